Source: an optimization exercise on an open RTL-to-GDS flow (aim: small area, a short achievable clock period and few clock cycles). Production flows keep margins and buffers that such runs may drop. RTL that was checked went through simulation tests only; none was proved equivalent to the original. The runs stand in the order in which they began. Some may have run side by side, so a run need not build on the results above it, and the first need not be the original design. The series may have gaps, and a smaller design here may also do less where the tests do not look. The RTL of runs 2 and 3 was laid out without a check of its function. Power figures rest on the tool's default switching activity, not on a simulated workload.

### design/flow/design.v
module alu #(
    parameter DATA_WIDTH = 32         
) (
    input  logic [DATA_WIDTH-1:0] operand_a,     
    input  logic [DATA_WIDTH-1:0] operand_b,     
    input  logic [3:0]             alu_control,   
    output logic [DATA_WIDTH-1:0] result,        
    output logic                   zero_flag      
);
    logic [DATA_WIDTH-1:0] alu_result;
    logic [4:0] shift_amount;
    assign shift_amount = operand_b[4:0];
    always_comb begin
        case (alu_control)
            4'b0000: begin
                alu_result = operand_a & operand_b;
            end
            4'b0001: begin
                alu_result = operand_a | operand_b;
            end
            4'b0010: begin
                alu_result = operand_a + operand_b;
            end
            4'b0110: begin
                alu_result = operand_a - operand_b;
            end
            4'b0111: begin
                alu_result = ($signed(operand_a) < $signed(operand_b)) ? 32'd1 : 32'd0;
            end
            4'b1101: begin
                alu_result = (operand_a < operand_b) ? 32'd1 : 32'd0;
            end
            4'b1000: begin
                alu_result = operand_a << shift_amount;
            end
            4'b1001: begin
                alu_result = operand_a >> shift_amount;
            end
            4'b1010: begin
                alu_result = $signed(operand_a) >>> shift_amount;
            end
            4'b1100: begin
                alu_result = operand_a ^ operand_b;
            end
            default: begin
                alu_result = operand_a + operand_b;
            end
        endcase
    end
    assign result = alu_result;
    assign zero_flag = (alu_result == 32'd0) ? 1'b1 : 1'b0;
endmodule
module branch_jump_control #(
    parameter DATA_WIDTH = 32,            
    parameter ADDR_WIDTH = 32             
) (
    input  logic                        Branch,            
    input  logic                        Jump,              
    input  logic [2:0]                  funct3,            
    input  logic                        zero_flag,         
    input  logic [DATA_WIDTH-1:0]       rs1_data,          
    input  logic [DATA_WIDTH-1:0]       rs2_data,          
    input  logic [ADDR_WIDTH-1:0]       branch_target,     
    input  logic [ADDR_WIDTH-1:0]       jump_target,      
    output logic                        PCSrc,             
    output logic                        flush,             
    output logic                        branch_taken       
);
    logic signed_less_than;
    assign signed_less_than = ($signed(rs1_data) < $signed(rs2_data));
    logic unsigned_less_than;
    assign unsigned_less_than = (rs1_data < rs2_data);
    always_comb begin
        if (Branch) begin
            case (funct3)
                3'b000: begin
                    branch_taken = zero_flag;
                end
                3'b001: begin
                    branch_taken = !zero_flag;
                end
                3'b100: begin
                    branch_taken = signed_less_than;
                end
                3'b101: begin
                    branch_taken = !signed_less_than;
                end
                3'b110: begin
                    branch_taken = unsigned_less_than;
                end
                3'b111: begin
                    branch_taken = !unsigned_less_than;
                end
                default: begin
                    branch_taken = 1'b0;
                end
            endcase
        end else begin
            branch_taken = 1'b0;
        end
    end
    logic jump_taken;
    assign jump_taken = Jump;   
    always_comb begin
        if (Jump) begin
            PCSrc = 1'b1;
        end else if (Branch && branch_taken) begin
            PCSrc = 1'b1;
        end else begin
            PCSrc = 1'b0;
        end
    end
    assign flush = branch_taken || jump_taken;
endmodule
module control_unit (
    input  logic [6:0]  opcode,         
    input  logic [2:0]  funct3,         
    input  logic [6:0]  funct7,         
    output logic        RegWrite,       
    output logic        MemRead,        
    output logic        MemWrite,       
    output logic        MemToReg,       
    output logic        ALUSrc,         
    output logic [1:0]  ALUOp,          
    output logic        Branch,          
    output logic        Jump            
);
    always_comb begin
        RegWrite = 1'b0;
        MemRead = 1'b0;
        MemWrite = 1'b0;
        MemToReg = 1'b0;
        ALUSrc = 1'b0;
        ALUOp = 2'b00;
        Branch = 1'b0;
        Jump = 1'b0;
        case (opcode)
            7'b0110011: begin
                RegWrite = 1'b1;       
                MemRead = 1'b0;        
                MemWrite = 1'b0;       
                MemToReg = 1'b0;       
                ALUSrc = 1'b0;         
                ALUOp = 2'b10;         
                Branch = 1'b0;         
                Jump = 1'b0;           
            end
            7'b0010011: begin
                RegWrite = 1'b1;       
                MemRead = 1'b0;        
                MemWrite = 1'b0;       
                MemToReg = 1'b0;       
                ALUSrc = 1'b1;         
                ALUOp = 2'b11;         
                Branch = 1'b0;         
                Jump = 1'b0;           
            end
            7'b0000011: begin
                RegWrite = 1'b1;       
                MemRead = 1'b1;        
                MemWrite = 1'b0;       
                MemToReg = 1'b1;       
                ALUSrc = 1'b1;         
                ALUOp = 2'b00;         
                Branch = 1'b0;         
                Jump = 1'b0;           
            end
            7'b0100011: begin
                RegWrite = 1'b0;       
                MemRead = 1'b0;        
                MemWrite = 1'b1;       
                MemToReg = 1'b0;       
                ALUSrc = 1'b1;         
                ALUOp = 2'b00;         
                Branch = 1'b0;         
                Jump = 1'b0;           
            end
            7'b1100011: begin
                RegWrite = 1'b0;       
                MemRead = 1'b0;        
                MemWrite = 1'b0;       
                MemToReg = 1'b0;       
                ALUSrc = 1'b0;         
                ALUOp = 2'b01;         
                Branch = 1'b1;         
                Jump = 1'b0;           
            end
            7'b0110111: begin
                RegWrite = 1'b1;       
                MemRead = 1'b0;        
                MemWrite = 1'b0;       
                MemToReg = 1'b0;       
                ALUSrc = 1'b1;         
                ALUOp = 2'b11;         
                Branch = 1'b0;         
                Jump = 1'b0;           
            end
            7'b0010111: begin
                RegWrite = 1'b1;       
                MemRead = 1'b0;        
                MemWrite = 1'b0;       
                MemToReg = 1'b0;       
                ALUSrc = 1'b1;         
                ALUOp = 2'b00;         
                Branch = 1'b0;         
                Jump = 1'b0;           
            end
            7'b1101111: begin
                RegWrite = 1'b1;       
                MemRead = 1'b0;        
                MemWrite = 1'b0;       
                MemToReg = 1'b0;       
                ALUSrc = 1'b0;         
                ALUOp = 2'b00;         
                Branch = 1'b0;         
                Jump = 1'b1;           
            end
            7'b1100111: begin
                RegWrite = 1'b1;       
                MemRead = 1'b0;        
                MemWrite = 1'b0;       
                MemToReg = 1'b0;       
                ALUSrc = 1'b1;         
                ALUOp = 2'b00;         
                Branch = 1'b0;         
                Jump = 1'b1;           
            end
            7'b1110011: begin
                RegWrite = 1'b0;       
                MemRead = 1'b0;        
                MemWrite = 1'b0;       
                MemToReg = 1'b0;       
                ALUSrc = 1'b0;         
                ALUOp = 2'b00;         
                Branch = 1'b0;         
                Jump = 1'b0;           
            end
            default: begin
                RegWrite = 1'b0;
                MemRead = 1'b0;
                MemWrite = 1'b0;
                MemToReg = 1'b0;
                ALUSrc = 1'b0;
                ALUOp = 2'b00;
                Branch = 1'b0;
                Jump = 1'b0;
            end
        endcase
    end
endmodule
module forwarding_unit (
    input  logic [4:0]  id_ex_rs1_addr,    
    input  logic [4:0]  id_ex_rs2_addr,    
    input  logic [4:0]  ex_mem_rd_addr,    
    input  logic [4:0]  mem_wb_rd_addr,    
    input  logic        ex_mem_reg_write,  
    input  logic        mem_wb_reg_write,  
    output logic [1:0]  ForwardA,          
    output logic [1:0]  ForwardB           
);
    always_comb begin
        ForwardA = 2'b00;
        if (ex_mem_reg_write && 
            (ex_mem_rd_addr != 5'b00000) && 
            (ex_mem_rd_addr == id_ex_rs1_addr)) begin
            ForwardA = 2'b10;
        end
        else if (mem_wb_reg_write && 
                 (mem_wb_rd_addr != 5'b00000) && 
                 (mem_wb_rd_addr == id_ex_rs1_addr)) begin
            ForwardA = 2'b01;
        end
    end
    always_comb begin
        ForwardB = 2'b00;
        if (ex_mem_reg_write && 
            (ex_mem_rd_addr != 5'b00000) && 
            (ex_mem_rd_addr == id_ex_rs2_addr)) begin
            ForwardB = 2'b10;
        end
        else if (mem_wb_reg_write && 
                 (mem_wb_rd_addr != 5'b00000) && 
                 (mem_wb_rd_addr == id_ex_rs2_addr)) begin
            ForwardB = 2'b01;
        end
    end
endmodule
module hazard_detection_unit (
    input  logic                        id_ex_MemRead,   
    input  logic [4:0]                  id_ex_rd_addr,   
    input  logic [4:0]                  if_id_rs1_addr,   
    input  logic [4:0]                  if_id_rs2_addr,  
    output logic                        stall,           
    output logic                        id_ex_flush      
);
    logic rs1_hazard;   
    logic rs2_hazard;   
    logic load_use_hazard;   
    assign rs1_hazard = id_ex_MemRead && 
                        (id_ex_rd_addr != 5'b00000) && 
                        (id_ex_rd_addr == if_id_rs1_addr);
    assign rs2_hazard = id_ex_MemRead && 
                        (id_ex_rd_addr != 5'b00000) && 
                        (id_ex_rd_addr == if_id_rs2_addr);
    assign load_use_hazard = rs1_hazard || rs2_hazard;
    assign stall = load_use_hazard;
    assign id_ex_flush = load_use_hazard;
endmodule
module imm_gen (
    input  logic [31:0] instruction,      
    output logic [31:0] immediate         
);
    always_comb begin
        case (instruction[6:0])
            7'b0010011,   
            7'b0000011,   
            7'b1100111:   
            begin
                immediate = {{20{instruction[31]}}, instruction[31:20]};
            end
            7'b0100011:   
            begin
                immediate = {{20{instruction[31]}}, instruction[31:25], instruction[11:7]};
            end
            7'b1100011:   
            begin
                immediate = {{19{instruction[31]}}, instruction[31], instruction[7], instruction[30:25], instruction[11:8], 1'b0};
            end
            7'b0110111,   
            7'b0010111:   
            begin
                immediate = {instruction[31:12], 12'b0};
            end
            7'b1101111:   
            begin
                immediate = {{11{instruction[31]}}, instruction[31], instruction[19:12], instruction[20], instruction[30:21], 1'b0};
            end
            default: begin
                immediate = 32'b0;
            end
        endcase
    end
endmodule
module reg_file #(
    parameter DATA_WIDTH = 32,         
    parameter ADDR_WIDTH = 5,           
    parameter NUM_REGS   = 32           
) (
    input  logic                        clk,            
    input  logic                        rst_n,          
    input  logic [ADDR_WIDTH-1:0]       rs1_addr,       
    output logic [DATA_WIDTH-1:0]       rs1_data,       
    input  logic [ADDR_WIDTH-1:0]       rs2_addr,       
    output logic [DATA_WIDTH-1:0]       rs2_data,       
    input  logic                        reg_write_en,   
    input  logic [ADDR_WIDTH-1:0]       rd_addr,        
    input  logic [DATA_WIDTH-1:0]       rd_data         
);
    logic [DATA_WIDTH-1:0] registers [NUM_REGS-1:0];
    always_ff @(posedge clk or negedge rst_n) begin
        if (!rst_n) begin
            for (int i = 0; i < NUM_REGS; i++) begin
                registers[i] <= {DATA_WIDTH{1'b0}};
            end
        end else begin
            if (reg_write_en && (rd_addr != 5'b00000)) begin
                registers[rd_addr] <= rd_data;
            end
        end
    end
    always_comb begin
        if (rs1_addr == 5'b00000) begin
            rs1_data = {DATA_WIDTH{1'b0}};
        end else begin
            rs1_data = (reg_write_en && (rd_addr == rs1_addr)) ? rd_data : registers[rs1_addr];
        end
        if (rs2_addr == 5'b00000) begin
            rs2_data = {DATA_WIDTH{1'b0}};
        end else begin
            rs2_data = (reg_write_en && (rd_addr == rs2_addr)) ? rd_data : registers[rs2_addr];
        end
    end
endmodule
module if_stage #(
    parameter DATA_WIDTH = 32,            
    parameter ADDR_WIDTH = 32,             
    parameter IMEM_DEPTH = 1024,           
    parameter IMEM_ADDR_WIDTH = 10         
) (
    input  logic                        clk,               
    input  logic                        rst_n,             
    input  logic [ADDR_WIDTH-1:0]       branch_target,    
    input  logic                        branch_taken,     
    input  logic                        stall,             
    input  logic                        flush,            
    output logic [ADDR_WIDTH-1:0]      imem_addr,        
    input  logic [DATA_WIDTH-1:0]       imem_data,        
    output logic [DATA_WIDTH-1:0]      instruction,       
    output logic [ADDR_WIDTH-1:0]      PC,                
    output logic [ADDR_WIDTH-1:0]      PC_plus_4         
);
    logic [ADDR_WIDTH-1:0] PC_reg;
    logic [ADDR_WIDTH-1:0] PC_next;
    logic [ADDR_WIDTH-1:0] PC_inc;
    assign PC_inc = PC_reg + 32'd4;
    always_comb begin
        if (branch_taken) begin
            PC_next = branch_target;
        end else if (stall) begin
            PC_next = PC_reg;
        end else begin
            PC_next = PC_inc;
        end
    end
    always_ff @(posedge clk or negedge rst_n) begin
        if (!rst_n) begin
            PC_reg <= {ADDR_WIDTH{1'b0}};
        end else begin
            PC_reg <= PC_next;
        end
    end
    assign imem_addr = PC_reg;
    logic [DATA_WIDTH-1:0] instruction_reg;
    logic [ADDR_WIDTH-1:0] PC_reg_out;
    logic [ADDR_WIDTH-1:0] PC_plus_4_reg;
    always_ff @(posedge clk or negedge rst_n) begin
        if (!rst_n) begin
            instruction_reg <= {DATA_WIDTH{1'b0}};
            PC_reg_out <= {ADDR_WIDTH{1'b0}};
            PC_plus_4_reg <= {ADDR_WIDTH{1'b0}};
        end else if (flush) begin
            instruction_reg <= 32'h00000013;
            PC_reg_out <= PC_reg;
            PC_plus_4_reg <= PC_inc;
        end else if (!stall) begin
            instruction_reg <= imem_data;
            PC_reg_out <= PC_reg;
            PC_plus_4_reg <= PC_inc;
        end
    end
    assign instruction = instruction_reg;
    assign PC = PC_reg_out;
    assign PC_plus_4 = PC_plus_4_reg;
endmodule
module if_id_reg #(
    parameter DATA_WIDTH = 32,            
    parameter ADDR_WIDTH = 32              
) (
    input  logic                        clk,               
    input  logic                        rst_n,             
    input  logic                        enable,            
    input  logic                        flush,             
    input  logic [DATA_WIDTH-1:0]       if_instruction,   
    input  logic [ADDR_WIDTH-1:0]       if_PC,             
    input  logic [ADDR_WIDTH-1:0]       if_PC_plus_4,      
    output logic [DATA_WIDTH-1:0]      id_instruction,    
    output logic [ADDR_WIDTH-1:0]       id_PC,             
    output logic [ADDR_WIDTH-1:0]       id_PC_plus_4      
);
    logic [DATA_WIDTH-1:0] instruction_reg;
    logic [ADDR_WIDTH-1:0] PC_reg;
    logic [ADDR_WIDTH-1:0] PC_plus_4_reg;
    always_ff @(posedge clk or negedge rst_n) begin
        if (!rst_n) begin
            instruction_reg <= {DATA_WIDTH{1'b0}};
            PC_reg <= {ADDR_WIDTH{1'b0}};
            PC_plus_4_reg <= {ADDR_WIDTH{1'b0}};
        end else if (flush) begin
            instruction_reg <= 32'h00000013;
            PC_reg <= if_PC;
            PC_plus_4_reg <= if_PC_plus_4;
        end else if (enable) begin
            instruction_reg <= if_instruction;
            PC_reg <= if_PC;
            PC_plus_4_reg <= if_PC_plus_4;
        end
    end
    assign id_instruction = instruction_reg;
    assign id_PC = PC_reg;
    assign id_PC_plus_4 = PC_plus_4_reg;
endmodule
module id_stage #(
    parameter DATA_WIDTH = 32,            
    parameter ADDR_WIDTH = 32             
) (
    input  logic                        clk,               
    input  logic                        rst_n,             
    input  logic [DATA_WIDTH-1:0]       instruction,       
    input  logic [ADDR_WIDTH-1:0]      PC,                
    input  logic [ADDR_WIDTH-1:0]      PC_plus_4,         
    input  logic                        wb_reg_write_en,   
    input  logic [4:0]                  wb_rd_addr,       
    input  logic [DATA_WIDTH-1:0]      wb_rd_data,        
    input  logic                        stall,             
    input  logic                        flush,             
    output logic [DATA_WIDTH-1:0]      rs1_data,          
    output logic [DATA_WIDTH-1:0]      rs2_data,          
    output logic [DATA_WIDTH-1:0]      immediate,         
    output logic [ADDR_WIDTH-1:0]      PC_out,            
    output logic [ADDR_WIDTH-1:0]      PC_plus_4_out,     
    output logic                        RegWrite,          
    output logic                        MemRead,           
    output logic                        MemWrite,          
    output logic                        MemToReg,          
    output logic                        ALUSrc,            
    output logic [1:0]                  ALUOp,             
    output logic                        Branch,             
    output logic                        Jump,               
    output logic [4:0]                  rs1_addr,          
    output logic [4:0]                  rs2_addr,          
    output logic [4:0]                  rd_addr,           
    output logic [2:0]                  funct3,            
    output logic [6:0]                  funct7,            
    output logic [6:0]                  opcode             
);
    assign opcode = instruction[6:0];
    assign funct3 = instruction[14:12];
    assign funct7 = instruction[31:25];
    assign rs1_addr = instruction[19:15];   
    assign rs2_addr = instruction[24:20];  
    assign rd_addr = instruction[11:7];    
    reg_file reg_file_inst (
        .clk(clk),
        .rst_n(rst_n),
        .rs1_addr(rs1_addr),
        .rs1_data(rs1_data),
        .rs2_addr(rs2_addr),
        .rs2_data(rs2_data),
        .reg_write_en(wb_reg_write_en),
        .rd_addr(wb_rd_addr),
        .rd_data(wb_rd_data)
    );
    control_unit control_unit_inst (
        .opcode(opcode),
        .funct3(funct3),
        .funct7(funct7),
        .RegWrite(RegWrite),
        .MemRead(MemRead),
        .MemWrite(MemWrite),
        .MemToReg(MemToReg),
        .ALUSrc(ALUSrc),
        .ALUOp(ALUOp),
        .Branch(Branch),
        .Jump(Jump)
    );
    imm_gen imm_gen_inst (
        .instruction(instruction),
        .immediate(immediate)
    );
    assign PC_out = PC;
    assign PC_plus_4_out = PC_plus_4;
endmodule
module id_ex_reg #(
    parameter DATA_WIDTH = 32,            
    parameter ADDR_WIDTH = 32             
) (
    input  logic                        clk,               
    input  logic                        rst_n,             
    input  logic                        enable,            
    input  logic                        flush,             
    input  logic [DATA_WIDTH-1:0]       id_rs1_data,       
    input  logic [DATA_WIDTH-1:0]       id_rs2_data,      
    input  logic [4:0]                  id_rs1_addr,       
    input  logic [4:0]                  id_rs2_addr,      
    input  logic [4:0]                  id_rd_addr,       
    input  logic [DATA_WIDTH-1:0]       id_immediate,      
    input  logic [ADDR_WIDTH-1:0]       id_PC,             
    input  logic [ADDR_WIDTH-1:0]       id_PC_plus_4,      
    input  logic                        id_RegWrite,       
    input  logic                        id_MemRead,        
    input  logic                        id_MemWrite,       
    input  logic                        id_MemToReg,       
    input  logic                        id_ALUSrc,         
    input  logic [1:0]                  id_ALUOp,          
    input  logic                        id_Branch,         
    input  logic                        id_Jump,           
    input  logic [2:0]                  id_funct3,         
    input  logic [6:0]                  id_funct7,         
    input  logic [6:0]                  id_opcode,         
    output logic [DATA_WIDTH-1:0]      ex_rs1_data,       
    output logic [DATA_WIDTH-1:0]      ex_rs2_data,       
    output logic [4:0]                  ex_rs1_addr,       
    output logic [4:0]                  ex_rs2_addr,      
    output logic [4:0]                  ex_rd_addr,       
    output logic [DATA_WIDTH-1:0]      ex_immediate,      
    output logic [ADDR_WIDTH-1:0]      ex_PC,             
    output logic [ADDR_WIDTH-1:0]      ex_PC_plus_4,      
    output logic                        ex_RegWrite,       
    output logic                        ex_MemRead,        
    output logic                        ex_MemWrite,       
    output logic                        ex_MemToReg,       
    output logic                        ex_ALUSrc,         
    output logic [1:0]                  ex_ALUOp,          
    output logic                        ex_Branch,         
    output logic                        ex_Jump,           
    output logic [2:0]                  ex_funct3,         
    output logic [6:0]                  ex_funct7,         
    output logic [6:0]                  ex_opcode          
);
    logic [DATA_WIDTH-1:0] rs1_data_reg;
    logic [DATA_WIDTH-1:0] rs2_data_reg;
    logic [4:0] rs1_addr_reg;
    logic [4:0] rs2_addr_reg;
    logic [4:0] rd_addr_reg;
    logic [DATA_WIDTH-1:0] immediate_reg;
    logic [ADDR_WIDTH-1:0] PC_reg;
    logic [ADDR_WIDTH-1:0] PC_plus_4_reg;
    logic RegWrite_reg;
    logic MemRead_reg;
    logic MemWrite_reg;
    logic MemToReg_reg;
    logic ALUSrc_reg;
    logic [1:0] ALUOp_reg;
    logic Branch_reg;
    logic Jump_reg;
    logic [2:0] funct3_reg;
    logic [6:0] funct7_reg;
    logic [6:0] opcode_reg;
    always_ff @(posedge clk or negedge rst_n) begin
        if (!rst_n) begin
            rs1_data_reg <= {DATA_WIDTH{1'b0}};
            rs2_data_reg <= {DATA_WIDTH{1'b0}};
            rs1_addr_reg <= 5'b00000;
            rs2_addr_reg <= 5'b00000;
            rd_addr_reg <= 5'b00000;
            immediate_reg <= {DATA_WIDTH{1'b0}};
            PC_reg <= {ADDR_WIDTH{1'b0}};
            PC_plus_4_reg <= {ADDR_WIDTH{1'b0}};
            RegWrite_reg <= 1'b0;
            MemRead_reg <= 1'b0;
            MemWrite_reg <= 1'b0;
            MemToReg_reg <= 1'b0;
            ALUSrc_reg <= 1'b0;
            ALUOp_reg <= 2'b00;
            Branch_reg <= 1'b0;
            Jump_reg <= 1'b0;
            funct3_reg <= 3'b000;
            funct7_reg <= 7'b0000000;
            opcode_reg <= 7'b0000000;
        end else if (flush) begin
            rs1_data_reg <= {DATA_WIDTH{1'b0}};
            rs2_data_reg <= {DATA_WIDTH{1'b0}};
            rs1_addr_reg <= 5'b00000;
            rs2_addr_reg <= 5'b00000;
            rd_addr_reg <= 5'b00000;
            immediate_reg <= {DATA_WIDTH{1'b0}};
            PC_reg <= id_PC;               
            PC_plus_4_reg <= id_PC_plus_4;  
            RegWrite_reg <= 1'b0;          
            MemRead_reg <= 1'b0;           
            MemWrite_reg <= 1'b0;          
            MemToReg_reg <= 1'b0;          
            ALUSrc_reg <= 1'b0;            
            ALUOp_reg <= 2'b00;            
            Branch_reg <= 1'b0;            
            Jump_reg <= 1'b0;              
            funct3_reg <= 3'b000;          
            funct7_reg <= 7'b0000000;      
        end else if (enable) begin
            rs1_data_reg <= id_rs1_data;
            rs2_data_reg <= id_rs2_data;
            rs1_addr_reg <= id_rs1_addr;
            rs2_addr_reg <= id_rs2_addr;
            rd_addr_reg <= id_rd_addr;
            immediate_reg <= id_immediate;
            PC_reg <= id_PC;
            PC_plus_4_reg <= id_PC_plus_4;
            RegWrite_reg <= id_RegWrite;
            MemRead_reg <= id_MemRead;
            MemWrite_reg <= id_MemWrite;
            MemToReg_reg <= id_MemToReg;
            ALUSrc_reg <= id_ALUSrc;
            ALUOp_reg <= id_ALUOp;
            Branch_reg <= id_Branch;
            Jump_reg <= id_Jump;
            funct3_reg <= id_funct3;
            funct7_reg <= id_funct7;
            opcode_reg <= id_opcode;
        end
    end
    assign ex_rs1_data = rs1_data_reg;
    assign ex_rs2_data = rs2_data_reg;
    assign ex_rs1_addr = rs1_addr_reg;
    assign ex_rs2_addr = rs2_addr_reg;
    assign ex_rd_addr = rd_addr_reg;
    assign ex_immediate = immediate_reg;
    assign ex_PC = PC_reg;
    assign ex_PC_plus_4 = PC_plus_4_reg;
    assign ex_RegWrite = RegWrite_reg;
    assign ex_MemRead = MemRead_reg;
    assign ex_MemWrite = MemWrite_reg;
    assign ex_MemToReg = MemToReg_reg;
    assign ex_ALUSrc = ALUSrc_reg;
    assign ex_ALUOp = ALUOp_reg;
    assign ex_Branch = Branch_reg;
    assign ex_Jump = Jump_reg;
    assign ex_funct3 = funct3_reg;
    assign ex_funct7 = funct7_reg;
    assign ex_opcode = opcode_reg;
endmodule
module ex_stage #(
    parameter DATA_WIDTH = 32,            
    parameter ADDR_WIDTH = 32             
) (
    input  logic [DATA_WIDTH-1:0]       id_ex_rs1_data,     
    input  logic [DATA_WIDTH-1:0]       id_ex_rs2_data,     
    input  logic [DATA_WIDTH-1:0]       id_ex_immediate,    
    input  logic [ADDR_WIDTH-1:0]       id_ex_PC,           
    input  logic [ADDR_WIDTH-1:0]       id_ex_PC_plus_4,    
    input  logic [DATA_WIDTH-1:0]       ex_mem_alu_result,  
    input  logic [DATA_WIDTH-1:0]       mem_wb_write_data,  
    input  logic [1:0]                   ForwardA,           
    input  logic [1:0]                   ForwardB,           
    input  logic                        ALUSrc,             
    input  logic [1:0]                  ALUOp,              
    input  logic [2:0]                  funct3,              
    input  logic [6:0]                  funct7,              
    input  logic [6:0]                  opcode,               
    input  logic                        Branch,              
    input  logic                        Jump,                
    output logic [DATA_WIDTH-1:0]       alu_result,         
    output logic                        zero_flag,          
    output logic                        branch_taken,        
    output logic [ADDR_WIDTH-1:0]       branch_target,      
    output logic [ADDR_WIDTH-1:0]       jump_target,        
    output logic [DATA_WIDTH-1:0]       rs2_data_out,       
    output logic [DATA_WIDTH-1:0]       rs1_data_forwarded_out,  
    output logic [DATA_WIDTH-1:0]       rs2_data_forwarded_out   
);
    logic [DATA_WIDTH-1:0] rs1_data_forwarded;   
    logic [DATA_WIDTH-1:0] rs2_data_forwarded;   
    logic [DATA_WIDTH-1:0] alu_operand_a;        
    logic [DATA_WIDTH-1:0] alu_operand_b;         
    logic [3:0] alu_control;
    always_comb begin
        case (ForwardA)
            2'b00: begin
                rs1_data_forwarded = id_ex_rs1_data;
            end
            2'b01: begin
                rs1_data_forwarded = mem_wb_write_data;
            end
            2'b10: begin
                rs1_data_forwarded = ex_mem_alu_result;
            end
            default: begin
                rs1_data_forwarded = id_ex_rs1_data;
            end
        endcase
    end
    always_comb begin
        case (ForwardB)
            2'b00: begin
                rs2_data_forwarded = id_ex_rs2_data;
            end
            2'b01: begin
                rs2_data_forwarded = mem_wb_write_data;
            end
            2'b10: begin
                rs2_data_forwarded = ex_mem_alu_result;
            end
            default: begin
                rs2_data_forwarded = id_ex_rs2_data;
            end
        endcase
    end
    assign alu_operand_a = (opcode == 7'b0010111) ? id_ex_PC : rs1_data_forwarded;
    assign alu_operand_b = ALUSrc ? id_ex_immediate : rs2_data_forwarded;
    always_comb begin
        case (ALUOp)
            2'b00: begin
                alu_control = 4'b0010;   
            end
            2'b01: begin
                alu_control = 4'b0110;   
            end
            2'b10: begin
                case ({funct7[5], funct3})
                    4'b0_000: alu_control = 4'b0010;   
                    4'b1_000: alu_control = 4'b0110;   
                    4'b0_001: alu_control = 4'b1000;   
                    4'b0_101: alu_control = 4'b1001;   
                    4'b1_101: alu_control = 4'b1010;   
                    4'b0_010: alu_control = 4'b0111;   
                    4'b0_011: alu_control = 4'b1101;   
                    4'b0_100: alu_control = 4'b1100;   
                    4'b0_110: alu_control = 4'b0001;   
                    4'b0_111: alu_control = 4'b0000;   
                    default:  alu_control = 4'b0010;   
                endcase
            end
            2'b11: begin
                case (funct3)
                    3'b000: alu_control = 4'b0010;   
                    3'b010: alu_control = 4'b0111;   
                    3'b011: alu_control = 4'b1101;   
                    3'b100: alu_control = 4'b1100;   
                    3'b110: alu_control = 4'b0001;   
                    3'b111: alu_control = 4'b0000;   
                    3'b001: alu_control = 4'b1000;   
                    3'b101: begin
                        if (funct7[5])
                            alu_control = 4'b1010;   
                        else
                            alu_control = 4'b1001;   
                    end
                    default: alu_control = 4'b0010;   
                endcase
            end
            default: begin
                alu_control = 4'b0010;   
            end
        endcase
    end
    logic [DATA_WIDTH-1:0] alu_raw_result;
    assign alu_result = Jump ? id_ex_PC_plus_4 :
                        (opcode == 7'b0110111) ? id_ex_immediate : alu_raw_result;
    alu alu_inst (
        .operand_a(alu_operand_a),
        .operand_b(alu_operand_b),
        .alu_control(alu_control),
        .result(alu_raw_result),
        .zero_flag(zero_flag)
    );
    assign branch_target = id_ex_PC + id_ex_immediate;
    always_comb begin
        if (Jump && opcode == 7'b1100111) begin
            jump_target = (rs1_data_forwarded + id_ex_immediate) & 32'hFFFFFFFE;
        end else if (Jump && opcode == 7'b1101111) begin
            jump_target = id_ex_PC + id_ex_immediate;
        end else begin
            jump_target = id_ex_PC + id_ex_immediate;
        end
    end
    logic less_than_flag;
    assign less_than_flag = ($signed(rs1_data_forwarded) < $signed(rs2_data_forwarded));
    always_comb begin
        if (Branch) begin
            case (funct3)
                3'b000: branch_taken = zero_flag;            
                3'b001: branch_taken = !zero_flag;           
                3'b100: branch_taken = less_than_flag;       
                3'b101: branch_taken = !less_than_flag;      
                3'b110: branch_taken = (rs1_data_forwarded < rs2_data_forwarded);   
                3'b111: branch_taken = (rs1_data_forwarded >= rs2_data_forwarded);  
                default: branch_taken = 1'b0;
            endcase
        end else begin
            branch_taken = 1'b0;
        end
    end
    assign rs2_data_out = rs2_data_forwarded;
    assign rs1_data_forwarded_out = rs1_data_forwarded;
    assign rs2_data_forwarded_out = rs2_data_forwarded;
endmodule
module ex_mem_reg #(
    parameter DATA_WIDTH = 32,            
    parameter ADDR_WIDTH = 32             
) (
    input  logic                        clk,               
    input  logic                        rst_n,             
    input  logic                        enable,            
    input  logic                        flush,             
    input  logic [DATA_WIDTH-1:0]       ex_alu_result,     
    input  logic [DATA_WIDTH-1:0]       ex_rs2_data,       
    input  logic [4:0]                  ex_rd_addr,        
    input  logic                        ex_MemRead,        
    input  logic                        ex_MemWrite,       
    input  logic                        ex_MemToReg,       
    input  logic                        ex_RegWrite,       
    input  logic                        ex_Branch,         
    input  logic                        ex_Jump,           
    input  logic                        ex_branch_taken,   
    input  logic [ADDR_WIDTH-1:0]       ex_branch_target,  
    input  logic [ADDR_WIDTH-1:0]       ex_jump_target,    
    input  logic                        ex_PCSrc,          
    input  logic                        ex_branch_flush,   
    output logic [DATA_WIDTH-1:0]      mem_alu_result,    
    output logic [DATA_WIDTH-1:0]      mem_rs2_data,       
    output logic [4:0]                  mem_rd_addr,       
    output logic                        mem_MemRead,       
    output logic                        mem_MemWrite,      
    output logic                        mem_MemToReg,      
    output logic                        mem_RegWrite,      
    output logic                        mem_Branch,        
    output logic                        mem_Jump,          
    output logic                        mem_branch_taken,  
    output logic [ADDR_WIDTH-1:0]       mem_branch_target,  
    output logic [ADDR_WIDTH-1:0]       mem_jump_target,   
    output logic                        mem_PCSrc,         
    output logic                        mem_branch_flush   
);
    logic [DATA_WIDTH-1:0] alu_result_reg;
    logic [DATA_WIDTH-1:0] rs2_data_reg;
    logic [4:0] rd_addr_reg;
    logic MemRead_reg;
    logic MemWrite_reg;
    logic MemToReg_reg;
    logic RegWrite_reg;
    logic Branch_reg;
    logic PCSrc_reg;
    logic branch_flush_reg;
    logic Jump_reg;
    logic branch_taken_reg;
    logic [ADDR_WIDTH-1:0] branch_target_reg;
    logic [ADDR_WIDTH-1:0] jump_target_reg;
    always_ff @(posedge clk or negedge rst_n) begin
        if (!rst_n) begin
            alu_result_reg <= {DATA_WIDTH{1'b0}};
            rs2_data_reg <= {DATA_WIDTH{1'b0}};
            rd_addr_reg <= 5'b00000;
            MemRead_reg <= 1'b0;
            MemWrite_reg <= 1'b0;
            MemToReg_reg <= 1'b0;
            RegWrite_reg <= 1'b0;
            Branch_reg <= 1'b0;
            Jump_reg <= 1'b0;
            branch_taken_reg <= 1'b0;
            branch_target_reg <= {ADDR_WIDTH{1'b0}};
            jump_target_reg <= {ADDR_WIDTH{1'b0}};
            PCSrc_reg <= 1'b0;
            branch_flush_reg <= 1'b0;
        end else if (flush) begin
            alu_result_reg <= {DATA_WIDTH{1'b0}};
            rs2_data_reg <= {DATA_WIDTH{1'b0}};
            rd_addr_reg <= 5'b00000;
            MemRead_reg <= 1'b0;          
            MemWrite_reg <= 1'b0;         
            MemToReg_reg <= 1'b0;         
            RegWrite_reg <= 1'b0;         
            Branch_reg <= 1'b0;           
            Jump_reg <= 1'b0;             
            branch_taken_reg <= 1'b0;     
            branch_target_reg <= {ADDR_WIDTH{1'b0}};
            jump_target_reg <= {ADDR_WIDTH{1'b0}};
            PCSrc_reg <= 1'b0;            
            branch_flush_reg <= 1'b0;     
        end else if (enable) begin
            alu_result_reg <= ex_alu_result;
            rs2_data_reg <= ex_rs2_data;
            rd_addr_reg <= ex_rd_addr;
            MemRead_reg <= ex_MemRead;
            MemWrite_reg <= ex_MemWrite;
            MemToReg_reg <= ex_MemToReg;
            RegWrite_reg <= ex_RegWrite;
            Branch_reg <= ex_Branch;
            Jump_reg <= ex_Jump;
            branch_taken_reg <= ex_branch_taken;
            branch_target_reg <= ex_branch_target;
            jump_target_reg <= ex_jump_target;
            PCSrc_reg <= ex_PCSrc;
            branch_flush_reg <= ex_branch_flush;
        end
    end
    assign mem_alu_result = alu_result_reg;
    assign mem_rs2_data = rs2_data_reg;
    assign mem_rd_addr = rd_addr_reg;
    assign mem_MemRead = MemRead_reg;
    assign mem_MemWrite = MemWrite_reg;
    assign mem_MemToReg = MemToReg_reg;
    assign mem_RegWrite = RegWrite_reg;
    assign mem_Branch = Branch_reg;
    assign mem_Jump = Jump_reg;
    assign mem_branch_taken = branch_taken_reg;
    assign mem_branch_target = branch_target_reg;
    assign mem_jump_target = jump_target_reg;
    assign mem_PCSrc = PCSrc_reg;
    assign mem_branch_flush = branch_flush_reg;
endmodule
module mem_wb_reg #(
    parameter DATA_WIDTH = 32,            
    parameter ADDR_WIDTH = 32             
) (
    input  logic                        clk,               
    input  logic                        rst_n,             
    input  logic                        enable,            
    input  logic                        flush,             
    input  logic [DATA_WIDTH-1:0]       mem_read_data,     
    input  logic [DATA_WIDTH-1:0]       mem_alu_result,     
    input  logic [4:0]                  mem_rd_addr,      
    input  logic                        mem_MemToReg,       
    input  logic                        mem_RegWrite,       
    output logic [DATA_WIDTH-1:0]      wb_mem_read_data,  
    output logic [DATA_WIDTH-1:0]      wb_alu_result,      
    output logic [4:0]                  wb_rd_addr,        
    output logic                        wb_MemToReg,       
    output logic                        wb_RegWrite         
);
    logic [DATA_WIDTH-1:0] mem_read_data_reg;
    logic [DATA_WIDTH-1:0] alu_result_reg;
    logic [4:0] rd_addr_reg;
    logic MemToReg_reg;
    logic RegWrite_reg;
    always_ff @(posedge clk or negedge rst_n) begin
        if (!rst_n) begin
            mem_read_data_reg <= {DATA_WIDTH{1'b0}};
            alu_result_reg <= {DATA_WIDTH{1'b0}};
            rd_addr_reg <= 5'b00000;
            MemToReg_reg <= 1'b0;
            RegWrite_reg <= 1'b0;
        end else if (flush) begin
            mem_read_data_reg <= {DATA_WIDTH{1'b0}};
            alu_result_reg <= {DATA_WIDTH{1'b0}};
            rd_addr_reg <= 5'b00000;
            MemToReg_reg <= 1'b0;         
            RegWrite_reg <= 1'b0;         
        end else if (enable) begin
            mem_read_data_reg <= mem_read_data;
            alu_result_reg <= mem_alu_result;
            rd_addr_reg <= mem_rd_addr;
            MemToReg_reg <= mem_MemToReg;
            RegWrite_reg <= mem_RegWrite;
        end
    end
    assign wb_mem_read_data = mem_read_data_reg;
    assign wb_alu_result = alu_result_reg;
    assign wb_rd_addr = rd_addr_reg;
    assign wb_MemToReg = MemToReg_reg;
    assign wb_RegWrite = RegWrite_reg;
endmodule
module wb_stage #(
    parameter DATA_WIDTH = 32            
) (
    input  logic [DATA_WIDTH-1:0]       mem_wb_alu_result,   
    input  logic [DATA_WIDTH-1:0]       mem_wb_mem_read_data,  
    input  logic                        mem_wb_MemToReg,      
    output logic [DATA_WIDTH-1:0]       wb_write_data        
);
    assign wb_write_data = mem_wb_MemToReg ? mem_wb_mem_read_data : mem_wb_alu_result;
endmodule
module riscv_pipeline #(
    parameter DATA_WIDTH = 32,            
    parameter ADDR_WIDTH = 32             
) (
    input  logic                        clk,               
    input  logic                        rst_n,             
    output logic [ADDR_WIDTH-1:0]       imem_addr,
    input  logic [DATA_WIDTH-1:0]       imem_rdata,
    output logic [ADDR_WIDTH-1:0]       dmem_addr,
    output logic [DATA_WIDTH-1:0]       dmem_wdata,
    output logic                        dmem_we,
    output logic                        dmem_re,
    input  logic [DATA_WIDTH-1:0]       dmem_rdata,
    output logic                        wb_valid,
    output logic [4:0]                  wb_rd,
    output logic [DATA_WIDTH-1:0]       wb_data
);
    logic [ADDR_WIDTH-1:0]             if_imem_addr;      
    logic [DATA_WIDTH-1:0]             if_imem_data;      
    logic [DATA_WIDTH-1:0]             if_instruction;    
    logic [ADDR_WIDTH-1:0]             if_PC;             
    logic [ADDR_WIDTH-1:0]             if_PC_plus_4;      
    logic [DATA_WIDTH-1:0]             id_instruction;    
    logic [ADDR_WIDTH-1:0]             id_PC;             
    logic [ADDR_WIDTH-1:0]             id_PC_plus_4;       
    logic [DATA_WIDTH-1:0]             id_rs1_data;       
    logic [DATA_WIDTH-1:0]             id_rs2_data;       
    logic [DATA_WIDTH-1:0]             id_immediate;      
    logic [ADDR_WIDTH-1:0]             id_PC_out;         
    logic [ADDR_WIDTH-1:0]             id_PC_plus_4_out;  
    logic [4:0]                        id_rs1_addr;      
    logic [4:0]                        id_rs2_addr;      
    logic [4:0]                        id_rd_addr;        
    logic [2:0]                        id_funct3;         
    logic [6:0]                        id_funct7;         
    logic [6:0]                        id_opcode;         
    logic                              id_RegWrite;       
    logic                              id_MemRead;         
    logic                              id_MemWrite;        
    logic                              id_MemToReg;        
    logic                              id_ALUSrc;          
    logic [1:0]                        id_ALUOp;          
    logic                              id_Branch;          
    logic                              id_Jump;            
    logic [DATA_WIDTH-1:0]             ex_rs1_data;       
    logic [DATA_WIDTH-1:0]             ex_rs2_data;       
    logic [DATA_WIDTH-1:0]             ex_immediate;      
    logic [ADDR_WIDTH-1:0]             ex_PC;             
    logic [ADDR_WIDTH-1:0]             ex_PC_plus_4;      
    logic [4:0]                        ex_rs1_addr;       
    logic [4:0]                        ex_rs2_addr;       
    logic [4:0]                        ex_rd_addr;        
    logic [2:0]                        ex_funct3;         
    logic [6:0]                        ex_funct7;         
    logic [6:0]                        ex_opcode;         
    logic                              ex_RegWrite;       
    logic                              ex_MemRead;        
    logic                              ex_MemWrite;       
    logic                              ex_MemToReg;       
    logic                              ex_ALUSrc;         
    logic [1:0]                        ex_ALUOp;          
    logic                              ex_Branch;         
    logic                              ex_Jump;           
    logic [DATA_WIDTH-1:0]             ex_alu_result;    
    logic                               ex_zero_flag;      
    logic                               ex_branch_taken;   
    logic [ADDR_WIDTH-1:0]             ex_branch_target;  
    logic [ADDR_WIDTH-1:0]             ex_jump_target;    
    logic [DATA_WIDTH-1:0]             ex_rs2_data_out;   
    logic [1:0]                        ForwardA;          
    logic [1:0]                        ForwardB;          
    logic [DATA_WIDTH-1:0]             mem_alu_result;    
    logic [DATA_WIDTH-1:0]             mem_rs2_data;     
    logic [4:0]                        mem_rd_addr;       
    logic                              mem_MemRead;       
    logic                              mem_MemWrite;      
    logic                              mem_MemToReg;      
    logic                              mem_RegWrite;      
    logic                              mem_Branch;        
    logic                              mem_Jump;          
    logic                              mem_branch_taken;  
    logic [ADDR_WIDTH-1:0]             mem_branch_target;  
    logic [ADDR_WIDTH-1:0]             mem_jump_target;   
    logic [DATA_WIDTH-1:0]             mem_read_data;     
    logic [DATA_WIDTH-1:0]             mem_alu_result_out;  
    logic [DATA_WIDTH-1:0]             wb_mem_read_data;  
    logic [DATA_WIDTH-1:0]             wb_alu_result;     
    logic [4:0]                        wb_rd_addr;        
    logic                              wb_MemToReg;       
    logic                              wb_RegWrite;       
    logic [DATA_WIDTH-1:0]             wb_write_data;    
    logic [ADDR_WIDTH-1:0]             branch_target;     
    logic                              branch_taken;       
    logic                              ex_PCSrc;           
    logic                              ex_branch_flush;    
    logic                              mem_PCSrc;          
    logic                              mem_branch_flush;   
    logic [DATA_WIDTH-1:0]             ex_rs1_data_forwarded;  
    logic [DATA_WIDTH-1:0]             ex_rs2_data_forwarded;  
    logic                              hazard_stall;             
    logic                              hazard_id_ex_flush;       
    logic                              pipeline_stall_internal;   
    logic                              pipeline_flush_internal;   
    assign imem_addr    = if_imem_addr;
    assign if_imem_data = imem_rdata;
    if_stage #(
        .DATA_WIDTH(DATA_WIDTH),
        .ADDR_WIDTH(ADDR_WIDTH)
    ) if_stage_inst (
        .clk(clk),
        .rst_n(rst_n),
        .branch_target(branch_target),       
        .branch_taken(mem_PCSrc),            
        .stall(pipeline_stall_internal),      
        .flush(pipeline_flush_internal),      
        .imem_addr(if_imem_addr),             
        .imem_data(if_imem_data),             
        .instruction(if_instruction),         
        .PC(if_PC),                           
        .PC_plus_4(if_PC_plus_4)              
    );
    if_id_reg #(
        .DATA_WIDTH(DATA_WIDTH),
        .ADDR_WIDTH(ADDR_WIDTH)
    ) if_id_reg_inst (
        .clk(clk),
        .rst_n(rst_n),
        .enable(~pipeline_stall_internal),   
        .flush(pipeline_flush_internal),     
        .if_instruction(if_instruction),     
        .if_PC(if_PC),                        
        .if_PC_plus_4(if_PC_plus_4),          
        .id_instruction(id_instruction),      
        .id_PC(id_PC),                        
        .id_PC_plus_4(id_PC_plus_4)           
    );
    id_stage #(
        .DATA_WIDTH(DATA_WIDTH),
        .ADDR_WIDTH(ADDR_WIDTH)
    ) id_stage_inst (
        .clk(clk),
        .rst_n(rst_n),
        .instruction(id_instruction),         
        .PC(id_PC),                           
        .PC_plus_4(id_PC_plus_4),             
        .wb_reg_write_en(wb_RegWrite),        
        .wb_rd_addr(wb_rd_addr),              
        .wb_rd_data(wb_write_data),           
        .stall(pipeline_stall_internal),      
        .flush(pipeline_flush_internal),      
        .rs1_data(id_rs1_data),               
        .rs2_data(id_rs2_data),               
        .immediate(id_immediate),             
        .PC_out(id_PC_out),                   
        .PC_plus_4_out(id_PC_plus_4_out),     
        .RegWrite(id_RegWrite),               
        .MemRead(id_MemRead),                 
        .MemWrite(id_MemWrite),               
        .MemToReg(id_MemToReg),               
        .ALUSrc(id_ALUSrc),                   
        .ALUOp(id_ALUOp),                     
        .Branch(id_Branch),                   
        .Jump(id_Jump),                       
        .rs1_addr(id_rs1_addr),                
        .rs2_addr(id_rs2_addr),               
        .rd_addr(id_rd_addr),                 
        .funct3(id_funct3),                   
        .funct7(id_funct7),                   
        .opcode(id_opcode)                    
    );
    id_ex_reg #(
        .DATA_WIDTH(DATA_WIDTH),
        .ADDR_WIDTH(ADDR_WIDTH)
    ) id_ex_reg_inst (
        .clk(clk),
        .rst_n(rst_n),
        .enable(~pipeline_stall_internal),     
        .flush(pipeline_flush_internal || hazard_id_ex_flush),  
        .id_rs1_data(id_rs1_data),            
        .id_rs2_data(id_rs2_data),            
        .id_rs1_addr(id_rs1_addr),             
        .id_rs2_addr(id_rs2_addr),             
        .id_rd_addr(id_rd_addr),               
        .id_immediate(id_immediate),           
        .id_PC(id_PC_out),                     
        .id_PC_plus_4(id_PC_plus_4_out),       
        .id_RegWrite(id_RegWrite),            
        .id_MemRead(id_MemRead),              
        .id_MemWrite(id_MemWrite),            
        .id_MemToReg(id_MemToReg),            
        .id_ALUSrc(id_ALUSrc),                
        .id_ALUOp(id_ALUOp),                  
        .id_Branch(id_Branch),                
        .id_Jump(id_Jump),                    
        .id_funct3(id_funct3),                
        .id_funct7(id_funct7),                
        .id_opcode(id_opcode),                
        .ex_rs1_data(ex_rs1_data),            
        .ex_rs2_data(ex_rs2_data),           
        .ex_rs1_addr(ex_rs1_addr),             
        .ex_rs2_addr(ex_rs2_addr),            
        .ex_rd_addr(ex_rd_addr),               
        .ex_immediate(ex_immediate),          
        .ex_PC(ex_PC),                        
        .ex_PC_plus_4(ex_PC_plus_4),          
        .ex_RegWrite(ex_RegWrite),            
        .ex_MemRead(ex_MemRead),              
        .ex_MemWrite(ex_MemWrite),            
        .ex_MemToReg(ex_MemToReg),            
        .ex_ALUSrc(ex_ALUSrc),                
        .ex_ALUOp(ex_ALUOp),                  
        .ex_Branch(ex_Branch),                
        .ex_Jump(ex_Jump),                    
        .ex_funct3(ex_funct3),                
        .ex_funct7(ex_funct7),                
        .ex_opcode(ex_opcode)                 
    );
    hazard_detection_unit hazard_detection_unit_inst (
        .id_ex_MemRead(ex_MemRead),           
        .id_ex_rd_addr(ex_rd_addr),            
        .if_id_rs1_addr(id_rs1_addr),         
        .if_id_rs2_addr(id_rs2_addr),         
        .stall(hazard_stall),                  
        .id_ex_flush(hazard_id_ex_flush)      
    );
    assign pipeline_stall_internal = hazard_stall;
    forwarding_unit forwarding_unit_inst (
        .id_ex_rs1_addr(ex_rs1_addr),         
        .id_ex_rs2_addr(ex_rs2_addr),         
        .ex_mem_rd_addr(mem_rd_addr),         
        .mem_wb_rd_addr(wb_rd_addr),          
        .ex_mem_reg_write(mem_RegWrite),      
        .mem_wb_reg_write(wb_RegWrite),      
        .ForwardA(ForwardA),                  
        .ForwardB(ForwardB)                    
    );
    ex_stage #(
        .DATA_WIDTH(DATA_WIDTH),
        .ADDR_WIDTH(ADDR_WIDTH)
    ) ex_stage_inst (
        .id_ex_rs1_data(ex_rs1_data),         
        .id_ex_rs2_data(ex_rs2_data),         
        .id_ex_immediate(ex_immediate),       
        .id_ex_PC(ex_PC),                     
        .id_ex_PC_plus_4(ex_PC_plus_4),      
        .ex_mem_alu_result(mem_alu_result),  
        .mem_wb_write_data(wb_write_data),    
        .ForwardA(ForwardA),                  
        .ForwardB(ForwardB),                   
        .ALUSrc(ex_ALUSrc),                   
        .ALUOp(ex_ALUOp),                     
        .funct3(ex_funct3),                   
        .funct7(ex_funct7),                   
        .opcode(ex_opcode),                   
        .Branch(ex_Branch),                   
        .Jump(ex_Jump),                       
        .alu_result(ex_alu_result),           
        .zero_flag(ex_zero_flag),             
        .branch_taken(ex_branch_taken),       
        .branch_target(ex_branch_target),     
        .jump_target(ex_jump_target),         
        .rs2_data_out(ex_rs2_data_out),       
        .rs1_data_forwarded_out(ex_rs1_data_forwarded),  
        .rs2_data_forwarded_out(ex_rs2_data_forwarded)   
    );
    branch_jump_control #(
        .DATA_WIDTH(DATA_WIDTH),
        .ADDR_WIDTH(ADDR_WIDTH)
    ) branch_jump_control_inst (
        .Branch(ex_Branch),                   
        .Jump(ex_Jump),                       
        .funct3(ex_funct3),                   
        .zero_flag(ex_zero_flag),             
        .rs1_data(ex_rs1_data_forwarded),    
        .rs2_data(ex_rs2_data_forwarded),    
        .branch_target(ex_branch_target),     
        .jump_target(ex_jump_target),         
        .PCSrc(ex_PCSrc),                     
        .flush(ex_branch_flush),              
        .branch_taken()                       
    );
    always_comb begin
        if (mem_PCSrc) begin
            if (mem_Jump) begin
                branch_target = mem_jump_target;
            end else begin
                branch_target = mem_branch_target;
            end
            branch_taken = 1'b1;
        end else begin
            branch_target = {ADDR_WIDTH{1'b0}};   
            branch_taken = 1'b0;
        end
    end
    assign pipeline_flush_internal = mem_branch_flush;
    ex_mem_reg #(
        .DATA_WIDTH(DATA_WIDTH),
        .ADDR_WIDTH(ADDR_WIDTH)
    ) ex_mem_reg_inst (
        .clk(clk),
        .rst_n(rst_n),
        .enable(1'b1)                    ,    
        .flush(pipeline_flush_internal),      
        .ex_alu_result(ex_alu_result),        
        .ex_rs2_data(ex_rs2_data_out),        
        .ex_rd_addr(ex_rd_addr),              
        .ex_MemRead(ex_MemRead),              
        .ex_MemWrite(ex_MemWrite),            
        .ex_MemToReg(ex_MemToReg),            
        .ex_RegWrite(ex_RegWrite),            
        .ex_Branch(ex_Branch),                
        .ex_Jump(ex_Jump),                    
        .ex_branch_taken(ex_branch_taken),    
        .ex_branch_target(ex_branch_target),  
        .ex_jump_target(ex_jump_target),      
        .ex_PCSrc(ex_PCSrc),                  
        .ex_branch_flush(ex_branch_flush),    
        .mem_alu_result(mem_alu_result),      
        .mem_rs2_data(mem_rs2_data),          
        .mem_rd_addr(mem_rd_addr),            
        .mem_MemRead(mem_MemRead),            
        .mem_MemWrite(mem_MemWrite),          
        .mem_MemToReg(mem_MemToReg),          
        .mem_RegWrite(mem_RegWrite),          
        .mem_Branch(mem_Branch),              
        .mem_Jump(mem_Jump),                  
        .mem_branch_taken(mem_branch_taken),  
        .mem_branch_target(mem_branch_target),  
        .mem_jump_target(mem_jump_target),    
        .mem_PCSrc(mem_PCSrc),                
        .mem_branch_flush(mem_branch_flush)   
    );
    assign dmem_addr          = mem_alu_result;
    assign dmem_wdata         = mem_rs2_data;
    assign dmem_we            = mem_MemWrite;
    assign dmem_re            = mem_MemRead;
    assign mem_read_data      = dmem_rdata;
    assign mem_alu_result_out = mem_alu_result;
    mem_wb_reg #(
        .DATA_WIDTH(DATA_WIDTH),
        .ADDR_WIDTH(ADDR_WIDTH)
    ) mem_wb_reg_inst (
        .clk(clk),
        .rst_n(rst_n),
        .enable(1'b1)                    ,    
        .flush(1'b0)                   ,      
        .mem_read_data(mem_read_data),        
        .mem_alu_result(mem_alu_result_out),  
        .mem_rd_addr(mem_rd_addr),            
        .mem_MemToReg(mem_MemToReg),          
        .mem_RegWrite(mem_RegWrite),          
        .wb_mem_read_data(wb_mem_read_data),  
        .wb_alu_result(wb_alu_result),         
        .wb_rd_addr(wb_rd_addr),              
        .wb_MemToReg(wb_MemToReg),            
        .wb_RegWrite(wb_RegWrite)             
    );
    wb_stage #(
        .DATA_WIDTH(DATA_WIDTH)
    ) wb_stage_inst (
        .mem_wb_alu_result(wb_alu_result),       
        .mem_wb_mem_read_data(wb_mem_read_data),  
        .mem_wb_MemToReg(wb_MemToReg),            
        .wb_write_data(wb_write_data)             
    );
    assign wb_valid = wb_RegWrite && (wb_rd_addr != 5'b00000);
    assign wb_rd    = wb_rd_addr;
    assign wb_data  = wb_write_data;
endmodule
### design/flow/run.sh
#!/bin/bash
# synth_recipe.tcl (not shown) runs the flow's synth.tcl, then flattens the netlist and writes it again
# the make line also repeats each setting of config.mk as NAME=value (left out here)
make -C /OpenROAD-flow-scripts/flow DESIGN_CONFIG=/design/flow/config.mk WORK_HOME=/design/flow/orfs CLKGATE_MAP_FILE= SYNTH_SCRIPT=/design/flow/synth_recipe.tcl finish
### design/flow/config.mk
export PLATFORM = sky130hd
export DESIGN_NAME = riscv_pipeline
export DESIGN_NICKNAME = riscv_pipeline
export VERILOG_FILES = /design/flow/design.v
export SDC_FILE = /design/flow/constraint.sdc
export NUM_CORES = 8
export LEC_CHECK = 0
export CAP_MARGIN = 20
export CORE_MARGIN = 2
export CORE_UTILIZATION = 40
export PLACE_DENSITY = 0.6
export SLEW_MARGIN = 20
### design/flow/constraint.sdc
create_clock -name core_clock -period 12.0 [get_ports {clk}]
set_input_delay 2.4000 -clock core_clock [delete_from_list [all_inputs] [get_ports {clk}]]
set_output_delay 2.4000 -clock core_clock [all_outputs]
set_load 0.01 [all_outputs]
==> summary.txt, run 1 <==
critical path's largest stage delay around 870 ps; drt total wl about 460,000 um; Sum Neg Setup Slack 0 ps; share of Yosys cell area claimed by the top area cell type roughly 47%; global-route wire length before repair around 630,000 um; drt drc 0; clock latency (worst-skew pair) around 900 ps; vias per cell ~7; initial core utilization slightly above 40%; FF+latch count, synth around 1,600; # Post-CTS Setup Buffers 0; most frequent cell after synthesis dfrtp_1; # port buffers approximately 200; Final ANT Viol Nets 0; H-tree levels 4; antenna violations before repair 38; vias in the first global route 78,200; Mapped Cells 9,417; Via Count 83,900; status no timing/DRC/antenna violations; slew margin rel. between 10% and 20%; post-synth top area cell dfrtp_1; required time of the critical path ~13,000 ps; global route hottest layer met2; unrepaired setup endpoints after global routing false; Slew Viols, Final 0; DR pass1 iterations 10; Overflow after GRT 0; M3 GR Usage 15.5%; # setup viols final 0; CP arrival 10,150 ps; Cell Rows about 170; met1 Use GR a little over half; post-synthesis sequential area ratio a little under half; met2 usage in global routing a little under three fifths; Root Driver clkbuf_16; Startpoint Class flop; Worst Path Max Fanout 38; Place WS around 3000 ps; yosys warns 14; worst vdd ir 0.185 mV; post-cts resize count 0; Reg with most FFs id_stage_inst.reg_file_inst.registers; PD cells approximately 170 nW/um2; Net count, final 9,456; slowest cell on the critical path a311oi_1; Crit. End Element flop; DIE AREA approximately 220,000 um2; GRT Overall Usage between 40% and 50%; Synth area leaders dfrtp_1 47%, a21oi_1 5.7%, a22oi_1 5.4%; worst hold-check path type reg -> reg; Final Wtd Congestion between 1 and 1.5; Worst-Margin Slew around 1300 ps; clk sink count around 1,600; leak pwr approximately 42 nW; Hold Buf Count CTS 0; Die X about 470 um; DP HPWL roughly 300,000 um; largest net degree at the start of global routing 165; Synth async-reset ratio 100%; clock slew at reported path FFs roughly 60 ps; Max-cap violations 0; initial DRC count between 10,000 and 15,000; crit path kind reg -> reg; layout cells sized above 1 a little over a tenth; Synth Cell Area approximately 85,000 um2; worst path bufs/invs 3; Final Critical Period about 9400 ps; Min Hold Slack 367 ps; total core area 212,000 um2; clk buf depth 3; Top FF cell, synth dfrtp_1; I/O pin total between 200 and 250; Setup Skew roughly 68 ps; # fillers around 20,000; synth unique cells 94; Fin. Hold Viols 0; Mean Syn Cell Area 9.05 um2; family with the most delay on the worst path compound AO/OA/AOI/OAI gates; Final Worst Setup Slack approximately 2600 ps; die height 466 um; f_max around 0.11 GHz; wire per inst between 30 and 40 um; CTS tree done; total CTS buffers 176; Final Cycle Share 78.2%; Post-Place Cell Area roughly 90,000 um2; post-layout power around 16 mW; max reg flops 992; Commonest cells post-synth 1,613 x dfrtp_1, 1,215 x nor2_1, 970 x a21oi_1; area delta synth->final 14.0%; final instance area ~97,000 um2; Post-synth EDFFs 0
where the power goes:
group / total (mW) / switching (mW) / internal, mW / leakage (nW)
Clock: 5.91 / 2.47 / 3.44 / 3.04
Combinational: 3.45 / 2.27 / 1.18 / 17.4
Sequential: 6.87 / 0.731 / 6.14 / 21.5
Total: 16.2 / 5.47 / 10.8 / 41.9
cells in the final DEF (no fill, tap or decap), drive strengths merged, types with 194 or more instances in the layout:
cell,instances
dfrtp,1613
nor2,1217
a21oi,971
nand2,737
a22oi,618
o21ai,609
buf,261
clkbuf,241
nor3,228
inv,201
clkdlybuf4s50,200
ha,194
through the flow:
step / std cells / utilization, %
floorplan: 9417 / -
global placement: 11800 / 42.7
detailed placement: 11800 / 42.8
CTS: 12100 / 45.7
global route: 12200 / 45.8
finish: 12200 / 45.8
final cells by class:
type	instances	area, um2	share of cell area [%]
inverter	194	728	0.750
timing repair buffer	463	4220	4.34
clock buffer	239	4960	5.11
clock inverter	80	1260	1.30
antenna	42	105	0.108
sequential	1613	40400	41.6
multi-input combinational	6744	42000	43.2
tap	2821	3530	3.63
routing by layer:
layer	wire length [um]	share of wire (%)
met1	179000	39
met2	180000	39
met3	61000	13
met4	35400	7.8
met5	390	0.086
logic make-up after synthesis:
family | synth area share (%)
mux | 3.57
buf+inv | 4.75
compound gates | 23.9
flops | 47.4
fa+ha+maj | 2.94
simple gates | 15.8
xor+xnor | 1.64
path summary, 6_finish.rpt:
kind | end | slack (ps) | from | cells past startpoint
max | ex_mem_reg_inst.PCSrc_reg$_DFF_PN0_ | 2610 | mem_wb_reg_inst.rd_addr_reg[1]$_DFF_PN0_ | 25
max in group asynchronous | mem_wb_reg_inst.alu_result_reg[3]$_DFF_PN0_ | 8040 | rst_n | 3
min reg2reg | id_ex_reg_inst.PC_reg[30]$_DFFE_PN0P_ | 370 | if_id_reg_inst.PC_reg[30]$_DFFE_PN0P_ | 0
min | id_ex_reg_inst.PC_reg[30]$_DFFE_PN0P_ | 370 | if_id_reg_inst.PC_reg[30]$_DFFE_PN0P_ | 0
max reg2reg | ex_mem_reg_inst.PCSrc_reg$_DFF_PN0_ | 2610 | mem_wb_reg_inst.rd_addr_reg[1]$_DFF_PN0_ | 25
min in group asynchronous | id_stage_inst.reg_file_inst.registers[8][24]$_DFFE_PN0P_ | 1500 | rst_n | 1
Testbench counts, summed over its fixed seeds: cycles 44,178.
==> run 2, diff against run 1 <==
==> design/flow/design.v (replaced) <==
module pfx_add #(
    parameter int N = 32
) (
    input  logic [N-1:0] a,
    input  logic [N-1:0] b,
    input  logic         cin,
    output logic [N-1:0] s,
    output logic         cout
);
    localparam int L = $clog2(N);
    logic [N-1:0] p, g;
    assign p = a ^ b;
    assign g = a & b;
    logic [N-1:0] gl [0:L];
    logic [N-1:0] pl [0:L];
    assign gl[0] = {g[N-1:1], g[0] | (p[0] & cin)};
    assign pl[0] = p;
    for (genvar l = 0; l < L; l++) begin : g_lvl
        for (genvar i = 0; i < N; i++) begin : g_bit
            if (i >= (1 << l)) begin : g_op
                assign gl[l+1][i] = gl[l][i] | (pl[l][i] & gl[l][i-(1<<l)]);
                assign pl[l+1][i] = pl[l][i] & pl[l][i-(1<<l)];
            end else begin : g_pass
                assign gl[l+1][i] = gl[l][i];
                assign pl[l+1][i] = pl[l][i];
            end
        end
    end
    assign s    = p ^ {gl[L][N-2:0], cin};
    assign cout = gl[L][N-1];
endmodule
module pfx_incdec #(
    parameter int N = 20
) (
    input  logic [N-1:0] x,
    input  logic         sgn,
    input  logic         cin,
    output logic [N-1:0] s
);
    localparam int L = $clog2(N);
    logic [N-1:0] ol [0:L];
    logic [N-1:0] zl [0:L];
    assign ol[0] = x;
    assign zl[0] = ~x;
    for (genvar l = 0; l < L; l++) begin : g_lvl
        for (genvar i = 0; i < N; i++) begin : g_bit
            if (i >= (1 << l)) begin : g_op
                assign ol[l+1][i] = ol[l][i] & ol[l][i-(1<<l)];
                assign zl[l+1][i] = zl[l][i] & zl[l][i-(1<<l)];
            end else begin : g_pass
                assign ol[l+1][i] = ol[l][i];
                assign zl[l+1][i] = zl[l][i];
            end
        end
    end
    logic [N-1:0] inc, dec;
    assign inc = x ^ {ol[L][N-2:0], 1'b1};
    assign dec = x ^ {zl[L][N-2:0], 1'b1};
    assign s = (sgn == cin) ? x : cin ? inc : dec;
endmodule
module pfx_inc #(
    parameter int N = 30
) (
    input  logic [N-1:0] x,
    output logic [N-1:0] s
);
    localparam int L = $clog2(N);
    logic [N-1:0] ol [0:L];
    assign ol[0] = x;
    for (genvar l = 0; l < L; l++) begin : g_lvl
        for (genvar i = 0; i < N; i++) begin : g_bit
            if (i >= (1 << l)) begin : g_op
                assign ol[l+1][i] = ol[l][i] & ol[l][i-(1<<l)];
            end else begin : g_pass
                assign ol[l+1][i] = ol[l][i];
            end
        end
    end
    assign s = x ^ {ol[L][N-2:0], 1'b1};
endmodule
module riscv_pipeline #(
    parameter DATA_WIDTH = 32,
    parameter ADDR_WIDTH = 32
) (
    input  logic                        clk,
    input  logic                        rst_n,
    output logic [ADDR_WIDTH-1:0]       imem_addr,
    input  logic [DATA_WIDTH-1:0]       imem_rdata,
    output logic [ADDR_WIDTH-1:0]       dmem_addr,
    output logic [DATA_WIDTH-1:0]       dmem_wdata,
    output logic                        dmem_we,
    output logic                        dmem_re,
    input  logic [DATA_WIDTH-1:0]       dmem_rdata,
    output logic                        wb_valid,
    output logic [4:0]                  wb_rd,
    output logic [DATA_WIDTH-1:0]       wb_data
);
    logic [31:2] x_pc4;          
    logic [31:2] x_tgt;          
    logic        x_pred;         
    logic [31:0] x_a;            
    logic [31:0] x_b;            
    logic [11:0] x_off;          
    logic [4:0]  x_rd;
    logic        x_we;           
    logic        x_link;         
    logic        x_ld, x_st, x_br, x_jalr;
    logic [2:0]  x_f3;           
    logic        x_alt;          
    logic        x_sub;          
    logic [31:0] wdata;          
    logic [31:2] npc;            
    logic        kill;           
    logic [31:2] fix;            
    logic [31:0] rf [1:31];
    logic [31:1] rf_v;
    for (genvar i = 1; i < 32; i++) begin : g_rf
        always_ff @(posedge clk)
            if (x_we && x_rd == i) rf[i] <= wdata;
        always_ff @(posedge clk or negedge rst_n)
            if (!rst_n) rf_v[i] <= 1'b0;
            else if (x_we && x_rd == i) rf_v[i] <= 1'b1;
    end
    assign npc = x_pred ? x_tgt : x_pc4;
    assign imem_addr = {npc, 2'b00};
    logic [31:0] ins;
    assign ins = imem_rdata;
    logic [4:0] f_op, f_rd, f_rs1, f_rs2;
    logic [2:0] f_f3;
    assign f_op  = ins[6:2];
    assign f_rd  = ins[11:7];
    assign f_f3  = ins[14:12];
    assign f_rs1 = ins[19:15];
    assign f_rs2 = ins[24:20];
    logic f_lui, f_auipc, f_jal, f_jalr, f_br, f_ld, f_st, f_opi, f_opr;
    assign f_lui   = (f_op == 5'b01101);
    assign f_auipc = (f_op == 5'b00101);
    assign f_jal   = (f_op == 5'b11011);
    assign f_jalr  = (f_op == 5'b11001);
    assign f_br    = (f_op == 5'b11000);
    assign f_ld    = (f_op == 5'b00000);
    assign f_st    = (f_op == 5'b01000);
    assign f_opi   = (f_op == 5'b00100);
    assign f_opr   = (f_op == 5'b01100);
    logic [31:0] imm_i, imm_s, imm_b, imm_u, imm_j;
    assign imm_i = {{20{ins[31]}}, ins[31:20]};
    assign imm_s = {{20{ins[31]}}, ins[31:25], ins[11:7]};
    assign imm_b = {{19{ins[31]}}, ins[31], ins[7], ins[30:25], ins[11:8], 1'b0};
    assign imm_u = {ins[31:12], 12'b0};
    assign imm_j = {{11{ins[31]}}, ins[31], ins[19:12], ins[20], ins[30:21], 1'b0};
    logic [31:0] rf_r1, rf_r2;
    always_comb begin
        rf_r1 = '0;
        rf_r2 = '0;
        for (int i = 1; i < 32; i++) begin
            rf_r1 = rf_r1 | (rf[i] & {32{rf_v[i] && f_rs1 == i}});
            rf_r2 = rf_r2 | (rf[i] & {32{rf_v[i] && f_rs2 == i}});
        end
    end
    logic [31:0] f_r1, f_r2;
    assign f_r1 = (x_we && x_rd == f_rs1) ? wdata : rf_r1;
    assign f_r2 = (x_we && x_rd == f_rs2) ? wdata : rf_r2;
    logic [20:2] f_off;
    logic [31:2] f_tgt;
    logic        f_tc;
    assign f_off = ins[3] ? imm_j[20:2] : imm_b[20:2];    
    pfx_add #(.N(19)) u_tgt_lo (.a(npc[20:2]), .b(f_off), .cin(1'b0), .s(f_tgt[20:2]), .cout(f_tc));
    pfx_incdec #(.N(11)) u_tgt_hi (.x(npc[31:21]), .sgn(ins[31]), .cin(f_tc), .s(f_tgt[31:21]));
    logic [31:2] f_pc4;
    pfx_inc #(.N(30)) u_pc4 (.x(npc), .s(f_pc4));
    always_ff @(posedge clk or negedge rst_n) begin
        if (!rst_n) begin
            x_pc4  <= 30'd0;              
            x_pred <= 1'b0;
            x_we   <= 1'b0;
            x_ld   <= 1'b0;
            x_st   <= 1'b0;
            x_br   <= 1'b0;
            x_jalr <= 1'b0;
        end else if (kill) begin
            x_pc4  <= fix;
            x_pred <= 1'b0;
            x_we   <= 1'b0;
            x_ld   <= 1'b0;
            x_st   <= 1'b0;
            x_br   <= 1'b0;
            x_jalr <= 1'b0;
        end else begin
            x_pc4  <= f_pc4;
            x_pred <= f_jal | (f_br & ins[31]);
            x_we   <= (f_lui | f_auipc | f_jal | f_jalr | f_ld | f_opi | f_opr) && f_rd != 5'd0;
            x_ld   <= f_ld;
            x_st   <= f_st;
            x_br   <= f_br;
            x_jalr <= f_jalr;
        end
    end
    always_ff @(posedge clk) begin
        x_tgt  <= f_tgt;
        x_rd   <= f_rd;
        x_link <= f_jal | f_jalr;
        x_f3   <= (f_lui | f_auipc) ? 3'b000 : f_f3;
        x_alt  <= ins[30] & (f_opr | (f_opi & f_f3 == 3'b101));
        x_sub  <= (ins[30] & f_opr & f_f3 == 3'b000) | ((f_opr | f_opi) & f_f3[2:1] == 2'b01) | f_br;
        x_a    <= f_auipc ? {npc, 2'b00} : f_lui ? 32'd0 : f_r1;
        x_b    <= f_opi ? imm_i : (f_lui | f_auipc) ? imm_u : f_r2;
        x_off  <= f_st ? imm_s[11:0] : imm_i[11:0];
    end
    logic [31:0] addr_sum;
    logic        addr_c;
    pfx_add #(.N(12)) u_addr_lo (.a(x_a[11:0]), .b(x_off), .cin(1'b0), .s(addr_sum[11:0]), .cout(addr_c));
    pfx_incdec #(.N(20)) u_addr_hi (.x(x_a[31:12]), .sgn(x_off[11]), .cin(addr_c), .s(addr_sum[31:12]));
    logic [31:0] sum;
    logic        sum_c;
    pfx_add #(.N(32)) u_sum (.a(x_a), .b(x_b ^ {32{x_sub}}), .cin(x_sub), .s(sum), .cout(sum_c));
    logic        slt, sltu;
    assign sltu = !sum_c;
    assign slt  = (x_a[31] ^ x_b[31]) ? x_a[31] : sum[31];
    logic b_eq, b_lt, b_ltu, b_cond;
    assign b_eq  = ~|(x_a ^ x_b);
    assign b_lt  = slt;
    assign b_ltu = sltu;
    always_comb begin
        case (x_f3)
            3'b000:  b_cond = b_eq;
            3'b001:  b_cond = !b_eq;
            3'b100:  b_cond = b_lt;
            3'b101:  b_cond = !b_lt;
            3'b110:  b_cond = b_ltu;
            3'b111:  b_cond = !b_ltu;
            default: b_cond = 1'b0;
        endcase
    end
    assign kill = x_jalr || (x_br && (b_cond != x_pred));
    assign fix  = x_jalr ? addr_sum[31:2] : b_cond ? x_tgt : x_pc4;
    logic        sh_left;
    logic [31:0] sh_in, sh_r, sh_out;
    assign sh_left = (x_f3 == 3'b001);
    always_comb begin
        for (int i = 0; i < 32; i++) sh_in[i] = sh_left ? x_a[31-i] : x_a[i];
    end
    assign sh_r = 32'($signed({x_alt & x_a[31], sh_in}) >>> x_b[4:0]);
    always_comb begin
        for (int i = 0; i < 32; i++) sh_out[i] = sh_left ? sh_r[31-i] : sh_r[i];
    end
    logic [31:0] alu;
    always_comb begin
        case (x_f3)
            3'b000:  alu = sum;
            3'b001:  alu = sh_out;
            3'b010:  alu = {31'd0, slt};
            3'b011:  alu = {31'd0, sltu};
            3'b100:  alu = x_a ^ x_b;
            3'b101:  alu = sh_out;
            3'b110:  alu = x_a | x_b;
            default: alu = x_a & x_b;
        endcase
    end
    assign wdata = x_ld ? dmem_rdata : x_link ? {x_pc4, 2'b00} : alu;
    assign dmem_addr  = addr_sum;
    assign dmem_wdata = x_b;
    assign dmem_we    = x_st;
    assign dmem_re    = x_ld;
    logic        t_valid;
    logic [4:0]  t_rd;
    logic [31:0] t_data;
    always_ff @(posedge clk or negedge rst_n)
        if (!rst_n) t_valid <= 1'b0;
        else        t_valid <= x_we;
    always_ff @(posedge clk) begin
        t_rd   <= x_rd;
        t_data <= wdata;
    end
    assign wb_valid = t_valid;
    assign wb_rd    = t_rd;
    assign wb_data  = t_data;
endmodule
==> design/flow/flow/run.sh (new file) <==
#!/bin/bash
set -euo pipefail
M=$(cat flow/margin.txt)
bash standard.sh SETUP_SLACK_MARGIN=$M finish > standard_flow.log 2>&1
==> design/flow/flow/margin.txt (new file) <==
7
==> design/flow/standard.sh (new file) <==
#!/bin/bash
# synth_recipe.tcl (not shown) runs the flow's synth.tcl, then flattens the netlist and writes it again
# the make line also repeats each setting of config.mk as NAME=value (left out here)
make -C /OpenROAD-flow-scripts/flow DESIGN_CONFIG=/design/flow/config.mk WORK_HOME=/design/flow/orfs CLKGATE_MAP_FILE= SYNTH_SCRIPT=/design/flow/synth_recipe.tcl "${@:-finish}"
removed: design/flow/run.sh
==> run 2 against run 1 <==
Net effect: sequential share of layout area rose by 6.9 points; global-route usage up 0.99 points; worst setup slack better by 3200 ps; power down 23%; register-to-register slack better by 4200 ps; cell count shrank 41%; die area decreased by 29%; final area decreased by 26%; first-iteration DRC count shrank 12%; synthesized area is 30% lower; synthesized cell count decreased by 48%.
==> summary.txt, run 2 <==
Synth area leaders edfxtp_1 50%, a22oi_1 6.7%, dfxtp_1 5.1%; Top FF cell, synth edfxtp_1; Reg with most FFs rf; CTS tree done; Mapped Cells 4,933 (-48%); Synth Cell Area 59,900 um2 (-30%); DP HPWL 190,000 um (-35%); commonest non-fill, non-tap cell in the layout edfxtp_1; Mean Syn Cell Area 12.1 um2 (+34%); crit path kind reg -> out; Worst R2R Start x_f3[0]$_SDFF_PP0_; Post-Layout Cell Count 7,211 (-41%); Synth async-reset ratio 5.60% (-94 points); leak pwr 24.8 nW (-41%); Final Critical Period 6230 ps (-3160 ps); R2R Setup Slk 6830 ps (+4220 ps); Crit. End Element output port; post-synth top area cell edfxtp_1; unrepaired setup endpoints after global routing true; share of Yosys cell area claimed by the top area cell type 49.7% (+2.4 points); Critical Path End dmem_addr[27]; die height 391 um (-16%); Multi-input gate area 25,100 um2 (-40%); clk buf depth 3 (unchanged); most frequent cell after synthesis edfxtp_1; clock latency (worst-skew pair) 810 ps (-100 ps); Worst-Margin Slew 1190 ps (-111 ps); commonest non-fill, non-tap cells in the layout 992 x edfxtp_1, 535 x a22oi_1, 262 x buf_4; FF+latch count, synth 1,214 (-25%); Setup Skew 61.2 ps (-7.12 ps); PD cells 175 nW/um2 (+4.9%); Via Count 56,300 (-33%); f_max 0.161 GHz (+51%); Worst Path Max Fanout 9 (-76%); H-tree levels 4 (unchanged); DR pass1 iterations 10 (unchanged); clock slew at reported path FFs 60 ps (about the same); worst reg2reg path endpoint rf[23][10]$_DFFE_PP_; Worst Setup SP x_a[7]$_DFF_P_; post-synthesis sequential area ratio 57.7% (+10 points); Sum Neg Setup Slack 0 ps (unchanged); drt drc 0 (unchanged); CP arrival 3830 ps (-6320 ps); Final Cycle Share 51.9% (-26 points); Final ANT Viol Nets 0 (unchanged); max reg flops 992 (unchanged); Die X 391 um (-16%); synth unique cells 95 (+1.1%); Fin. Hold Viols 0 (unchanged); DIE AREA 153,000 um2 (-29%); worst hold-check path type reg -> reg; Max-cap violations 0 (unchanged); drt total wl 331,000 um (-27%); # setup viols final 0 (unchanged); Startpoint Class flop; vias in the first global route 51,800 (-34%); wire per inst 45.9 um (+23%); Post-synth EDFFs 992 (+992); # fillers 13,100 (-35%); Overflow after GRT 0 (unchanged); status no timing/DRC/antenna violations; Net count, final 5,355 (-43%); GRT Overall Usage 42.0% (+0.99 points); Final Wtd Congestion 1.03 (+0.53%); initial core utilization 40.4% (+0.20 points); vias per cell 7.81 (+14%); required time of the critical path 9600 ps (-3170 ps); slew margin rel. 20.4% (+7.4 points); yosys warns 19 (+5); clk sink count 1,214 (-25%); antenna violations before repair 32 (-16%); layout cells sized above 1 18.9% (+8.4 points); Register Area 34,600 um2 (-14%); total core area 148,000 um2 (-30%); Cells after DPL 6,829 (-42%); Commonest cells post-synth 992 x edfxtp_1, 535 x a22oi_1, 357 x clkbuf_1; area delta synth->final 19.3%; Root Driver clkbuf_16; initial DRC count 13,000 (-12%); global-route wire length before repair 440,000 um (-30%); worst r2r path cells 13 (-48%); I/O pin total 202 (unchanged); Cell Rows 141 (-17%); largest net degree at the start of global routing 69 (-58%); Slew Viols, Final 0 (unchanged); total CTS buffers 130 (-26%); # port buffers 197 (-2.0%); post-layout power 12.5 mW (-23%); worst vdd ir 0.146 mV (-21%)
run 2: changes by cell type after synthesis, moves of 141 or more:
| cell | before | now |
|---|---|---|
| a21oi_1 | 970 | 190 |
| clkbuf_1 | 766 | 357 |
| dfrtp_1 | 1613 | 68 |
| dfxtp_1 | 0 | 154 |
| edfxtp_1 | 0 | 992 |
| nand2_1 | 737 | 238 |
| nor2_1 | 1215 | 167 |
| nor3_1 | 227 | 86 |
| o21ai_0 | 604 | 135 |
run 2: cells by family after synthesis:
group	Yosys count	share of synthesized area, %
multiplexers	148	3.57
adder cells (fa/ha/maj)	130	2.75
buffers and inverters	564	3.65
other	1	0.00626
AO/OA/AOI/OAI	1681	21.3
XOR/XNOR	152	2.22
AND/OR/NAND/NOR	1043	8.82
flip-flops	1214	57.7
run 2: worst min path at each step:
| stage | startpoint | endpoint | slack (ps) | cells after the start |
|---|---|---|---|---|
| 5_1_grt | x_rd[1]$_DFF_P_ | t_rd[1]$_DFF_P_ | 500 | 0 |
| 3_3_place_gp | rf_v[6]$_DFFE_PN0P_ | rf_v[6]$_DFFE_PN0P_ | 460 | 1 |
| 4_1_cts | rf_v[19]$_DFFE_PN0P_ | rf_v[19]$_DFFE_PN0P_ | 480 | 1 |
| 3_5_place_dp | rf_v[18]$_DFFE_PN0P_ | rf_v[18]$_DFFE_PN0P_ | 460 | 1 |
| 2_1_floorplan | x_rd[2]$_DFF_P_ | t_rd[2]$_DFF_P_ | 330 | 0 |
| 6_report | x_rd[1]$_DFF_P_ | t_rd[1]$_DFF_P_ | 480 | 0 |
run 2: metal layers:
metal  GRT usage, %  up-vias  wire [um]
li1               -    20500          -
met1           49.4    27200     107000
met2           58.4     6549     131000
met3           20.4     2020      59100
met4           32.5       34      33800
met5          0.574        -        355
run 2: final cells by class:
type                       count  area share, %
timing repair buffer         511           6.37
multi-input combinational   3162           35.1
sequential                  1214           48.4
inverter                     134          0.757
antenna                       22         0.0771
tap                         1930           3.38
clock inverter                61          0.848
clock buffer                 171           4.95
timing repair inverter         6         0.0595
run 2: stage by stage:
stage,utilization [%],instance area (um2),setup slack [ps],hold WS (ps)
finish,48.2,71400,5770,485
global route,48.2,71400,5760,502
CTS,47.6,70600,5860,479
detailed placement,43.6,64700,5200,463
global placement,43.6,64700,5220,458
floorplan,-,60000,6710,329
run 2: repair_timing:
action,in CTS,in global routing
pin swaps,62,50
gates cloned,14,2
setup buffers,69,43
resized for setup,404,129
hold buffers,0,0
endpoints found under the setup margin,512,355
run 2: power by group:
group | leakage (nW) | total, mW | switching, mW | internal (mW)
clock network | 2.03 | 4.01 | 1.79 | 2.21
registers | 11.2 | 5.28 | 0.337 | 4.94
logic | 11.6 | 3.24 | 2.07 | 1.17
total | 24.8 | 12.5 | 4.20 | 8.32
run 2: critical path: stages (launching register included):
cell and delay, ps:
dfxtp_2 700, ha_1 440, and3_1 250, a31o_4 250
o21bai_4 220, buf_6 160, buf_6 100, buf_6 100
nand4_1 200, mux2i_4 240, xnor2_2 170, buf_2 190
==> run 3, diff against run 2 <==
--- a/design/flow/design.v
+++ b/design/flow/design.v
@@ -100,6 +100,7 @@
     logic        x_pred;         
     logic [31:0] x_a;            
     logic [31:0] x_b;            
+    logic        x_fa, x_fb;     
     logic [11:0] x_off;          
     logic [4:0]  x_rd;
     logic        x_we;           
@@ -108,18 +109,24 @@
     logic [2:0]  x_f3;           
     logic        x_alt;          
     logic        x_sub;          
-    logic [31:0] wdata;          
+    logic [31:0] m_addr;         
+    logic [31:0] m_val;          
+    logic [4:0]  m_rd;
+    logic        m_we, m_ld, m_st;
+    logic [31:0] x_res;          
+    logic [31:0] m_wdata;        
     logic [31:2] npc;            
     logic        kill;           
     logic [31:2] fix;            
+    logic        stall;          
     logic [31:0] rf [1:31];
     logic [31:1] rf_v;
     for (genvar i = 1; i < 32; i++) begin : g_rf
         always_ff @(posedge clk)
-            if (x_we && x_rd == i) rf[i] <= wdata;
+            if (m_we && m_rd == i) rf[i] <= m_wdata;
         always_ff @(posedge clk or negedge rst_n)
             if (!rst_n) rf_v[i] <= 1'b0;
-            else if (x_we && x_rd == i) rf_v[i] <= 1'b1;
+            else if (m_we && m_rd == i) rf_v[i] <= 1'b1;
     end
     assign npc = x_pred ? x_tgt : x_pc4;
     assign imem_addr = {npc, 2'b00};
@@ -157,9 +164,15 @@
             rf_r2 = rf_r2 | (rf[i] & {32{rf_v[i] && f_rs2 == i}});
         end
     end
+    logic f_x1, f_x2, f_m1, f_m2;
+    assign f_x1 = x_we && x_rd == f_rs1;
+    assign f_x2 = x_we && x_rd == f_rs2;
+    assign stall = x_ld && ((f_x1 && !(f_lui || f_auipc || f_jal)) || (f_x2 && (f_opr || f_br || f_st)));
+    assign f_m1 = m_we && m_rd == f_rs1;
+    assign f_m2 = m_we && m_rd == f_rs2;
     logic [31:0] f_r1, f_r2;
-    assign f_r1 = (x_we && x_rd == f_rs1) ? wdata : rf_r1;
-    assign f_r2 = (x_we && x_rd == f_rs2) ? wdata : rf_r2;
+    assign f_r1 = f_m1 ? m_wdata : rf_r1;
+    assign f_r2 = f_m2 ? m_wdata : rf_r2;
     logic [20:2] f_off;
     logic [31:2] f_tgt;
     logic        f_tc;
@@ -177,8 +190,8 @@
             x_st   <= 1'b0;
             x_br   <= 1'b0;
             x_jalr <= 1'b0;
-        end else if (kill) begin
-            x_pc4  <= fix;
+        end else if (kill || stall) begin
+            x_pc4  <= stall ? npc : fix;
             x_pred <= 1'b0;
             x_we   <= 1'b0;
             x_ld   <= 1'b0;
@@ -204,30 +217,33 @@
         x_sub  <= (ins[30] & f_opr & f_f3 == 3'b000) | ((f_opr | f_opi) & f_f3[2:1] == 2'b01) | f_br;
         x_a    <= f_auipc ? {npc, 2'b00} : f_lui ? 32'd0 : f_r1;
         x_b    <= f_opi ? imm_i : (f_lui | f_auipc) ? imm_u : f_r2;
+        x_fa   <= f_x1 && !(f_auipc || f_lui);
+        x_fb   <= f_x2 && !(f_opi || f_lui || f_auipc);
         x_off  <= f_st ? imm_s[11:0] : imm_i[11:0];
     end
+    logic [31:0] a, b;
+    assign a = x_fa ? m_val : x_a;
+    assign b = x_fb ? m_val : x_b;
     logic [31:0] addr_sum;
     logic        addr_c;
-    pfx_add #(.N(12)) u_addr_lo (.a(x_a[11:0]), .b(x_off), .cin(1'b0), .s(addr_sum[11:0]), .cout(addr_c));
-    pfx_incdec #(.N(20)) u_addr_hi (.x(x_a[31:12]), .sgn(x_off[11]), .cin(addr_c), .s(addr_sum[31:12]));
+    pfx_add #(.N(12)) u_addr_lo (.a(a[11:0]), .b(x_off), .cin(1'b0), .s(addr_sum[11:0]), .cout(addr_c));
+    pfx_incdec #(.N(20)) u_addr_hi (.x(a[31:12]), .sgn(x_off[11]), .cin(addr_c), .s(addr_sum[31:12]));
     logic [31:0] sum;
     logic        sum_c;
-    pfx_add #(.N(32)) u_sum (.a(x_a), .b(x_b ^ {32{x_sub}}), .cin(x_sub), .s(sum), .cout(sum_c));
+    pfx_add #(.N(32)) u_sum (.a(a), .b(b ^ {32{x_sub}}), .cin(x_sub), .s(sum), .cout(sum_c));
     logic        slt, sltu;
     assign sltu = !sum_c;
-    assign slt  = (x_a[31] ^ x_b[31]) ? x_a[31] : sum[31];
-    logic b_eq, b_lt, b_ltu, b_cond;
-    assign b_eq  = ~|(x_a ^ x_b);
-    assign b_lt  = slt;
-    assign b_ltu = sltu;
+    assign slt  = (a[31] ^ b[31]) ? a[31] : sum[31];
+    logic b_eq, b_cond;
+    assign b_eq = ~|(a ^ b);
     always_comb begin
         case (x_f3)
             3'b000:  b_cond = b_eq;
             3'b001:  b_cond = !b_eq;
-            3'b100:  b_cond = b_lt;
-            3'b101:  b_cond = !b_lt;
-            3'b110:  b_cond = b_ltu;
-            3'b111:  b_cond = !b_ltu;
+            3'b100:  b_cond = slt;
+            3'b101:  b_cond = !slt;
+            3'b110:  b_cond = sltu;
+            3'b111:  b_cond = !sltu;
             default: b_cond = 1'b0;
         endcase
     end
@@ -237,9 +253,9 @@
     logic [31:0] sh_in, sh_r, sh_out;
     assign sh_left = (x_f3 == 3'b001);
     always_comb begin
-        for (int i = 0; i < 32; i++) sh_in[i] = sh_left ? x_a[31-i] : x_a[i];
-    end
-    assign sh_r = 32'($signed({x_alt & x_a[31], sh_in}) >>> x_b[4:0]);
+        for (int i = 0; i < 32; i++) sh_in[i] = sh_left ? a[31-i] : a[i];
+    end
+    assign sh_r = 32'($signed({x_alt & a[31], sh_in}) >>> b[4:0]);
     always_comb begin
         for (int i = 0; i < 32; i++) sh_out[i] = sh_left ? sh_r[31-i] : sh_r[i];
     end
@@ -250,26 +266,43 @@
             3'b001:  alu = sh_out;
             3'b010:  alu = {31'd0, slt};
             3'b011:  alu = {31'd0, sltu};
-            3'b100:  alu = x_a ^ x_b;
+            3'b100:  alu = a ^ b;
             3'b101:  alu = sh_out;
-            3'b110:  alu = x_a | x_b;
-            default: alu = x_a & x_b;
+            3'b110:  alu = a | b;
+            default: alu = a & b;
         endcase
     end
-    assign wdata = x_ld ? dmem_rdata : x_link ? {x_pc4, 2'b00} : alu;
-    assign dmem_addr  = addr_sum;
-    assign dmem_wdata = x_b;
-    assign dmem_we    = x_st;
-    assign dmem_re    = x_ld;
+    assign x_res = x_link ? {x_pc4, 2'b00} : alu;
+    always_ff @(posedge clk or negedge rst_n) begin
+        if (!rst_n) begin
+            m_we <= 1'b0;
+            m_ld <= 1'b0;
+            m_st <= 1'b0;
+        end else begin
+            m_we <= x_we;
+            m_ld <= x_ld;
+            m_st <= x_st;
+        end
+    end
+    always_ff @(posedge clk) begin
+        m_addr <= addr_sum;
+        m_val  <= x_st ? b : x_res;
+        m_rd   <= x_rd;
+    end
+    assign dmem_addr  = m_addr;
+    assign dmem_wdata = m_val;
+    assign dmem_we    = m_st;
+    assign dmem_re    = m_ld;
+    assign m_wdata = m_ld ? dmem_rdata : m_val;
     logic        t_valid;
     logic [4:0]  t_rd;
     logic [31:0] t_data;
     always_ff @(posedge clk or negedge rst_n)
         if (!rst_n) t_valid <= 1'b0;
-        else        t_valid <= x_we;
+        else        t_valid <= m_we;
     always_ff @(posedge clk) begin
-        t_rd   <= x_rd;
-        t_data <= wdata;
+        t_rd   <= m_rd;
+        t_data <= m_wdata;
     end
     assign wb_valid = t_valid;
     assign wb_rd    = t_rd;
==> design/flow/flow/margin.txt (replaced) <==
8
==> run 3 against run 2 <==
Net effect: sequential share of layout area shrank 6.0 points; still clean on timing, DRC and antenna; clock skew shrank 4.7 ps; count of clock-buffer cells in the layout grew 13; critical path type is now in -> reg; sequential power grew 7.4%; via count grew 10%.
==> summary.txt, run 3 <==
slew margin rel. 10.7% (-9.7 points); f_max 0.214 GHz (+33%); DP HPWL 195,000 um (+2.7%); Final Cycle Share 38.9% (-13 points); Synth area leaders edfxtp_1 48%, dfxtp_1 7.2%, a22oi_1 6.3%; Startpoint Class input port; Final Worst Setup Slack 7330 ps (+1560 ps); DR pass1 iterations 15 (+5); fin util 55.2% (+7.0 points); drt drc 0 (unchanged); initial core utilization 40.4% (about the same); wire per inst 45.4 um (-1.0%); clock latency (worst-skew pair) 850 ps (+40 ps); Mapped Cells 5,177 (+4.9%); Setup Skew 56.5 ps (-4.68 ps); post-synth top area cell edfxtp_1; commonest non-fill, non-tap cell in the layout edfxtp_1; Synth Cell Area 62,400 um2 (+4.2%); global-route wire length before repair 477,000 um (+8.5%); clock slew at reported path FFs 60 ps (about the same); CTS tree done; max reg flops 992 (unchanged); Fin. Hold Viols 0 (unchanged); initial DRC count 14,600 (+12%); clk sink count 1,288 (+6.1%); Overflow after GRT 0 (unchanged); Sum Neg Setup Slack 0 ps (unchanged); Crit. End Element flop; Final Wtd Congestion 1.03 (about the same); Root Driver clkbuf_16; Synth async-reset ratio 5.51% (-0.089 points); Post-Place Cell Area 67,800 um2 (+4.9%); most frequent cell after synthesis edfxtp_1; Top FF cell, synth edfxtp_1; Post-synth EDFFs 992 (unchanged); most frequent CP cell nand2_1; Slew Viols, Final 0 (unchanged); # port buffers 197 (unchanged); Die X 399 um (+2.0%); CP arrival 5420 ps (+1590 ps); Commonest cells post-synth 992 x edfxtp_1, 526 x a22oi_1, 355 x clkbuf_1; synth unique cells 100 (+5.3%); Final ANT Viol Nets 0 (unchanged); worst hold-check path type reg -> reg; GRT Overall Usage 44.1% (+2.1 points); share of Yosys cell area claimed by the top area cell type 47.7% (-2.0 points); antenna violations before repair 43 (+34%); Net count, final 6,111 (+14%); largest net degree at the start of global routing 68 (-1.4%); worst vdd ir 0.154 mV (+5.8%); slowest cell on the critical path clkdlybuf4s50_1; Reg with most FFs rf; crit path kind in -> reg; drt total wl 368,000 um (+11%); die height 399 um (+2.0%); critical path's largest stage delay 820 ps (+120 ps); total CTS buffers 141 (+8.5%); worst path bufs/invs 3 (-1); Mean Syn Cell Area 12.1 um2 (-0.74%); final instance area 85,200 um2 (+19%); post-synthesis sequential area ratio 57.8% (+0.088 points); clk buf depth 3 (unchanged); Cell Rows 144 (+2.1%); Worst Path Max Fanout 6 (-3); Worst-Margin Slew 1330 ps (+136 ps); Max-cap violations 0 (unchanged); # setup viols final 0 (unchanged); H-tree levels 4 (unchanged); leak pwr 31.0 nW (+25%); Via Count 62,100 (+10%); total core area 154,000 um2 (+4.2%); vias in the first global route 56,400 (+9.0%); Min Hold Slack 396 ps (-88.8 ps); area delta synth->final 36.6%; family with the most delay on the worst path buffers and inverters; DIE AREA 159,000 um2 (+4.1%); # fillers 12,400 (-5.0%); unrepaired setup endpoints after global routing true; required time of the critical path 12,750 ps (+3150 ps); FF+latch count, synth 1,288 (+6.1%); commonest non-fill, non-tap cells in the layout 992 x edfxtp_1, 500 x buf_4, 480 x a22oi_1; I/O pin total 202 (unchanged); Place WS 5220 ps (+17.1 ps); yosys warns 19 (unchanged); crit-path cells clkdlybuf4s50_1, nand2_1, nand2_1, ha_1, a21o_1, nor2_2, a211oi_4, nor2_4, buf_4, o21ai_4, buf_12, mux2i_2, xnor2_1; PD cells 166 nW/um2 (-5.5%); layout cells sized above 1 33.8% (+15 points); status no timing/DRC/antenna violations; Final Critical Period 4670 ps (-1560 ps); vias per cell 7.66 (-2.0%)
run 3: path summary, 6_finish.rpt:
| check | from | to | slack [ps] | cells after the start |
|---|---|---|---|---|
| worst max-delay path | imem_rdata[14] | x_tgt[25]$_DFF_P_ | 7330 | 13 |
| worst min-delay path | x_rd[0]$_DFF_P_ | m_rd[0]$_DFF_P_ | 400 | 0 |
| worst max register to register | x_fb$_DFF_P_ | x_pc4[16]$_DFFE_PN0P_ | 7330 | 21 |
| worst min register to register | x_rd[0]$_DFF_P_ | m_rd[0]$_DFF_P_ | 400 | 0 |
| min in group asynchronous | rst_n | rf_v[4]$_DFFE_PN0P_ | 1630 | 1 |
| max in group asynchronous | rst_n | x_pred$_DFF_PN0_ | 9360 | 2 |
run 3: power by group:
part	leakage (nW)	switching, mW	internal [mW]
combinational	16.8	2.29	1.52
sequential	11.8	0.381	5.29
clock	2.33	2.02	2.62
run 3: timing repair:
action | in CTS | in global routing
setup buffers | 452 | 150
resized for setup | 1267 | 375
hold buffers | 0 | 0
gates cloned | 48 | 10
endpoints found under the setup margin | 316 | 190
endpoints found under the hold margin | 0 | 0
pin swaps | 256 | 223
run 3: worst register-to-register path: stages, from the launching register on:
cell and delay, ps:
dfxtp_4 370, buf_12 160, buf_16 170, or3b_2 510, nand2_4 110, nor2_4 40
fa_2 420, a211oi_4 260, o21ai_2 100, o211ai_1 100, buf_4 190, o311ai_4 120
buf_12 160, a21oi_4 190, xnor2_2 130, nor2_4 230, nor4_4 70, buf_4 160
nor3_4 340, buf_4 190, mux2_4 300, o32ai_2 250
run 3: cell type report:
class	count	area (um2)	area share, %
Antenna cell	35	87.6	0.103
Clock buffer	184	3850	4.52
Clock inverter	74	966	1.13
Inverter	128	556	0.652
Multi-Input combinational cell	3341	29500	34.6
Sequential cell	1288	36200	42.5
Tap cell	2044	2560	3.00
Timing Repair Buffer	1014	11500	13.5
Timing Repair inverter	1	5.00	0.00587
run 3: routing by layer:
metal / vias up / GRT usage (%) / share of wire, %
li1: 22400 / - / -
met1: 29600 / 49.0 / 31
met2: 7410 / 61.2 / 39
met3: 2649 / 22.7 / 18
met4: 42 / 39.3 / 12
met5: - / 3.03 / 0.33
run 3: cells by family after synthesis:
kind of cell,Yosys count,share of synthesized area (%)
AO/OA/AOI/OAI,1691,20.4
flip-flops,1288,57.8
AND/OR/NAND/NOR,1083,8.76
buffers and inverters,555,3.45
multiplexers,279,4.79
XOR/XNOR,150,2.11
adder cells (fa/ha/maj),130,2.64
other,1,0.00601
run 3: stage by stage:
step / total power [mW] / std cells
2_1_floorplan: 7.07 / 5178
3_3_place_gp: 8.40 / 7153
3_5_place_dp: 8.42 / 7155
4_1_cts: 13.6 / 7913
5_1_grt: 14.4 / 8084
6_report: 14.1 / 8109
==> run 4, diff against run 3 <==
--- a/design/flow/design.v
+++ b/design/flow/design.v
@@ -7,7 +7,7 @@
     output logic [N-1:0] s,
     output logic         cout
 );
-    localparam int L = $clog2(N);
+    localparam int L = (N <= 2) ? 1 : (N <= 4) ? 2 : (N <= 8) ? 3 : (N <= 16) ? 4 : (N <= 32) ? 5 : 6;
     logic [N-1:0] p, g;
     assign p = a ^ b;
     assign g = a & b;
@@ -37,7 +37,7 @@
     input  logic         cin,
     output logic [N-1:0] s
 );
-    localparam int L = $clog2(N);
+    localparam int L = (N <= 2) ? 1 : (N <= 4) ? 2 : (N <= 8) ? 3 : (N <= 16) ? 4 : (N <= 32) ? 5 : 6;
     logic [N-1:0] ol [0:L];
     logic [N-1:0] zl [0:L];
     assign ol[0] = x;
@@ -64,7 +64,7 @@
     input  logic [N-1:0] x,
     output logic [N-1:0] s
 );
-    localparam int L = $clog2(N);
+    localparam int L = (N <= 2) ? 1 : (N <= 4) ? 2 : (N <= 8) ? 3 : (N <= 16) ? 4 : (N <= 32) ? 5 : 6;
     logic [N-1:0] ol [0:L];
     assign ol[0] = x;
     for (genvar l = 0; l < L; l++) begin : g_lvl
==> design/flow/flow/margin.txt (replaced) <==
7.6
==> run 4 against run 3 <==
Net effect: maximum frequency shrank 0.78%; critical endpoint is now x_tgt[29]$_DFF_P_; die area unchanged; still clean; largest power group unchanged; clock power about the same; register-to-register slack gained 30 ps.
==> summary.txt, run 4 <==
M3 GR Usage 19.0% (-3.8 points); Root Driver clkbuf_16; global-route wire length before repair 449,000 um (-5.9%); total core area 154,000 um2 (unchanged); min-delay src x_rd[0]$_DFF_P_; f_max 0.212 GHz (-0.78%); vias per cell 7.57 (-1.2%); DIE AREA 159,000 um2 (unchanged); Max-cap violations 0 (unchanged); worst reg2reg path endpoint x_pc4[14]$_DFFE_PN0P_; Crit. End Element flop; total CTS buffers 142 (+0.71%); Post-Place Cell Area 67,000 um2 (-1.2%); most frequent cell after synthesis edfxtp_1; Reg with most FFs rf; hold depth 0 (unchanged); Sum Neg Setup Slack 0 ps (unchanged); initial DRC count 12,700 (-13%); Startpoint Class input port; crit path kind in -> reg; Final Critical Period 4710 ps (+36.8 ps); slew margin rel. 15.9% (+5.2 points); I/O pin total 202 (unchanged); Final Wtd Congestion 1.01 (-1.6%); yosys warns 19 (unchanged); met2 usage in global routing 58.2% (-3.0 points); antenna violations before repair 26 (-40%); CP arrival 5430 ps (about the same); leak pwr 27.8 nW (-10%); max reg flops 992 (unchanged); clk buf depth 3 (unchanged); Final ANT Viol Nets 0 (unchanged); DR pass1 iterations 14 (-1); post-synthesis sequential area ratio 57.8% (unchanged); Worst-Margin Slew 1260 ps (-71.3 ps); share of Yosys cell area claimed by the top area cell type 47.7% (unchanged); clock slew at reported path FFs 70 ps (about the same); # port buffers 197 (unchanged); Overflow after GRT 0 (unchanged); Synth area leaders edfxtp_1 48%, dfxtp_1 7.2%, a22oi_1 6.3%; vias in the first global route 53,700 (-4.8%); Post-Synth Simple-Gate Area 8.76% (unchanged); # setup viols final 0 (unchanged); Mean Syn Cell Area 12.1 um2 (unchanged); Worst R2R Start x_fa$_DFF_P_; Synth Area in Compound Gates 20.4% (unchanged); commonest non-fill, non-tap cell in the layout edfxtp_1; Post-synth EDFFs 992 (unchanged); worst r2r path cells 21 (unchanged); Worst Path Max Fanout 5 (-1); synth unique cells 100 (unchanged); Min Hold Slack 379 ps (-17.4 ps); Final Cycle Share 39.2% (+0.31 points); Via Count 58,800 (-5.4%); multiplexer area fraction after synthesis 4.79% (unchanged); layout cells sized above 1 24.0% (-9.8 points); Synth Cell Area 62,400 um2 (unchanged); required time of the critical path 12,720 ps (-30 ps); R2R Setup Slk 7360 ps (+30 ps); Die X 399 um (unchanged); Net count, final 5,789 (-5.3%); Post-Synth Adder-Cell Area 2.64% (unchanged); met1 Use GR 47.7% (-1.3 points); GRT Overall Usage 41.2% (-2.9 points); # fillers 13,100 (+5.7%); Multi-input gate area 27,100 um2 (-8.0%); commonest non-fill, non-tap cells in the layout 992 x edfxtp_1, 524 x a22oi_1, 343 x buf_4; area delta synth->final 25.9%; drt drc 0 (unchanged); drt total wl 342,000 um (-7.3%); status no timing/DRC/antenna violations; Register Area 36,100 um2 (-0.21%); wire per inst 44.0 um (-3.2%); FF+latch count, synth 1,288 (unchanged); unrepaired setup endpoints after global routing true; clk sink count 1,288 (unchanged); post-synth top area cell edfxtp_1; CTS tree done; Slew Viols, Final 0 (unchanged); initial core utilization 40.4% (unchanged); die height 399 um (unchanged); Synth async-reset ratio 5.51% (unchanged); Min-Delay Endpoint m_rd[0]$_DFF_P_; Cell Rows 144 (unchanged); Mapped Cells 5,177 (unchanged); Hold Buf Count CTS 0 (unchanged); clock latency (worst-skew pair) 820 ps (-30 ps); PD cells 176 nW/um2 (+6.1%); global route hottest layer met2; final instance area 78,500 um2 (-7.9%); Setup Skew 72.4 ps (+15.9 ps); largest net degree at the start of global routing 69 (+1.5%); Post-Synth XOR/XNOR Area 2.11% (unchanged); worst vdd ir 0.141 mV (-8.3%); Fin. Hold Viols 0 (unchanged); DP HPWL 190,000 um (-3.0%); largest family of logic cells by synthesized area compound AO/OA/AOI/OAI gates; H-tree levels 4 (unchanged); worst hold-check path type reg -> reg; Top FF cell, synth edfxtp_1; Commonest cells post-synth 992 x edfxtp_1, 526 x a22oi_1, 355 x clkbuf_1
[run 4: cell count changes in the layout (fill, tap and decap cells not counted), sizes merged, moves of 7 or more]
| cell | before | now |
|---|---|---|
| bufbuf | 18 | 9 |
| dlygate4sd2 | 97 | 5 |
| clkinvlp | 18 | 7 |
| clkdlybuf4s50 | 39 | 143 |
| buf | 839 | 522 |
| clkinv | 46 | 62 |
| diode | 35 | 10 |
| clkdlybuf4s15 | 8 | 1 |
[run 4: layer usage]
metal  vias to the layer above  wire [um]
li1                      21700          -
met1                     28200     109000
met2                      6697     136000
met3                      2090      58200
met4                        34      38000
met5                         -        485
[run 4: how the worst max path moves through the flow]
stage	startpoint	endpoint	slack (ps)	cells after the start
after floorplan	imem_rdata[3]	x_tgt[24]$_DFF_P_	7070	16
after global placement	imem_rdata[3]	x_pc4[8]$_DFFE_PN0P_	5110	15
after detailed placement	imem_rdata[3]	x_pc4[8]$_DFFE_PN0P_	5120	15
after CTS	x_fb$_DFF_P_	x_pc4[15]$_DFFE_PN0P_	7390	15
after global routing	imem_rdata[3]	x_tgt[29]$_DFF_P_	7190	18
final	imem_rdata[27]	x_tgt[29]$_DFF_P_	7290	11
[run 4: final cells by class]
class                      count  share of cell area (%)
antenna                       10                  0.0319
clock buffer                 189                    5.06
clock inverter                74                    1.14
inverter                     128                   0.679
multi-input combinational   3339                    34.5
sequential                  1288                    46.0
tap                         2044                    3.26
timing repair buffer         694                    9.31
[run 4: metrics by stage]
step                      total power, mW  setup WS [ps]  instances  util (%)
after floorplan                      7.04           7070       5178         -
after global placement               8.38           5110       7157      43.4
after detailed placement             8.40           5120       7157      43.4
after CTS                            13.4           7390       7622      49.3
after global routing                 14.1           7190       7757      50.8
final                                13.8           7290       7766      50.9
[run 4: cells by family after synthesis]
group	Yosys count
simple gates	1083
buf+inv	555
other cells	1
flops	1288
mux	279
xor+xnor	150
compound gates	1691
fa+ha+maj	130
[run 4: what timing repair did]
| item | CTS | global route |
|---|---|---|
| setup buffers | 178 | 128 |
| gates resized for setup | 733 | 265 |
| setup endpoints to repair | 217 | 147 |
| pin swaps | 74 | 108 |
| cloned | 24 | 5 |
[run 4: power by group]
part	switching (mW)	internal, mW
clock network	1.97	2.66
logic	2.12	1.40
registers	0.375	5.28
total	4.46	9.33
[run 4: worst max-delay path, stage by stage]
cell and delay, ps:
clkdlybuf4s50_1 890, ha_1 290, nand4_1 80, a21boi_0 390, o31ai_4 110, a211oi_2 340
nor2_2 90, o21ai_4 220, clkbuf_16 200, mux2i_1 250, xnor2_1 160
Testbench counts for the RTL of run 4, summed over its fixed seeds: cycles 32,739.
==> run 5, diff against run 4 <==
--- a/design/flow/design.v
+++ b/design/flow/design.v
@@ -78,6 +78,40 @@
     end
     assign s = x ^ {ol[L][N-2:0], 1'b1};
 endmodule
+module pfx_cmp (
+    input  logic [31:0] a,
+    input  logic [31:0] b,
+    output logic        eq,
+    output logic        ltu,
+    output logic        lts
+);
+    logic [31:0] l0, e0;
+    logic [15:0] l1, e1;
+    logic [7:0]  l2, e2;
+    logic [3:0]  l3, e3;
+    logic [1:0]  l4, e4;
+    assign l0 = ~a & b;
+    assign e0 = ~(a ^ b);
+    for (genvar j = 0; j < 16; j++) begin : g1
+        assign l1[j] = l0[2*j+1] | (e0[2*j+1] & l0[2*j]);
+        assign e1[j] = e0[2*j+1] & e0[2*j];
+    end
+    for (genvar j = 0; j < 8; j++) begin : g2
+        assign l2[j] = l1[2*j+1] | (e1[2*j+1] & l1[2*j]);
+        assign e2[j] = e1[2*j+1] & e1[2*j];
+    end
+    for (genvar j = 0; j < 4; j++) begin : g3
+        assign l3[j] = l2[2*j+1] | (e2[2*j+1] & l2[2*j]);
+        assign e3[j] = e2[2*j+1] & e2[2*j];
+    end
+    for (genvar j = 0; j < 2; j++) begin : g4
+        assign l4[j] = l3[2*j+1] | (e3[2*j+1] & l3[2*j]);
+        assign e4[j] = e3[2*j+1] & e3[2*j];
+    end
+    assign ltu = l4[1] | (e4[1] & l4[0]);
+    assign eq  = e4[1] & e4[0];
+    assign lts = ltu ^ (a[31] ^ b[31]);
+endmodule
 module riscv_pipeline #(
     parameter DATA_WIDTH = 32,
     parameter ADDR_WIDTH = 32
@@ -95,17 +129,16 @@
     output logic [4:0]                  wb_rd,
     output logic [DATA_WIDTH-1:0]       wb_data
 );
-    logic [31:2] x_pc4;          
-    logic [31:2] x_tgt;          
+    logic [31:2] x_nxt;          
+    logic [31:2] x_oth;          
     logic        x_pred;         
     logic [31:0] x_a;            
     logic [31:0] x_b;            
-    logic        x_fa, x_fb;     
     logic [11:0] x_off;          
     logic [4:0]  x_rd;
     logic        x_we;           
-    logic        x_link;         
-    logic        x_ld, x_st, x_br, x_jalr;
+    logic        x_jmp;          
+    logic        x_ld, x_st, x_br;
     logic [2:0]  x_f3;           
     logic        x_alt;          
     logic        x_sub;          
@@ -116,8 +149,6 @@
     logic [31:0] x_res;          
     logic [31:0] m_wdata;        
     logic [31:2] npc;            
-    logic        kill;           
-    logic [31:2] fix;            
     logic        stall;          
     logic [31:0] rf [1:31];
     logic [31:1] rf_v;
@@ -128,7 +159,7 @@
             if (!rst_n) rf_v[i] <= 1'b0;
             else if (m_we && m_rd == i) rf_v[i] <= 1'b1;
     end
-    assign npc = x_pred ? x_tgt : x_pc4;
+    assign npc = x_nxt;
     assign imem_addr = {npc, 2'b00};
     logic [31:0] ins;
     assign ins = imem_rdata;
@@ -170,60 +201,67 @@
     assign stall = x_ld && ((f_x1 && !(f_lui || f_auipc || f_jal)) || (f_x2 && (f_opr || f_br || f_st)));
     assign f_m1 = m_we && m_rd == f_rs1;
     assign f_m2 = m_we && m_rd == f_rs2;
-    logic [31:0] f_r1, f_r2;
-    assign f_r1 = f_m1 ? m_wdata : rf_r1;
-    assign f_r2 = f_m2 ? m_wdata : rf_r2;
-    logic [20:2] f_off;
+    logic        f_use1, f_use2;     
+    logic [31:0] f_oth1, f_oth2;
+    logic        f_fa, f_fb;         
+    assign f_fa   = f_x1 && !(f_auipc || f_lui || f_jal);
+    assign f_fb   = f_x2 && !(f_opi || f_lui || f_auipc || f_jal || f_jalr);
+    assign f_use1 = !(f_auipc || f_lui || f_jal || f_x1 || f_m1);
+    assign f_use2 = !(f_opi || f_lui || f_auipc || f_jal || f_jalr || f_x2 || f_m2);
+    assign f_oth1 = f_fa ? x_res : (f_auipc | f_jal) ? {npc, 2'b00} : f_lui ? 32'd0 : m_wdata;
+    assign f_oth2 = f_fb ? x_res : (f_opi | f_jalr) ? imm_i : f_jal ? imm_j :
+                    (f_lui | f_auipc) ? imm_u : m_wdata;
     logic [31:2] f_tgt;
-    logic        f_tc;
-    assign f_off = ins[3] ? imm_j[20:2] : imm_b[20:2];    
-    pfx_add #(.N(19)) u_tgt_lo (.a(npc[20:2]), .b(f_off), .cin(1'b0), .s(f_tgt[20:2]), .cout(f_tc));
-    pfx_incdec #(.N(11)) u_tgt_hi (.x(npc[31:21]), .sgn(ins[31]), .cin(f_tc), .s(f_tgt[31:21]));
+    logic        f_cb;
+    pfx_add #(.N(11)) u_tgt_lo (.a(npc[12:2]), .b(imm_b[12:2]), .cin(1'b0), .s(f_tgt[12:2]), .cout(f_cb));
+    pfx_incdec #(.N(19)) u_tgt_hi (.x(npc[31:13]), .sgn(ins[31]), .cin(f_cb), .s(f_tgt[31:13]));
     logic [31:2] f_pc4;
     pfx_inc #(.N(30)) u_pc4 (.x(npc), .s(f_pc4));
+    logic        f_pred;              
+    logic        f_go;                
+    assign f_pred = f_br & ins[31];
+    assign f_go   = !x_jmp && !stall && !(x_br && (b_cond != x_pred));
+    logic        s_tgt, s_pc4, s_oth, s_addr, s_hold;
+    logic [31:2] nxt_d;
+    assign s_tgt  = f_go && f_pred;
+    assign s_pc4  = f_go && !f_pred;
+    assign s_oth  = x_br && (b_cond != x_pred);
+    assign s_addr = x_jmp;
+    assign s_hold = stall;
+    assign nxt_d  = (f_tgt & {30{s_tgt}}) | (f_pc4 & {30{s_pc4}}) | (x_oth & {30{s_oth}}) |
+                    (sum[31:2] & {30{s_addr}}) | (x_nxt & {30{s_hold}});
     always_ff @(posedge clk or negedge rst_n) begin
         if (!rst_n) begin
-            x_pc4  <= 30'd0;              
-            x_pred <= 1'b0;
-            x_we   <= 1'b0;
-            x_ld   <= 1'b0;
-            x_st   <= 1'b0;
-            x_br   <= 1'b0;
-            x_jalr <= 1'b0;
-        end else if (kill || stall) begin
-            x_pc4  <= stall ? npc : fix;
+            x_nxt  <= 30'd0;              
             x_pred <= 1'b0;
             x_we   <= 1'b0;
             x_ld   <= 1'b0;
             x_st   <= 1'b0;
             x_br   <= 1'b0;
-            x_jalr <= 1'b0;
+            x_jmp  <= 1'b0;
         end else begin
-            x_pc4  <= f_pc4;
-            x_pred <= f_jal | (f_br & ins[31]);
-            x_we   <= (f_lui | f_auipc | f_jal | f_jalr | f_ld | f_opi | f_opr) && f_rd != 5'd0;
-            x_ld   <= f_ld;
-            x_st   <= f_st;
-            x_br   <= f_br;
-            x_jalr <= f_jalr;
+            x_nxt  <= nxt_d;
+            x_pred <= f_go && f_pred;
+            x_we   <= f_go && (f_lui | f_auipc | f_jal | f_jalr | f_ld | f_opi | f_opr) && f_rd != 5'd0;
+            x_ld   <= f_go && f_ld;
+            x_st   <= f_go && f_st;
+            x_br   <= f_go && f_br;
+            x_jmp  <= f_go && (f_jal | f_jalr);
         end
     end
     always_ff @(posedge clk) begin
-        x_tgt  <= f_tgt;
+        x_oth  <= f_pred ? f_pc4 : f_tgt;
         x_rd   <= f_rd;
-        x_link <= f_jal | f_jalr;
-        x_f3   <= (f_lui | f_auipc) ? 3'b000 : f_f3;
+        x_f3   <= (f_lui | f_auipc | f_jal) ? 3'b000 : f_f3;
         x_alt  <= ins[30] & (f_opr | (f_opi & f_f3 == 3'b101));
-        x_sub  <= (ins[30] & f_opr & f_f3 == 3'b000) | ((f_opr | f_opi) & f_f3[2:1] == 2'b01) | f_br;
-        x_a    <= f_auipc ? {npc, 2'b00} : f_lui ? 32'd0 : f_r1;
-        x_b    <= f_opi ? imm_i : (f_lui | f_auipc) ? imm_u : f_r2;
-        x_fa   <= f_x1 && !(f_auipc || f_lui);
-        x_fb   <= f_x2 && !(f_opi || f_lui || f_auipc);
+        x_sub  <= ins[30] & f_opr & f_f3 == 3'b000;
+        x_a    <= f_use1 ? rf_r1 : f_oth1;
+        x_b    <= f_use2 ? rf_r2 : f_oth2;
         x_off  <= f_st ? imm_s[11:0] : imm_i[11:0];
     end
     logic [31:0] a, b;
-    assign a = x_fa ? m_val : x_a;
-    assign b = x_fb ? m_val : x_b;
+    assign a = x_a;
+    assign b = x_b;
     logic [31:0] addr_sum;
     logic        addr_c;
     pfx_add #(.N(12)) u_addr_lo (.a(a[11:0]), .b(x_off), .cin(1'b0), .s(addr_sum[11:0]), .cout(addr_c));
@@ -231,11 +269,8 @@
     logic [31:0] sum;
     logic        sum_c;
     pfx_add #(.N(32)) u_sum (.a(a), .b(b ^ {32{x_sub}}), .cin(x_sub), .s(sum), .cout(sum_c));
-    logic        slt, sltu;
-    assign sltu = !sum_c;
-    assign slt  = (a[31] ^ b[31]) ? a[31] : sum[31];
-    logic b_eq, b_cond;
-    assign b_eq = ~|(a ^ b);
+    logic b_eq, slt, sltu, b_cond;
+    pfx_cmp u_cmp (.a(a), .b(b), .eq(b_eq), .ltu(sltu), .lts(slt));
     always_comb begin
         case (x_f3)
             3'b000:  b_cond = b_eq;
@@ -247,8 +282,6 @@
             default: b_cond = 1'b0;
         endcase
     end
-    assign kill = x_jalr || (x_br && (b_cond != x_pred));
-    assign fix  = x_jalr ? addr_sum[31:2] : b_cond ? x_tgt : x_pc4;
     logic        sh_left;
     logic [31:0] sh_in, sh_r, sh_out;
     assign sh_left = (x_f3 == 3'b001);
@@ -272,7 +305,7 @@
             default: alu = a & b;
         endcase
     end
-    assign x_res = x_link ? {x_pc4, 2'b00} : alu;
+    assign x_res = x_jmp ? {x_nxt, 2'b00} : alu;
     always_ff @(posedge clk or negedge rst_n) begin
         if (!rst_n) begin
             m_we <= 1'b0;
==> design/flow/flow/run.sh (replaced) <==
#!/bin/bash
set -euo pipefail
ARGS=()
while IFS= read -r line; do
  [[ -z "$line" || "$line" == \#* ]] && continue
  ARGS+=("$line")
done < flow/knobs.txt
bash standard.sh "${ARGS[@]}" finish > standard_flow.log 2>&1
==> design/flow/flow/knobs.txt (new file) <==
SETUP_SLACK_MARGIN=7.8
CTS_BUF_LIST=sky130_fd_sc_hd__clkbuf_4 sky130_fd_sc_hd__clkbuf_8
BUFFER_PORTS_ARGS=-buffer_cell sky130_fd_sc_hd__buf_2
--- a/design/flow/config.mk
+++ b/design/flow/config.mk
@@ -7,6 +7,6 @@
 export LEC_CHECK = 0
 export CAP_MARGIN = 20
 export CORE_MARGIN = 2
-export CORE_UTILIZATION = 40
-export PLACE_DENSITY = 0.6
+export CORE_UTILIZATION = 50
+export PLACE_DENSITY = 0.65
 export SLEW_MARGIN = 20
removed: design/flow/flow/margin.txt
==> run 5 against run 4 <==
Net effect: critical path depth down 1; first-iteration DRC count grew 12%; clock power is 14% lower; largest cell class unchanged; highest routed layer unchanged.
==> summary.txt, run 5 <==
# setup viols final 0 (unchanged); worst hold-check path type reg -> reg; total core area 124,000 um2 (-20%); Post-synth EDFFs 992 (unchanged); # port buffers 197 (unchanged); I/O pin total 202 (unchanged); vias per cell 7.97 (+5.3%); Sum Neg Setup Slack 0 ps (unchanged); commonest non-fill, non-tap cells in the layout 992 x edfxtp_1, 403 x a221oi_1, 400 x a22o_1; slew margin rel. 11.6% (-4.3 points); Final Worst Setup Slack 7580 ps (+285 ps); Max-cap violations 0 (unchanged); Place WS 5930 ps (+813 ps); Final Cycle Share 36.9% (-2.4 points); Synth Cell Area 62,300 um2 (about the same); share of Yosys cell area claimed by the top area cell type 47.8% (about the same); Post-Layout Cell Count 7,144 (-8.0%); slowest cell on the critical path nor3_2; status no timing/DRC/antenna violations; Slew Viols, Final 0 (unchanged); Commonest cells post-synth 992 x edfxtp_1, 414 x a221oi_1, 400 x a22o_1; H-tree levels 4 (unchanged); Die X 357 um (-10%); DIE AREA 128,000 um2 (-20%); Final Wtd Congestion 1.04 (+3.3%); final instance area 72,400 um2 (-7.8%); GRT Overall Usage 47.4% (+6.1 points); max reg flops 992 (unchanged); initial core utilization 50.4% (+10 points); Min Hold Slack 386 ps (+6.87 ps); CP arrival 5240 ps (-190 ps); PD cells 174 nW/um2 (-1.2%); Net count, final 5,522 (-4.6%); Post-Place Cell Area 65,500 um2 (-2.2%); fin util 58.5% (+7.7 points); Cell Rows 129 (-10%); post-synthesis sequential area ratio 57.8% (about the same); Mean Syn Cell Area 12.3 um2 (+1.7%); Cells after DPL 6,654 (-7.0%); worst vdd ir 0.156 mV (+10%); vias in the first global route 52,000 (-3.2%); Hold Buf Count CTS 0 (unchanged); Synth area leaders edfxtp_1 48%, dfxtp_1 7.1%, a221oi_1 5.8%; Final ANT Viol Nets 0 (unchanged); global-route wire length before repair 415,000 um (-7.5%); clk buf depth 3 (unchanged); unrepaired setup endpoints after global routing true; leak pwr 25.9 nW (-6.7%); synth unique cells 97 (-3.0%); DP HPWL 179,000 um (-5.3%); Root Driver clkbuf_8; Overflow after GRT 0 (unchanged); Crit. End Element flop; clk sink count 1,285 (-0.23%); f_max 0.226 GHz (+6.4%); drt total wl 314,000 um (-8.1%); Setup Skew 71.2 ps (-1.17 ps); most frequent cell after synthesis edfxtp_1; Synth async-reset ratio 5.53% (+0.013 points); Startpoint Class input port; family with the most delay on the worst path simple AND/OR/NAND/NOR gates; antenna violations before repair 29 (+12%); clock slew at reported path FFs 70 ps (about the same); die height 357 um (-10%); Worst-Margin Slew 1290 ps (+30.2 ps); commonest non-fill, non-tap cell in the layout edfxtp_1; initial DRC count 14,200 (+12%); critical path's largest stage delay 730 ps (-160 ps); worst path bufs/invs 2 (unchanged); largest net degree at the start of global routing 75 (+8.7%); wire per inst 44.0 um (about the same); Reg with most FFs rf; drt drc 0 (unchanged); DR pass1 iterations 15 (+1); post-layout power 12.6 mW (-8.9%); total CTS buffers 201 (+42%); clock latency (worst-skew pair) 990 ps (+170 ps); post-synth top area cell edfxtp_1; Via Count 56,900 (-3.1%); yosys warns 19 (unchanged); crit path kind in -> reg; layout cells sized above 1 23.1% (-0.90 points); Fin. Hold Viols 0 (unchanged); CTS tree done; Top FF cell, synth edfxtp_1; FF+latch count, synth 1,285 (-0.23%); required time of the critical path 12,820 ps (+100 ps); Final Critical Period 4420 ps (-285 ps); Worst Path Max Fanout 32 (+27); crit-path cells clkbuf_4, nor2b_2, and2_1, and3_2, buf_6, a22o_1, a221oi_1, nand4_1, nor3_2, a2111oi_2; area delta synth->final 16.1%; Mapped Cells 5,088 (-1.7%)
## run 5: cell types whose count changed after synthesis, moves of 23 or more
cell / before / now
nand3_1: 155 / 100
xor2_1: 32 / 76
a22oi_1: 526 / 112
mux4_2: 8 / 41
ha_1: 127 / 150
o31ai_1: 36 / 12
a22o_1: 207 / 400
a21oi_1: 136 / 185
a221oi_1: 220 / 414
mux2_2: 64 / 39
nor3_1: 64 / 100
xnor2_1: 118 / 86
mux2i_1: 205 / 93
## run 5: metal layers
metal | up-vias | global-route usage, % | wire [um]
met3 | 2202 | 22.6 | 55600
met2 | 6579 | 66.2 | 125000
met1 | 27000 | 55.1 | 97700
li1 | 21100 | - | -
met5 | - | 1.56 | 971
met4 | 50 | 38.6 | 34900
## run 5: layout make-up
type                            instances  area, um2
Antenna cell                           28       70.1
Clock buffer                          287       3600
Clock inverter                         92        656
Fill cell                           10100      51300
Inverter                              130        531
Multi-Input combinational cell       3245      25900
Sequential cell                      1285      36100
Tap cell                             1637       2050
Timing Repair Buffer                  440       3460
## run 5: timing repair
item | CTS | global route
buffers inserted | 32 | 41
gates cloned | 2 | 8
endpoints found under the setup margin | 169 | 114
resized for setup | 246 | 186
pin swaps | 23 | 46
## run 5: cell families (layout without fill, tap and decap cells)
| family | count (synthesis) | count (layout) | synth area share (%) |
|---|---|---|---|
| DFF | 1285 | 1285 | 57.8 |
| buffers and inverters | 560 | 949 | 3.57 |
| adders and majority gates | 153 | 153 | 3.11 |
| xor gates and xnor gates | 162 | 162 | 2.28 |
| muxes | 176 | 176 | 3.76 |
| and+or+nand+nor | 1094 | 1094 | 8.78 |
| AOI/OAI and AO/OA | 1657 | 1658 | 20.7 |
| other | 1 | 30 | 0.00602 |
## run 5: power by group
group | internal [mW] | switching (mW) | leakage [nW]
logic | 0.977 | 1.93 | 11.9
clock network | 2.09 | 1.87 | 2.24
registers | 5.27 | 0.436 | 11.8
total | 8.34 | 4.23 | 25.9
## run 5: final timing paths
kind | slack (ps) | cells past startpoint | from | end
hold reg to reg | 390 | 0 | x_st$_DFF_PN0_ | m_st$_DFF_PN0_
setup reg to reg | 7670 | 15 | x_sub$_DFF_P_ | x_a[27]$_DFF_P_
hold / removal | 390 | 0 | x_st$_DFF_PN0_ | m_st$_DFF_PN0_
min in group asynchronous | 1310 | 1 | rst_n | x_nxt[11]$_DFF_PN0_
setup / recovery | 7580 | 10 | imem_rdata[15] | x_a[1]$_DFF_P_
max in group asynchronous | 9500 | 2 | rst_n | x_nxt[4]$_DFF_PN0_
Testbench counts for the RTL of run 5, summed over its fixed seeds: cycles 33,074.
==> run 6, diff against run 5 <==
==> design/flow/flow/knobs.txt (replaced) <==
SETUP_SLACK_MARGIN=7.8
CTS_ARGS=-sink_clustering_enable -repair_clock_nets -dont_use_dummy_load -buf_list {sky130_fd_sc_hd__clkbuf_4 sky130_fd_sc_hd__clkbuf_8}
BUFFER_PORTS_ARGS=-buffer_cell sky130_fd_sc_hd__buf_2
==> run 6 against run 5 <==
Net effect: cell count down 2.5%; critical path type unchanged; final area down 1.9%; critical endpoint is now x_b[5]$_DFF_P_; power down 6.9%.
==> summary.txt, run 6 <==
die height 357 um (unchanged); required time of the critical path 12,760 ps (-60 ps); Reg with most FFs rf; met1 Use GR 55.1% (about the same); Min Hold Slack 388 ps (+2.21 ps); Setup Skew 94.9 ps (+23.8 ps); CP arrival 5160 ps (-80 ps); Final Worst Setup Slack 7600 ps (+24.4 ps); area delta synth->final 13.9%; Fin. Hold Viols 0 (unchanged); crit-path cells clkbuf_4, nor3b_1, and3_2, buf_8, a222oi_1, nand3_1, nor3_4, nor2_1, a221oi_1, o21ai_0; Cell Rows 129 (unchanged); slowest cell on the critical path a222oi_1; Crit. End Element flop; post-layout power 11.7 mW (-6.9%); Overflow after GRT 0 (unchanged); crit path kind in -> reg; Mapped Cells 5,088 (unchanged); drt total wl 313,000 um (-0.28%); max reg flops 992 (unchanged); commonest non-fill, non-tap cell in the layout edfxtp_1; Max-cap violations 0 (unchanged); largest net degree at the start of global routing 75 (unchanged); Place WS 5930 ps (unchanged); Register Area 36,100 um2 (about the same); # fillers 10,100 (+0.40%); leak pwr 25.1 nW (-2.9%); Synth Cell Area 62,300 um2 (unchanged); # port buffers 197 (unchanged); vias in the first global route 51,600 (-0.82%); I/O pin total 202 (unchanged); Post-synth EDFFs 992 (unchanged); # setup viols final 0 (unchanged); PD cells 165 nW/um2 (-5.1%); Hold Buf Count CTS 0 (unchanged); Final Cycle Share 36.7% (-0.20 points); Final Wtd Congestion 1.04 (unchanged); met2 usage in global routing 66.1% (-0.11 points); critical path's largest stage delay 490 ps (-240 ps); Synth area leaders edfxtp_1 48%, dfxtp_1 7.1%, a221oi_1 5.8%; worst hold-check path type reg -> reg; clk sink count 1,285 (unchanged); post-synthesis sequential area ratio 57.8% (unchanged); drt drc 0 (unchanged); CTS tree done; Synth async-reset ratio 5.53% (unchanged); Via Count 56,400 (-0.88%); total core area 124,000 um2 (unchanged); worst vdd ir 0.133 mV (-15%); Root Driver clkbuf_8; H-tree levels 4 (unchanged); FF+latch count, synth 1,285 (unchanged); post-synth top area cell edfxtp_1; DP HPWL 179,000 um (unchanged); vias per cell 8.10 (+1.6%); Final ANT Viol Nets 0 (unchanged); commonest non-fill, non-tap cells in the layout 992 x edfxtp_1, 403 x a221oi_1, 400 x a22o_1; Final Critical Period 4400 ps (-24.4 ps); M3 GR Usage 22.8% (+0.20 points); Worst Path Max Fanout 32 (unchanged); initial DRC count 14,300 (+1.1%); min-delay src x_st$_DFF_PN0_; status no timing/DRC/antenna violations; clk buf depth 3 (unchanged); Mean Syn Cell Area 12.3 um2 (unchanged); GRT Overall Usage 47.3% (-0.069 points); Worst Setup SP imem_rdata[22]; DIE AREA 128,000 um2 (unchanged); Worst R2R Start x_f3[0]$_SDFF_PP0_; Worst-Margin Slew 1230 ps (-56.5 ps); DR pass1 iterations 15 (unchanged); Startpoint Class input port; layout cells sized above 1 21.4% (-1.7 points); Sum Neg Setup Slack 0 ps (unchanged); Net count, final 5,523 (+0.018%); clock latency (worst-skew pair) 980 ps (about the same); f_max 0.227 GHz (+0.56%); Top FF cell, synth edfxtp_1; Die X 357 um (unchanged); clock slew at reported path FFs 50 ps (-20 ps); wire per inst 44.9 um (+2.2%); global-route wire length before repair 414,000 um (-0.34%); most frequent cell after synthesis edfxtp_1; Slew Viols, Final 0 (unchanged); share of Yosys cell area claimed by the top area cell type 47.8% (unchanged); unrepaired setup endpoints after global routing true; Multi-input gate area 25,900 um2 (about the same); total CTS buffers 201 (unchanged); initial core utilization 50.4% (unchanged); synth unique cells 97 (unchanged); yosys warns 19 (unchanged); Cells after DPL 6,654 (unchanged); Post-Layout Cell Count 6,968 (-2.5%); slew margin rel. 15.5% (+3.9 points); global route hottest layer met2; Commonest cells post-synth 992 x edfxtp_1, 414 x a221oi_1, 400 x a22o_1; antenna violations before repair 27 (-6.9%)
-- run 6: changes by cell type in the layout (fill, tap and decap cells not counted), sizes merged --
| cell | change |
|---|---|
| clkbuf | -83 |
| clkinv | -72 |
| inv | -8 |
| bufinv | -7 |
| clkinvlp | -5 |
| buf | -1 |
| bufbuf | -1 |
| diode | +1 |
-- run 6: worst max-delay path, delay by kind of cell --
kind            cells  cell delay, ps
buf+inv             2             470
compound gates      3             980
simple gates        5            1280
-- run 6: report_power, final --
part / internal [mW] / total (mW) / switching, mW
combinational: 0.985 / 2.90 / 1.92
sequential: 5.27 / 5.72 / 0.447
clock: 1.46 / 3.08 / 1.62
total: 7.72 / 11.7 / 3.98
-- run 6: metal layers --
layer | wire length (um) | part of all wire [%]
met1 | 97600 | 31
met5 | 878 | 0.28
met2 | 124000 | 40
met4 | 34400 | 11
met3 | 55900 | 18
-- run 6: area by class of cell --
| class | instances | share of cell area, % |
|---|---|---|
| clock buffers | 201 | 3.90 |
| diodes | 29 | 0.102 |
| flip-flops and latches | 1285 | 50.8 |
| multi-input cells | 3245 | 36.5 |
| inverters | 130 | 0.737 |
| repair buffers | 441 | 5.03 |
| well taps | 1637 | 2.88 |
-- run 6: cells by family after synthesis --
logic type	count (synthesis)	synth area share [%]
xor+xnor	162	2.28
other cells	1	0.00602
flops	1285	57.8
buf+inv	560	3.57
simple gates	1094	8.78
compound gates	1657	20.7
fa+ha+maj	153	3.11
mux	176	3.76
-- run 6: stage by stage --
stage               area (um2)  util, %
floorplan                63000        -
global placement         65500     53.0
detailed placement       65500     53.0
CTS                      69600     56.3
global route             71000     57.4
finish                   71000     57.4
-- run 6: what timing repair did --
action / 4_1_cts / 5_1_grt
gates resized for setup: 267 / 191
setup endpoints to repair: 168 / 117
hold endpoints to repair: 0 / 0
setup buffers: 30 / 44
gates cloned: 1 / 9
pin swaps: 30 / 53
-- run 6: worst paths after layout --
kind                                             to  slack [ps]  depth (start not counted)
max in group asynchronous            m_ld$_DFF_PN0_        9530                          2
worst max register to register      x_a[23]$_DFF_P_        7710                         12
worst min register to register       m_st$_DFF_PN0_         390                          0
min in group asynchronous       x_nxt[11]$_DFF_PN0_        1320                          1
worst min-delay path                 m_st$_DFF_PN0_         390                          0
worst max-delay path                 x_b[5]$_DFF_P_        7600                         10
==> run 7, diff against run 6 <==
--- a/design/flow/config.mk
+++ b/design/flow/config.mk
@@ -7,6 +7,6 @@
 export LEC_CHECK = 0
 export CAP_MARGIN = 20
 export CORE_MARGIN = 2
-export CORE_UTILIZATION = 50
-export PLACE_DENSITY = 0.65
+export CORE_UTILIZATION = 55
+export PLACE_DENSITY = 0.68
 export SLEW_MARGIN = 20
==> run 7 against run 6 <==
Net effect: clock skew is 12 ps higher; cell count shrank 2.2%; combinational power is essentially flat; register-to-register slack improved by 40 ps; count of clock-buffer cells in the layout unchanged; clock power about the same; highest routed layer unchanged; sequential share of layout area rose by 0.27 points; non-clock buffer count shrank 1; synthesized cell count stayed put; utilization grew 5.3 points.
==> summary.txt, run 7 <==
status no timing/DRC/antenna violations; slew margin rel. 19.8% (+4.3 points); PD cells 165 nW/um2 (about the same); Final Cycle Share 36.5% (-0.21 points); Reg with most FFs rf; max reg flops 992 (unchanged); initial core utilization 55.4% (+5.0 points); commonest non-fill, non-tap cells in the layout 992 x edfxtp_1, 400 x a22o_1, 398 x a221oi_1; Via Count 56,700 (+0.57%); vias per cell 8.32 (+2.8%); Fin. Hold Viols 0 (unchanged); DR pass1 iterations 21 (+6); total core area 112,000 um2 (-9.0%); Net count, final 5,522 (-0.018%); I/O pin total 202 (unchanged); leak pwr 25.1 nW (-0.25%); # fillers 8,778 (-13%); CTS tree done; Commonest cells post-synth 992 x edfxtp_1, 414 x a221oi_1, 400 x a22o_1; DP HPWL 178,000 um (-1.1%); largest net degree at the start of global routing 72 (-4.0%); Crit. End Element flop; Post-Place Cell Area 65,300 um2 (-0.26%); Synth async-reset ratio 5.53% (unchanged); post-synth top area cell edfxtp_1; synth unique cells 97 (unchanged); met2 usage in global routing 71.4% (+5.4 points); R2R Setup Slk 7750 ps (+40 ps); Hold Buf Count CTS 0 (unchanged); Synth area leaders edfxtp_1 48%, dfxtp_1 7.1%, a221oi_1 5.8%; Post-synth EDFFs 992 (unchanged); Overflow after GRT 0 (unchanged); Max-cap violations 0 (unchanged); Sum Neg Setup Slack 0 ps (unchanged); # port buffers 197 (unchanged); Top FF cell, synth edfxtp_1; DIE AREA 116,000 um2 (-9.0%); drt total wl 309,000 um (-1.2%); Slew Viols, Final 0 (unchanged); commonest non-fill, non-tap cell in the layout edfxtp_1; f_max 0.229 GHz (+0.58%); met1 Use GR 59.8% (+4.7 points); die height 341 um (-4.6%); Die X 341 um (-4.6%); post-synthesis sequential area ratio 57.8% (unchanged); FF+latch count, synth 1,285 (unchanged); crit path kind in -> reg; global route hottest layer met2; M3 GR Usage 26.8% (+4.0 points); Mean Syn Cell Area 12.3 um2 (unchanged); H-tree levels 4 (unchanged); Synth Cell Area 62,300 um2 (unchanged); global-route wire length before repair 412,000 um (-0.43%); clk sink count 1,285 (unchanged); Worst-Margin Slew 1170 ps (-62.9 ps); post-layout power 11.6 mW (-0.49%); unrepaired setup endpoints after global routing true; Startpoint Class input port; worst vdd ir 0.122 mV (-8.4%); Cell Rows 123 (-4.7%); most frequent cell after synthesis edfxtp_1; total CTS buffers 201 (unchanged); required time of the critical path 12,770 ps (about the same); wire per inst 45.4 um (+0.96%); GRT Overall Usage 51.6% (+4.3 points); share of Yosys cell area claimed by the top area cell type 47.8% (unchanged); drt drc 0 (unchanged); layout cells sized above 1 21.1% (-0.22 points); clock latency (worst-skew pair) 940 ps (-40 ps); Setup Skew 107 ps (+11.7 ps); antenna violations before repair 24 (-11%); Root Driver clkbuf_8; vias in the first global route 52,200 (+1.1%); Final Critical Period 4370 ps (-25.5 ps); Mapped Cells 5,088 (unchanged); Final Wtd Congestion 1.05 (+0.46%); clock slew at reported path FFs 60 ps (about the same); area delta synth->final 13.3%; Min Hold Slack 395 ps (+7.53 ps); Worst Path Max Fanout 20 (-38%); clk buf depth 3 (unchanged); # setup viols final 0 (unchanged); Final ANT Viol Nets 0 (unchanged); worst hold-check path type reg -> reg; final instance area 70,600 um2 (-0.55%); CP arrival 5140 ps (-20 ps); initial DRC count 13,200 (-8.1%); yosys warns 19 (unchanged)
-- run 7: final timing paths --
kind | from | endpoint | depth (start not counted)
setup / recovery | imem_rdata[20] | x_b[12]$_DFF_P_ | 9
hold / removal | x_ld$_DFF_PN0_ | m_ld$_DFF_PN0_ | 0
setup reg to reg | x_sub$_DFF_P_ | m_val[15]$_DFF_P_ | 12
hold reg to reg | x_ld$_DFF_PN0_ | m_ld$_DFF_PN0_ | 0
max in group asynchronous | rst_n | x_nxt[23]$_DFF_PN0_ | 1
min in group asynchronous | rst_n | rf_v[11]$_DFFE_PN0P_ | 1
-- run 7: what timing repair did --
action / CTS / global route
buffers inserted: 23 / 51
endpoints found under the setup margin: 149 / 122
gates cloned: 1 / 6
pin swaps: 14 / 44
gates resized for setup: 242 / 194
-- run 7: metal layers --
metal	routed length [um]	part of all wire [%]
met2	123000	40
met3	55100	18
met1	96400	31
met5	490	0.16
met4	34400	11
-- run 7: per-stage QoR --
step	utilization, %	worst slack [ps]	std cells
CTS	61.6	7710	6744
detailed placement	58.1	6030	6519
global route	62.7	7720	6803
floorplan	-	7240	5089
finish	62.8	7630	6817
global placement	58.1	6060	6519
-- run 7: cell families (layout without fill, tap and decap cells) --
family                     count (synthesis)  in the layout  synth area share (%)
DFF                                     1285           1285                  57.8
xor gates and xnor gates                 162            162                  2.28
and+or+nand+nor                         1094           1094                  8.78
other                                      1             18               0.00602
buffers and inverters                    560            771                  3.57
AOI/OAI and AO/OA                       1657           1658                  20.7
adders and majority gates                153            153                  3.11
muxes                                    176            176                  3.76
-- run 7: final cells by class --
type | instances | area [um2] | area share, %
inverter | 130 | 517 | 0.732
clock buffer | 201 | 2770 | 3.92
multi-input combinational | 3245 | 25800 | 36.6
tap | 1500 | 1880 | 2.66
sequential | 1285 | 36100 | 51.1
antenna | 16 | 40.0 | 0.0567
timing repair buffer | 440 | 3480 | 4.93
-- run 7: critical path, cell delays in order --
cell,delay [ps]
buf_4,220
nor2b_2,440
and3_4,700
buf_4,510
a22o_1,210
a221oi_1,50
nand4_1,280
o21ai_4,170
o21ai_0,100
-- run 7: power breakdown --
part	internal (mW)	leakage (nW)	switching [mW]
clock network	1.46	1.45	1.59
registers	5.26	11.8	0.433
logic	0.976	11.8	1.91
==> run 8, diff against run 7 <==
==> design/flow/flow/run.sh (replaced) <==
#!/bin/bash
set -euo pipefail
ARGS=()
while IFS= read -r line; do
  [[ -z "$line" || "$line" == \#* ]] && continue
  ARGS+=("${line//@FLOW@/$PWD/flow}")
done < flow/knobs.txt
bash standard.sh "${ARGS[@]}" finish > standard_flow.log 2>&1
==> design/flow/flow/knobs.txt (replaced) <==
SETUP_SLACK_MARGIN=7.6
CTS_ARGS=-sink_clustering_enable -repair_clock_nets -dont_use_dummy_load -buf_list {sky130_fd_sc_hd__clkbuf_4 sky130_fd_sc_hd__clkbuf_8}
BUFFER_PORTS_ARGS=-buffer_cell sky130_fd_sc_hd__buf_2
LAYER_PARASITICS_FILE=@FLOW@/setRC_pess.tcl
==> design/flow/flow/setRC_pess.tcl (new file) <==
# The platform's layer RC (platforms/sky130hd/setRC.tcl) with the wire
# resistance and capacitance raised by 30%, for the placement and repair
# estimates only: the estimates from placement and global routing fall short
# of the parasitics extracted from the routed layout, so the repairs aim a
# little past them.
set_layer_rc -layer li1 -capacitance [expr 1.3 * 1.499e-04] -resistance [expr 1.3 * 7.176e-02]
set_layer_rc -layer met1 -capacitance [expr 1.3 * 1.72375E-04] -resistance [expr 1.3 * 8.929e-04]
set_layer_rc -layer met2 -capacitance [expr 1.3 * 1.36233E-04] -resistance [expr 1.3 * 8.929e-04]
set_layer_rc -layer met3 -capacitance [expr 1.3 * 2.14962E-04] -resistance [expr 1.3 * 1.567e-04]
set_layer_rc -layer met4 -capacitance [expr 1.3 * 1.48128E-04] -resistance [expr 1.3 * 1.567e-04]
set_layer_rc -layer met5 -capacitance [expr 1.3 * 1.54087E-04] -resistance [expr 1.3 * 1.781e-05]

set_layer_rc -via mcon -resistance 9.249146E-3
set_layer_rc -via via -resistance 4.5E-3
set_layer_rc -via via2 -resistance 3.368786E-3
set_layer_rc -via via3 -resistance 0.376635E-3
set_layer_rc -via via4 -resistance 0.00580E-3

set_wire_rc -signal -layer met1
set_wire_rc -clock -layer met3
--- a/design/flow/config.mk
+++ b/design/flow/config.mk
@@ -7,6 +7,6 @@
 export LEC_CHECK = 0
 export CAP_MARGIN = 20
 export CORE_MARGIN = 2
-export CORE_UTILIZATION = 55
-export PLACE_DENSITY = 0.68
+export CORE_UTILIZATION = 50
+export PLACE_DENSITY = 0.65
 export SLEW_MARGIN = 20
==> run 8 against run 7 <==
Net effect: still clean; cell count increased by 3.7%; register-to-register slack got worse by 50 ps; worst hold slack got worse by 8.4 ps; global-route usage decreased by 3.0 points; synthesized area is the same; via count is 0.41% higher; final area is 1.8% higher; critical path depth rose by 4; critical path type unchanged.
==> summary.txt, run 8 <==
Fin. Hold Viols 0 (unchanged); Mapped Cells 5,088 (unchanged); f_max 0.228 GHz (-0.43%); Synth area leaders edfxtp_1 48%, dfxtp_1 7.1%, a221oi_1 5.8%; Post-synth EDFFs 992 (unchanged); Post-Layout Cell Count 7,068 (+3.7%); P_int 7.95 mW (+3.2%); PD cells 167 nW/um2 (+1.2%); Post-Synth Simple-Gate Area 8.78% (unchanged); drt total wl 319,000 um (+3.2%); area delta synth->final 15.3%; Synth async-reset ratio 5.53% (unchanged); Max-cap violations 0 (unchanged); sw frac 33.7% (-0.11 points); switching power 4.05 mW (+2.7%); Post-Synth Adder-Cell Area 3.11% (unchanged); leak pwr 25.6 nW (+2.2%); drt drc 0 (unchanged); Setup Skew 187 ps (+80.3 ps); met1 Use GR 55.3% (-4.5 points); Synth Cell Area 62,300 um2 (unchanged); Startpoint Class input port; largest family of logic cells by synthesized area compound AO/OA/AOI/OAI gates; synth unique cells 97 (unchanged); Net count, final 5,634 (+2.0%); Slew Viols, Final 0 (unchanged); vias per cell 8.06 (-3.2%); global route hottest layer met2; total CTS buffers 232 (+15%); Final Wtd Congestion 1.05 (-0.11%); Hold Buf Count CTS 0 (unchanged); largest net degree at the start of global routing 59 (-18%); Worst Path Max Fanout 6 (-70%); met2 usage in global routing 67.2% (-4.2 points); CTS tree done; Cell Rows 129 (+4.9%); status no timing/DRC/antenna violations; critical path's largest stage delay 400 ps (-300 ps); FF+latch count, synth 1,285 (unchanged); Die X 357 um (+4.8%); commonest non-fill, non-tap cells in the layout 992 x edfxtp_1, 405 x a221oi_1, 400 x a22o_1; Overflow after GRT 0 (unchanged); vias in the first global route 52,400 (+0.40%); unrepaired setup endpoints after global routing true; # fillers 10,100 (+16%); required time of the critical path 12,770 ps (about the same); clock latency (worst-skew pair) 1040 ps (+100 ps); Post-Synth XOR/XNOR Area 2.28% (unchanged); Commonest cells post-synth 992 x edfxtp_1, 414 x a221oi_1, 400 x a22o_1; Reg with most FFs rf; M3 GR Usage 24.7% (-2.1 points); Crit. End Element flop; Cells after DPL 6,728 (+3.2%); CP arrival 5160 ps (+20 ps); Sum Neg Setup Slack 0 ps (unchanged); Worst-Margin Slew 1120 ps (-46.9 ps); wire per inst 45.1 um (-0.51%); slew margin rel. 25.2% (+5.4 points); H-tree levels 4 (unchanged); layout cells sized above 1 22.9% (+1.8 points); Final Critical Period 4390 ps (+19.1 ps); Final ANT Viol Nets 0 (unchanged); Synth Area in Compound Gates 20.7% (unchanged); DP HPWL 193,000 um (+8.9%); Top FF cell, synth edfxtp_1; antenna violations before repair 19 (-21%); # port buffers 197 (unchanged); max reg flops 992 (unchanged); initial core utilization 50.4% (-5.0 points); multiplexer area fraction after synthesis 3.76% (unchanged); global-route wire length before repair 423,000 um (+2.7%); crit path kind in -> reg; clk buf depth 3 (unchanged); Clock Power Share 27.9% (+1.6 points); post-synth top area cell edfxtp_1; commonest non-fill, non-tap cell in the layout edfxtp_1; most frequent cell after synthesis edfxtp_1; share of Yosys cell area claimed by the top area cell type 47.8% (unchanged); worst vdd ir 0.194 mV (+60%); Mean Syn Cell Area 12.3 um2 (unchanged); Via Count 57,000 (+0.41%); clock slew at reported path FFs 60 ps (about the same); Sequential Power Share 47.2% (-1.7 points); worst hold-check path type reg -> reg; family with the most delay on the worst path compound AO/OA/AOI/OAI gates; GRT Overall Usage 48.5% (-3.0 points); DR pass1 iterations 15 (-29%); die height 357 um (+4.8%); Root Driver clkbuf_8; I/O pin total 202 (unchanged); # setup viols final 0 (unchanged); total core area 124,000 um2 (+9.9%); crit-path cells buf_2, ha_1, o21ai_1, nor2_2, o311a_4, o21ai_4, nand4_1, nor4_4, nand2_4, o22a_1, xnor2_1, a221oi_1, o21ai_1; most frequent CP cell o21ai_1; Combinational Power Share 25.0% (+0.2 points); initial DRC count 13,700 (+3.7%); slowest cell on the critical path o311a_4; DIE AREA 128,000 um2 (+9.9%); Final Cycle Share 36.6% (+0.16 points); clk sink count 1,285 (unchanged); yosys warns 19 (unchanged); worst path bufs/invs 1 (-1); post-synthesis sequential area ratio 57.8% (unchanged)
[run 8: cell counts after synthesis]
No cell type changed its count.
[run 8: power by group through the flow]
| stage | clock (mW) | sequential, mW | combinational [mW] |
|---|---|---|---|
| 6_report | 3.34 | 5.66 | 2.99 |
| 3_3_place_gp | 0 | 5.75 | 2.90 |
| 3_5_place_dp | 0 | 5.70 | 2.64 |
| 4_1_cts | 3.54 | 5.69 | 3.03 |
| 2_1_floorplan | 0 | 5.56 | 1.49 |
| 5_1_grt | 3.79 | 5.73 | 3.45 |
[run 8: worst paths after layout]
kind	to	slack (ps)	cells past startpoint	start
setup reg to reg	x_nxt[15]$_DFF_PN0_	7700	14	x_a[15]$_DFF_P_
min in group asynchronous	x_nxt[14]$_DFF_PN0_	1370	1	rst_n
hold reg to reg	m_rd[0]$_DFF_P_	390	0	x_rd[0]$_DFF_P_
max in group asynchronous	x_jmp$_DFF_PN0_	9470	2	rst_n
setup / recovery	x_nxt[29]$_DFF_PN0_	7610	13	imem_rdata[25]
hold / removal	m_rd[0]$_DFF_P_	390	0	x_rd[0]$_DFF_P_
[run 8: cell families (layout without fill, tap and decap cells)]
family / Yosys count / in the layout
simple gates: 1094 / 1097
buf+inv: 560 / 881
other cells: 1 / 20
fa+ha+maj: 153 / 153
mux: 176 / 176
xor+xnor: 162 / 162
compound gates: 1657 / 1657
flops: 1285 / 1285
[run 8: through the flow]
stage	utilization [%]	hold WS (ps)	power (mW)	area [um2]	setup slack [ps]
global route	58.1	411	13.0	71800	7460
CTS	56.9	391	12.3	70300	7480
floorplan	-	329	7.05	62600	7240
finish	58.1	387	12.0	71900	7610
global placement	53.4	380	8.65	66000	5610
detailed placement	53.4	386	8.34	66000	5970
[run 8: cell type report]
class | instances | area [um2] | area share, %
multi-input cells | 3247 | 25900 | 36.0
flip-flops and latches | 1285 | 36100 | 50.2
clock buffers | 232 | 3190 | 4.44
well taps | 1637 | 2050 | 2.85
inverters | 130 | 520 | 0.724
diodes | 18 | 45.0 | 0.0627
repair buffers | 519 | 4070 | 5.66
[run 8: timing repair]
action,CTS,global route
setup endpoints to repair,156,131
gates resized for setup,226,209
cloned,2,5
endpoints found under the hold margin,0,0
pin swaps,20,49
buffers inserted,23,58
[run 8: layer usage]
metal  share of wire [%]  vias to the layer above
li1                    -                    21100
met1                  31                    26900
met2                  40                     6632
met3                  18                     2306
met4                  12                       41
met5                0.27                        -
[run 8: worst register-to-register path: stages, from the launching register on]
cell and delay (ps):
dfxtp_2 330, buf_12 140, clkinvlp_4 190, ha_4 290
or4_4 590, nor3b_4 310, o211ai_1 220, a21o_2 290
mux2_4 340, mux2i_4 300, a21oi_4 160, buf_6 170
or3_4 370, or4_1 420, o211ai_1 120
==> run 9, diff against run 8 <==
--- a/design/flow/design.v
+++ b/design/flow/design.v
@@ -151,13 +151,9 @@
     logic [31:2] npc;            
     logic        stall;          
     logic [31:0] rf [1:31];
-    logic [31:1] rf_v;
     for (genvar i = 1; i < 32; i++) begin : g_rf
         always_ff @(posedge clk)
-            if (m_we && m_rd == i) rf[i] <= m_wdata;
-        always_ff @(posedge clk or negedge rst_n)
-            if (!rst_n) rf_v[i] <= 1'b0;
-            else if (m_we && m_rd == i) rf_v[i] <= 1'b1;
+            if ((m_we && m_rd == i) || !rst_n) rf[i] <= m_wdata;
     end
     assign npc = x_nxt;
     assign imem_addr = {npc, 2'b00};
@@ -188,12 +184,16 @@
     assign imm_j = {{11{ins[31]}}, ins[31], ins[19:12], ins[20], ins[30:21], 1'b0};
     logic [31:0] rf_r1, rf_r2;
     always_comb begin
-        rf_r1 = '0;
-        rf_r2 = '0;
-        for (int i = 1; i < 32; i++) begin
-            rf_r1 = rf_r1 | (rf[i] & {32{rf_v[i] && f_rs1 == i}});
-            rf_r2 = rf_r2 | (rf[i] & {32{rf_v[i] && f_rs2 == i}});
+        logic [31:0] lo1, hi1, lo2, hi2;
+        lo1 = '0; hi1 = '0; lo2 = '0; hi2 = '0;
+        for (int i = 0; i < 16; i++) begin
+            if (i != 0) lo1 = lo1 | (rf[i] & {32{f_rs1[3:0] == i}});
+            hi1 = hi1 | (rf[16+i] & {32{f_rs1[3:0] == i}});
+            if (i != 0) lo2 = lo2 | (rf[i] & {32{f_rs2[3:0] == i}});
+            hi2 = hi2 | (rf[16+i] & {32{f_rs2[3:0] == i}});
         end
+        rf_r1 = f_rs1[4] ? hi1 : lo1;
+        rf_r2 = f_rs2[4] ? hi2 : lo2;
     end
     logic f_x1, f_x2, f_m1, f_m2;
     assign f_x1 = x_we && x_rd == f_rs1;
@@ -308,18 +308,19 @@
     assign x_res = x_jmp ? {x_nxt, 2'b00} : alu;
     always_ff @(posedge clk or negedge rst_n) begin
         if (!rst_n) begin
-            m_we <= 1'b0;
-            m_ld <= 1'b0;
-            m_st <= 1'b0;
+            m_we  <= 1'b0;
+            m_ld  <= 1'b0;
+            m_st  <= 1'b0;
+            m_val <= 32'd0;               
         end else begin
-            m_we <= x_we;
-            m_ld <= x_ld;
-            m_st <= x_st;
+            m_we  <= x_we;
+            m_ld  <= x_ld;
+            m_st  <= x_st;
+            m_val <= x_st ? b : x_res;
         end
     end
     always_ff @(posedge clk) begin
         m_addr <= addr_sum;
-        m_val  <= x_st ? b : x_res;
         m_rd   <= x_rd;
     end
     assign dmem_addr  = m_addr;
==> design/flow/flow/run.sh (replaced) <==
#!/bin/bash
set -euo pipefail
ARGS=()
while IFS= read -r line; do
  [[ -z "$line" || "$line" == \#* ]] && continue
  ARGS+=("$line")
done < flow/knobs.txt
bash standard.sh "${ARGS[@]}" finish > standard_flow.log 2>&1
==> design/flow/flow/knobs.txt (replaced) <==
SETUP_SLACK_MARGIN=7.8
CTS_ARGS=-sink_clustering_enable -repair_clock_nets -dont_use_dummy_load -buf_list {sky130_fd_sc_hd__clkbuf_4 sky130_fd_sc_hd__clkbuf_8}
BUFFER_PORTS_ARGS=-buffer_cell sky130_fd_sc_hd__buf_2
--- a/design/flow/config.mk
+++ b/design/flow/config.mk
@@ -7,6 +7,6 @@
 export LEC_CHECK = 0
 export CAP_MARGIN = 20
 export CORE_MARGIN = 2
-export CORE_UTILIZATION = 50
-export PLACE_DENSITY = 0.65
+export CORE_UTILIZATION = 55
+export PLACE_DENSITY = 0.68
 export SLEW_MARGIN = 20
removed: design/flow/flow/setRC_pess.tcl
==> run 9 against run 8 <==
Net effect: still clean; worst setup slack better by 83 ps; critical path depth is 1 lower; power is 21% higher; worst hold slack better by 14 ps; clock power is 11% lower; cell count is 1.8% lower; die area is 9.8% lower; critical endpoint is now x_a[31]$_DFF_P_; largest power group unchanged.
==> summary.txt, run 9 <==
largest net degree at the start of global routing 65 (+10%); Final Wtd Congestion 1.10 (+4.9%); Final Cycle Share 35.9% (-0.69 points); initial DRC count 11,100 (-19%); yosys warns 19 (unchanged); global route hottest layer met2; Startpoint Class flop; share of Yosys cell area claimed by the top area cell type 48.2% (+0.45 points); Top FF cell, synth edfxtp_1; Final Worst Setup Slack 7690 ps (+82.6 ps); Synth async-reset ratio 5.74% (+0.22 points); global-route wire length before repair 382,000 um (-9.7%); Worst R2R Start x_f3[0]$_SDFF_PP0_; # fillers 8,625 (-15%); Place WS 5430 ps (-540 ps); I/O pin total 202 (unchanged); clock slew at reported path FFs 60 ps (about the same); layout cells sized above 1 17.9% (-5.0 points); M3 GR Usage 17.3% (-7.3 points); Crit. End Element flop; Synth area leaders edfxtp_1 48%, a22oi_1 6.7%, dfxtp_1 6.2%; Overflow after GRT 0 (unchanged); antenna violations before repair 13 (-6); Cell Rows 122 (-5.4%); FF+latch count, synth 1,254 (-2.4%); crit path kind reg -> reg; Synth Cell Area 61,800 um2 (-0.94%); Die X 339 um (-5.0%); # port buffers 197 (unchanged); synth unique cells 88 (-9.3%); clk buf depth 3 (unchanged); Slew Viols, Final 0 (unchanged); die height 339 um (-5.0%); Setup Skew 95.6 ps (-91.3 ps); area delta synth->final 13.3%; DR pass1 iterations 13 (-2); CP arrival 5170 ps (about the same); CTS tree done; Worst Path Max Fanout 30 (+24); worst hold-check path type reg -> reg; Post-synth EDFFs 992 (unchanged); Mapped Cells 5,232 (+2.8%); max reg flops 992 (unchanged); vias in the first global route 51,300 (-2.0%); PD cells 207 nW/um2 (+24%); met1 Use GR 55.9% (+0.57 points); post-layout power 14.5 mW (+21%); clock latency (worst-skew pair) 940 ps (-100 ps); vias per cell 7.88 (-2.2%); required time of the critical path 12,860 ps (+90 ps); Worst-Margin Slew 1220 ps (+98.0 ps); f_max 0.232 GHz (+1.9%); commonest non-fill, non-tap cells in the layout 992 x edfxtp_1, 550 x a22oi_1, 302 x nand2_1; min-delay src x_rd[4]$_DFF_P_; wire per inst 40.1 um (-11%); worst vdd ir 0.117 mV (-40%); GRT Overall Usage 46.9% (-1.6 points); hold depth 0 (unchanged); drt total wl 278,000 um (-13%); Commonest cells post-synth 992 x edfxtp_1, 555 x a22oi_1, 344 x clkbuf_1; Final ANT Viol Nets 0 (unchanged); Hold Buf Count CTS 0 (unchanged); clk sink count 1,254 (-2.4%); Reg with most FFs rf; leak pwr 25.0 nW (-2.4%); status no timing/DRC/antenna violations; fin util 63.0% (+4.9 points); Mean Syn Cell Area 11.8 um2 (-3.7%); most frequent cell after synthesis edfxtp_1; unrepaired setup endpoints after global routing true; DIE AREA 115,000 um2 (-9.8%); Post-Place Cell Area 65,100 um2 (-1.4%); met2 usage in global routing 68.5% (+1.3 points); Worst Setup SP x_f3[0]$_SDFF_PP0_; post-synthesis sequential area ratio 57.3% (-0.45 points); Net count, final 5,654 (+0.35%); Root Driver clkbuf_8; Post-Layout Cell Count 6,938 (-1.8%); drt drc 0 (unchanged); commonest non-fill, non-tap cell in the layout edfxtp_1; Max-cap violations 0 (unchanged); H-tree levels 4 (unchanged); slew margin rel. 18.3% (-6.8 points); total CTS buffers 197 (-15%); Final Critical Period 4310 ps (-82.6 ps); worst r2r path cells 12 (-2); Via Count 54,700 (-4.0%); Cells after DPL 6,669 (-0.88%); DP HPWL 160,000 um (-17%); # setup viols final 0 (unchanged); post-synth top area cell edfxtp_1; total core area 111,000 um2 (-10%); Min Hold Slack 401 ps (+14.3 ps); initial core utilization 55.6% (+5.2 points); final instance area 69,900 um2 (-2.7%); Fin. Hold Viols 0 (unchanged); Sum Neg Setup Slack 0 ps (unchanged)
## run 9: area by class of cell
type / count / area (um2) / area share, %
tap: 1488 / 1860 / 2.66
sequential: 1254 / 35500 / 50.7
multi-input combinational: 3411 / 25900 / 37.0
clock buffer: 197 / 2710 / 3.88
timing repair buffer: 418 / 3420 / 4.89
antenna: 17 / 42.5 / 0.0608
inverter: 153 / 594 / 0.850
## run 9: worst max-delay path, stage by stage, from the launching register on
cell and delay, ps:
dfxtp_1 480, buf_8 270, nor3b_4 220, clkbuf_8 370, mux2i_2 500, nand2_1 100, a22oi_1 510, a2bb2oi_1 200
o221ai_1 320, o21ai_0 800, a21oi_2 160, o21ai_0 220, o2bb2ai_1 130
## run 9: what timing repair did
item / 4_1_cts / 5_1_grt
setup endpoints to repair: 149 / 137
pin swaps: 20 / 12
gates cloned: 3 / 5
setup buffers: 24 / 21
hold endpoints to repair: 0 / 0
gates resized for setup: 232 / 114
## run 9: path summary, 6_finish.rpt
| kind | endpoint | slack, ps |
|---|---|---|
| hold / removal | m_rd[4]$_DFF_P_ | 400 |
| setup reg to reg | x_a[31]$_DFF_P_ | 7690 |
| max in group asynchronous | x_nxt[24]$_DFF_PN0_ | 8920 |
| min in group asynchronous | m_ld$_DFF_PN0_ | 1610 |
| setup / recovery | x_a[31]$_DFF_P_ | 7690 |
| hold reg to reg | m_rd[4]$_DFF_P_ | 400 |
## run 9: kinds of logic (layout without fill, tap and decap cells)
group | after synthesis | count (layout) | share of synthesized area [%]
other cells | 1 | 19 | 0.00607
flops | 1254 | 1254 | 57.3
xor+xnor | 169 | 169 | 2.40
simple gates | 1097 | 1098 | 8.61
fa+ha+maj | 153 | 153 | 3.14
mux | 156 | 156 | 3.35
buf+inv | 569 | 768 | 3.56
compound gates | 1833 | 1833 | 21.6
## run 9: report_power, final
group	internal, mW	switching (mW)
Sequential	6.14	0.862
Combinational	1.42	3.06
Clock	1.44	1.54
Total	8.99	5.46
## run 9: per-layer routing
metal	up-vias	share of wire [%]
li1	21300	-
met1	26000	32
met2	5803	42
met3	1575	16
met4	12	10
met5	-	0.077
Testbench counts for the RTL of run 9, summed over its fixed seeds: cycles 33,074.

## re-timing with driven ports
The results above use ideal ports. As a check the final layouts listed here were re-extracted and re-timed, cells and wires unchanged. Step 1, drivers: a clkbuf_16 drives clk and a buf_2 each remaining input, both assumed. Step 2, shift: input delay + t, output delay - t, t = (earliest + latest rising clock arrival at the registers) / 2. This alone moves slack from input paths to output paths. Slacks: no drivers / after step 1 / after step 2; pairs: no drivers / after step 1.
| run | t (ns) | setup WS [ns] | hold slack, ns | worst setup path at the end | pins driven straight from the clock port |
|---|---|---|---|---|---|
| run 1 | 0.969 | 2.614 / 2.614 / 2.614 | 0.367 / 0.367 / 0.367 | register to register | 1 |
| run 2 | 0.855 | 5.771 / 5.694 / 5.911 | 0.485 / 0.485 / 0.485 | input to register | 1 |
| run 3 | 0.908 | 7.328 / 7.329 / 6.451 | 0.396 / 0.396 / 0.396 | input to register | 1 |
| run 4 | 0.861 | 7.291 / 7.319 / 6.457 | 0.379 / 0.379 / 0.379 | input to register | 1 |
| run 5 | 1.029 | 7.576 / 7.627 / 6.598 | 0.386 / 0.386 / 0.386 | input to register | 1 |
| run 6 | 1.008 | 7.600 / 7.653 / 6.646 | 0.388 / 0.388 / 0.388 | input to register | 1 |
| run 7 | 0.960 | 7.626 / 7.675 / 6.715 | 0.395 / 0.395 / 0.395 | input to register | 1 |
| run 8 | 1.022 | 7.607 / 7.624 / 6.602 | 0.387 / 0.387 / 0.387 | input to register | 1 |
| run 9 | 0.960 | 7.689 / 7.677 / 6.717 | 0.401 / 0.401 / 0.401 | input to register | 1 |
After both steps every run listed still meets setup and hold. The setup slack of run 8, which loses most, moves by +0.017 ns with the drivers and by -1.005 ns with both steps.
